Context: an optimization exercise on an open-source flow, tuned for small area and a short achievable clock period. The choices shown serve that exercise and are no tape-out recipe.
At most, simulation tests tie the RTL to the original design; equivalence was not proved.
The runs stand in the order in which they began. Some may have run side by side, so a run need not build on the results above it, and the first need not be the original design.
Not every run is shown, and edits may drop behaviour that the tests do not exercise.
The RTL of runs 3, 4, 6, 7 and 9 was laid out without a check of its function.
Power is estimated from default activity; no workload was simulated.

[flow/config.mk]
export PLATFORM = sky130hd
export DESIGN_NAME = altfp_divider_33
export DESIGN_NICKNAME = altfp_divider_33
export VERILOG_FILES = /design/flow/design.v
export SDC_FILE = /design/flow/constraint.sdc
export NUM_CORES = 4
export LEC_CHECK = 0
export CAP_MARGIN = 20
export CORE_MARGIN = 2
export CORE_UTILIZATION = 45
export PLACE_DENSITY = 0.6
export SLEW_MARGIN = 20
[flow/constraint.sdc]
create_clock -name core_clock -period 5.0 [get_ports {clock}]
set_input_delay 1.0000 -clock core_clock [delete_from_list [all_inputs] [get_ports {clock}]]
set_output_delay 1.0000 -clock core_clock [all_outputs]
set_load 0.01 [all_outputs]
[flow/design.v]
module altfp_divider_33 (clk_en, clock, dataa, datab, result);
    input         clk_en;
    input         clock;
    input  [31:0] dataa;
    input  [31:0] datab;
    output [31:0] result;
    localparam NIT = 24;           
    localparam NDLY = 33 - 3 - NIT - 2;
    reg        s1_s;
    reg [7:0]  s1_ea, s1_eb;
    reg [22:0] s1_fa, s1_fb;
    always @(posedge clock) if (clk_en) begin
        s1_s  <= dataa[31] ^ datab[31];
        s1_ea <= dataa[30:23];
        s1_eb <= datab[30:23];
        s1_fa <= dataa[22:0];
        s1_fb <= datab[22:0];
    end
    wire a_zero = (s1_ea == 8'd0);
    wire b_zero = (s1_eb == 8'd0);
    wire a_max  = (s1_ea == 8'hff);
    wire b_max  = (s1_eb == 8'hff);
    wire a_nan  = a_max & (s1_fa != 23'd0);
    wire b_nan  = b_max & (s1_fb != 23'd0);
    wire a_inf  = a_max & ~a_nan;
    wire b_inf  = b_max & ~b_nan;
    wire r_nan  = a_nan | b_nan | (a_zero & b_zero) | (a_inf & b_inf);
    wire r_inf  = ~r_nan & (a_inf | b_zero);
    wire r_zero = ~r_nan & ~r_inf & (a_zero | b_inf);
    wire a_lt_b = (s1_fa < s1_fb);
    wire [9:0] e_hi = {2'b00, s1_ea} - {2'b00, s1_eb} + 10'd127;
    wire [9:0] e_lo = {2'b00, s1_ea} - {2'b00, s1_eb} + 10'd126;
    wire hi_ovf = ~e_hi[9] & (e_hi[8] | (e_hi[7:0] == 8'hff));
    wire hi_unf = e_hi[9] | (e_hi[8:0] == 9'd0);
    wire lo_ovf = ~e_lo[9] & (e_lo[8] | (e_lo[7:0] == 8'hff));
    wire lo_unf = e_lo[9] | (e_lo[8:0] == 9'd0);
    wire ovf = a_lt_b ? lo_ovf : hi_ovf;
    wire unf = a_lt_b ? lo_unf : hi_unf;
    wire [7:0] e_n = a_lt_b ? e_lo[7:0] : e_hi[7:0];
    wire spec = r_nan | r_inf | r_zero;
    wire big  = r_nan | r_inf | (~spec & ovf);
    wire kill = spec | ovf | unf;
    reg        s2_s, s2_lt, s2_kill, s2_nan;
    reg [7:0]  s2_e;
    reg [22:0] s2_fa, s2_fb;
    always @(posedge clock) if (clk_en) begin
        s2_s    <= s1_s;
        s2_lt   <= a_lt_b;
        s2_kill <= kill;
        s2_nan  <= r_nan;
        s2_e    <= big ? 8'hff : (kill ? 8'h00 : e_n);
        s2_fa   <= s1_fa;
        s2_fb   <= s1_fb;
    end
    wire [24:0] dvd = s2_lt ? {1'b1, s2_fa, 1'b0} : {1'b0, 1'b1, s2_fa};
    wire [24:0] r3  = dvd - {1'b0, 1'b1, s2_fb};
    reg        s3_s;
    reg [7:0]  s3_e;
    reg [22:0] s3_fb;
    reg [23:0] s3_r;
    always @(posedge clock) if (clk_en) begin
        s3_s  <= s2_s;
        s3_e  <= s2_e;
        s3_fb <= s2_kill ? 23'd0 : s2_fb;
        s3_r  <= s2_kill ? {1'b0, s2_nan, 22'd0} : r3[23:0];
    end
    wire        it_s  [0:NIT];
    wire [7:0]  it_e  [0:NIT];
    wire [22:0] it_fb [0:NIT];
    wire [23:0] it_r  [0:NIT];
    wire [NIT-1:0] it_q [0:NIT];
    assign it_s[0]  = s3_s;
    assign it_e[0]  = s3_e;
    assign it_fb[0] = s3_fb;
    assign it_r[0]  = s3_r;
    assign it_q[0]  = {NIT{1'b0}};
    genvar k;
    generate
        for (k = 0; k < NIT; k = k + 1) begin : g_it
            wire [25:0] t = {1'b0, it_r[k], 1'b0} - {2'b01, it_fb[k]};
            wire q = ~t[25];
            reg        s;
            reg [7:0]  e;
            reg [22:0] fb;
            reg [23:0] r;
            reg [NIT-1:0] qq;
            always @(posedge clock) if (clk_en) begin
                s  <= it_s[k];
                e  <= it_e[k];
                fb <= it_fb[k];
                r  <= q ? t[23:0] : {it_r[k][22:0], 1'b0};
                qq <= {it_q[k][NIT-2:0], q};
            end
            assign it_s[k+1]  = s;
            assign it_e[k+1]  = e;
            assign it_fb[k+1] = fb;
            assign it_r[k+1]  = r;
            assign it_q[k+1]  = qq;
        end
    endgenerate
    reg        st_s, st_st;
    reg [7:0]  st_e;
    reg [23:0] st_q;
    always @(posedge clock) if (clk_en) begin
        st_s  <= it_s[NIT];
        st_e  <= it_e[NIT];
        st_q  <= it_q[NIT];
        st_st <= |it_r[NIT];
    end
    wire inc = st_q[0] & (st_st | st_q[1]);
    wire [22:0] frac = st_q[23:1] + {22'd0, inc};
    wire [31:0] rd [0:NDLY];
    reg  [31:0] rd0;
    always @(posedge clock) if (clk_en) rd0 <= {st_s, st_e, frac};
    assign rd[0] = rd0;
    generate
        for (k = 0; k < NDLY; k = k + 1) begin : g_dly
            reg [31:0] d;
            always @(posedge clock) if (clk_en) d <= rd[k];
            assign rd[k+1] = d;
        end
    endgenerate
    assign result = rd[NDLY];
endmodule
[flow/run.sh]
#!/bin/bash
# synth_recipe.tcl (not shown) runs the flow's synth.tcl, then flattens the netlist and writes it again
# the make line also repeats each setting of config.mk as NAME=value (left out here)
make -C /OpenROAD-flow-scripts/flow DESIGN_CONFIG=/design/flow/config.mk WORK_HOME=/design/flow/orfs CLKGATE_MAP_FILE= SYNTH_SCRIPT=/design/flow/synth_recipe.tcl finish
==> results_tabular.tex, run 1 <==
\begin{tabular}{lr}
\hline
Metric & Value \\
\hline
\multicolumn{2}{l}{\textbf{Run status}} \\
\quad Status & complete, no violations \\
\multicolumn{2}{l}{\textbf{Placement}} \\
\quad Post-DP Area & 100900 sq um \\
\quad Port Buffer Count & 97 \\
\quad Detailed-placement wirelength estimate & 131900 um \\
\quad Post-placement setup slack & 0.9222 ns \\
\quad Placed cell count & 10240 \\
\quad GP Congestion & 0.8675 \\
\multicolumn{2}{l}{\textbf{Routing}} \\
\quad Highest metal layer with signal wires & met5 \\
\quad Wire length on met1 & 86330 um \\
\quad Wire length reported by the detailed router & 185200 um \\
\quad Number of antenna-violating nets in the routed design & 0 \\
\quad Met2 wire length & 85620 um \\
\quad 1st-iter DRT viols & 3925 \\
\quad Pre-antenna DRT Iters & 6 \\
\quad Via Count & 55950 \\
\quad Vias per std cell & 5.260 \\
\quad Wire length per cell after detailed routing & 17.41 um \\
\quad Total length of routed met3 wires & 7526 um \\
\quad Remaining DRCs & 0 \\
\multicolumn{2}{l}{\textbf{Clocking}} \\
\quad Resized cells post-CTS & 0 \\
\quad Hold buffer count at CTS & 0 \\
\quad Clock root buffer & clkbuf\_16 \\
\quad Clock tree from TritonCTS & done \\
\quad H-tree levels & 4 \\
\quad Max clock buf depth & 3 \\
\quad Clock latency on the worst-skew pair & 0.86 ns \\
\quad Clock-pin slew on the worst setup and hold paths & 0.06 ns \\
\quad Clock net sink count & 1992 \\
\quad Setup Fix Bufs, Post-CTS & 0 \\
\quad CTS Buf Count & 214 \\
\multicolumn{2}{l}{\textbf{Pwr}} \\
\quad P\_leak & 0.04212 uW \\
\quad Power per cell area & 617.8 nW/um\^{}2 \\
\quad Worst-case vdd ir drop & 370.1 uV \\
\multicolumn{2}{l}{\textbf{Floorplanning}} \\
\quad Standard-cell rows & 169 \\
\quad Die Y & 465.6 um \\
\quad Initial cell density of the core & 45.25\% \\
\quad Die footprint & 216700 sq um \\
\quad Core area & 211900 sq um \\
\quad Width of the chip & 465.6 um \\
\quad Count of pins on the block boundary & 98 \\
\multicolumn{2}{l}{\textbf{Layout}} \\
\quad Combined area of the multi-input logic cells & 32890 sq um \\
\quad Fin area & 107900 sq um \\
\quad Layout cells sized above 1 & 9.612\% \\
\quad Post-route non-filler standard cell count & 10640 \\
\quad Synthesis-to-layout area growth & 12.58\% \\
\quad Highest-count cells in the layout ignoring fill and taps & 1992 x edfxtp\_1, 762 x inv\_1, 588 x ha\_1 \\
\quad Most frequent standard cell in the layout excluding fill and tap cells & edfxtp\_1 \\
\quad Layout filler cell count & 18110 \\
\quad Number of nets in the finished design & 8317 \\
\quad Sequential cell area & 59820 sq um \\
\multicolumn{2}{l}{\textbf{Critical path}} \\
\quad Critical Path End Type & flop \\
\quad Kind of start point of the critical path & flop \\
\quad Crit path kind & flop to flop \\
\quad Required time of the critical path & 5.59 ns \\
\quad Maximum fanout along the worst path & 8 \\
\quad Worst EP arrival & 4.71 ns \\
\multicolumn{2}{l}{\textbf{Global route}} \\
\quad Wire length of the first global-routing pass & 297100 um \\
\quad Total gr overflow & 0 \\
\quad GR Util All Layers & 16.98\% \\
\quad Via count of the first global-routing pass & 55410 \\
\quad Maximum number of pins on one net before global-route repair & 156 \\
\quad Initial antenna violation count & 8 \\
\multicolumn{2}{l}{\textbf{Synth}} \\
\quad Cell area after technology mapping & 95870 sq um \\
\quad Cell types with the largest area share after synthesis & edfxtp\_1 62\%, ha\_1 7.7\%, mux2\_2 3.5\% \\
\quad Number of cells produced by synthesis & 7344 \\
\quad Cell type contributing the most total cell area after synthesis & edfxtp\_1 \\
\quad Total of warnings raised by yosys & 1 \\
\quad Flip-flop and latch count after synthesis & 1992 \\
\quad Number of distinct library cells after synthesis & 86 \\
\quad Sequential share of the synthesized area & 62.40\% \\
\quad Top FF cell, synth & edfxtp\_1 \\
\quad Fraction of synthesis flops using an asynchronous set or reset pin & 0\% \\
\quad Number of flops mapped to enable cells by yosys & 1992 \\
\quad Post-synth top area share & 62.40\% \\
\quad Syn Area/Cell & 13.05 sq um \\
\multicolumn{2}{l}{\textbf{Worst hold path}} \\
\quad Worst Hold Class & flop to flop \\
\multicolumn{2}{l}{\textbf{Timing}} \\
\quad Setup repair after global routing missed its margin & no \\
\quad Total setup violations reported at the end of the flow & 0 \\
\quad Worst Hold Slack & 0.3687 ns \\
\quad Worst slew margin & 31.34\% \\
\quad Max Freq & 242.9 MHz \\
\quad Post-route clock period utilization & 82.34\% \\
\quad Worst clock skew & 0.05754 ns \\
\quad Post-route setup slack & 0.8828 ns \\
\quad Transition time of the tightest slew-check pin & 1.017 ns \\
\quad Number of hold violations in the final report & 0 \\
\quad Total negative slack for setup checks & 0 ns \\
\quad Max-slew violation total from the final report & 0 \\
\quad Period minus WS final & 4.117 ns \\
\multicolumn{2}{l}{\textbf{Run}} \\
\quad Max-cap violations & 0 \\
\hline
\end{tabular}
cell usage after synthesis, types with 13 or more instances:
cell type and count:
edfxtp_1 1992, o21a_1 102, ha_1 588, fa_1 26
or3_1 27, nor2_1 438, a211oi_1 36, nor2b_1 129
nand4_1 35, nor3_1 90, or2_2 24, a21o_1 169
a21boi_0 25, clkbuf_1 80, o21ai_1 19, o211ai_1 21
a31oi_1 47, o21bai_1 50, a2111oi_0 13, nand3_1 102
and3_1 54, buf_2 15, o31ai_1 40, and2_1 35
a21oi_1 487, xnor2_1 312, inv_1 762, o21ai_0 399
nand2_1 366, a31o_2 13, nor4_1 29, xor2_1 162
mux2i_1 26, a41oi_1 15, a211o_1 24, nand2b_1 106
mux2_2 296
power breakdown:
| group | switching [uW] | total, uW | internal [uW] |
|---|---|---|---|
| clock network | 6580 | 15800 | 9220 |
| logic | 13700 | 25200 | 11500 |
| registers | 2070 | 25700 | 23600 |
| total | 22300 | 66700 | 44400 |
stage by stage:
step / total power (uW) / utilization, %
after global placement: 50450 / 47.61
final: 66670 / 50.94
after floorplan: 44590 / -
after global routing: 71290 / 50.94
after detailed placement: 51020 / 47.61
after CTS: 67260 / 50.93
critical path: stages, from the launching register on:
cell      delay, ns
edfxtp_1       0.37
inv_1          0.06
ha_1           0.22
fa_1           0.42
xor2_1         0.45
ha_1           0.36
inv_1          0.14
a21oi_1        0.44
nor2_1         0.10
a41o_1         0.24
and3_1         0.16
o32ai_1        0.44
o211a_1        0.35
o21ai_1        0.11
cell type report:
cell class / count / share of cell area, %
flip-flops and latches: 1992 / 55.43
multi-input cells: 4492 / 30.47
clock buffers: 257 / 5.112
well taps: 2821 / 3.270
inverters: 763 / 2.654
repair buffers: 174 / 1.649
clock inverters: 135 / 1.411
diodes: 2 / 0.004637
path summary, 6_finish.rpt:
kind	depth (start not counted)	slack, ns	to	from
setup / recovery	13	0.88	s2_e[7]	s1_ea[0]
hold / removal	0	0.37	g_it[9].qq[6]	g_it[8].qq[5]
setup reg to reg	13	0.88	s2_e[7]	s1_ea[0]
hold reg to reg	0	0.37	g_it[9].qq[6]	g_it[8].qq[5]
state kept, by name, indices dropped and copies added (netlist names), 23 cells and up:
name,count
g_dly.d,128
g_it.e,192
g_it.fb,529
g_it.qq,300
g_it.r,576
g_it.s,24
rd0,32
s1_fa,23
s1_fb,23
s2_fa,23
s2_fb,23
s3_fb,23
s3_r,24
st_q,24
kinds of logic after synthesis:
kind of cell	synth area share [%]
DFF	62.40
AOI/OAI and AO/OA	10.40
and+or+nand+nor	7.522
buffers and inverters	3.387
adders and majority gates	8.217
xor gates and xnor gates	4.330
muxes	3.748
metal layers:
metal  track usage, %  vias up
met1            23.55    26930
met4            5.721        2
met5                0        -
li1                 -    27720
met2            27.23      985
met3            2.683      313
==> inputs of run 2 (changes only) <==
--- a/flow/config.mk
+++ b/flow/config.mk
@@ -6,7 +6,9 @@
 export NUM_CORES = 4
 export LEC_CHECK = 0
+export ABC_CLOCK_PERIOD_IN_PS = 2500
 export CAP_MARGIN = 20
 export CORE_MARGIN = 2
 export CORE_UTILIZATION = 45
 export PLACE_DENSITY = 0.6
+export SETUP_SLACK_MARGIN = 2.5
 export SLEW_MARGIN = 20
==> results_tabular.tex, run 2 <==
\begin{tabular}{lr}
\hline
Metric & Value \\
\hline
\multicolumn{2}{l}{\textbf{Layout}} \\
\quad Synthesis-to-layout area growth & 28.63\% \\
\quad Layout cells sized above 1 & 29.98\% \\
\quad Top flop regs & g\_it.r (576), g\_it.fb (529), g\_it.qq (300) \\
\quad Max FFs per register & 576 \\
\quad Fin area & 123300 sq um \\
\quad Most frequent standard cell in the layout excluding fill and tap cells & edfxtp\_1 \\
\quad Highest-count cells in the layout ignoring fill and taps & 1992 x edfxtp\_1, 706 x inv\_1, 462 x ha\_1 \\
\quad Most flop-heavy register & g\_it.r \\
\quad Number of nets in the finished design & 9022 \\
\quad Layout filler cell count & 16350 \\
\multicolumn{2}{l}{\textbf{Timing}} \\
\quad Worst slew margin & 20.42\% \\
\quad Worst Hold Slack & 0.3902 ns \\
\quad Setup repair after global routing missed its margin & yes \\
\quad Worst clock skew & 0.06058 ns \\
\quad Max-slew violation total from the final report & 0 \\
\quad Total setup violations reported at the end of the flow & 0 \\
\quad Total negative slack for setup checks & 0 ns \\
\quad Transition time of the tightest slew-check pin & 1.185 ns \\
\quad Post-route clock period utilization & 70.39\% \\
\quad Max Freq & 284.1 MHz \\
\quad Period minus WS final & 3.520 ns \\
\quad Number of hold violations in the final report & 0 \\
\multicolumn{2}{l}{\textbf{Routing}} \\
\quad Wire length on met1 & 93930 um \\
\quad Met2 wire length & 109100 um \\
\quad Total length of routed met3 wires & 7311 um \\
\quad Pre-antenna DRT Iters & 5 \\
\quad Number of antenna-violating nets in the routed design & 0 \\
\quad Via Count & 60650 \\
\quad Wire length reported by the detailed router & 216000 um \\
\quad Wire length per cell after detailed routing & 19.05 um \\
\quad 1st-iter DRT viols & 3618 \\
\quad Vias per std cell & 5.348 \\
\quad Highest metal layer with signal wires & met4 \\
\quad Remaining DRCs & 0 \\
\multicolumn{2}{l}{\textbf{Pwr}} \\
\quad Sequential Power Share & 31.5\% \\
\quad P\_leak & 0.04821 uW \\
\quad Logic gate share of total power & 50.1\% \\
\quad Switch Pwr & 29530 uW \\
\quad Clock network fraction of design power & 18.4\% \\
\quad Cell internal power dissipation & 53480 uW \\
\quad Fraction of power spent switching nets & 35.58\% \\
\quad Worst-case vdd ir drop & 449.4 uV \\
\quad Power per cell area & 673.2 nW/um\^{}2 \\
\multicolumn{2}{l}{\textbf{Synth}} \\
\quad Fraction of synthesis flops using an asynchronous set or reset pin & 0\% \\
\quad Post-synth top area share & 62.40\% \\
\quad Sequential share of the synthesized area & 62.40\% \\
\quad Syn Area/Cell & 13.05 sq um \\
\quad Cell types with the largest area share after synthesis & edfxtp\_1 62\%, ha\_1 7.7\%, mux2\_2 3.5\% \\
\quad Number of distinct library cells after synthesis & 86 \\
\quad Number of flops mapped to enable cells by yosys & 1992 \\
\quad Cell area after technology mapping & 95870 sq um \\
\quad Cell type contributing the most total cell area after synthesis & edfxtp\_1 \\
\quad Most frequently used cell type in the post-synthesis netlist & edfxtp\_1 \\
\quad Most instantiated cells after synthesis & 1992 x edfxtp\_1, 762 x inv\_1, 588 x ha\_1 \\
\quad Number of cells produced by synthesis & 7344 \\
\quad Total of warnings raised by yosys & 1 \\
\quad Flip-flop and latch count after synthesis & 1992 \\
\quad Top FF cell, synth & edfxtp\_1 \\
\multicolumn{2}{l}{\textbf{Worst hold path}} \\
\quad Startpoint of the lowest-slack hold path & g\_it[7].e[1] \\
\quad Worst Hold Class & flop to flop \\
\multicolumn{2}{l}{\textbf{Critical path}} \\
\quad Most frequent cell on the critical path & buf\_6 \\
\quad Worst EP arrival & 4.10 ns \\
\quad Crit path kind & flop to flop \\
\quad Critical Path End Type & flop \\
\quad Source of the critical timing path & g\_it[0].fb[6] \\
\quad Largest stage delay on the critical path & 0.48 ns \\
\quad Library cell contributing the largest single delay on the critical path & nor4\_1 \\
\quad Required time of the critical path & 5.58 ns \\
\quad Kind of start point of the critical path & flop \\
\quad Maximum fanout along the worst path & 6 \\
\quad Crit path cell chain & inv\_1 > ha\_1 > nor4\_1 > a211oi\_2 > o21ai\_2 > buf\_6 > o31ai\_4 > a41o\_1 > o31a\_1 > o31a\_1 > buf\_6 > buf\_6 > clkbuf\_16 > mux2\_2 \\
\quad FF-to-FF Start & g\_it[0].fb[6] \\
\multicolumn{2}{l}{\textbf{Placement}} \\
\quad Post-DP Area & 102500 sq um \\
\quad Detailed-placement wirelength estimate & 129500 um \\
\quad Port Buffer Count & 97 \\
\quad GP Congestion & 0.8566 \\
\multicolumn{2}{l}{\textbf{Floorplanning}} \\
\quad Standard-cell rows & 169 \\
\quad Count of pins on the block boundary & 98 \\
\quad Die Y & 465.6 um \\
\quad Die footprint & 216700 sq um \\
\quad Width of the chip & 465.6 um \\
\quad Initial cell density of the core & 45.25\% \\
\quad Core area & 211900 sq um \\
\multicolumn{2}{l}{\textbf{Global route}} \\
\quad Wire length of the first global-routing pass & 333900 um \\
\quad Total gr overflow & 0 \\
\quad Via count of the first global-routing pass & 61100 \\
\quad GR Util All Layers & 19.20\% \\
\quad Initial antenna violation count & 2 \\
\quad Maximum number of pins on one net before global-route repair & 174 \\
\multicolumn{2}{l}{\textbf{Clocking}} \\
\quad Clock latency on the worst-skew pair & 0.87 ns \\
\quad Max clock buf depth & 3 \\
\quad Clock-pin slew on the worst setup and hold paths & 0.06 ns \\
\quad CTS Buf Count & 211 \\
\quad Clock tree from TritonCTS & done \\
\quad Clock root buffer & clkbuf\_16 \\
\quad Clock net sink count & 1992 \\
\quad H-tree levels & 4 \\
\multicolumn{2}{l}{\textbf{Run}} \\
\quad Max-cap violations & 0 \\
\multicolumn{2}{l}{\textbf{Run status}} \\
\quad Status & complete, no violations \\
\hline
\end{tabular}
==> run 2: area by class of cell <==
| type | instances | area [sq um] | share of cell area [%] |
|---|---|---|---|
| Sequential cell | 1992 | 59820 | 48.51 |
| Multi-Input combinational cell | 4518 | 40860 | 33.14 |
| Timing Repair Buffer | 851 | 9308 | 7.548 |
| Clock buffer | 256 | 5470 | 4.436 |
| Tap cell | 2821 | 3530 | 2.862 |
| Inverter | 763 | 2939 | 2.383 |
| Clock inverter | 130 | 1297 | 1.052 |
| Timing Repair inverter | 5 | 81.33 | 0.06595 |
| Antenna cell | 3 | 7.507 | 0.006088 |
==> run 2: path summary, 6_finish.rpt <==
kind	to	slack, ns	cells past startpoint
min reg2reg	g_it[8].e[1]	0.39	0
min	g_it[8].e[1]	0.39	0
max	g_it[1].r[22]	1.48	14
max reg2reg	g_it[1].r[22]	1.48	14
==> run 2: worst max-delay path: cells and delay by family (launching register included) <==
family	cells	cell delay (ns)
AOI/OAI and AO/OA	6	1.20
adders and majority gates	1	0.25
buffers and inverters	5	0.63
DFF	1	0.40
muxes	1	0.27
and+or+nand+nor	1	0.48
==> run 2: power groups by stage <==
| stage | logic [uW] | registers, uW | clock network [uW] |
|---|---|---|---|
| global route | 44800 | 26500 | 16300 |
| finish | 41600 | 26100 | 15200 |
| floorplan | 22200 | 25100 | 0 |
| detailed placement | 26700 | 26100 | 0 |
| global placement | 26200 | 26100 | 0 |
| CTS | 37300 | 26000 | 15700 |
==> run 2: metal layers <==
layer	global-route usage, %	vias up
li1	-	29170
met1	24.80	30010
met2	33.52	1087
met3	2.677	377
met4	5.692	0
met5	0	-
==> run 2: logic make-up (layout without fill, tap and decap cells) <==
family                   count (synthesis)  count (layout)  share of synthesized area [%]
AND/OR/NAND/NOR                       1492            1494                          7.522
other                                    0               3                              0
XOR/XNOR                               474             474                          4.330
AO/OA/AOI/OAI                         1590            1614                          10.40
buffers and inverters                  860            2005                          3.387
adder cells (fa/ha/maj)                614             614                          8.217
multiplexers                           322             322                          3.748
flip-flops                            1992            1992                          62.40
==> run 2: timing repair <==
| action | CTS | global route |
|---|---|---|
| hold buffers | 0 | 0 |
| endpoints found under the setup margin | 664 | 632 |
| pin swaps | 311 | 338 |
| setup buffers | 430 | 198 |
| cloned | 81 | 10 |
| resized for setup | 1168 | 585 |
==> run 2: stage by stage <==
step	util [%]	total power, uW	worst slack, ns	instances
3_5_place_dp	48.40	52880	1.020	10230
5_1_grt	58.20	87580	1.331	11340
3_3_place_gp	48.40	52340	0.9051	10230
6_report	58.20	83010	1.480	11340
2_1_floorplan	-	47310	1.794	7344
4_1_cts	56.13	79020	1.456	11130
==> inputs of run 3 (changes only) <==
--- a/flow/design.v
+++ b/flow/design.v
@@ -26,33 +26,27 @@
     wire b_inf  = b_max & ~b_nan;
     wire r_nan  = a_nan | b_nan | (a_zero & b_zero) | (a_inf & b_inf);
-    wire r_inf  = ~r_nan & (a_inf | b_zero);
-    wire r_zero = ~r_nan & ~r_inf & (a_zero | b_inf);
+    wire r_big  = r_nan | a_inf | b_zero;           
+    wire r_spec = r_big | a_zero | b_inf;           
     wire a_lt_b = (s1_fa < s1_fb);
-    wire [9:0] e_hi = {2'b00, s1_ea} - {2'b00, s1_eb} + 10'd127;
-    wire [9:0] e_lo = {2'b00, s1_ea} - {2'b00, s1_eb} + 10'd126;
-    wire hi_ovf = ~e_hi[9] & (e_hi[8] | (e_hi[7:0] == 8'hff));
-    wire hi_unf = e_hi[9] | (e_hi[8:0] == 9'd0);
-    wire lo_ovf = ~e_lo[9] & (e_lo[8] | (e_lo[7:0] == 8'hff));
-    wire lo_unf = e_lo[9] | (e_lo[8:0] == 9'd0);
-    wire ovf = a_lt_b ? lo_ovf : hi_ovf;
-    wire unf = a_lt_b ? lo_unf : hi_unf;
-    wire [7:0] e_n = a_lt_b ? e_lo[7:0] : e_hi[7:0];
-    wire spec = r_nan | r_inf | r_zero;
-    wire big  = r_nan | r_inf | (~spec & ovf);
-    wire kill = spec | ovf | unf;
-    reg        s2_s, s2_lt, s2_kill, s2_nan;
-    reg [7:0]  s2_e;
-    reg [22:0] s2_fa, s2_fb;
+    reg        s2_s, s2_lt, s2_nan, s2_big, s2_spec;
+    reg [9:0]  s2_e;
+    reg [24:0] s2_dvd;
+    reg [22:0] s2_fb;
     always @(posedge clock) if (clk_en) begin
         s2_s    <= s1_s;
         s2_lt   <= a_lt_b;
-        s2_kill <= kill;
         s2_nan  <= r_nan;
-        s2_e    <= big ? 8'hff : (kill ? 8'h00 : e_n);
-        s2_fa   <= s1_fa;
+        s2_big  <= r_big;
+        s2_spec <= r_spec;
+        s2_e    <= {2'b00, s1_ea} - {2'b00, s1_eb} + 10'd127;
+        s2_dvd  <= a_lt_b ? {1'b1, s1_fa, 1'b0} : {1'b0, 1'b1, s1_fa};
         s2_fb   <= s1_fb;
     end
-    wire [24:0] dvd = s2_lt ? {1'b1, s2_fa, 1'b0} : {1'b0, 1'b1, s2_fa};
-    wire [24:0] r3  = dvd - {1'b0, 1'b1, s2_fb};
+    wire [9:0]  e_n  = s2_e - {9'd0, s2_lt};
+    wire ovf  = ~e_n[9] & (e_n[8] | (e_n[7:0] == 8'hff));
+    wire unf  = e_n[9] | (e_n[8:0] == 9'd0);
+    wire big  = s2_big | (~s2_spec & ovf);
+    wire kill = s2_spec | ovf | unf;
+    wire [24:0] r3 = s2_dvd - {1'b0, 1'b1, s2_fb};
     reg        s3_s;
     reg [7:0]  s3_e;
@@ -61,7 +55,7 @@
     always @(posedge clock) if (clk_en) begin
         s3_s  <= s2_s;
-        s3_e  <= s2_e;
-        s3_fb <= s2_kill ? 23'd0 : s2_fb;
-        s3_r  <= s2_kill ? {1'b0, s2_nan, 22'd0} : r3[23:0];
+        s3_e  <= big ? 8'hff : (kill ? 8'h00 : e_n[7:0]);
+        s3_fb <= kill ? 23'd0 : s2_fb;
+        s3_r  <= kill ? {1'b0, s2_nan, 22'd0} : r3[23:0];
     end
     wire        it_s  [0:NIT];
==> results_tabular.tex, run 3 <==
\begin{tabular}{lr}
\hline
Metric & Value \\
\hline
\multicolumn{2}{l}{\textbf{Run}} \\
\quad Max-cap violations & 0 \\
\multicolumn{2}{l}{\textbf{Synth}} \\
\quad Fraction of synthesis flops using an asynchronous set or reset pin & 0\% \\
\quad Number of cells produced by synthesis & 7751 \\
\quad Combinational family with the most area after synthesis & compound AO/OA/AOI/OAI gates \\
\quad Cell types with the largest area share after synthesis & edfxtp\_1 61\%, ha\_1 7.5\%, a21oi\_1 3.4\% \\
\quad Sequential share of the synthesized area & 61.04\% \\
\quad Total of warnings raised by yosys & 1 \\
\quad Number of flops mapped to enable cells by yosys & 1996 \\
\quad Flip-flop and latch count after synthesis & 1996 \\
\quad Adder-cell area share of the yosys netlist & 7.985\% \\
\quad Cell type contributing the most total cell area after synthesis & edfxtp\_1 \\
\quad Simple logic cell fraction of the synthesized area & 7.928\% \\
\quad Cell area after technology mapping & 98190 sq um \\
\quad Most frequently used cell type in the post-synthesis netlist & edfxtp\_1 \\
\quad Top FF cell, synth & edfxtp\_1 \\
\quad Number of distinct library cells after synthesis & 98 \\
\quad Most instantiated cells after synthesis & 1996 x edfxtp\_1, 800 x inv\_1, 659 x a21oi\_1 \\
\quad Multiplexer share of the synthesized area & 3.057\% \\
\quad Compound-Gate Fraction of Synth Area & 12.07\% \\
\quad Fraction of synthesized cell area in xor and xnor cells & 4.148\% \\
\quad Syn Area/Cell & 12.67 sq um \\
\quad Post-synth top area share & 61.04\% \\
\multicolumn{2}{l}{\textbf{Floorplanning}} \\
\quad Standard-cell rows & 171 \\
\quad Count of pins on the block boundary & 98 \\
\quad Die footprint & 222000 sq um \\
\quad Width of the chip & 471.1 um \\
\quad Initial cell density of the core & 45.26\% \\
\quad Core area & 217000 sq um \\
\quad Die Y & 471.1 um \\
\multicolumn{2}{l}{\textbf{Global route}} \\
\quad Met1 Resource Use GR & 24.97\% \\
\quad Initial antenna violation count & 2 \\
\quad Total gr overflow & 0 \\
\quad Most used routing layer in global routing & met2 \\
\quad GR Util All Layers & 19.48\% \\
\quad GR met3 Demand/Resource & 2.807\% \\
\quad Wire length of the first global-routing pass & 347000 um \\
\quad Met2 track utilization from global routing & 33.92\% \\
\quad Maximum number of pins on one net before global-route repair & 130 \\
\quad Via count of the first global-routing pass & 63540 \\
\multicolumn{2}{l}{\textbf{Critical path}} \\
\quad Worst EP arrival & 3.90 ns \\
\quad Required time of the critical path & 5.58 ns \\
\quad Critical Path End Type & flop \\
\quad Crit path kind & flop to flop \\
\quad Kind of start point of the critical path & flop \\
\quad Maximum fanout along the worst path & 6 \\
\multicolumn{2}{l}{\textbf{Layout}} \\
\quad Utilization after layout & 58.19\% \\
\quad Most frequent standard cell in the layout excluding fill and tap cells & edfxtp\_1 \\
\quad Most flop-heavy register & g\_it.r \\
\quad Number of nets in the finished design & 9370 \\
\quad Synthesis-to-layout area growth & 28.57\% \\
\quad Layout cells sized above 1 & 29.04\% \\
\quad Top flop regs & g\_it.r (576), g\_it.fb (529), g\_it.qq (300) \\
\quad Highest-count cells in the layout ignoring fill and taps & 1996 x edfxtp\_1, 734 x inv\_1, 428 x ha\_1 \\
\quad Max FFs per register & 576 \\
\multicolumn{2}{l}{\textbf{Timing}} \\
\quad Max-slew violation total from the final report & 0 \\
\quad Total negative slack for setup checks & 0 ns \\
\quad Worst clock skew & 0.03234 ns \\
\quad Period minus WS final & 3.314 ns \\
\quad Total setup violations reported at the end of the flow & 0 \\
\quad Transition time of the tightest slew-check pin & 1.086 ns \\
\quad Setup repair after global routing missed its margin & yes \\
\quad Number of hold violations in the final report & 0 \\
\quad Post-route clock period utilization & 66.29\% \\
\quad Max Freq & 301.7 MHz \\
\quad Worst slew margin & 27.03\% \\
\multicolumn{2}{l}{\textbf{Routing}} \\
\quad Vias per std cell & 5.417 \\
\quad Pre-antenna DRT Iters & 5 \\
\quad Wire length reported by the detailed router & 224100 um \\
\quad Wire length per cell after detailed routing & 19.10 um \\
\quad Number of antenna-violating nets in the routed design & 0 \\
\quad Via Count & 63560 \\
\quad Remaining DRCs & 0 \\
\quad 1st-iter DRT viols & 4063 \\
\multicolumn{2}{l}{\textbf{Pwr}} \\
\quad Switch Pwr & 29500 uW \\
\quad Power per cell area & 660.7 nW/um\^{}2 \\
\quad P\_leak & 0.04916 uW \\
\quad Sequential Power Share & 31.6\% \\
\quad Logic gate share of total power & 49.1\% \\
\quad Fraction of power spent switching nets & 35.37\% \\
\quad Clock network fraction of design power & 19.3\% \\
\quad Worst-case vdd ir drop & 352.9 uV \\
\quad Cell internal power dissipation & 53910 uW \\
\multicolumn{2}{l}{\textbf{Clocking}} \\
\quad Clock latency on the worst-skew pair & 0.83 ns \\
\quad Clock root buffer & clkbuf\_16 \\
\quad CTS Buf Count & 212 \\
\quad Max clock buf depth & 3 \\
\quad Hold buffer count at CTS & 0 \\
\quad Clock-pin slew on the worst setup and hold paths & 0.07 ns \\
\quad H-tree levels & 4 \\
\quad Clock net sink count & 1996 \\
\quad Clock tree from TritonCTS & done \\
\multicolumn{2}{l}{\textbf{Run status}} \\
\quad Status & complete, no violations \\
\multicolumn{2}{l}{\textbf{Placement}} \\
\quad Port Buffer Count & 97 \\
\quad Detailed-placement wirelength estimate & 139300 um \\
\quad GP Congestion & 0.8631 \\
\multicolumn{2}{l}{\textbf{Worst hold path}} \\
\quad Worst Hold Class & flop to flop \\
\hline
\end{tabular}
## run 3: changes by cell type after synthesis, sizes merged, moves of 35 or more
cell | previous run | this run
o21ai | 418 | 383
inv | 763 | 803
nand2 | 366 | 318
nor2 | 438 | 569
a21oi | 487 | 662
mux2 | 296 | 233
xnor2 | 312 | 274
a21o | 169 | 262
buf | 17 | 56
## run 3: power groups by stage
stage / clock network (uW) / registers (uW) / logic, uW
floorplan: 0 / 25000 / 22500
global placement: 0 / 26200 / 26400
detailed placement: 0 / 26200 / 26900
CTS: 16600 / 26200 / 37100
global route: 17200 / 26700 / 44100
finish: 16100 / 26300 / 41000
## run 3: cell families after synthesis
| group | Yosys count |
|---|---|
| XOR/XNOR | 465 |
| AND/OR/NAND/NOR | 1607 |
| flip-flops | 1996 |
| multiplexers | 264 |
| adder cells (fa/ha/maj) | 611 |
| AO/OA/AOI/OAI | 1860 |
| buffers and inverters | 948 |
## run 3: final timing paths
check	cells past startpoint	startpoint	slack, ns	to
max reg2reg	14	g_it[12].r[0]	1.69	g_it[13].r[5]
max	14	g_it[12].r[0]	1.69	g_it[13].r[5]
min reg2reg	0	g_it[3].qq[3]	0.41	g_it[4].qq[4]
min	0	g_it[3].qq[3]	0.41	g_it[4].qq[4]
## run 3: repair_timing
action | in CTS | in global routing
resized for setup | 1284 | 611
pin swaps | 324 | 273
buffers inserted | 452 | 173
gates cloned | 79 | 4
setup endpoints to repair | 716 | 688
## run 3: final cells by class
cell class                 count  area, sq um
fill                       16960        90700
sequential                  1996        59940
multi-input combinational   4837        43040
timing repair buffer         837         9308
clock buffer                 254         5505
tap                         2854         3571
inverter                     803         3073
clock inverter               145         1689
timing repair inverter         6        118.9
antenna                        1        2.502
## run 3: metal layers
layer / routed length, um / vias to the layer above
met5: 13 / -
met3: 8636 / 400
li1: - / 30650
met1: 95510 / 31220
met2: 113600 / 1296
met4: 6336 / 2
## run 3: critical path, stage by stage, from the launching register on
cell	delay, ns
edfxtp_1	0.40
ha_1	0.29
nor2b_4	0.13
o31a_1	0.32
nor3_4	0.19
o211ai_1	0.10
buf_4	0.17
a221oi_4	0.25
o31a_1	0.24
nor3b_4	0.07
o31ai_4	0.18
buf_6	0.15
buf_12	0.12
buf_12	0.14
mux2_4	0.30
## run 3: through the flow
step	instances	hold WS [ns]	instance area (sq um)	total power (uW)	setup slack, ns
after floorplan	7751	0.4003	100900	47470	1.904
after global placement	10630	0.4002	104900	52620	1.199
after detailed placement	10630	0.4045	104900	53130	1.151
after CTS	11560	0.4049	122300	79900	1.705
after global routing	11730	0.4143	126200	88000	1.547
final	11730	0.4098	126200	83410	1.686
==> inputs of run 4 (changes only) <==
--- a/flow/design.v
+++ b/flow/design.v
@@ -6,5 +6,5 @@
     output [31:0] result;
     localparam NIT = 24;           
-    localparam NDLY = 33 - 3 - NIT - 2;
+    localparam NDLY = 33 - 3 - NIT - 3;
     reg        s1_s;
     reg [7:0]  s1_ea, s1_eb;
@@ -62,43 +62,80 @@
     wire [7:0]  it_e  [0:NIT];
     wire [22:0] it_fb [0:NIT];
-    wire [23:0] it_r  [0:NIT];
-    wire [NIT-1:0] it_q [0:NIT];
+    wire [25:0] it_ws [0:NIT];
+    wire [25:0] it_wc [0:NIT];
+    wire [NIT-1:0] it_qp [0:NIT];
+    wire [NIT-1:0] it_qn [0:NIT];
     assign it_s[0]  = s3_s;
     assign it_e[0]  = s3_e;
     assign it_fb[0] = s3_fb;
-    assign it_r[0]  = s3_r;
-    assign it_q[0]  = {NIT{1'b0}};
+    assign it_ws[0] = {2'b00, s3_r};
+    assign it_wc[0] = 26'd0;
+    assign it_qp[0] = {NIT{1'b0}};
+    assign it_qn[0] = {NIT{1'b0}};
     genvar k;
     generate
         for (k = 0; k < NIT; k = k + 1) begin : g_it
-            wire [25:0] t = {1'b0, it_r[k], 1'b0} - {2'b01, it_fb[k]};
-            wire q = ~t[25];
+            wire [25:0] ws = it_ws[k];
+            wire [25:0] wc = it_wc[k];
+            wire [4:0]  v  = ws[25:21] + wc[25:21];
+            wire qp = ~v[4];
+            wire qn = v[4] & ~(&v[3:0]);
+            wire [25:0] d  = {3'b001, it_fb[k]};
+            wire [25:0] x  = ({26{qp}} & ~d) | ({26{qn}} & d);
+            wire [25:0] a2 = {ws[24:0], 1'b0};
+            wire [25:0] c2 = {wc[24:0], 1'b0};
+            wire [25:0] sn = a2 ^ c2 ^ x;
+            wire [25:0] cn = (a2 & c2) | (a2 & x) | (c2 & x);
             reg        s;
             reg [7:0]  e;
             reg [22:0] fb;
-            reg [23:0] r;
-            reg [NIT-1:0] qq;
+            reg [25:0] rs, rc;
+            reg [NIT-1:0] rqp, rqn;
             always @(posedge clock) if (clk_en) begin
-                s  <= it_s[k];
-                e  <= it_e[k];
-                fb <= it_fb[k];
-                r  <= q ? t[23:0] : {it_r[k][22:0], 1'b0};
-                qq <= {it_q[k][NIT-2:0], q};
+                s   <= it_s[k];
+                e   <= it_e[k];
+                fb  <= it_fb[k];
+                rs  <= sn;
+                rc  <= {cn[24:0], qp};
+                rqp <= {it_qp[k][NIT-2:0], qp};
+                rqn <= {it_qn[k][NIT-2:0], qn};
             end
             assign it_s[k+1]  = s;
             assign it_e[k+1]  = e;
             assign it_fb[k+1] = fb;
-            assign it_r[k+1]  = r;
-            assign it_q[k+1]  = qq;
+            assign it_ws[k+1] = rs;
+            assign it_wc[k+1] = rc;
+            assign it_qp[k+1] = rqp;
+            assign it_qn[k+1] = rqn;
         end
     endgenerate
+    wire [25:0] fs = it_ws[NIT];
+    wire [25:0] fc = it_wc[NIT];
+    wire [25:0] fw = fs + fc;
+    wire [25:0] fd = {3'b001, it_fb[NIT]};
+    wire z0 = &((fs ^ fc) ~^ {fs[24:0] | fc[24:0], 1'b0});
+    wire [25:0] gs = fs ^ fc ^ fd;
+    wire [25:0] gc = {(fs[24:0] & fc[24:0]) | (fs[24:0] & fd[24:0]) | (fc[24:0] & fd[24:0]), 1'b0};
+    wire z1 = &((gs ^ gc) ~^ {gs[24:0] | gc[24:0], 1'b0});
+    reg        f1_s, f1_neg, f1_st;
+    reg [7:0]  f1_e;
+    reg [NIT-1:0] f1_qp, f1_qn;
+    always @(posedge clock) if (clk_en) begin
+        f1_s   <= it_s[NIT];
+        f1_e   <= it_e[NIT];
+        f1_neg <= fw[25];
+        f1_st  <= fw[25] ? ~z1 : ~z0;
+        f1_qp  <= it_qp[NIT];
+        f1_qn  <= it_qn[NIT];
+    end
+    wire [NIT-1:0] fq = f1_qp + ~f1_qn + {{(NIT-1){1'b0}}, ~f1_neg};
     reg        st_s, st_st;
     reg [7:0]  st_e;
     reg [23:0] st_q;
     always @(posedge clock) if (clk_en) begin
-        st_s  <= it_s[NIT];
-        st_e  <= it_e[NIT];
-        st_q  <= it_q[NIT];
-        st_st <= |it_r[NIT];
+        st_s  <= f1_s;
+        st_e  <= f1_e;
+        st_q  <= fq;
+        st_st <= f1_st;
     end
     wire inc = st_q[0] & (st_st | st_q[1]);
==> results_tabular.tex, run 4 <==
\begin{tabular}{lr}
\hline
Metric & Value \\
\hline
\multicolumn{2}{l}{\textbf{Run}} \\
\quad Max-cap violations & 0 \\
\multicolumn{2}{l}{\textbf{Timing}} \\
\quad Number of hold violations in the final report & 0 \\
\quad Worst Hold Slack & 0.3895 ns \\
\quad Post-route clock period utilization & 63.53\% \\
\quad Max-slew violation total from the final report & 0 \\
\quad Worst slew margin & 15.59\% \\
\quad Total negative slack for setup checks & 0 ns \\
\quad Max Freq & 314.8 MHz \\
\quad Worst clock skew & 0.04898 ns \\
\quad Period minus WS final & 3.176 ns \\
\quad Total setup violations reported at the end of the flow & 0 \\
\quad Transition time of the tightest slew-check pin & 1.266 ns \\
\quad Setup repair after global routing missed its margin & yes \\
\multicolumn{2}{l}{\textbf{Worst hold path}} \\
\quad Worst Hold Path Cells & 0 \\
\quad Worst Hold Class & flop to flop \\
\multicolumn{2}{l}{\textbf{Synth}} \\
\quad Sequential share of the synthesized area & 71.30\% \\
\quad Cell types with the largest area share after synthesis & edfxtp\_1 71\%, fa\_1 9.4\%, inv\_1 7.3\% \\
\quad Syn Area/Cell & 14.90 sq um \\
\quad Cell area after technology mapping & 122900 sq um \\
\quad Post-synth top area share & 71.30\% \\
\quad Most instantiated cells after synthesis & 2918 x edfxtp\_1, 2385 x inv\_1, 598 x nor2\_1 \\
\quad Top FF cell, synth & edfxtp\_1 \\
\quad Fraction of synthesis flops using an asynchronous set or reset pin & 0\% \\
\quad Flip-flop and latch count after synthesis & 2918 \\
\quad Number of flops mapped to enable cells by yosys & 2918 \\
\quad Most frequently used cell type in the post-synthesis netlist & edfxtp\_1 \\
\quad Number of cells produced by synthesis & 8247 \\
\quad Number of distinct library cells after synthesis & 66 \\
\quad Total of warnings raised by yosys & 1 \\
\quad Cell type contributing the most total cell area after synthesis & edfxtp\_1 \\
\multicolumn{2}{l}{\textbf{Run status}} \\
\quad Status & complete, no violations \\
\multicolumn{2}{l}{\textbf{Routing}} \\
\quad Via Count & 61030 \\
\quad Remaining DRCs & 0 \\
\quad Vias per std cell & 4.688 \\
\quad Wire length per cell after detailed routing & 17.67 um \\
\quad Pre-antenna DRT Iters & 8 \\
\quad Number of antenna-violating nets in the routed design & 0 \\
\quad 1st-iter DRT viols & 2832 \\
\quad Wire length reported by the detailed router & 230000 um \\
\multicolumn{2}{l}{\textbf{Critical path}} \\
\quad Worst reg-to-reg setup slack & 1.82 ns \\
\quad Crit path kind & flop to flop \\
\quad Critical Path End Type & flop \\
\quad Cell count of the worst reg-to-reg path & 16 \\
\quad End point of the critical path & g\_it[19].rs[7] \\
\quad Largest stage delay on the critical path & 0.52 ns \\
\quad Kind of start point of the critical path & flop \\
\quad Crit path cell chain & ha\_2 > inv\_2 > fa\_2 > nor2b\_4 > o21a\_1 > nor2\_2 > xnor2\_2 > buf\_12 > inv\_12 > buf\_12 > a31oi\_4 > buf\_6 > buf\_16 > a21oi\_4 > fa\_2 > inv\_1 \\
\quad Critical register-to-register path endpoint & g\_it[19].rs[7] \\
\quad Library cell contributing the largest single delay on the critical path & fa\_2 \\
\quad Maximum fanout along the worst path & 6 \\
\quad Required time of the critical path & 5.65 ns \\
\quad FF-to-FF Start & g\_it[18].rs[21] \\
\quad Worst EP arrival & 3.82 ns \\
\quad Source of the critical timing path & g\_it[18].rs[21] \\
\multicolumn{2}{l}{\textbf{Layout}} \\
\quad Utilization after layout & 57.37\% \\
\quad Number of nets in the finished design & 10130 \\
\quad Layout cells sized above 1 & 31.94\% \\
\quad Highest-count cells in the layout ignoring fill and taps & 2918 x edfxtp\_1, 1889 x inv\_1, 509 x nor2\_1 \\
\quad Most flop-heavy register & g\_it.rs \\
\quad Post-route non-filler standard cell count & 13020 \\
\quad Most frequent standard cell in the layout excluding fill and tap cells & edfxtp\_1 \\
\quad Top flop regs & g\_it.rs (623), g\_it.rc (576), g\_it.fb (552) \\
\quad Max FFs per register & 623 \\
\quad Synthesis-to-layout area growth & 26.61\% \\
\multicolumn{2}{l}{\textbf{Global route}} \\
\quad GR Util All Layers & 16.32\% \\
\quad Via count of the first global-routing pass & 65720 \\
\quad Initial antenna violation count & 2 \\
\quad Maximum number of pins on one net before global-route repair & 167 \\
\quad Total gr overflow & 0 \\
\quad Wire length of the first global-routing pass & 353900 um \\
\multicolumn{2}{l}{\textbf{Clocking}} \\
\quad Clock net sink count & 2918 \\
\quad Hold buffer count at CTS & 0 \\
\quad Clock-pin slew on the worst setup and hold paths & 0.06 ns \\
\quad Clock tree from TritonCTS & done \\
\quad Clock root buffer & clkbuf\_16 \\
\quad CTS Buf Count & 310 \\
\quad Max clock buf depth & 4 \\
\quad Clock latency on the worst-skew pair & 0.89 ns \\
\quad H-tree levels & 5 \\
\multicolumn{2}{l}{\textbf{Floorplanning}} \\
\quad Initial cell density of the core & 45.31\% \\
\quad Standard-cell rows & 191 \\
\quad Width of the chip & 526.6 um \\
\quad Die Y & 526.6 um \\
\quad Die footprint & 277300 sq um \\
\quad Count of pins on the block boundary & 98 \\
\quad Core area & 271200 sq um \\
\multicolumn{2}{l}{\textbf{Placement}} \\
\quad Port Buffer Count & 97 \\
\quad Detailed-placement wirelength estimate & 122400 um \\
\quad Placed cell count & 11890 \\
\quad GP Congestion & 0.7776 \\
\hline
\end{tabular}
## run 4: per-layer routing
| layer | wire length [um] | part of all wire, % | global-route usage, % | up-vias |
|---|---|---|---|---|
| met5 | 0 | 0 | 0 | - |
| met4 | 13400 | 5.8 | 7.590 | 0 |
| met3 | 6714 | 2.9 | 2.241 | 584 |
| met2 | 134300 | 58 | 33.39 | 887 |
| met1 | 75560 | 33 | 15.63 | 30510 |
| li1 | - | - | - | 29050 |
## run 4: how the worst min path moves through the flow
stage	start	endpoint
3_5_place_dp	g_it[23].e[6]	f1_e[6]
3_3_place_gp	g_it[15].e[0]	g_it[16].e[0]
6_report	g_it[5].e[2]	g_it[6].e[2]
5_1_grt	g_it[8].e[1]	g_it[9].e[1]
2_1_floorplan	g_it[23].e[0]	f1_e[0]
4_1_cts	g_it[5].e[2]	g_it[6].e[2]
## run 4: cells by family (layout without fill, tap and decap cells)
kind of cell | count (synthesis) | after routing | share of synthesized area [%]
simple gates | 921 | 928 | 3.306
other cells | 0 | 7 | 0
fa+ha+maj | 867 | 867 | 12.35
compound gates | 811 | 835 | 3.644
buf+inv | 2492 | 3655 | 7.630
flops | 2918 | 2918 | 71.30
mux | 29 | 29 | 0.2637
xor+xnor | 209 | 209 | 1.505
## run 4: layout make-up
class                           instances  area, sq um
Timing Repair Buffer                  713         8904
Tap cell                             3570         4467
Clock inverter                        179         1929
Antenna cell                            7        17.52
Sequential cell                      2918        87620
Inverter                             2385         9200
Fill cell                           20410       115600
Clock buffer                          378         8098
Multi-Input combinational cell       2868        35360
## run 4: timing repair
item	CTS	global route
pin swaps	177	215
setup endpoints to repair	1248	1224
setup buffers	324	142
gates resized for setup	1823	1044
gates cloned	81	13
## run 4: stage by stage
stage	worst slack [ns]	instance area [sq um]
3_3_place_gp	1.229	129700
4_1_cts	1.951	150800
3_5_place_dp	1.165	129700
2_1_floorplan	2.202	124200
5_1_grt	1.751	155600
6_report	1.824	155600
## run 4: critical path: cells and delay by family (launching register included)
kind	cells	cell delay, ns
fa+ha+maj	3	1.07
flops	1	0.36
buf+inv	7	0.66
xor+xnor	1	0.22
simple gates	2	0.20
compound gates	3	0.41
Power of run 4 is not shown: default switching activity piles up to over one toggle a cycle in this logic, so the estimate is an artifact.
==> inputs of run 5 (changes only) <==
==> flow/design.v (replaced) <==
module altfp_divider_33 (clk_en, clock, dataa, datab, result);
    input         clk_en;
    input         clock;
    input  [31:0] dataa;
    input  [31:0] datab;
    output [31:0] result;
    localparam NIT = 24;           
    localparam NDLY = 33 - 4 - NIT - 2;
    reg        s1_s;
    reg [7:0]  s1_ea, s1_eb;
    reg [22:0] s1_fa, s1_fb;
    always @(posedge clock) if (clk_en) begin
        s1_s  <= dataa[31] ^ datab[31];
        s1_ea <= dataa[30:23];
        s1_eb <= datab[30:23];
        s1_fa <= dataa[22:0];
        s1_fb <= datab[22:0];
    end
    wire a_zero = (s1_ea == 8'd0);
    wire b_zero = (s1_eb == 8'd0);
    wire a_max  = (s1_ea == 8'hff);
    wire b_max  = (s1_eb == 8'hff);
    wire a_nan  = a_max & (s1_fa != 23'd0);
    wire b_nan  = b_max & (s1_fb != 23'd0);
    wire a_inf  = a_max & ~a_nan;
    wire b_inf  = b_max & ~b_nan;
    wire r_nan  = a_nan | b_nan | (a_zero & b_zero) | (a_inf & b_inf);
    wire r_big  = r_nan | a_inf | b_zero;           
    wire r_spec = r_big | a_zero | b_inf;           
    wire a_lt_b = (s1_fa < s1_fb);
    reg        s2_s, s2_lt, s2_nan, s2_big, s2_spec;
    reg [9:0]  s2_e;
    reg [22:0] s2_fa;
    reg [22:0] s2_fb;
    always @(posedge clock) if (clk_en) begin
        s2_s    <= s1_s;
        s2_lt   <= a_lt_b;
        s2_nan  <= r_nan;
        s2_big  <= r_big;
        s2_spec <= r_spec;
        s2_e    <= {2'b00, s1_ea} - {2'b00, s1_eb} + 10'd127;
        s2_fa   <= s1_fa;
        s2_fb   <= s1_fb;
    end
    wire [9:0]  e_n  = s2_e - {9'd0, s2_lt};
    wire ovf  = ~e_n[9] & (e_n[8] | (e_n[7:0] == 8'hff));
    wire unf  = e_n[9] | (e_n[8:0] == 9'd0);
    wire big  = s2_big | (~s2_spec & ovf);
    wire kill = s2_spec | ovf | unf;
    reg        s2b_s, s2b_kill, s2b_nan;
    reg [7:0]  s2b_e;
    reg [24:0] s2b_dvd;
    reg [22:0] s2b_fb;
    always @(posedge clock) if (clk_en) begin
        s2b_s    <= s2_s;
        s2b_kill <= kill;
        s2b_nan  <= s2_nan;
        s2b_e    <= big ? 8'hff : (kill ? 8'h00 : e_n[7:0]);
        s2b_dvd  <= s2_lt ? {1'b1, s2_fa, 1'b0} : {1'b0, 1'b1, s2_fa};
        s2b_fb   <= s2_fb;
    end
    wire [24:0] r3 = s2b_dvd - {1'b0, 1'b1, s2b_fb};
    reg        s3_s;
    reg [7:0]  s3_e;
    reg [22:0] s3_fb;       
    reg [23:0] s3_r;
    always @(posedge clock) if (clk_en) begin
        s3_s  <= s2b_s;
        s3_e  <= s2b_e;
        s3_fb <= s2b_kill ? {23{1'b1}} : ~s2b_fb;
        s3_r  <= s2b_kill ? {1'b0, s2b_nan, 22'd0} : r3[23:0];
    end
    wire        it_s  [0:NIT];
    wire [7:0]  it_e  [0:NIT];
    wire [22:0] it_fb [0:NIT];      
    wire [23:0] it_r  [0:NIT];
    wire [NIT-1:0] it_q [0:NIT];
    assign it_s[0]  = s3_s;
    assign it_e[0]  = s3_e;
    assign it_fb[0] = s3_fb;
    assign it_r[0]  = s3_r;
    assign it_q[0]  = {NIT{1'b0}};
    genvar k;
    generate
        for (k = 0; k < NIT; k = k + 1) begin : g_it
            wire [25:0] t = {1'b0, it_r[k], 1'b0} + {3'b110, it_fb[k]} + 26'd1;
            wire q = ~t[25];
            reg        s;
            reg [7:0]  e;
            reg [22:0] fb;
            reg [23:0] r;
            reg [NIT-1:0] qq;
            always @(posedge clock) if (clk_en) begin
                s  <= it_s[k];
                e  <= it_e[k];
                fb <= it_fb[k];
                r  <= q ? t[23:0] : {it_r[k][22:0], 1'b0};
                qq <= {it_q[k][NIT-2:0], q};
            end
            assign it_s[k+1]  = s;
            assign it_e[k+1]  = e;
            assign it_fb[k+1] = fb;
            assign it_r[k+1]  = r;
            assign it_q[k+1]  = qq;
        end
    endgenerate
    reg        st_s, st_st;
    reg [7:0]  st_e;
    reg [23:0] st_q;
    always @(posedge clock) if (clk_en) begin
        st_s  <= it_s[NIT];
        st_e  <= it_e[NIT];
        st_q  <= it_q[NIT];
        st_st <= |it_r[NIT];
    end
    wire inc = st_q[0] & (st_st | st_q[1]);
    wire [22:0] frac = st_q[23:1] + {22'd0, inc};
    wire [31:0] rd [0:NDLY];
    reg  [31:0] rd0;
    always @(posedge clock) if (clk_en) rd0 <= {st_s, st_e, frac};
    assign rd[0] = rd0;
    generate
        for (k = 0; k < NDLY; k = k + 1) begin : g_dly
            reg [31:0] d;
            always @(posedge clock) if (clk_en) d <= rd[k];
            assign rd[k+1] = d;
        end
    endgenerate
    assign result = rd[NDLY];
endmodule
--- a/flow/config.mk
+++ b/flow/config.mk
@@ -6,9 +6,8 @@
 export NUM_CORES = 4
 export LEC_CHECK = 0
-export ABC_CLOCK_PERIOD_IN_PS = 2500
 export CAP_MARGIN = 20
 export CORE_MARGIN = 2
-export CORE_UTILIZATION = 45
-export PLACE_DENSITY = 0.6
-export SETUP_SLACK_MARGIN = 2.5
+export CORE_UTILIZATION = 60
+export PLACE_DENSITY = 0.7
+export SETUP_SLACK_MARGIN = 1.5
 export SLEW_MARGIN = 20
==> results_tabular.tex, run 5 <==
\begin{tabular}{lr}
\hline
Metric & Value \\
\hline
\multicolumn{2}{l}{\textbf{Run status}} \\
\quad Status & complete, no violations \\
\multicolumn{2}{l}{\textbf{Global route}} \\
\quad Maximum number of pins on one net before global-route repair & 126 \\
\quad Via count of the first global-routing pass & 55810 \\
\quad GR Util All Layers & 23.40\% \\
\quad Total gr overflow & 0 \\
\quad Wire length of the first global-routing pass & 302800 um \\
\quad Initial antenna violation count & 2 \\
\multicolumn{2}{l}{\textbf{Layout}} \\
\quad Post-route non-filler standard cell count & 9596 \\
\quad Most flop-heavy register & g\_it.r \\
\quad Layout cells sized above 1 & 11.08\% \\
\quad Sequential cell area & 60690 sq um \\
\quad Most frequent standard cell in the layout excluding fill and tap cells & edfxtp\_1 \\
\quad Ant. Diodes & 0 \\
\quad Number of nets in the finished design & 8041 \\
\quad Synthesis-to-layout area growth & 11.86\% \\
\quad Highest-count cells in the layout ignoring fill and taps & 2021 x edfxtp\_1, 584 x ha\_1, 515 x a21oi\_1 \\
\quad Top flop regs & g\_it.r (576), g\_it.fb (529), g\_it.qq (300) \\
\quad Layout filler cell count & 11200 \\
\quad Fin area & 107700 sq um \\
\quad Combined area of the multi-input logic cells & 34520 sq um \\
\quad Max FFs per register & 576 \\
\multicolumn{2}{l}{\textbf{Critical path}} \\
\quad Kind of start point of the critical path & flop \\
\quad Crit path cell chain & ha\_1 > a2111oi\_0 > o21ai\_0 > a41oi\_2 > o21a\_1 > o311ai\_1 > a21o\_1 > a21oi\_4 > buf\_12 > mux2\_2 \\
\quad Worst reg-to-reg setup slack & 1.58 ns \\
\quad Crit path kind & flop to flop \\
\quad Largest stage delay on the critical path & 0.44 ns \\
\quad Library cell contributing the largest single delay on the critical path & a2111oi\_0 \\
\quad Required time of the critical path & 5.56 ns \\
\quad Critical register-to-register path endpoint & g\_it[8].r[16] \\
\quad Maximum fanout along the worst path & 12 \\
\quad Cell count of the worst reg-to-reg path & 10 \\
\quad FF-to-FF Start & g\_it[7].r[5] \\
\quad Worst EP arrival & 3.98 ns \\
\quad Critical Path End Type & flop \\
\multicolumn{2}{l}{\textbf{Synth}} \\
\quad Post-synth top area share & 63.04\% \\
\quad Fraction of synthesis flops using an asynchronous set or reset pin & 0\% \\
\quad Number of cells produced by synthesis & 7051 \\
\quad Sequential share of the synthesized area & 63.04\% \\
\quad Most frequently used cell type in the post-synthesis netlist & edfxtp\_1 \\
\quad Cell type contributing the most total cell area after synthesis & edfxtp\_1 \\
\quad Cell area after technology mapping & 96270 sq um \\
\quad Total of warnings raised by yosys & 1 \\
\quad Cell types with the largest area share after synthesis & edfxtp\_1 63\%, ha\_1 7.6\%, mux2\_2 2.9\% \\
\quad Number of distinct library cells after synthesis & 104 \\
\quad Flip-flop and latch count after synthesis & 2021 \\
\quad Top FF cell, synth & edfxtp\_1 \\
\quad Number of flops mapped to enable cells by yosys & 2021 \\
\quad Most instantiated cells after synthesis & 2021 x edfxtp\_1, 585 x ha\_1, 523 x a21oi\_1 \\
\quad Syn Area/Cell & 13.65 sq um \\
\multicolumn{2}{l}{\textbf{Placement}} \\
\quad GP Congestion & 0.9223 \\
\quad Port Buffer Count & 97 \\
\quad Post-DP Area & 100000 sq um \\
\quad Detailed-placement wirelength estimate & 133900 um \\
\quad Post-placement setup slack & 1.192 ns \\
\quad Placed cell count & 9175 \\
\multicolumn{2}{l}{\textbf{Clocking}} \\
\quad H-tree levels & 4 \\
\quad Clock root buffer & clkbuf\_16 \\
\quad Clock-pin slew on the worst setup and hold paths & 0.06 ns \\
\quad Max clock buf depth & 3 \\
\quad Hold buffer count at CTS & 0 \\
\quad Clock net sink count & 2021 \\
\quad Clock tree from TritonCTS & done \\
\quad CTS Buf Count & 204 \\
\quad Clock latency on the worst-skew pair & 0.84 ns \\
\multicolumn{2}{l}{\textbf{Worst hold path}} \\
\quad Worst Hold Class & flop to flop \\
\quad Worst Hold Path Cells & 0 \\
\quad Startpoint of the lowest-slack hold path & g\_it[21].e[2] \\
\quad Destination of the worst hold path & g\_it[22].e[2] \\
\multicolumn{2}{l}{\textbf{Routing}} \\
\quad Remaining DRCs & 0 \\
\quad Number of antenna-violating nets in the routed design & 0 \\
\quad 1st-iter DRT viols & 4362 \\
\quad Wire length reported by the detailed router & 193700 um \\
\quad Vias per std cell & 5.954 \\
\quad Via Count & 57130 \\
\quad Wire length per cell after detailed routing & 20.19 um \\
\quad Pre-antenna DRT Iters & 6 \\
\multicolumn{2}{l}{\textbf{Floorplanning}} \\
\quad Die footprint & 163700 sq um \\
\quad Width of the chip & 404.6 um \\
\quad Initial cell density of the core & 60.57\% \\
\quad Count of pins on the block boundary & 98 \\
\quad Core area & 158900 sq um \\
\quad Standard-cell rows & 146 \\
\quad Die Y & 404.6 um \\
\multicolumn{2}{l}{\textbf{Pwr}} \\
\quad P\_leak & 0.04035 uW \\
\quad Power per cell area & 619.8 nW/um\^{}2 \\
\quad Worst-case vdd ir drop & 468.6 uV \\
\multicolumn{2}{l}{\textbf{Timing}} \\
\quad Total setup violations reported at the end of the flow & 0 \\
\quad Max Freq & 292.1 MHz \\
\quad Period minus WS final & 3.423 ns \\
\quad Transition time of the tightest slew-check pin & 0.9883 ns \\
\quad Total negative slack for setup checks & 0 ns \\
\quad Post-route setup slack & 1.577 ns \\
\quad Setup repair after global routing missed its margin & yes \\
\quad Number of hold violations in the final report & 0 \\
\quad Worst clock skew & 0.05028 ns \\
\quad Post-route clock period utilization & 68.47\% \\
\quad Worst slew margin & 34.11\% \\
\quad Max-slew violation total from the final report & 0 \\
\multicolumn{2}{l}{\textbf{Run}} \\
\quad Max-cap violations & 0 \\
\hline
\end{tabular}
[run 5: changes by cell type after synthesis, moves of 189 or more]
cell	previous run	this run
ha_1	290	585
nand2_1	91	379
fa_1	577	26
edfxtp_1	2918	2021
o21ai_0	87	376
inv_1	2385	273
a21o_1	44	233
mux2_2	23	244
[run 5: critical path, delay by kind of cell, from the launching register on]
kind	cells	cell delay, ns
compound gates	7	1.89
flops	1	0.41
fa+ha+maj	1	0.35
mux	1	0.34
buf+inv	1	0.16
[run 5: cell type report]
| type | instances | share of cell area (%) |
|---|---|---|
| flip-flops and latches | 2021 | 56.36 |
| repair buffers | 220 | 2.126 |
| multi-input cells | 4643 | 32.06 |
| inverters | 274 | 0.9551 |
| well taps | 2072 | 2.407 |
| clock buffers | 236 | 4.872 |
| clock inverters | 130 | 1.225 |
[run 5: per-layer routing]
metal,wire length [um],share of wire (%),up-vias,GRT usage (%)
li1,-,-,27600,-
met1,85520,44,27890,31.83
met2,94090,49,1310,39.10
met3,8327,4.3,329,3.055
met4,5775,3.0,0,7.862
met5,0,0,-,0
[run 5: repair_timing]
action	CTS	global route
setup endpoints to repair	292	346
pin swaps	10	24
resized for setup	29	69
gates cloned	7	7
buffers inserted	20	21
[run 5: kinds of logic after synthesis]
family / count (synthesis) / share of synthesized area [%]
flops: 2021 / 63.04
compound gates: 1718 / 11.51
simple gates: 1504 / 7.447
fa+ha+maj: 611 / 8.144
xor+xnor: 495 / 4.504
buf+inv: 399 / 1.782
mux: 303 / 3.570
[run 5: how the worst max path moves through the flow]
stage,cells past startpoint,slack (ns),to,start
2_1_floorplan,11,1.98,g_it[10].r[10],g_it[9].fb[1]
3_5_place_dp,10,1.19,g_it[17].r[19],g_it[16].fb[1]
3_3_place_gp,11,1.27,g_it[12].r[3],g_it[11].fb[1]
4_1_cts,9,1.50,g_it[5].r[21],g_it[4].r[12]
6_report,10,1.58,g_it[8].r[16],g_it[7].r[5]
5_1_grt,11,1.46,g_it[12].r[16],g_it[11].fb[3]
[run 5: power breakdown]
part / leakage [uW] / switching (uW) / total (uW) / internal (uW)
sequential: 0.0197 / 2310 / 26000 / 23700
combinational: 0.0175 / 14100 / 25800 / 11800
clock: 0.00317 / 6390 / 14900 / 8510
[run 5: per-stage QoR]
stage / hold slack (ns) / utilization (%) / power (uW)
final: 0.3770 / 67.76 / 66740
after global routing: 0.3866 / 67.76 / 70900
after CTS: 0.3692 / 67.36 / 66350
after detailed placement: 0.4045 / 62.92 / 50480
after global placement: 0.4004 / 62.92 / 49950
after floorplan: 0.4003 / - / 44620
==> inputs of run 6 (changes only) <==
--- a/flow/design.v
+++ b/flow/design.v
@@ -9,5 +9,5 @@
     reg        s1_s;
     reg [7:0]  s1_ea, s1_eb;
-    reg [22:0] s1_fa, s1_fb;
+    reg [22:0] s1_fa, s1_nfb;    
     always @(posedge clock) if (clk_en) begin
         s1_s  <= dataa[31] ^ datab[31];
@@ -15,5 +15,5 @@
         s1_eb <= datab[30:23];
         s1_fa <= dataa[22:0];
-        s1_fb <= datab[22:0];
+        s1_nfb <= ~datab[22:0];
     end
     wire a_zero = (s1_ea == 8'd0);
@@ -22,5 +22,5 @@
     wire b_max  = (s1_eb == 8'hff);
     wire a_nan  = a_max & (s1_fa != 23'd0);
-    wire b_nan  = b_max & (s1_fb != 23'd0);
+    wire b_nan  = b_max & (s1_nfb != {23{1'b1}});
     wire a_inf  = a_max & ~a_nan;
     wire b_inf  = b_max & ~b_nan;
@@ -28,9 +28,12 @@
     wire r_big  = r_nan | a_inf | b_zero;           
     wire r_spec = r_big | a_zero | b_inf;           
-    wire a_lt_b = (s1_fa < s1_fb);
+    wire [24:0] cmp_d;
+    wire cmp_c;
+    div_sub25 u_cmp (.x({2'b01, s1_fa}), .nfb(s1_nfb), .d(cmp_d), .c(cmp_c));
+    wire a_lt_b = ~cmp_c;
     reg        s2_s, s2_lt, s2_nan, s2_big, s2_spec;
     reg [9:0]  s2_e;
     reg [22:0] s2_fa;
-    reg [22:0] s2_fb;
+    reg [22:0] s2_nfb;
     always @(posedge clock) if (clk_en) begin
         s2_s    <= s1_s;
@@ -41,5 +44,5 @@
         s2_e    <= {2'b00, s1_ea} - {2'b00, s1_eb} + 10'd127;
         s2_fa   <= s1_fa;
-        s2_fb   <= s1_fb;
+        s2_nfb  <= s1_nfb;
     end
     wire [9:0]  e_n  = s2_e - {9'd0, s2_lt};
@@ -51,5 +54,5 @@
     reg [7:0]  s2b_e;
     reg [24:0] s2b_dvd;
-    reg [22:0] s2b_fb;
+    reg [22:0] s2b_nfb;
     always @(posedge clock) if (clk_en) begin
         s2b_s    <= s2_s;
@@ -58,7 +61,9 @@
         s2b_e    <= big ? 8'hff : (kill ? 8'h00 : e_n[7:0]);
         s2b_dvd  <= s2_lt ? {1'b1, s2_fa, 1'b0} : {1'b0, 1'b1, s2_fa};
-        s2b_fb   <= s2_fb;
+        s2b_nfb  <= s2_nfb;
     end
-    wire [24:0] r3 = s2b_dvd - {1'b0, 1'b1, s2b_fb};
+    wire [24:0] r3;
+    wire r3_c;
+    div_sub25 u_first (.x(s2b_dvd), .nfb(s2b_nfb), .d(r3), .c(r3_c));
     reg        s3_s;
     reg [7:0]  s3_e;
@@ -68,5 +73,5 @@
         s3_s  <= s2b_s;
         s3_e  <= s2b_e;
-        s3_fb <= s2b_kill ? {23{1'b1}} : ~s2b_fb;
+        s3_fb <= s2b_kill ? {23{1'b1}} : s2b_nfb;
         s3_r  <= s2b_kill ? {1'b0, s2b_nan, 22'd0} : r3[23:0];
     end
@@ -84,6 +89,7 @@
     generate
         for (k = 0; k < NIT; k = k + 1) begin : g_it
-            wire [25:0] t = {1'b0, it_r[k], 1'b0} + {3'b110, it_fb[k]} + 26'd1;
-            wire q = ~t[25];
+            wire [24:0] t;
+            wire q;
+            div_sub25 u_sub (.x({it_r[k], 1'b0}), .nfb(it_fb[k]), .d(t), .c(q));
             reg        s;
             reg [7:0]  e;
@@ -129,2 +135,50 @@
     assign result = rd[NDLY];
 endmodule
+module div_sub25 (x, nfb, d, c);
+    input  [24:0] x;
+    input  [22:0] nfb;
+    output [24:0] d;
+    output        c;
+    wire [24:0] nd = {2'b10, nfb};           
+    wire [24:0] g = x & nd;
+    wire [24:0] p = x ^ nd;
+    wire [24:0] gl [0:5];
+    wire [24:0] pl [0:5];
+    assign gl[0] = {g[24:1], g[0] | p[0]};
+    assign pl[0] = {p[24:1], 1'b0};
+    genvar l, i;
+    generate
+        for (l = 0; l < 5; l = l + 1) begin : g_l
+            for (i = 0; i < 25; i = i + 1) begin : g_b
+                if (((i >> l) & 1) == 1) begin : g_m
+                    localparam integer J = ((i >> l) << l) - 1;
+                    localparam integer LO = (i >> (l + 1)) << (l + 1);
+                    if (LO == 0) begin : g_g
+                        div_gcell u (.gh(gl[l][i]), .ph(pl[l][i]), .gl(gl[l][J]), .g(gl[l+1][i]));
+                        assign pl[l+1][i] = 1'b0;
+                    end else begin : g_gp
+                        div_gpcell u (.gh(gl[l][i]), .ph(pl[l][i]), .gl(gl[l][J]), .pl(pl[l][J]),
+                                      .g(gl[l+1][i]), .p(pl[l+1][i]));
+                    end
+                end else begin : g_p
+                    assign gl[l+1][i] = gl[l][i];
+                    assign pl[l+1][i] = pl[l][i];
+                end
+            end
+        end
+    endgenerate
+    wire [25:0] cy = {gl[5], 1'b1};
+    assign d = p ^ cy[24:0];
+    assign c = cy[25];
+endmodule
+module div_gcell (gh, ph, gl, g);
+    input gh, ph, gl;
+    output g;
+    assign g = gh | (ph & gl);
+endmodule
+module div_gpcell (gh, ph, gl, pl, g, p);
+    input gh, ph, gl, pl;
+    output g, p;
+    assign g = gh | (ph & gl);
+    assign p = ph & pl;
+endmodule
--- a/flow/config.mk
+++ b/flow/config.mk
@@ -12,2 +12,3 @@
 export SETUP_SLACK_MARGIN = 1.5
 export SLEW_MARGIN = 20
+export SYNTH_HIERARCHICAL = 1
==> results_tabular.tex, run 6 <==
\begin{tabular}{lr}
\hline
Metric & Value \\
\hline
\multicolumn{2}{l}{\textbf{Global route}} \\
\quad Wire length of the first global-routing pass & 262100 um \\
\quad Initial antenna violation count & 5 \\
\quad Maximum number of pins on one net before global-route repair & 148 \\
\quad Total gr overflow & 0 \\
\quad GR Util All Layers & 19.19\% \\
\quad Via count of the first global-routing pass & 54030 \\
\multicolumn{2}{l}{\textbf{Critical path}} \\
\quad Number of buffers and inverters on the critical path & 0 \\
\quad Kind of start point of the critical path & flop \\
\quad Largest stage delay on the critical path & 0.59 ns \\
\quad Worst EP arrival & 3.85 ns \\
\quad Maximum fanout along the worst path & 25 \\
\quad Required time of the critical path & 5.55 ns \\
\quad Cell count of the worst reg-to-reg path & 7 \\
\quad Crit path cell chain & ha\_1 > and2\_1 > a21o\_1 > a21o\_1 > a21o\_1 > a21o\_2 > mux2\_2 \\
\quad Crit path kind & flop to flop \\
\quad Worst reg-to-reg setup slack & 1.70 ns \\
\quad Gate family responsible for the most delay along the worst path & compound AO/OA/AOI/OAI gates \\
\quad Most frequent cell on the critical path & a21o\_1 \\
\quad Critical Path Stages & 7 \\
\quad Critical Path End Type & flop \\
\quad Library cell contributing the largest single delay on the critical path & a21o\_2 \\
\multicolumn{2}{l}{\textbf{Routing}} \\
\quad Wire length per cell after detailed routing & 17.45 um \\
\quad 1st-iter DRT viols & 2514 \\
\quad Wire length reported by the detailed router & 158700 um \\
\quad Number of antenna-violating nets in the routed design & 0 \\
\quad Via Count & 50510 \\
\quad Remaining DRCs & 0 \\
\quad Vias per std cell & 5.554 \\
\quad Pre-antenna DRT Iters & 5 \\
\multicolumn{2}{l}{\textbf{Floorplanning}} \\
\quad Width of the chip & 407.2 um \\
\quad Standard-cell rows & 147 \\
\quad Initial cell density of the core & 60.60\% \\
\quad Die footprint & 165800 sq um \\
\quad Core area & 160900 sq um \\
\quad Count of pins on the block boundary & 98 \\
\quad Die Y & 407.2 um \\
\multicolumn{2}{l}{\textbf{Clocking}} \\
\quad Clock tree from TritonCTS & done \\
\quad Hold buffer count at CTS & 0 \\
\quad Clock latency on the worst-skew pair & 0.84 ns \\
\quad Clock root buffer & clkbuf\_16 \\
\quad CTS Buf Count & 204 \\
\quad Max clock buf depth & 3 \\
\quad Clock-pin slew on the worst setup and hold paths & 0.07 ns \\
\quad H-tree levels & 4 \\
\quad Clock net sink count & 2021 \\
\multicolumn{2}{l}{\textbf{Synth}} \\
\quad Number of cells produced by synthesis & 6438 \\
\quad Syn Area/Cell & 15.15 sq um \\
\quad Total of warnings raised by yosys & 8 \\
\quad Cell area after technology mapping & 97520 sq um \\
\multicolumn{2}{l}{\textbf{Worst hold path}} \\
\quad Worst Hold Class & flop to flop \\
\quad Worst Hold Path Cells & 0 \\
\multicolumn{2}{l}{\textbf{Layout}} \\
\quad Synthesis-to-layout area growth & 11.30\% \\
\quad Layout filler cell count & 10990 \\
\quad Highest-count cells in the layout ignoring fill and taps & 2021 x edfxtp\_1, 1328 x a21o\_1, 792 x and2\_1 \\
\quad Most flop-heavy register & g\_it.r \\
\quad Post-route non-filler standard cell count & 9094 \\
\quad Layout cells sized above 1 & 14.21\% \\
\quad Most frequent standard cell in the layout excluding fill and tap cells & edfxtp\_1 \\
\quad Number of nets in the finished design & 7426 \\
\quad Max FFs per register & 576 \\
\quad Utilization after layout & 67.45\% \\
\quad Top flop regs & g\_it.r (576), g\_it.fb (529), g\_it.qq (300) \\
\multicolumn{2}{l}{\textbf{Run status}} \\
\quad Status & complete, no violations \\
\multicolumn{2}{l}{\textbf{Timing}} \\
\quad Max-slew violation total from the final report & 0 \\
\quad Worst slew margin & 37.86\% \\
\quad Total setup violations reported at the end of the flow & 0 \\
\quad Post-route clock period utilization & 65.98\% \\
\quad Setup repair after global routing missed its margin & no \\
\quad Worst Hold Slack & 0.4015 ns \\
\quad Transition time of the tightest slew-check pin & 0.9236 ns \\
\quad Max Freq & 303.1 MHz \\
\quad Total negative slack for setup checks & 0 ns \\
\quad Post-route setup slack & 1.701 ns \\
\quad Number of hold violations in the final report & 0 \\
\quad Period minus WS final & 3.299 ns \\
\quad Worst clock skew & 0.04371 ns \\
\multicolumn{2}{l}{\textbf{Run}} \\
\quad Max-cap violations & 0 \\
\multicolumn{2}{l}{\textbf{Placement}} \\
\quad Placed cell count & 8703 \\
\quad GP Congestion & 0.8143 \\
\quad Post-placement setup slack & 1.331 ns \\
\quad Port Buffer Count & 97 \\
\quad Detailed-placement wirelength estimate & 110300 um \\
\multicolumn{2}{l}{\textbf{Pwr}} \\
\quad Power per cell area & 593.9 nW/um\^{}2 \\
\quad P\_leak & 0.04723 uW \\
\quad Worst-case vdd ir drop & 386.7 uV \\
\hline
\end{tabular}
-- run 6: metal layers --
metal | GRT usage [%] | routed length [um] | vias up
met1 | 20.14 | 60150 | 24850
li1 | - | - | 24780
met4 | 8.685 | 6115 | 0
met5 | 0 | 0 | -
met2 | 37.32 | 88500 | 565
met3 | 2.891 | 3914 | 318
-- run 6: through the flow --
step | instance area (sq um) | power [uW]
after detailed placement | 101700 | 49460
after floorplan | 97620 | 44290
after CTS | 108500 | 65100
after global routing | 108500 | 68570
after global placement | 101700 | 48520
final | 108500 | 64470
-- run 6: repair_timing --
| action | 4_1_cts | 5_1_grt |
|---|---|---|
| endpoints found under the setup margin | 347 | 14 |
| setup buffers | 0 | 0 |
| resized for setup | 17 | 1 |
-- run 6: area by class of cell --
| class | instances | area [sq um] | area share [%] |
|---|---|---|---|
| repair buffers | 163 | 1697 | 1.563 |
| inverters | 170 | 638.1 | 0.5879 |
| clock inverters | 138 | 1553 | 1.431 |
| clock buffers | 239 | 5236 | 4.824 |
| well taps | 2160 | 2703 | 2.490 |
| diodes | 14 | 35.03 | 0.03228 |
| multi-input cells | 4189 | 36000 | 33.16 |
| flip-flops and latches | 2021 | 60690 | 55.91 |
-- run 6: worst reg2reg max path: stages (launching register included) --
cell	delay, ns
edfxtp_1	0.45
ha_1	0.37
and2_1	0.14
a21o_1	0.24
a21o_1	0.37
a21o_1	0.42
a21o_2	0.59
mux2_2	0.45
-- run 6: worst paths after layout --
kind,startpoint,to
worst max-delay path,g_it[4].r[1],g_it[5].r[1]
worst min-delay path,g_it[17].qq[6],g_it[18].qq[7]
worst max register to register,g_it[4].r[1],g_it[5].r[1]
worst min register to register,g_it[17].qq[6],g_it[18].qq[7]
-- run 6: power breakdown --
part	internal, uW	switching (uW)
registers	23700	1830
logic	12500	11200
clock network	8830	6440
total	45000	19400
==> inputs of run 7 (changes only) <==
--- a/flow/config.mk
+++ b/flow/config.mk
@@ -10,5 +10,5 @@
 export CORE_UTILIZATION = 60
 export PLACE_DENSITY = 0.7
-export SETUP_SLACK_MARGIN = 1.5
+export SETUP_SLACK_MARGIN = 2.7
 export SLEW_MARGIN = 20
 export SYNTH_HIERARCHICAL = 1
==> results_tabular.tex, run 7 <==
\begin{tabular}{lr}
\hline
Metric & Value \\
\hline
\multicolumn{2}{l}{\textbf{Critical path}} \\
\quad Required time of the critical path & 5.59 ns \\
\quad Library cell contributing the largest single delay on the critical path & or4\_4 \\
\quad Critical Path End Type & flop \\
\quad Worst EP arrival & 3.27 ns \\
\quad Kind of start point of the critical path & flop \\
\quad Crit path cell chain & inv\_1 > ha\_2 > inv\_2 > fa\_2 > a211oi\_2 > nor2\_2 > xor2\_2 > or2\_4 > or4\_4 > xor2\_1 \\
\quad Cell count of the worst reg-to-reg path & 10 \\
\quad Maximum fanout along the worst path & 3 \\
\quad FF-to-FF Start & s1\_ea[0] \\
\quad Largest stage delay on the critical path & 0.42 ns \\
\quad Crit path kind & flop to flop \\
\quad Source of the critical timing path & s1\_ea[0] \\
\quad Worst reg-to-reg setup slack & 2.31 ns \\
\quad Critical register-to-register path endpoint & s2\_e[7] \\
\multicolumn{2}{l}{\textbf{Routing}} \\
\quad Vias per std cell & 5.638 \\
\quad Number of antenna-violating nets in the routed design & 0 \\
\quad 1st-iter DRT viols & 2515 \\
\quad Remaining DRCs & 0 \\
\quad Pre-antenna DRT Iters & 5 \\
\quad Via Count & 53390 \\
\quad Wire length reported by the detailed router & 187500 um \\
\quad Wire length per cell after detailed routing & 19.81 um \\
\multicolumn{2}{l}{\textbf{Timing}} \\
\quad Max-slew violation total from the final report & 0 \\
\quad Worst clock skew & 0.03894 ns \\
\quad Number of hold violations in the final report & 0 \\
\quad Worst Hold Slack & 0.3989 ns \\
\quad Transition time of the tightest slew-check pin & 1.081 ns \\
\quad Total negative slack for setup checks & 0 ns \\
\quad Post-route setup slack & 2.314 ns \\
\quad Worst slew margin & 27.95\% \\
\quad Setup repair after global routing missed its margin & yes \\
\quad Period minus WS final & 2.686 ns \\
\quad Max Freq & 372.3 MHz \\
\quad Total setup violations reported at the end of the flow & 0 \\
\quad Post-route clock period utilization & 53.72\% \\
\multicolumn{2}{l}{\textbf{Global route}} \\
\quad Initial antenna violation count & 3 \\
\quad Wire length of the first global-routing pass & 292200 um \\
\quad Total gr overflow & 0 \\
\quad GR Util All Layers & 22.09\% \\
\quad Via count of the first global-routing pass & 57100 \\
\quad Most used routing layer in global routing & met2 \\
\quad Met2 track utilization from global routing & 44.14\% \\
\quad Maximum number of pins on one net before global-route repair & 162 \\
\quad Met1 Resource Use GR & 20.74\% \\
\quad GR met3 Demand/Resource & 3.230\% \\
\multicolumn{2}{l}{\textbf{Layout}} \\
\quad Max FFs per register & 576 \\
\quad Combined area of the multi-input logic cells & 41530 sq um \\
\quad Most flop-heavy register & g\_it.r \\
\quad Layout cells sized above 1 & 25.99\% \\
\quad Sequential cell area & 60690 sq um \\
\quad Layout filler cell count & 10040 \\
\quad Number of nets in the finished design & 7809 \\
\quad Synthesis-to-layout area growth & 19.71\% \\
\quad Top flop regs & g\_it.r (576), g\_it.fb (529), g\_it.qq (300) \\
\quad Highest-count cells in the layout ignoring fill and taps & 2021 x edfxtp\_1, 1238 x a21o\_1, 715 x and2\_1 \\
\quad Most frequent standard cell in the layout excluding fill and tap cells & edfxtp\_1 \\
\multicolumn{2}{l}{\textbf{Floorplanning}} \\
\quad Width of the chip & 407.2 um \\
\quad Count of pins on the block boundary & 98 \\
\quad Initial cell density of the core & 60.60\% \\
\quad Standard-cell rows & 147 \\
\quad Core area & 160900 sq um \\
\quad Die footprint & 165800 sq um \\
\quad Die Y & 407.2 um \\
\multicolumn{2}{l}{\textbf{Pwr}} \\
\quad Worst-case vdd ir drop & 472.4 uV \\
\quad P\_leak & 0.04959 uW \\
\quad Power per cell area & 609.7 nW/um\^{}2 \\
\multicolumn{2}{l}{\textbf{Placement}} \\
\quad GP Congestion & 0.8228 \\
\quad Port Buffer Count & 97 \\
\quad Post-placement setup slack & 1.286 ns \\
\quad Detailed-placement wirelength estimate & 108600 um \\
\multicolumn{2}{l}{\textbf{Synth}} \\
\quad Syn Area/Cell & 15.15 sq um \\
\quad Number of cells produced by synthesis & 6438 \\
\quad Total of warnings raised by yosys & 8 \\
\quad Cell area after technology mapping & 97520 sq um \\
\multicolumn{2}{l}{\textbf{Clocking}} \\
\quad Clock tree from TritonCTS & done \\
\quad Clock net sink count & 2021 \\
\quad Clock latency on the worst-skew pair & 0.85 ns \\
\quad H-tree levels & 4 \\
\quad Clock root buffer & clkbuf\_16 \\
\quad CTS Buf Count & 207 \\
\quad Clock-pin slew on the worst setup and hold paths & 0.06 ns \\
\quad Max clock buf depth & 3 \\
\multicolumn{2}{l}{\textbf{Worst hold path}} \\
\quad Destination of the worst hold path & g\_it[1].qq[1] \\
\quad Worst Hold Path Cells & 0 \\
\quad Worst Hold Class & flop to flop \\
\quad Startpoint of the lowest-slack hold path & g\_it[0].qq \\
\multicolumn{2}{l}{\textbf{Run}} \\
\quad Max-cap violations & 0 \\
\multicolumn{2}{l}{\textbf{Run status}} \\
\quad Status & complete, no violations \\
\hline
\end{tabular}
==> run 7: worst max-delay path: cells and delay by family (launching register included) <==
family	cells	cell delay (ns)
compound gates	1	0.27
xor+xnor	2	0.32
fa+ha+maj	2	0.53
buf+inv	2	0.13
flops	1	0.41
simple gates	3	0.76
==> run 7: per-layer routing <==
metal,up-vias,share of wire (%),routed length (um)
li1,25680,-,-
met3,531,2.7,5137
met4,0,6.2,11680
met5,-,0,0
met1,26320,34,63180
met2,855,57,107500
==> run 7: worst max-delay path by stage <==
stage	to	slack [ns]	depth (start not counted)
after floorplan	g_it[0].r[10]	2.36	9
after global placement	g_it[11].r[20]	1.38	7
after detailed placement	g_it[2].r[2]	1.29	7
after CTS	g_it[16].r[23]	2.35	9
after global routing	s2_e[7]	2.18	10
final	s2_e[7]	2.31	10
==> run 7: final cells by class <==
class,instances,area share (%)
clock inverter,148,1.341
sequential,2021,51.98
clock buffer,231,4.514
inverter,170,0.5466
tap,2160,2.315
timing repair buffer,476,3.711
multi-input combinational,4256,35.57
antenna,7,0.01500
==> run 7: through the flow <==
| stage | util, % | std cells | total power (uW) | area [sq um] |
|---|---|---|---|---|
| 6_report | 72.54 | 9469 | 71180 | 116700 |
| 2_1_floorplan | - | 6464 | 44930 | 98380 |
| 3_3_place_gp | 63.18 | 8704 | 48450 | 101700 |
| 3_5_place_dp | 63.18 | 8704 | 49370 | 101700 |
| 5_1_grt | 72.54 | 9468 | 75240 | 116700 |
| 4_1_cts | 70.67 | 9358 | 69600 | 113700 |
==> run 7: timing repair <==
| action | in CTS | in global routing |
|---|---|---|
| resized for setup | 619 | 242 |
| pin swaps | 216 | 83 |
| endpoints found under the setup margin | 657 | 644 |
| gates cloned | 69 | 9 |
| hold buffers | 0 | 0 |
| setup buffers | 206 | 95 |
==> run 7: where the power goes <==
group / internal [uW] / total (uW) / switching [uW]
Sequential: 23700 / 26100 / 2380
Clock: 8950 / 15400 / 6460
Combinational: 16200 / 29700 / 13400
Total: 48900 / 71200 / 22300
==> inputs of run 8 (changes only) <==
--- a/flow/design.v
+++ b/flow/design.v
@@ -33,5 +33,5 @@
     wire a_lt_b = ~cmp_c;
     reg        s2_s, s2_lt, s2_nan, s2_big, s2_spec;
-    reg [9:0]  s2_e;
+    reg [9:0]  s2_e;        
     reg [22:0] s2_fa;
     reg [22:0] s2_nfb;
@@ -42,9 +42,9 @@
         s2_big  <= r_big;
         s2_spec <= r_spec;
-        s2_e    <= {2'b00, s1_ea} - {2'b00, s1_eb} + 10'd127;
+        s2_e    <= {2'b00, s1_ea} - {2'b00, s1_eb};
         s2_fa   <= s1_fa;
         s2_nfb  <= s1_nfb;
     end
-    wire [9:0]  e_n  = s2_e - {9'd0, s2_lt};
+    wire [9:0]  e_n  = s2_e + (s2_lt ? 10'd126 : 10'd127);
     wire ovf  = ~e_n[9] & (e_n[8] | (e_n[7:0] == 8'hff));
     wire unf  = e_n[9] | (e_n[8:0] == 9'd0);
==> results_tabular.tex, run 8 <==
\begin{tabular}{lr}
\hline
Metric & Value \\
\hline
\multicolumn{2}{l}{\textbf{Layout}} \\
\quad Most flop-heavy register & g\_it.r \\
\quad Max FFs per register & 576 \\
\quad Top flop regs & g\_it.r (576), g\_it.fb (529), g\_it.qq (300) \\
\quad Utilization after layout & 73.33\% \\
\quad Combined area of the multi-input logic cells & 41890 sq um \\
\quad Layout cells sized above 1 & 27.45\% \\
\quad Synthesis-to-layout area growth & 21.24\% \\
\quad Number of nets in the finished design & 7901 \\
\quad Sequential cell area & 60660 sq um \\
\quad Highest-count cells in the layout ignoring fill and taps & 2020 x edfxtp\_1, 1246 x a21o\_1, 706 x and2\_1 \\
\quad Layout filler cell count & 10170 \\
\quad Ant. Diodes & 0 \\
\quad Most frequent standard cell in the layout excluding fill and tap cells & edfxtp\_1 \\
\multicolumn{2}{l}{\textbf{Clocking}} \\
\quad Clock root buffer & clkbuf\_16 \\
\quad Max clock buf depth & 3 \\
\quad Clock net sink count & 2020 \\
\quad CTS Buf Count & 205 \\
\quad Hold buffer count at CTS & 0 \\
\quad Clock latency on the worst-skew pair & 0.85 ns \\
\quad H-tree levels & 4 \\
\quad Clock tree from TritonCTS & done \\
\quad Clock-pin slew on the worst setup and hold paths & 0.06 ns \\
\multicolumn{2}{l}{\textbf{Floorplanning}} \\
\quad Standard-cell rows & 147 \\
\quad Width of the chip & 406.5 um \\
\quad Die Y & 406.5 um \\
\quad Count of pins on the block boundary & 98 \\
\quad Initial cell density of the core & 60.48\% \\
\quad Die footprint & 165300 sq um \\
\quad Core area & 160800 sq um \\
\multicolumn{2}{l}{\textbf{Timing}} \\
\quad Post-route setup slack & 2.374 ns \\
\quad Worst clock skew & 0.03047 ns \\
\quad Total setup violations reported at the end of the flow & 0 \\
\quad Post-route clock period utilization & 52.51\% \\
\quad Worst slew margin & 35.65\% \\
\quad Max Freq & 380.9 MHz \\
\quad Total negative slack for setup checks & 0 ns \\
\quad Period minus WS final & 2.626 ns \\
\quad Number of hold violations in the final report & 0 \\
\quad Max-slew violation total from the final report & 0 \\
\quad Worst Hold Slack & 0.3953 ns \\
\quad Setup repair after global routing missed its margin & yes \\
\quad Transition time of the tightest slew-check pin & 0.9653 ns \\
\multicolumn{2}{l}{\textbf{Global route}} \\
\quad Total gr overflow & 0 \\
\quad GR Util All Layers & 23.24\% \\
\quad Via count of the first global-routing pass & 55920 \\
\quad Initial antenna violation count & 2 \\
\quad Maximum number of pins on one net before global-route repair & 140 \\
\quad Wire length of the first global-routing pass & 301600 um \\
\multicolumn{2}{l}{\textbf{Routing}} \\
\quad Pre-antenna DRT Iters & 5 \\
\quad Wire length reported by the detailed router & 195200 um \\
\quad Via Count & 54200 \\
\quad Wire length per cell after detailed routing & 20.41 um \\
\quad 1st-iter DRT viols & 3060 \\
\quad Number of antenna-violating nets in the routed design & 0 \\
\quad Vias per std cell & 5.667 \\
\quad Remaining DRCs & 0 \\
\multicolumn{2}{l}{\textbf{Worst hold path}} \\
\quad Startpoint of the lowest-slack hold path & g\_it[11].e[0] \\
\quad Worst Hold Class & flop to flop \\
\quad Worst Hold Path Cells & 0 \\
\quad Destination of the worst hold path & g\_it[12].e[0] \\
\multicolumn{2}{l}{\textbf{Critical path}} \\
\quad Crit path kind & flop to flop \\
\quad Cell count of the worst reg-to-reg path & 8 \\
\quad Worst EP arrival & 3.21 ns \\
\quad Required time of the critical path & 5.58 ns \\
\quad FF-to-FF Start & g\_it[18].r[8] \\
\quad Maximum fanout along the worst path & 25 \\
\quad Critical register-to-register path endpoint & g\_it[19].r[5] \\
\quad Worst reg-to-reg setup slack & 2.37 ns \\
\quad Critical Path End Type & flop \\
\quad Kind of start point of the critical path & flop \\
\multicolumn{2}{l}{\textbf{Placement}} \\
\quad Detailed-placement wirelength estimate & 114700 um \\
\quad Port Buffer Count & 97 \\
\quad GP Congestion & 0.8180 \\
\quad Post-placement setup slack & 1.320 ns \\
\multicolumn{2}{l}{\textbf{Synth}} \\
\quad Cell area after technology mapping & 97220 sq um \\
\quad Number of cells produced by synthesis & 6408 \\
\quad Syn Area/Cell & 15.17 sq um \\
\quad Total of warnings raised by yosys & 8 \\
\multicolumn{2}{l}{\textbf{Pwr}} \\
\quad Power per cell area & 613.0 nW/um\^{}2 \\
\quad P\_leak & 0.05014 uW \\
\quad Worst-case vdd ir drop & 457.9 uV \\
\quad Total power consumption of the routed design & 72260 uW \\
\multicolumn{2}{l}{\textbf{Run status}} \\
\quad Status & complete, no violations \\
\multicolumn{2}{l}{\textbf{Run}} \\
\quad Max-cap violations & 0 \\
\hline
\end{tabular}
==> run 8: critical path: stages, from the launching register on <==
cell and delay [ns]:
edfxtp_1 0.39, ha_1 0.35, a21o_1 0.21, a21o_1 0.25, a21o_1 0.25, a21o_4 0.23, a21o_1 0.19, buf_12 0.16
mux2_2 0.29
==> run 8: power by group <==
group / leakage, uW / internal [uW] / switching (uW)
combinational: 0.0271 / 16600 / 13400
clock: 0.00338 / 9240 / 6500
sequential: 0.0197 / 23800 / 2710
==> run 8: final cells by class <==
class / instances / share of cell area [%]
Clock inverter: 138 / 1.415
Clock buffer: 247 / 4.522
Multi-Input combinational cell: 4249 / 35.54
Tap cell: 2160 / 2.293
Sequential cell: 2020 / 51.46
Timing Repair Buffer: 578 / 4.224
Inverter: 171 / 0.5488
==> run 8: what timing repair did <==
item,CTS,global route
gates cloned,87,3
hold endpoints to repair,0,0
pin swaps,223,125
resized for setup,663,237
buffers inserted,283,137
setup endpoints to repair,649,654
==> run 8: per-stage QoR <==
stage	area (sq um)	instances
3_5_place_dp	101400	8668
6_report	117900	9563
5_1_grt	117900	9563
3_3_place_gp	101400	8668
2_1_floorplan	98100	6434
4_1_cts	115000	9423
==> run 8: worst max path at each step <==
stage | cells past startpoint | to | startpoint
6_report | 8 | g_it[19].r[5] | g_it[18].r[8]
5_1_grt | 10 | g_it[19].r[23] | g_it[18].fb[0]
4_1_cts | 9 | g_it[0].r[12] | s3_fb[1]
3_5_place_dp | 7 | g_it[6].r[22] | g_it[5].fb[1]
3_3_place_gp | 7 | g_it[6].r[22] | g_it[5].fb[1]
2_1_floorplan | 9 | g_it[0].r[10] | s3_r[0]
==> run 8: routing by layer <==
layer  up-vias  global-route usage, %  share of wire (%)
met1     27070                  28.08                 41
met4         2                  8.070                3.0
met5         -                      0             0.0046
met2       881                  42.51                 53
met3       361                  3.101                3.2
li1      25880                      -                  -
==> inputs of run 9 (changes only) <==
--- a/flow/design.v
+++ b/flow/design.v
@@ -143,42 +143,182 @@
     wire [24:0] g = x & nd;
     wire [24:0] p = x ^ nd;
-    wire [24:0] gl [0:5];
-    wire [24:0] pl [0:5];
-    assign gl[0] = {g[24:1], g[0] | p[0]};
-    assign pl[0] = {p[24:1], 1'b0};
-    genvar l, i;
-    generate
-        for (l = 0; l < 5; l = l + 1) begin : g_l
-            for (i = 0; i < 25; i = i + 1) begin : g_b
-                if (((i >> l) & 1) == 1) begin : g_m
-                    localparam integer J = ((i >> l) << l) - 1;
-                    localparam integer LO = (i >> (l + 1)) << (l + 1);
-                    if (LO == 0) begin : g_g
-                        div_gcell u (.gh(gl[l][i]), .ph(pl[l][i]), .gl(gl[l][J]), .g(gl[l+1][i]));
-                        assign pl[l+1][i] = 1'b0;
-                    end else begin : g_gp
-                        div_gpcell u (.gh(gl[l][i]), .ph(pl[l][i]), .gl(gl[l][J]), .pl(pl[l][J]),
-                                      .g(gl[l+1][i]), .p(pl[l+1][i]));
-                    end
-                end else begin : g_p
-                    assign gl[l+1][i] = gl[l][i];
-                    assign pl[l+1][i] = pl[l][i];
-                end
-            end
-        end
-    endgenerate
-    wire [25:0] cy = {gl[5], 1'b1};
-    assign d = p ^ cy[24:0];
-    assign c = cy[25];
-endmodule
-module div_gcell (gh, ph, gl, g);
+    wire g0 = g[0] | p[0];                    
+    wire ga0_1;
+    div_g_pp u0 (.gh(g[1]), .ph(p[1]), .gl(g0), .g(ga0_1));
+    wire ga0_3, pa0_3;
+    div_gp_pp u1 (.gh(g[3]), .ph(p[3]), .gl(g[2]), .pl(p[2]), .g(ga0_3), .p(pa0_3));
+    wire ga0_5, pa0_5;
+    div_gp_pp u2 (.gh(g[5]), .ph(p[5]), .gl(g[4]), .pl(p[4]), .g(ga0_5), .p(pa0_5));
+    wire ga0_7, pa0_7;
+    div_gp_pp u3 (.gh(g[7]), .ph(p[7]), .gl(g[6]), .pl(p[6]), .g(ga0_7), .p(pa0_7));
+    wire ga0_9, pa0_9;
+    div_gp_pp u4 (.gh(g[9]), .ph(p[9]), .gl(g[8]), .pl(p[8]), .g(ga0_9), .p(pa0_9));
+    wire ga0_11, pa0_11;
+    div_gp_pp u5 (.gh(g[11]), .ph(p[11]), .gl(g[10]), .pl(p[10]), .g(ga0_11), .p(pa0_11));
+    wire ga0_13, pa0_13;
+    div_gp_pp u6 (.gh(g[13]), .ph(p[13]), .gl(g[12]), .pl(p[12]), .g(ga0_13), .p(pa0_13));
+    wire ga0_15, pa0_15;
+    div_gp_pp u7 (.gh(g[15]), .ph(p[15]), .gl(g[14]), .pl(p[14]), .g(ga0_15), .p(pa0_15));
+    wire ga0_17, pa0_17;
+    div_gp_pp u8 (.gh(g[17]), .ph(p[17]), .gl(g[16]), .pl(p[16]), .g(ga0_17), .p(pa0_17));
+    wire ga0_19, pa0_19;
+    div_gp_pp u9 (.gh(g[19]), .ph(p[19]), .gl(g[18]), .pl(p[18]), .g(ga0_19), .p(pa0_19));
+    wire ga0_21, pa0_21;
+    div_gp_pp u10 (.gh(g[21]), .ph(p[21]), .gl(g[20]), .pl(p[20]), .g(ga0_21), .p(pa0_21));
+    wire ga0_23, pa0_23;
+    div_gp_pp u11 (.gh(g[23]), .ph(p[23]), .gl(g[22]), .pl(p[22]), .g(ga0_23), .p(pa0_23));
+    wire ga1_2;
+    div_g_pn u12 (.gh(g[2]), .ph(p[2]), .gl(ga0_1), .g(ga1_2));
+    wire ga1_3;
+    div_g_nn u13 (.gh(ga0_3), .ph(pa0_3), .gl(ga0_1), .g(ga1_3));
+    wire ga1_6, pa1_6;
+    div_gp_pn u14 (.gh(g[6]), .ph(p[6]), .gl(ga0_5), .pl(pa0_5), .g(ga1_6), .p(pa1_6));
+    wire ga1_7, pa1_7;
+    div_gp_nn u15 (.gh(ga0_7), .ph(pa0_7), .gl(ga0_5), .pl(pa0_5), .g(ga1_7), .p(pa1_7));
+    wire ga1_10, pa1_10;
+    div_gp_pn u16 (.gh(g[10]), .ph(p[10]), .gl(ga0_9), .pl(pa0_9), .g(ga1_10), .p(pa1_10));
+    wire ga1_11, pa1_11;
+    div_gp_nn u17 (.gh(ga0_11), .ph(pa0_11), .gl(ga0_9), .pl(pa0_9), .g(ga1_11), .p(pa1_11));
+    wire ga1_14, pa1_14;
+    div_gp_pn u18 (.gh(g[14]), .ph(p[14]), .gl(ga0_13), .pl(pa0_13), .g(ga1_14), .p(pa1_14));
+    wire ga1_15, pa1_15;
+    div_gp_nn u19 (.gh(ga0_15), .ph(pa0_15), .gl(ga0_13), .pl(pa0_13), .g(ga1_15), .p(pa1_15));
+    wire ga1_18, pa1_18;
+    div_gp_pn u20 (.gh(g[18]), .ph(p[18]), .gl(ga0_17), .pl(pa0_17), .g(ga1_18), .p(pa1_18));
+    wire ga1_19, pa1_19;
+    div_gp_nn u21 (.gh(ga0_19), .ph(pa0_19), .gl(ga0_17), .pl(pa0_17), .g(ga1_19), .p(pa1_19));
+    wire ga1_22, pa1_22;
+    div_gp_pn u22 (.gh(g[22]), .ph(p[22]), .gl(ga0_21), .pl(pa0_21), .g(ga1_22), .p(pa1_22));
+    wire ga1_23, pa1_23;
+    div_gp_nn u23 (.gh(ga0_23), .ph(pa0_23), .gl(ga0_21), .pl(pa0_21), .g(ga1_23), .p(pa1_23));
+    wire ga2_4;
+    div_g_pp u24 (.gh(g[4]), .ph(p[4]), .gl(ga1_3), .g(ga2_4));
+    wire ga2_5;
+    div_g_np u25 (.gh(ga0_5), .ph(pa0_5), .gl(ga1_3), .g(ga2_5));
+    wire ga2_6;
+    div_g_np u26 (.gh(ga1_6), .ph(pa1_6), .gl(ga1_3), .g(ga2_6));
+    wire ga2_7;
+    div_g_pp u27 (.gh(ga1_7), .ph(pa1_7), .gl(ga1_3), .g(ga2_7));
+    wire ga2_12, pa2_12;
+    div_gp_pp u28 (.gh(g[12]), .ph(p[12]), .gl(ga1_11), .pl(pa1_11), .g(ga2_12), .p(pa2_12));
+    wire ga2_13, pa2_13;
+    div_gp_np u29 (.gh(ga0_13), .ph(pa0_13), .gl(ga1_11), .pl(pa1_11), .g(ga2_13), .p(pa2_13));
+    wire ga2_14, pa2_14;
+    div_gp_np u30 (.gh(ga1_14), .ph(pa1_14), .gl(ga1_11), .pl(pa1_11), .g(ga2_14), .p(pa2_14));
+    wire ga2_15, pa2_15;
+    div_gp_pp u31 (.gh(ga1_15), .ph(pa1_15), .gl(ga1_11), .pl(pa1_11), .g(ga2_15), .p(pa2_15));
+    wire ga2_20, pa2_20;
+    div_gp_pp u32 (.gh(g[20]), .ph(p[20]), .gl(ga1_19), .pl(pa1_19), .g(ga2_20), .p(pa2_20));
+    wire ga2_21, pa2_21;
+    div_gp_np u33 (.gh(ga0_21), .ph(pa0_21), .gl(ga1_19), .pl(pa1_19), .g(ga2_21), .p(pa2_21));
+    wire ga2_22, pa2_22;
+    div_gp_np u34 (.gh(ga1_22), .ph(pa1_22), .gl(ga1_19), .pl(pa1_19), .g(ga2_22), .p(pa2_22));
+    wire ga2_23, pa2_23;
+    div_gp_pp u35 (.gh(ga1_23), .ph(pa1_23), .gl(ga1_19), .pl(pa1_19), .g(ga2_23), .p(pa2_23));
+    wire ga3_8;
+    div_g_pn u36 (.gh(g[8]), .ph(p[8]), .gl(ga2_7), .g(ga3_8));
+    wire ga3_9;
+    div_g_nn u37 (.gh(ga0_9), .ph(pa0_9), .gl(ga2_7), .g(ga3_9));
+    wire ga3_10;
+    div_g_nn u38 (.gh(ga1_10), .ph(pa1_10), .gl(ga2_7), .g(ga3_10));
+    wire ga3_11;
+    div_g_pn u39 (.gh(ga1_11), .ph(pa1_11), .gl(ga2_7), .g(ga3_11));
+    wire ga3_12;
+    div_g_nn u40 (.gh(ga2_12), .ph(pa2_12), .gl(ga2_7), .g(ga3_12));
+    wire ga3_13;
+    div_g_pn u41 (.gh(ga2_13), .ph(pa2_13), .gl(ga2_7), .g(ga3_13));
+    wire ga3_14;
+    div_g_pn u42 (.gh(ga2_14), .ph(pa2_14), .gl(ga2_7), .g(ga3_14));
+    wire ga3_15;
+    div_g_nn u43 (.gh(ga2_15), .ph(pa2_15), .gl(ga2_7), .g(ga3_15));
+    wire ga3_24, pa3_24;
+    div_gp_pn u44 (.gh(g[24]), .ph(p[24]), .gl(ga2_23), .pl(pa2_23), .g(ga3_24), .p(pa3_24));
+    wire ga4_16;
+    div_g_pp u45 (.gh(g[16]), .ph(p[16]), .gl(ga3_15), .g(ga4_16));
+    wire ga4_17;
+    div_g_np u46 (.gh(ga0_17), .ph(pa0_17), .gl(ga3_15), .g(ga4_17));
+    wire ga4_18;
+    div_g_np u47 (.gh(ga1_18), .ph(pa1_18), .gl(ga3_15), .g(ga4_18));
+    wire ga4_19;
+    div_g_pp u48 (.gh(ga1_19), .ph(pa1_19), .gl(ga3_15), .g(ga4_19));
+    wire ga4_20;
+    div_g_np u49 (.gh(ga2_20), .ph(pa2_20), .gl(ga3_15), .g(ga4_20));
+    wire ga4_21;
+    div_g_pp u50 (.gh(ga2_21), .ph(pa2_21), .gl(ga3_15), .g(ga4_21));
+    wire ga4_22;
+    div_g_pp u51 (.gh(ga2_22), .ph(pa2_22), .gl(ga3_15), .g(ga4_22));
+    wire ga4_23;
+    div_g_np u52 (.gh(ga2_23), .ph(pa2_23), .gl(ga3_15), .g(ga4_23));
+    wire ga4_24;
+    div_g_np u53 (.gh(ga3_24), .ph(pa3_24), .gl(ga3_15), .g(ga4_24));
+    assign d[0] = ~p[0];
+    assign d[1] = p[1] ^ g0;
+    assign d[2] = p[2] ~^ ga0_1;
+    assign d[3] = p[3] ~^ ga1_2;
+    assign d[4] = p[4] ^ ga1_3;
+    assign d[5] = p[5] ~^ ga2_4;
+    assign d[6] = p[6] ^ ga2_5;
+    assign d[7] = p[7] ^ ga2_6;
+    assign d[8] = p[8] ~^ ga2_7;
+    assign d[9] = p[9] ~^ ga3_8;
+    assign d[10] = p[10] ^ ga3_9;
+    assign d[11] = p[11] ^ ga3_10;
+    assign d[12] = p[12] ~^ ga3_11;
+    assign d[13] = p[13] ^ ga3_12;
+    assign d[14] = p[14] ~^ ga3_13;
+    assign d[15] = p[15] ~^ ga3_14;
+    assign d[16] = p[16] ^ ga3_15;
+    assign d[17] = p[17] ~^ ga4_16;
+    assign d[18] = p[18] ^ ga4_17;
+    assign d[19] = p[19] ^ ga4_18;
+    assign d[20] = p[20] ~^ ga4_19;
+    assign d[21] = p[21] ^ ga4_20;
+    assign d[22] = p[22] ~^ ga4_21;
+    assign d[23] = p[23] ~^ ga4_22;
+    assign d[24] = p[24] ^ ga4_23;
+    assign c = ga4_24;
+endmodule
+module div_g_nn (gh, ph, gl, g);
     input gh, ph, gl;
     output g;
-    assign g = gh | (ph & gl);
-endmodule
-module div_gpcell (gh, ph, gl, pl, g, p);
+    assign g = (~gh | (~ph & ~gl));
+endmodule
+module div_g_np (gh, ph, gl, g);
+    input gh, ph, gl;
+    output g;
+    assign g = (~gh | (~ph & gl));
+endmodule
+module div_g_pn (gh, ph, gl, g);
+    input gh, ph, gl;
+    output g;
+    assign g = ~(gh | (ph & ~gl));
+endmodule
+module div_g_pp (gh, ph, gl, g);
+    input gh, ph, gl;
+    output g;
+    assign g = ~(gh | (ph & gl));
+endmodule
+module div_gp_nn (gh, ph, gl, pl, g, p);
     input gh, ph, gl, pl;
     output g, p;
-    assign g = gh | (ph & gl);
-    assign p = ph & pl;
-endmodule
+    assign g = (~gh | (~ph & ~gl));
+    assign p = (~ph & ~pl);
+endmodule
+module div_gp_np (gh, ph, gl, pl, g, p);
+    input gh, ph, gl, pl;
+    output g, p;
+    assign g = (~gh | (~ph & gl));
+    assign p = (~ph & pl);
+endmodule
+module div_gp_pn (gh, ph, gl, pl, g, p);
+    input gh, ph, gl, pl;
+    output g, p;
+    assign g = ~(gh | (ph & ~gl));
+    assign p = ~(ph & ~pl);
+endmodule
+module div_gp_pp (gh, ph, gl, pl, g, p);
+    input gh, ph, gl, pl;
+    output g, p;
+    assign g = ~(gh | (ph & gl));
+    assign p = ~(ph & pl);
+endmodule
==> results_tabular.tex, run 9 <==
\begin{tabular}{lr}
\hline
Metric & Value \\
\hline
\multicolumn{2}{l}{\textbf{Timing}} \\
\quad Max-slew violation total from the final report & 0 \\
\quad Total setup violations reported at the end of the flow & 0 \\
\quad Post-route setup slack & 2.371 ns \\
\quad Worst clock skew & 0.02894 ns \\
\quad Transition time of the tightest slew-check pin & 1.079 ns \\
\quad Total negative slack for setup checks & 0 ns \\
\quad Number of hold violations in the final report & 0 \\
\quad Max Freq & 380.3 MHz \\
\quad Post-route clock period utilization & 52.59\% \\
\quad Period minus WS final & 2.629 ns \\
\quad Worst slew margin & 27.37\% \\
\quad Setup repair after global routing missed its margin & yes \\
\multicolumn{2}{l}{\textbf{Critical path}} \\
\quad Source of the critical timing path & g\_it[21].fb[5] \\
\quad Maximum fanout along the worst path & 6 \\
\quad Critical Path End Type & flop \\
\quad Cell count of the worst reg-to-reg path & 10 \\
\quad Crit path kind & flop to flop \\
\quad Kind of start point of the critical path & flop \\
\quad Required time of the critical path & 5.60 ns \\
\quad FF-to-FF Start & g\_it[21].fb[5] \\
\quad Worst EP arrival & 3.23 ns \\
\multicolumn{2}{l}{\textbf{Clocking}} \\
\quad Clock root buffer & clkbuf\_16 \\
\quad H-tree levels & 4 \\
\quad Clock-pin slew on the worst setup and hold paths & 0.06 ns \\
\quad CTS Buf Count & 207 \\
\quad Max clock buf depth & 3 \\
\quad Clock tree from TritonCTS & done \\
\quad Clock latency on the worst-skew pair & 0.86 ns \\
\quad Clock net sink count & 2020 \\
\multicolumn{2}{l}{\textbf{Placement}} \\
\quad Post-placement setup slack & 1.477 ns \\
\quad Post-DP Area & 106800 sq um \\
\quad Detailed-placement wirelength estimate & 117200 um \\
\quad Port Buffer Count & 97 \\
\quad GP Congestion & 0.7956 \\
\multicolumn{2}{l}{\textbf{Layout}} \\
\quad Highest-count cells in the layout ignoring fill and taps & 2020 x edfxtp\_1, 772 x buf\_4, 685 x a21oi\_2 \\
\quad Number of nets in the finished design & 8864 \\
\quad Synthesis-to-layout area growth & 32.74\% \\
\quad Layout cells sized above 1 & 47.02\% \\
\quad Most flop-heavy register & g\_it.r \\
\quad Max FFs per register & 576 \\
\quad Fin area & 130400 sq um \\
\quad Top flop regs & g\_it.r (576), g\_it.fb (529), g\_it.qq (300) \\
\quad Most frequent standard cell in the layout excluding fill and tap cells & edfxtp\_1 \\
\multicolumn{2}{l}{\textbf{Routing}} \\
\quad Vias per std cell & 5.406 \\
\quad Pre-antenna DRT Iters & 5 \\
\quad Number of antenna-violating nets in the routed design & 0 \\
\quad Wire length reported by the detailed router & 204300 um \\
\quad 1st-iter DRT viols & 2610 \\
\quad Total length of routed met3 wires & 5206 um \\
\quad Wire length per cell after detailed routing & 19.38 um \\
\quad Met2 wire length & 114200 um \\
\quad Remaining DRCs & 0 \\
\quad Highest metal layer with signal wires & met4 \\
\quad Wire length on met1 & 75020 um \\
\quad Via Count & 57000 \\
\multicolumn{2}{l}{\textbf{Global route}} \\
\quad Initial antenna violation count & 1 \\
\quad Total gr overflow & 0 \\
\quad Wire length of the first global-routing pass & 307600 um \\
\quad Via count of the first global-routing pass & 58830 \\
\quad GR Util All Layers & 23.26\% \\
\quad Maximum number of pins on one net before global-route repair & 129 \\
\multicolumn{2}{l}{\textbf{Synth}} \\
\quad Cell area after technology mapping & 98260 sq um \\
\quad Total of warnings raised by yosys & 7 \\
\quad Number of cells produced by synthesis & 6933 \\
\quad Syn Area/Cell & 14.17 sq um \\
\multicolumn{2}{l}{\textbf{Pwr}} \\
\quad Clock network fraction of design power & 18.2\% \\
\quad Sequential Power Share & 30.9\% \\
\quad Switch Pwr & 28730 uW \\
\quad Fraction of power spent switching nets & 33.31\% \\
\quad Logic gate share of total power & 50.9\% \\
\quad P\_leak & 0.04910 uW \\
\quad Cell internal power dissipation & 57510 uW \\
\quad Power per cell area & 661.2 nW/um\^{}2 \\
\quad Total power consumption of the routed design & 86240 uW \\
\quad Worst-case vdd ir drop & 510.0 uV \\
\multicolumn{2}{l}{\textbf{Floorplanning}} \\
\quad Die footprint & 167000 sq um \\
\quad Die Y & 408.7 um \\
\quad Width of the chip & 408.7 um \\
\quad Initial cell density of the core & 60.37\% \\
\quad Count of pins on the block boundary & 98 \\
\quad Standard-cell rows & 148 \\
\quad Core area & 162800 sq um \\
\multicolumn{2}{l}{\textbf{Worst hold path}} \\
\quad Worst Hold Path Cells & 0 \\
\quad Startpoint of the lowest-slack hold path & g\_it[9].qq[9] \\
\quad Worst Hold Class & flop to flop \\
\multicolumn{2}{l}{\textbf{Run status}} \\
\quad Status & complete, no violations \\
\multicolumn{2}{l}{\textbf{Run}} \\
\quad Max-cap violations & 0 \\
\hline
\end{tabular}
## run 9: metal layers
layer / GRT usage [%] / vias up
met2: 45.42 / 769
met4: 10.80 / 0
met3: 2.967 / 457
met1: 24.48 / 28170
met5: 0 / -
li1: - / 27600
## run 9: worst paths after layout
| kind | slack [ns] | end |
|---|---|---|
| worst max register to register | 2.37 | g_it[22].r[23] |
| worst min register to register | 0.41 | g_it[10].qq[10] |
| worst max-delay path | 2.37 | g_it[22].r[23] |
| worst min-delay path | 0.41 | g_it[10].qq[10] |
## run 9: layout make-up
cell class / count / area (sq um)
diodes: 1 / 2.502
multi-input cells: 4165 / 46720
fillers: 8453 / 32340
flip-flops and latches: 2020 / 60660
repair buffers: 1096 / 10670
clock inverters: 150 / 1684
clock buffers: 238 / 5296
inverters: 698 / 2679
well taps: 2175 / 2721
## run 9: per-stage QoR
stage / std cells / util (%) / hold WS, ns
final: 10540 / 80.13 / 0.4075
after global routing: 10540 / 80.13 / 0.4168
after CTS: 10160 / 76.76 / 0.4094
after detailed placement: 9226 / 65.61 / 0.4045
after global placement: 9219 / 65.49 / 0.4004
after floorplan: 6959 / - / 0.4003
## run 9: power by group through the flow
stage | Combinational [uW] | Clock, uW | Sequential [uW]
finish | 43900 | 15700 | 26700
global route | 46900 | 16600 | 27000
CTS | 39700 | 16000 | 26400
detailed placement | 31200 | 0 | 26100
global placement | 30000 | 0 | 26000
floorplan | 27300 | 0 | 25300
## run 9: what timing repair did
item / 4_1_cts / 5_1_grt
setup endpoints to repair: 653 / 636
gates resized for setup: 1069 / 441
hold buffers: 0 / 0
pin swaps: 321 / 335
gates cloned: 38 / 2
setup buffers: 509 / 379
## run 9: worst max-delay path: stages, from the launching register on
cell	delay, ns
edfxtp_1	0.43
ha_4	0.32
nand2_2	0.08
nor2_2	0.17
a21oi_4	0.10
o21ai_4	0.23
clkinvlp_4	0.17
buf_6	0.16
o21ai_4	0.19
clkbuf_16	0.21
mux2_4	0.30
==> inputs of run 10 (changes only) <==
==> flow/design.v: back to that of run 8 <==
--- a/flow/config.mk
+++ b/flow/config.mk
@@ -8,7 +8,7 @@
 export CAP_MARGIN = 20
 export CORE_MARGIN = 2
-export CORE_UTILIZATION = 60
-export PLACE_DENSITY = 0.7
-export SETUP_SLACK_MARGIN = 2.7
+export CORE_UTILIZATION = 70
+export PLACE_DENSITY = 0.8
+export SETUP_SLACK_MARGIN = 3.0
 export SLEW_MARGIN = 20
 export SYNTH_HIERARCHICAL = 1
==> results_tabular.tex, run 10 <==
\begin{tabular}{lr}
\hline
Metric & Value \\
\hline
\multicolumn{2}{l}{\textbf{Run status}} \\
\quad Status & complete, no violations \\
\multicolumn{2}{l}{\textbf{Global route}} \\
\quad Via count of the first global-routing pass & 58630 \\
\quad Wire length of the first global-routing pass & 324200 um \\
\quad Initial antenna violation count & 2 \\
\quad Total gr overflow & 0 \\
\quad Maximum number of pins on one net before global-route repair & 134 \\
\quad GR Util All Layers & 29.51\% \\
\multicolumn{2}{l}{\textbf{Layout}} \\
\quad Sequential cell area & 60660 sq um \\
\quad Utilization after layout & 85.01\% \\
\quad Fin area & 117000 sq um \\
\quad Post-route non-filler standard cell count & 9152 \\
\quad Layout filler cell count & 6185 \\
\quad Highest-count cells in the layout ignoring fill and taps & 2020 x edfxtp\_1, 1235 x a21o\_1, 689 x and2\_1 \\
\quad Max FFs per register & 576 \\
\quad Synthesis-to-layout area growth & 20.36\% \\
\quad Number of nets in the finished design & 7872 \\
\quad Combined area of the multi-input logic cells & 42080 sq um \\
\quad Top flop regs & g\_it.r (576), g\_it.fb (529), g\_it.qq (300) \\
\quad Most flop-heavy register & g\_it.r \\
\quad Most frequent standard cell in the layout excluding fill and tap cells & edfxtp\_1 \\
\quad Layout cells sized above 1 & 27.39\% \\
\multicolumn{2}{l}{\textbf{Clocking}} \\
\quad Clock tree from TritonCTS & done \\
\quad Clock net sink count & 2020 \\
\quad Clock root buffer & clkbuf\_16 \\
\quad CTS Buf Count & 196 \\
\quad Max clock buf depth & 3 \\
\quad Clock latency on the worst-skew pair & 0.87 ns \\
\quad Hold buffer count at CTS & 0 \\
\quad H-tree levels & 4 \\
\quad Clock-pin slew on the worst setup and hold paths & 0.10 ns \\
\multicolumn{2}{l}{\textbf{Pwr}} \\
\quad Logic gate share of total power & 42.9\% \\
\quad Switch Pwr & 24270 uW \\
\quad Sequential Power Share & 36.1\% \\
\quad Cell internal power dissipation & 49150 uW \\
\quad Worst-case vdd ir drop & 453.3 uV \\
\quad Power per cell area & 627.4 nW/um\^{}2 \\
\quad Fraction of power spent switching nets & 33.05\% \\
\quad Clock network fraction of design power & 21.1\% \\
\quad P\_leak & 0.04996 uW \\
\multicolumn{2}{l}{\textbf{Critical path}} \\
\quad Maximum fanout along the worst path & 7 \\
\quad Kind of start point of the critical path & flop \\
\quad Worst EP arrival & 3.29 ns \\
\quad Crit path cell chain & inv\_2 > ha\_4 > inv\_1 > a21o\_1 > a21o\_1 > a21o\_4 > a21o\_4 > a21o\_1 > xor2\_1 > mux2\_4 \\
\quad Critical Path End Type & flop \\
\quad Largest stage delay on the critical path & 0.46 ns \\
\quad Library cell contributing the largest single delay on the critical path & edfxtp\_1 \\
\quad Required time of the critical path & 5.55 ns \\
\quad Crit path kind & flop to flop \\
\quad Most frequent cell on the critical path & a21o\_1 \\
\multicolumn{2}{l}{\textbf{Floorplanning}} \\
\quad Standard-cell rows & 136 \\
\quad Core area & 137700 sq um \\
\quad Initial cell density of the core & 70.63\% \\
\quad Width of the chip & 376.7 um \\
\quad Die footprint & 141900 sq um \\
\quad Die Y & 376.7 um \\
\quad Count of pins on the block boundary & 98 \\
\multicolumn{2}{l}{\textbf{Routing}} \\
\quad Remaining DRCs & 0 \\
\quad 1st-iter DRT viols & 4369 \\
\quad Wire length per cell after detailed routing & 25.05 um \\
\quad Via Count & 57000 \\
\quad Pre-antenna DRT Iters & 6 \\
\quad Number of antenna-violating nets in the routed design & 0 \\
\quad Vias per std cell & 6.228 \\
\quad Wire length reported by the detailed router & 229200 um \\
\multicolumn{2}{l}{\textbf{Placement}} \\
\quad Port Buffer Count & 97 \\
\quad Detailed-placement wirelength estimate & 114300 um \\
\quad GP Congestion & 0.8363 \\
\quad Post-DP Area & 101000 sq um \\
\quad Placed cell count & 8297 \\
\multicolumn{2}{l}{\textbf{Timing}} \\
\quad Transition time of the tightest slew-check pin & 0.9957 ns \\
\quad Total setup violations reported at the end of the flow & 0 \\
\quad Max Freq & 364.6 MHz \\
\quad Post-route clock period utilization & 54.85\% \\
\quad Worst clock skew & 0.07346 ns \\
\quad Setup repair after global routing missed its margin & yes \\
\quad Total negative slack for setup checks & 0 ns \\
\quad Max-slew violation total from the final report & 0 \\
\quad Number of hold violations in the final report & 0 \\
\quad Period minus WS final & 2.743 ns \\
\quad Worst slew margin & 33.62\% \\
\multicolumn{2}{l}{\textbf{Synth}} \\
\quad Total of warnings raised by yosys & 8 \\
\quad Syn Area/Cell & 15.17 sq um \\
\quad Number of cells produced by synthesis & 6408 \\
\quad Cell area after technology mapping & 97220 sq um \\
\multicolumn{2}{l}{\textbf{Worst hold path}} \\
\quad Worst Hold Class & flop to flop \\
\multicolumn{2}{l}{\textbf{Run}} \\
\quad Max-cap violations & 0 \\
\hline
\end{tabular}
[run 10: layer usage]
metal | up-vias | global-route usage [%] | wire [um]
li1 | 25830 | - | -
met1 | 28620 | 32.75 | 82210
met5 | - | 0 | 10
met3 | 689 | 4.212 | 10340
met2 | 1858 | 55.21 | 123200
met4 | 2 | 14.34 | 13510
[run 10: power by group through the flow]
| stage | clock network, uW | logic, uW | registers (uW) |
|---|---|---|---|
| 2_1_floorplan | 0 | 19900 | 25100 |
| 4_1_cts | 15500 | 28400 | 26100 |
| 5_1_grt | 16300 | 33600 | 26800 |
| 3_5_place_dp | 0 | 23500 | 26100 |
| 6_report | 15500 | 31500 | 26500 |
| 3_3_place_gp | 0 | 22400 | 26000 |
[run 10: cell type report]
class                      instances  area share [%]
clock inverter                   124           1.412
inverter                         171          0.5592
timing repair buffer             548           3.996
sequential                      2020           51.83
antenna                            1        0.002138
clock buffer                     235           4.316
tap                             1794           1.918
multi-input combinational       4259           35.96
[run 10: what timing repair did]
item,CTS,global route
gates resized for setup,701,284
setup buffers,232,166
endpoints found under the setup margin,669,672
cloned,95,2
pin swaps,248,155
[run 10: critical path: cells and delay by family (launching register included)]
family / cells / cell delay, ns
AOI/OAI and AO/OA: 5 / 1.15
DFF: 1 / 0.46
muxes: 1 / 0.28
buffers and inverters: 2 / 0.21
adders and majority gates: 1 / 0.17
xor gates and xnor gates: 1 / 0.17
[run 10: metrics by stage]
step | power [uW] | setup WS [ns] | hold slack, ns
after global routing | 76690 | 2.242 | 0.4061
after CTS | 69910 | 2.419 | 0.4024
final | 73420 | 2.257 | 0.3922
after floorplan | 45020 | 2.362 | 0.4003
after detailed placement | 49580 | 1.310 | 0.4045
after global placement | 48460 | 1.389 | 0.4000
[run 10: worst paths after layout]
| kind | from | cells past startpoint | slack [ns] | to |
|---|---|---|---|---|
| setup reg to reg | g_it[14].fb[0] | 10 | 2.26 | g_it[15].r[23] |
| hold / removal | rd0[1] | 0 | 0.39 | g_dly[0].d[1] |
| setup / recovery | g_it[14].fb[0] | 10 | 2.26 | g_it[15].r[23] |
| hold reg to reg | rd0[1] | 0 | 0.39 | g_dly[0].d[1] |
==> inputs of run 11 (changes only) <==
--- a/flow/config.mk
+++ b/flow/config.mk
@@ -8,6 +8,7 @@
 export CAP_MARGIN = 20
 export CORE_MARGIN = 2
-export CORE_UTILIZATION = 70
-export PLACE_DENSITY = 0.8
+export CORE_UTILIZATION = 60
+export CTS_BUF_LIST = sky130_fd_sc_hd__clkbuf_8
+export PLACE_DENSITY = 0.7
 export SETUP_SLACK_MARGIN = 3.0
 export SLEW_MARGIN = 20
==> results_tabular.tex, run 11 <==
\begin{tabular}{lr}
\hline
Metric & Value \\
\hline
\multicolumn{2}{l}{\textbf{Timing}} \\
\quad Max Freq & 381.1 MHz \\
\quad Max-slew violation total from the final report & 0 \\
\quad Total setup violations reported at the end of the flow & 0 \\
\quad Post-route setup slack & 2.376 ns \\
\quad Transition time of the tightest slew-check pin & 0.9643 ns \\
\quad Worst clock skew & 0.07581 ns \\
\quad Post-route clock period utilization & 52.48\% \\
\quad Worst slew margin & 35.72\% \\
\quad Number of hold violations in the final report & 0 \\
\quad Total negative slack for setup checks & 0 ns \\
\quad Period minus WS final & 2.624 ns \\
\quad Setup repair after global routing missed its margin & yes \\
\multicolumn{2}{l}{\textbf{Global route}} \\
\quad Via count of the first global-routing pass & 56960 \\
\quad GR Util All Layers & 23.79\% \\
\quad Initial antenna violation count & 3 \\
\quad Total gr overflow & 0 \\
\quad Maximum number of pins on one net before global-route repair & 146 \\
\quad Wire length of the first global-routing pass & 307700 um \\
\multicolumn{2}{l}{\textbf{Floorplanning}} \\
\quad Width of the chip & 406.5 um \\
\quad Core area & 160800 sq um \\
\quad Die footprint & 165300 sq um \\
\quad Count of pins on the block boundary & 98 \\
\quad Die Y & 406.5 um \\
\quad Initial cell density of the core & 60.48\% \\
\quad Standard-cell rows & 147 \\
\multicolumn{2}{l}{\textbf{Critical path}} \\
\quad Critical Path Stages & 8 \\
\quad Crit path cell chain & ha\_4 > a21o\_1 > a21o\_4 > a21o\_4 > a21o\_4 > a21o\_1 > xor2\_1 > mux2\_4 \\
\quad Library cell contributing the largest single delay on the critical path & edfxtp\_1 \\
\quad Required time of the critical path & 5.74 ns \\
\quad Largest stage delay on the critical path & 0.44 ns \\
\quad Critical register-to-register path endpoint & g\_it[20].r[23] \\
\quad Worst reg-to-reg setup slack & 2.38 ns \\
\quad End point of the critical path & g\_it[20].r[23] \\
\quad Crit path kind & flop to flop \\
\quad Worst EP arrival & 3.37 ns \\
\quad Most frequent cell on the critical path & a21o\_4 \\
\quad Kind of start point of the critical path & flop \\
\quad Gate family responsible for the most delay along the worst path & compound AO/OA/AOI/OAI gates \\
\quad FF-to-FF Start & g\_it[19].r[0] \\
\quad Cell count of the worst reg-to-reg path & 8 \\
\quad Number of buffers and inverters on the critical path & 0 \\
\quad Critical Path End Type & flop \\
\quad Maximum fanout along the worst path & 6 \\
\quad Source of the critical timing path & g\_it[19].r[0] \\
\multicolumn{2}{l}{\textbf{Routing}} \\
\quad Vias per std cell & 5.638 \\
\quad Number of antenna-violating nets in the routed design & 0 \\
\quad Pre-antenna DRT Iters & 8 \\
\quad Via Count & 54990 \\
\quad 1st-iter DRT viols & 3336 \\
\quad Remaining DRCs & 0 \\
\quad Wire length per cell after detailed routing & 20.39 um \\
\quad Wire length reported by the detailed router & 198900 um \\
\multicolumn{2}{l}{\textbf{Run}} \\
\quad Max-cap violations & 0 \\
\multicolumn{2}{l}{\textbf{Clocking}} \\
\quad CTS Buf Count & 350 \\
\quad Clock net sink count & 2020 \\
\quad Clock latency on the worst-skew pair & 1.07 ns \\
\quad Clock-pin slew on the worst setup and hold paths & 0.06 ns \\
\quad H-tree levels & 5 \\
\quad Clock root buffer & clkbuf\_8 \\
\quad Clock tree from TritonCTS & done \\
\quad Max clock buf depth & 4 \\
\multicolumn{2}{l}{\textbf{Placement}} \\
\quad Port Buffer Count & 97 \\
\quad Post-DP Area & 101200 sq um \\
\quad GP Congestion & 0.8276 \\
\quad Post-placement setup slack & 1.366 ns \\
\quad Detailed-placement wirelength estimate & 112900 um \\
\multicolumn{2}{l}{\textbf{Run status}} \\
\quad Status & complete, no violations \\
\multicolumn{2}{l}{\textbf{Synth}} \\
\quad Number of cells produced by synthesis & 6408 \\
\quad Cell area after technology mapping & 97220 sq um \\
\quad Syn Area/Cell & 15.17 sq um \\
\quad Total of warnings raised by yosys & 8 \\
\multicolumn{2}{l}{\textbf{Layout}} \\
\quad Number of nets in the finished design & 8022 \\
\quad Utilization after layout & 72.48\% \\
\quad Layout filler cell count & 10380 \\
\quad Most frequent standard cell in the layout excluding fill and tap cells & edfxtp\_1 \\
\quad Most flop-heavy register & g\_it.r \\
\quad Fin area & 116500 sq um \\
\quad Layout cells sized above 1 & 27.80\% \\
\quad Max FFs per register & 576 \\
\quad Synthesis-to-layout area growth & 19.84\% \\
\quad Sequential cell area & 60660 sq um \\
\quad Combined area of the multi-input logic cells & 41700 sq um \\
\quad Top flop regs & g\_it.r (576), g\_it.fb (529), g\_it.qq (300) \\
\quad Highest-count cells in the layout ignoring fill and taps & 2020 x edfxtp\_1, 1235 x a21o\_1, 699 x and2\_1 \\
\multicolumn{2}{l}{\textbf{Pwr}} \\
\quad Worst-case vdd ir drop & 387.7 uV \\
\quad Total power consumption of the routed design & 69890 uW \\
\quad P\_leak & 0.05021 uW \\
\quad Power per cell area & 599.9 nW/um\^{}2 \\
\multicolumn{2}{l}{\textbf{Worst hold path}} \\
\quad Worst Hold Class & flop to flop \\
\hline
\end{tabular}
-- run 11: power by group --
part	total [uW]	internal [uW]	switching, uW
Clock	13600	7110	6440
Sequential	26400	23800	2620
Combinational	29900	16400	13500
Total	69900	47300	22600
-- run 11: what timing repair did --
item,4_1_cts,5_1_grt
setup buffers,271,131
endpoints found under the hold margin,0,0
pin swaps,259,101
endpoints found under the setup margin,667,663
cloned,97,0
hold buffers,0,0
resized for setup,717,202
-- run 11: final cells by class --
type                       count  area share (%)
multi-input combinational   4257           35.79
inverter                     171          0.5616
antenna                        6         0.01289
clock inverter               237           1.053
sequential                  2020           52.06
tap                         2160           2.320
timing repair buffer         546           3.976
clock buffer                 358           4.229
-- run 11: worst reg2reg max path: cells and delay by family (launching register included) --
family,cells,cell delay (ns)
compound gates,5,1.17
xor+xnor,1,0.16
fa+ha+maj,1,0.27
flops,1,0.44
mux,1,0.26
-- run 11: worst min-delay path by stage --
stage                        start             end  depth (start not counted)
finish               g_it[17].e[1]   g_it[18].e[1]                          0
global route         g_it[17].e[1]   g_it[18].e[1]                          0
CTS                  g_it[17].e[1]   g_it[18].e[1]                          0
detailed placement         rd0[19]  g_dly[0].d[19]                          0
global placement    g_dly[0].d[21]  g_dly[1].d[21]                          0
floorplan                   rd0[0]   g_dly[0].d[0]                          0
-- run 11: routing by layer --
layer	vias up	track usage, %	wire length [um]
met5	-	0	0
met4	0	8.564	6000
met2	978	43.10	104400
met1	27420	28.69	81470
met3	421	3.635	6978
li1	26180	-	-
-- run 11: metrics by stage --
stage / std cells / hold WS [ns]
detailed placement: 8655 / 0.4045
CTS: 9618 / 0.3673
global route: 9752 / 0.3687
global placement: 8655 / 0.4009
finish: 9755 / 0.3691
floorplan: 6434 / 0.4003
==> inputs of run 12 (changes only) <==
--- a/flow/config.mk
+++ b/flow/config.mk
@@ -9,5 +9,4 @@
 export CORE_MARGIN = 2
 export CORE_UTILIZATION = 60
-export CTS_BUF_LIST = sky130_fd_sc_hd__clkbuf_8
 export PLACE_DENSITY = 0.7
 export SETUP_SLACK_MARGIN = 3.0
==> results_tabular.tex, run 12 <==
\begin{tabular}{lr}
\hline
Metric & Value \\
\hline
\multicolumn{2}{l}{\textbf{Timing}} \\
\quad Period minus WS final & 2.603 ns \\
\quad Transition time of the tightest slew-check pin & 0.9660 ns \\
\quad Setup repair after global routing missed its margin & yes \\
\quad Max-slew violation total from the final report & 0 \\
\quad Total negative slack for setup checks & 0 ns \\
\quad Post-route clock period utilization & 52.05\% \\
\quad Worst slew margin & 35.60\% \\
\quad Total setup violations reported at the end of the flow & 0 \\
\quad Max Freq & 384.2 MHz \\
\quad Number of hold violations in the final report & 0 \\
\quad Worst clock skew & 0.06825 ns \\
\multicolumn{2}{l}{\textbf{Clocking}} \\
\quad Clock root buffer & clkbuf\_16 \\
\quad Clock-pin slew on the worst setup and hold paths & 0.06 ns \\
\quad Clock latency on the worst-skew pair & 0.85 ns \\
\quad Max clock buf depth & 3 \\
\quad Clock net sink count & 2020 \\
\quad Clock tree from TritonCTS & done \\
\quad Hold buffer count at CTS & 0 \\
\quad H-tree levels & 4 \\
\quad CTS Buf Count & 204 \\
\multicolumn{2}{l}{\textbf{Synth}} \\
\quad Cell area after technology mapping & 97220 sq um \\
\quad Total of warnings raised by yosys & 8 \\
\quad Number of cells produced by synthesis & 6408 \\
\quad Syn Area/Cell & 15.17 sq um \\
\multicolumn{2}{l}{\textbf{Critical path}} \\
\quad Critical Path End Type & flop \\
\quad Crit path cell chain & ha\_1 > a21o\_1 > a21o\_4 > a21o\_4 > a21o\_4 > a21o\_4 > buf\_12 > mux2\_2 \\
\quad Maximum fanout along the worst path & 13 \\
\quad Required time of the critical path & 5.55 ns \\
\quad Worst EP arrival & 3.15 ns \\
\quad Library cell contributing the largest single delay on the critical path & edfxtp\_1 \\
\quad Number of buffers and inverters on the critical path & 1 \\
\quad Most frequent cell on the critical path & a21o\_4 \\
\quad Largest stage delay on the critical path & 0.39 ns \\
\quad Crit path kind & flop to flop \\
\quad Gate family responsible for the most delay along the worst path & compound AO/OA/AOI/OAI gates \\
\quad Kind of start point of the critical path & flop \\
\multicolumn{2}{l}{\textbf{Layout}} \\
\quad Ant. Diodes & 0 \\
\quad Number of nets in the finished design & 7833 \\
\quad Layout cells sized above 1 & 26.56\% \\
\quad Most frequent standard cell in the layout excluding fill and tap cells & edfxtp\_1 \\
\quad Post-route non-filler standard cell count & 9491 \\
\quad Top flop regs & g\_it.r (576), g\_it.fb (529), g\_it.qq (300) \\
\quad Highest-count cells in the layout ignoring fill and taps & 2020 x edfxtp\_1, 1235 x a21o\_1, 705 x and2\_1 \\
\quad Most flop-heavy register & g\_it.r \\
\quad Synthesis-to-layout area growth & 20.10\% \\
\quad Max FFs per register & 576 \\
\multicolumn{2}{l}{\textbf{Placement}} \\
\quad Placed cell count & 8655 \\
\quad GP Congestion & 0.8276 \\
\quad Port Buffer Count & 97 \\
\quad Detailed-placement wirelength estimate & 112900 um \\
\multicolumn{2}{l}{\textbf{Routing}} \\
\quad Highest metal layer with signal wires & met4 \\
\quad Met2 wire length & 103400 um \\
\quad Via Count & 53860 \\
\quad Number of antenna-violating nets in the routed design & 0 \\
\quad Wire length per cell after detailed routing & 20.55 um \\
\quad Vias per std cell & 5.675 \\
\quad Pre-antenna DRT Iters & 5 \\
\quad Remaining DRCs & 0 \\
\quad Wire length on met1 & 81090 um \\
\quad Total length of routed met3 wires & 5908 um \\
\quad Wire length reported by the detailed router & 195100 um \\
\quad 1st-iter DRT viols & 3113 \\
\multicolumn{2}{l}{\textbf{Pwr}} \\
\quad Total power consumption of the routed design & 71260 uW \\
\quad Power per cell area & 610.3 nW/um\^{}2 \\
\quad Worst-case vdd ir drop & 410.3 uV \\
\quad P\_leak & 0.04967 uW \\
\multicolumn{2}{l}{\textbf{Floorplanning}} \\
\quad Core area & 160800 sq um \\
\quad Initial cell density of the core & 60.48\% \\
\quad Width of the chip & 406.5 um \\
\quad Die footprint & 165300 sq um \\
\quad Count of pins on the block boundary & 98 \\
\quad Standard-cell rows & 147 \\
\quad Die Y & 406.5 um \\
\multicolumn{2}{l}{\textbf{Global route}} \\
\quad Initial antenna violation count & 0 \\
\quad Wire length of the first global-routing pass & 303100 um \\
\quad GR Util All Layers & 23.35\% \\
\quad Maximum number of pins on one net before global-route repair & 146 \\
\quad Via count of the first global-routing pass & 55570 \\
\quad Total gr overflow & 0 \\
\multicolumn{2}{l}{\textbf{Worst hold path}} \\
\quad Worst Hold Class & flop to flop \\
\multicolumn{2}{l}{\textbf{Run}} \\
\quad Max-cap violations & 0 \\
\multicolumn{2}{l}{\textbf{Run status}} \\
\quad Status & complete, no violations \\
\hline
\end{tabular}
## run 12: power by group
group | switching [uW] | internal [uW] | total [uW]
combinational | 13300 | 16100 | 29500
clock | 6540 | 8830 | 15400
sequential | 2630 | 23800 | 26400
## run 12: through the flow
step | area (sq um) | hold slack [ns] | worst slack [ns] | utilization, %
3_5_place_dp | 101200 | 0.4045 | 1.366 | 62.98
5_1_grt | 116800 | 0.3927 | 2.321 | 72.64
6_report | 116800 | 0.3822 | 2.397 | 72.64
3_3_place_gp | 101200 | 0.4009 | 1.383 | 62.98
4_1_cts | 114400 | 0.3761 | 2.418 | 71.15
2_1_floorplan | 98100 | 0.4003 | 2.362 | -
## run 12: worst reg2reg max path, stage by stage (launching register included)
cell and delay [ns]:
edfxtp_1 0.39, ha_1 0.33, a21o_1 0.21, a21o_4 0.23, a21o_4 0.23, a21o_4 0.26, a21o_4 0.25, buf_12 0.15
mux2_2 0.30
## run 12: worst paths after layout
path / start / endpoint / slack, ns / cells past startpoint
hold / removal: g_it[16].qq[15] / g_it[17].qq[16] / 0.38 / 0
hold reg to reg: g_it[16].qq[15] / g_it[17].qq[16] / 0.38 / 0
setup reg to reg: g_it[18].fb[1] / g_it[19].r[2] / 2.40 / 8
setup / recovery: g_it[18].fb[1] / g_it[19].r[2] / 2.40 / 8
## run 12: final cells by class
cell class / instances / area [sq um]
timing repair buffer: 504 / 4245
clock inverter: 137 / 1551
clock buffer: 243 / 5273
inverter: 171 / 654.4
sequential: 2020 / 60660
fill: 10200 / 43980
multi-input combinational: 4256 / 41680
tap: 2160 / 2703
## run 12: per-layer routing
layer,global-route usage (%),vias up
met1,28.87,27020
met2,42.67,802
li1,-,25730
met5,0,-
met4,6.667,0
met3,3.105,308
## run 12: repair_timing
item,in CTS,in global routing
cloned,94,1
pin swaps,238,111
endpoints found under the setup margin,667,665
gates resized for setup,693,198
setup buffers,254,107
==> inputs of run 13 (changes only) <==
--- a/flow/design.v
+++ b/flow/design.v
@@ -6,15 +6,10 @@
     output [31:0] result;
     localparam NIT = 24;           
-    localparam NDLY = 33 - 4 - NIT - 2;
-    reg        s1_s;
-    reg [7:0]  s1_ea, s1_eb;
-    reg [22:0] s1_fa, s1_nfb;    
-    always @(posedge clock) if (clk_en) begin
-        s1_s  <= dataa[31] ^ datab[31];
-        s1_ea <= dataa[30:23];
-        s1_eb <= datab[30:23];
-        s1_fa <= dataa[22:0];
-        s1_nfb <= ~datab[22:0];
-    end
+    localparam NDLY = 33 - 3 - NIT - 2;
+    wire        s1_s   = dataa[31] ^ datab[31];
+    wire [7:0]  s1_ea  = dataa[30:23];
+    wire [7:0]  s1_eb  = datab[30:23];
+    wire [22:0] s1_fa  = dataa[22:0];
+    wire [22:0] s1_nfb = ~datab[22:0];    
     wire a_zero = (s1_ea == 8'd0);
     wire b_zero = (s1_eb == 8'd0);
==> results_tabular.tex, run 13 <==
\begin{tabular}{lr}
\hline
Metric & Value \\
\hline
\multicolumn{2}{l}{\textbf{Clocking}} \\
\quad Clock net sink count & 1989 \\
\quad Clock latency on the worst-skew pair & 0.87 ns \\
\quad H-tree levels & 4 \\
\quad Hold buffer count at CTS & 0 \\
\quad Clock-pin slew on the worst setup and hold paths & 0.06 ns \\
\quad CTS Buf Count & 203 \\
\quad Max clock buf depth & 3 \\
\quad Clock root buffer & clkbuf\_16 \\
\quad Clock tree from TritonCTS & done \\
\multicolumn{2}{l}{\textbf{Placement}} \\
\quad Port Buffer Count & 97 \\
\quad Post-DP Area & 100700 sq um \\
\quad GP Congestion & 0.8376 \\
\quad Detailed-placement wirelength estimate & 112800 um \\
\multicolumn{2}{l}{\textbf{Timing}} \\
\quad Max Freq & 389.7 MHz \\
\quad Worst clock skew & 0.04143 ns \\
\quad Number of hold violations in the final report & 0 \\
\quad Worst slew margin & 39.91\% \\
\quad Post-route clock period utilization & 51.33\% \\
\quad Total negative slack for setup checks & 0 ns \\
\quad Period minus WS final & 2.566 ns \\
\quad Setup repair after global routing missed its margin & yes \\
\quad Transition time of the tightest slew-check pin & 0.9014 ns \\
\quad Total setup violations reported at the end of the flow & 0 \\
\quad Max-slew violation total from the final report & 0 \\
\multicolumn{2}{l}{\textbf{Pwr}} \\
\quad Logic gate share of total power & 41.9\% \\
\quad Clock network fraction of design power & 21.7\% \\
\quad P\_leak & 0.05002 uW \\
\quad Power per cell area & 610.6 nW/um\^{}2 \\
\quad Cell internal power dissipation & 49060 uW \\
\quad Worst-case vdd ir drop & 492.8 uV \\
\quad Sequential Power Share & 36.4\% \\
\quad Fraction of power spent switching nets & 31.58\% \\
\quad Switch Pwr & 22640 uW \\
\multicolumn{2}{l}{\textbf{Layout}} \\
\quad Sequential cell area & 59730 sq um \\
\quad Synthesis-to-layout area growth & 21.78\% \\
\quad Layout filler cell count & 9878 \\
\quad Max FFs per register & 576 \\
\quad Fin area & 117400 sq um \\
\quad Most flop-heavy register & g\_it.r \\
\quad Top flop regs & g\_it.r (576), g\_it.fb (529), g\_it.qq (300) \\
\quad Ant. Diodes & 0 \\
\quad Most frequent standard cell in the layout excluding fill and tap cells & edfxtp\_1 \\
\quad Highest-count cells in the layout ignoring fill and taps & 1989 x edfxtp\_1, 1244 x a21o\_1, 706 x and2\_1 \\
\quad Layout cells sized above 1 & 28.45\% \\
\quad Combined area of the multi-input logic cells & 42500 sq um \\
\quad Number of nets in the finished design & 7866 \\
\multicolumn{2}{l}{\textbf{Routing}} \\
\quad Wire length per cell after detailed routing & 20.72 um \\
\quad Pre-antenna DRT Iters & 7 \\
\quad Vias per std cell & 5.713 \\
\quad Number of antenna-violating nets in the routed design & 0 \\
\quad Via Count & 53970 \\
\quad 1st-iter DRT viols & 3105 \\
\quad Remaining DRCs & 0 \\
\quad Wire length reported by the detailed router & 195700 um \\
\multicolumn{2}{l}{\textbf{Synth}} \\
\quad Number of cells produced by synthesis & 6393 \\
\quad Cell area after technology mapping & 96430 sq um \\
\quad Total of warnings raised by yosys & 8 \\
\quad Syn Area/Cell & 15.08 sq um \\
\multicolumn{2}{l}{\textbf{Global route}} \\
\quad GR Util All Layers & 23.55\% \\
\quad Via count of the first global-routing pass & 55890 \\
\quad Wire length of the first global-routing pass & 302400 um \\
\quad Total gr overflow & 0 \\
\quad Initial antenna violation count & 0 \\
\quad Maximum number of pins on one net before global-route repair & 159 \\
\multicolumn{2}{l}{\textbf{Floorplanning}} \\
\quad Die footprint & 163900 sq um \\
\quad Standard-cell rows & 147 \\
\quad Die Y & 404.9 um \\
\quad Initial cell density of the core & 60.26\% \\
\quad Count of pins on the block boundary & 98 \\
\quad Width of the chip & 404.9 um \\
\quad Core area & 160000 sq um \\
\multicolumn{2}{l}{\textbf{Critical path}} \\
\quad Gate family responsible for the most delay along the worst path & compound AO/OA/AOI/OAI gates \\
\quad Most frequent cell on the critical path & a21o\_4 \\
\quad Number of buffers and inverters on the critical path & 1 \\
\quad Crit path cell chain & ha\_4 > a21o\_1 > a21o\_4 > a21o\_4 > a21o\_4 > a21o\_4 > buf\_6 > mux2\_4 \\
\quad Crit path kind & flop to flop \\
\quad Largest stage delay on the critical path & 0.44 ns \\
\quad Library cell contributing the largest single delay on the critical path & edfxtp\_1 \\
\quad Source of the critical timing path & g\_it[13].r[0] \\
\quad Worst EP arrival & 3.16 ns \\
\quad Maximum fanout along the worst path & 7 \\
\quad Kind of start point of the critical path & flop \\
\quad FF-to-FF Start & g\_it[13].r[0] \\
\quad Required time of the critical path & 5.59 ns \\
\quad Critical Path End Type & flop \\
\multicolumn{2}{l}{\textbf{Run}} \\
\quad Max-cap violations & 0 \\
\multicolumn{2}{l}{\textbf{Worst hold path}} \\
\quad Worst Hold Class & flop to flop \\
\quad Startpoint of the lowest-slack hold path & s2b\_e[2] \\
\multicolumn{2}{l}{\textbf{Run status}} \\
\quad Status & complete, no violations \\
\hline
\end{tabular}
## run 13: per-stage QoR
step | utilization [%] | setup slack, ns | hold slack, ns | cells | total power (uW)
after floorplan | - | 2.362 | 0.4003 | 6419 | 44630
after global placement | 62.92 | 1.461 | 0.4003 | 8557 | 48360
after detailed placement | 62.92 | 1.404 | 0.4045 | 8557 | 49140
after CTS | 71.61 | 2.439 | 0.3919 | 9312 | 70160
after global routing | 73.39 | 2.378 | 0.4098 | 9447 | 75780
final | 73.39 | 2.434 | 0.3993 | 9447 | 71700
## run 13: final cells by class
class                   count  share of cell area [%]
repair buffers            565                   4.195
clock inverters           139                   1.450
inverters                 173                  0.6041
clock buffers             237                   4.471
well taps                2086                   2.223
flip-flops and latches   1989                   50.86
multi-input cells        4258                   36.19
## run 13: power groups by stage
stage / Clock (uW) / Combinational [uW] / Sequential (uW)
after global placement: 0 / 22600 / 25800
after CTS: 15900 / 28300 / 25900
after detailed placement: 0 / 23300 / 25800
final: 15600 / 30000 / 26100
after global routing: 16600 / 32800 / 26400
after floorplan: 0 / 19900 / 24700
## run 13: final timing paths
path | to | slack (ns) | cells after the start
setup reg to reg | g_it[14].r[20] | 2.43 | 8
hold / removal | s3_e[2] | 0.40 | 0
setup / recovery | g_it[14].r[20] | 2.43 | 8
hold reg to reg | s3_e[2] | 0.40 | 0
## run 13: what timing repair did
action                     CTS  global route
buffers inserted           291           134
gates resized for setup    711           239
pin swaps                  240           116
gates cloned                88             1
setup endpoints to repair  671           665
## run 13: metal layers
metal	routed length [um]	share of wire (%)	vias to the layer above	track usage [%]
met5	0	0	-	0
li1	-	-	25790	-
met3	6044	3.1	337	3.095
met2	105700	54	839	44.16
met1	76860	39	27000	27.18
met4	7044	3.6	0	9.014
==> inputs of run 14 (changes only) <==
--- a/flow/config.mk
+++ b/flow/config.mk
@@ -10,5 +10,5 @@
 export CORE_UTILIZATION = 60
 export PLACE_DENSITY = 0.7
-export SETUP_SLACK_MARGIN = 3.0
+export SETUP_SLACK_MARGIN = 3.5
 export SLEW_MARGIN = 20
 export SYNTH_HIERARCHICAL = 1
==> results_tabular.tex, run 14 <==
\begin{tabular}{lr}
\hline
Metric & Value \\
\hline
\multicolumn{2}{l}{\textbf{Run status}} \\
\quad Status & complete, no violations \\
\multicolumn{2}{l}{\textbf{Critical path}} \\
\quad Largest stage delay on the critical path & 0.48 ns \\
\quad Number of buffers and inverters on the critical path & 3 \\
\quad Crit path cell chain & inv\_1 > ha\_2 > inv\_2 > a21o\_1 > a21o\_1 > a21o\_4 > a21o\_4 > a21o\_4 > clkbuf\_16 > mux2\_2 \\
\quad Maximum fanout along the worst path & 6 \\
\quad Required time of the critical path & 5.56 ns \\
\quad Library cell contributing the largest single delay on the critical path & edfxtp\_1 \\
\quad Worst EP arrival & 3.18 ns \\
\quad Critical Path End Type & flop \\
\quad Crit path kind & flop to flop \\
\quad Gate family responsible for the most delay along the worst path & compound AO/OA/AOI/OAI gates \\
\quad Most frequent cell on the critical path & a21o\_4 \\
\quad Cell count of the worst reg-to-reg path & 10 \\
\quad Kind of start point of the critical path & flop \\
\quad Critical Path Stages & 10 \\
\multicolumn{2}{l}{\textbf{Layout}} \\
\quad Max FFs per register & 576 \\
\quad Highest-count cells in the layout ignoring fill and taps & 1989 x edfxtp\_1, 1247 x a21o\_1, 688 x and2\_1 \\
\quad Utilization after layout & 74.26\% \\
\quad Top flop regs & g\_it.r (576), g\_it.fb (529), g\_it.qq (300) \\
\quad Most frequent standard cell in the layout excluding fill and tap cells & edfxtp\_1 \\
\quad Most flop-heavy register & g\_it.r \\
\quad Synthesis-to-layout area growth & 23.22\% \\
\quad Post-route non-filler standard cell count & 9544 \\
\quad Layout cells sized above 1 & 31.08\% \\
\quad Number of nets in the finished design & 7963 \\
\multicolumn{2}{l}{\textbf{Global route}} \\
\quad Met2 track utilization from global routing & 45.14\% \\
\quad Via count of the first global-routing pass & 56940 \\
\quad Most used routing layer in global routing & met2 \\
\quad Initial antenna violation count & 1 \\
\quad Wire length of the first global-routing pass & 309900 um \\
\quad Met1 Resource Use GR & 27.93\% \\
\quad Maximum number of pins on one net before global-route repair & 160 \\
\quad GR met3 Demand/Resource & 3.170\% \\
\quad Total gr overflow & 0 \\
\quad GR Util All Layers & 24.11\% \\
\multicolumn{2}{l}{\textbf{Worst hold path}} \\
\quad Worst Hold Path Cells & 0 \\
\quad Worst Hold Class & flop to flop \\
\multicolumn{2}{l}{\textbf{Timing}} \\
\quad Number of hold violations in the final report & 0 \\
\quad Worst Hold Slack & 0.3699 ns \\
\quad Period minus WS final & 2.627 ns \\
\quad Max Freq & 380.6 MHz \\
\quad Post-route setup slack & 2.373 ns \\
\quad Worst clock skew & 0.05818 ns \\
\quad Worst slew margin & 63.13\% \\
\quad Total negative slack for setup checks & 0 ns \\
\quad Transition time of the tightest slew-check pin & 0.5480 ns \\
\quad Total setup violations reported at the end of the flow & 0 \\
\quad Max-slew violation total from the final report & 0 \\
\quad Setup repair after global routing missed its margin & yes \\
\quad Post-route clock period utilization & 52.54\% \\
\multicolumn{2}{l}{\textbf{Pwr}} \\
\quad Sequential Power Share & 36.5\% \\
\quad Worst-case vdd ir drop & 442.3 uV \\
\quad Logic gate share of total power & 42.8\% \\
\quad Switch Pwr & 22710 uW \\
\quad Clock network fraction of design power & 20.7\% \\
\quad Fraction of power spent switching nets & 31.69\% \\
\quad Power per cell area & 603.0 nW/um\^{}2 \\
\quad Cell internal power dissipation & 48940 uW \\
\quad P\_leak & 0.05059 uW \\
\multicolumn{2}{l}{\textbf{Routing}} \\
\quad Number of antenna-violating nets in the routed design & 0 \\
\quad Remaining DRCs & 0 \\
\quad Via Count & 54410 \\
\quad Pre-antenna DRT Iters & 5 \\
\quad 1st-iter DRT viols & 3004 \\
\quad Vias per std cell & 5.701 \\
\quad Wire length reported by the detailed router & 201100 um \\
\quad Wire length per cell after detailed routing & 21.07 um \\
\multicolumn{2}{l}{\textbf{Placement}} \\
\quad Post-placement setup slack & 1.431 ns \\
\quad Placed cell count & 8567 \\
\quad GP Congestion & 0.8017 \\
\quad Port Buffer Count & 97 \\
\quad Detailed-placement wirelength estimate & 111200 um \\
\multicolumn{2}{l}{\textbf{Clocking}} \\
\quad Hold buffer count at CTS & 0 \\
\quad Clock net sink count & 1989 \\
\quad Max clock buf depth & 3 \\
\quad H-tree levels & 4 \\
\quad CTS Buf Count & 202 \\
\quad Clock root buffer & clkbuf\_16 \\
\quad Clock-pin slew on the worst setup and hold paths & 0.06 ns \\
\quad Clock latency on the worst-skew pair & 0.85 ns \\
\quad Clock tree from TritonCTS & done \\
\multicolumn{2}{l}{\textbf{Floorplanning}} \\
\quad Width of the chip & 404.9 um \\
\quad Count of pins on the block boundary & 98 \\
\quad Die Y & 404.9 um \\
\quad Standard-cell rows & 147 \\
\quad Initial cell density of the core & 60.26\% \\
\quad Core area & 160000 sq um \\
\quad Die footprint & 163900 sq um \\
\multicolumn{2}{l}{\textbf{Synth}} \\
\quad Syn Area/Cell & 15.08 sq um \\
\quad Number of cells produced by synthesis & 6393 \\
\quad Cell area after technology mapping & 96430 sq um \\
\quad Total of warnings raised by yosys & 8 \\
\multicolumn{2}{l}{\textbf{Run}} \\
\quad Max-cap violations & 0 \\
\hline
\end{tabular}
## run 14: path summary, 6_finish.rpt
check / start / to / slack (ns)
worst min-delay path: g_it[2].qq[0] / g_it[3].qq[1] / 0.37
worst max-delay path: g_it[8].fb[0] / g_it[9].r[21] / 2.37
worst max register to register: g_it[8].fb[0] / g_it[9].r[21] / 2.37
worst min register to register: g_it[2].qq[0] / g_it[3].qq[1] / 0.37
## run 14: what timing repair did
action | in CTS | in global routing
pin swaps | 320 | 118
gates resized for setup | 1048 | 278
buffers inserted | 365 | 127
endpoints found under the setup margin | 2203 | 924
cloned | 103 | 7
## run 14: metrics by stage
stage	total power (uW)	instance area, sq um
floorplan	44640	97760
global placement	48330	100900
detailed placement	49120	100900
CTS	69960	115800
global route	75630	118800
finish	71650	118800
## run 14: power by group through the flow
stage               registers [uW]  clock network (uW)  logic (uW)
finish                       26100               14800       30700
floorplan                    24700                   0       19900
CTS                          25900               15200       28900
global placement             25800                   0       22500
detailed placement           25800                   0       23300
global route                 26500               15800       33400
## run 14: final cells by class
cell class | count | area, sq um
clock buffers | 245 | 5216
multi-input cells | 4261 | 43200
flip-flops and latches | 1989 | 59730
fillers | 9651 | 41190
repair buffers | 660 | 6022
inverters | 173 | 711.9
clock inverters | 129 | 1336
diodes | 1 | 2.502
well taps | 2086 | 2610
## run 14: routing by layer
metal  wire [um]  share of wire [%]  vias up
met2      108000                 54      831
li1            -                  -    25990
met4        8073                4.0        0
met5           0                  0        -
met1       79030                 39    27220
met3        5998                3.0      371
==> inputs of run 15 (changes only) <==
--- a/flow/design.v
+++ b/flow/design.v
@@ -136,13 +136,24 @@
     output        c;
     wire [24:0] nd = {2'b10, nfb};           
-    wire [24:0] g = x & nd;
-    wire [24:0] p = x ^ nd;
-    wire [24:0] gl [0:5];
-    wire [24:0] pl [0:5];
-    assign gl[0] = {g[24:1], g[0] | p[0]};
-    assign pl[0] = {p[24:1], 1'b0};
+    wire [24:0] p = x ^ nd;                  
+    wire [24:0] gl [1:5];
+    wire [24:0] pl [1:5];
     genvar l, i;
     generate
-        for (l = 0; l < 5; l = l + 1) begin : g_l
+        for (i = 0; i < 25; i = i + 1) begin : g_b0
+            if (i == 0) begin : g_c
+                div_l0c u (.x0(x[0]), .n0(nd[0]), .g(gl[1][0]));
+                assign pl[1][0] = 1'b0;
+            end else if (i == 1) begin : g_g
+                div_l0g u (.x1(x[1]), .n1(nd[1]), .x0(x[0]), .n0(nd[0]), .g(gl[1][1]));
+                assign pl[1][1] = 1'b0;
+            end else if ((i & 1) == 1) begin : g_gp
+                div_l0gp u (.x1(x[i]), .n1(nd[i]), .x0(x[i-1]), .n0(nd[i-1]),
+                            .g(gl[1][i]), .p(pl[1][i]));
+            end else begin : g_e
+                div_l0e u (.x(x[i]), .n(nd[i]), .g(gl[1][i]), .p(pl[1][i]));
+            end
+        end
+        for (l = 1; l < 5; l = l + 1) begin : g_l
             for (i = 0; i < 25; i = i + 1) begin : g_b
                 if (((i >> l) & 1) == 1) begin : g_m
@@ -167,4 +178,26 @@
     assign c = cy[25];
 endmodule
+module div_l0c (x0, n0, g);
+    input x0, n0;
+    output g;
+    assign g = x0 | n0;
+endmodule
+module div_l0g (x1, n1, x0, n0, g);
+    input x1, n1, x0, n0;
+    output g;
+    assign g = (x1 & n1) | ((x1 | n1) & (x0 | n0));
+endmodule
+module div_l0gp (x1, n1, x0, n0, g, p);
+    input x1, n1, x0, n0;
+    output g, p;
+    assign g = (x1 & n1) | ((x1 | n1) & x0 & n0);
+    assign p = (x1 | n1) & (x0 | n0);
+endmodule
+module div_l0e (x, n, g, p);
+    input x, n;
+    output g, p;
+    assign g = x & n;
+    assign p = x | n;
+endmodule
 module div_gcell (gh, ph, gl, g);
     input gh, ph, gl;
--- a/flow/config.mk
+++ b/flow/config.mk
@@ -10,5 +10,5 @@
 export CORE_UTILIZATION = 60
 export PLACE_DENSITY = 0.7
-export SETUP_SLACK_MARGIN = 3.5
+export SETUP_SLACK_MARGIN = 3.0
 export SLEW_MARGIN = 20
 export SYNTH_HIERARCHICAL = 1
==> results_tabular.tex, run 15 <==
\begin{tabular}{lr}
\hline
Metric & Value \\
\hline
\multicolumn{2}{l}{\textbf{Run status}} \\
\quad Status & complete, no violations \\
\multicolumn{2}{l}{\textbf{Routing}} \\
\quad Wire length reported by the detailed router & 203500 um \\
\quad Via Count & 60080 \\
\quad Number of antenna-violating nets in the routed design & 0 \\
\quad 1st-iter DRT viols & 3594 \\
\quad Pre-antenna DRT Iters & 5 \\
\quad Remaining DRCs & 0 \\
\quad Vias per std cell & 5.770 \\
\quad Wire length per cell after detailed routing & 19.54 um \\
\multicolumn{2}{l}{\textbf{Floorplanning}} \\
\quad Width of the chip & 422.0 um \\
\quad Initial cell density of the core & 60.31\% \\
\quad Standard-cell rows & 153 \\
\quad Die Y & 422.0 um \\
\quad Core area & 173800 sq um \\
\quad Die footprint & 178100 sq um \\
\quad Count of pins on the block boundary & 98 \\
\multicolumn{2}{l}{\textbf{Layout}} \\
\quad Most flop-heavy register & g\_it.r \\
\quad Number of nets in the finished design & 7987 \\
\quad Synthesis-to-layout area growth & 17.18\% \\
\quad Layout filler cell count & 11470 \\
\quad Ant. Diodes & 0 \\
\quad Utilization after layout & 70.67\% \\
\quad Layout cells sized above 1 & 28.64\% \\
\quad Top flop regs & g\_it.r (576), g\_it.fb (529), g\_it.qq (300) \\
\quad Highest-count cells in the layout ignoring fill and taps & 1989 x edfxtp\_1, 946 x a21o\_1, 550 x xor3\_1 \\
\quad Max FFs per register & 576 \\
\quad Most frequent standard cell in the layout excluding fill and tap cells & edfxtp\_1 \\
\multicolumn{2}{l}{\textbf{Pwr}} \\
\quad Switch Pwr & 23770 uW \\
\quad Total power consumption of the routed design & 76650 uW \\
\quad Cell internal power dissipation & 52880 uW \\
\quad Worst-case vdd ir drop & 434.1 uV \\
\quad Power per cell area & 624.0 nW/um\^{}2 \\
\quad Fraction of power spent switching nets & 31.01\% \\
\quad P\_leak & 0.05103 uW \\
\quad Sequential Power Share & 36.2\% \\
\quad Logic gate share of total power & 44.2\% \\
\quad Clock network fraction of design power & 19.7\% \\
\multicolumn{2}{l}{\textbf{Critical path}} \\
\quad Required time of the critical path & 5.60 ns \\
\quad Critical Path End Type & flop \\
\quad Crit path kind & flop to flop \\
\quad Maximum fanout along the worst path & 13 \\
\quad Worst reg-to-reg setup slack & 2.35 ns \\
\quad Cell count of the worst reg-to-reg path & 8 \\
\quad Worst EP arrival & 3.25 ns \\
\quad Kind of start point of the critical path & flop \\
\multicolumn{2}{l}{\textbf{Timing}} \\
\quad Number of hold violations in the final report & 0 \\
\quad Setup repair after global routing missed its margin & yes \\
\quad Total negative slack for setup checks & 0 ns \\
\quad Worst clock skew & 0.04638 ns \\
\quad Worst slew margin & 38.09\% \\
\quad Transition time of the tightest slew-check pin & 0.9287 ns \\
\quad Post-route clock period utilization & 53.05\% \\
\quad Period minus WS final & 2.653 ns \\
\quad Post-route setup slack & 2.347 ns \\
\quad Max Freq & 377.0 MHz \\
\quad Total setup violations reported at the end of the flow & 0 \\
\quad Worst Hold Slack & 0.3766 ns \\
\quad Max-slew violation total from the final report & 0 \\
\multicolumn{2}{l}{\textbf{Worst hold path}} \\
\quad Worst Hold Class & flop to flop \\
\quad Worst Hold Path Cells & 0 \\
\multicolumn{2}{l}{\textbf{Clocking}} \\
\quad CTS Buf Count & 204 \\
\quad H-tree levels & 4 \\
\quad Clock net sink count & 1989 \\
\quad Max clock buf depth & 3 \\
\quad Clock tree from TritonCTS & done \\
\quad Clock root buffer & clkbuf\_16 \\
\quad Clock-pin slew on the worst setup and hold paths & 0.06 ns \\
\quad Clock latency on the worst-skew pair & 0.85 ns \\
\multicolumn{2}{l}{\textbf{Synth}} \\
\quad Total of warnings raised by yosys & 8 \\
\quad Cell area after technology mapping & 104800 sq um \\
\quad Number of cells produced by synthesis & 6972 \\
\quad Syn Area/Cell & 15.04 sq um \\
\multicolumn{2}{l}{\textbf{Global route}} \\
\quad Wire length of the first global-routing pass & 320500 um \\
\quad Total gr overflow & 0 \\
\quad Maximum number of pins on one net before global-route repair & 175 \\
\quad GR Util All Layers & 22.41\% \\
\quad Via count of the first global-routing pass & 60420 \\
\quad Initial antenna violation count & 0 \\
\multicolumn{2}{l}{\textbf{Placement}} \\
\quad Post-placement setup slack & 1.599 ns \\
\quad Detailed-placement wirelength estimate & 112900 um \\
\quad GP Congestion & 0.7882 \\
\quad Port Buffer Count & 97 \\
\multicolumn{2}{l}{\textbf{Run}} \\
\quad Max-cap violations & 0 \\
\hline
\end{tabular}
==> run 15: worst max-delay path, stage by stage (launching register included) <==
cell	delay [ns]
edfxtp_1	0.44
o21ai_0	0.27
nand2_1	0.14
a21o_4	0.24
a21o_4	0.25
a21o_4	0.26
a21o_4	0.27
buf_12	0.17
mux2_4	0.33
==> run 15: repair_timing <==
| action | CTS | global route |
|---|---|---|
| pin swaps | 224 | 181 |
| gates cloned | 82 | 2 |
| buffers inserted | 267 | 173 |
| setup endpoints to repair | 677 | 667 |
| hold buffers | 0 | 0 |
| resized for setup | 513 | 162 |
==> run 15: power by group through the flow <==
stage / Clock [uW] / Combinational [uW] / Sequential (uW)
2_1_floorplan: 0 / 23200 / 26900
3_3_place_gp: 0 / 26100 / 27900
3_5_place_dp: 0 / 26700 / 28100
4_1_cts: 15500 / 32400 / 27700
5_1_grt: 16100 / 36200 / 28300
6_report: 15100 / 33800 / 27700
==> run 15: layout make-up <==
cell class / count / area (sq um) / share of cell area (%)
Tap cell: 2325 / 2909 / 2.368
Clock inverter: 146 / 1451 / 1.181
Multi-Input combinational cell: 5078 / 47730 / 38.85
Sequential cell: 1989 / 59730 / 48.62
Clock buffer: 238 / 5233 / 4.259
Inverter: 44 / 190.2 / 0.1548
Timing Repair Buffer: 592 / 5607 / 4.564
==> run 15: metal layers <==
layer | track usage, % | part of all wire [%]
met4 | 10.74 | 5.4
met5 | 0 | 0
met2 | 42.37 | 54
met3 | 2.930 | 3.1
met1 | 24.70 | 38
==> run 15: worst paths after layout <==
check | endpoint | startpoint
worst max-delay path | g_it[17].r[7] | g_it[16].fb[0]
worst min-delay path | g_it[7].e[1] | g_it[6].e[1]
worst max register to register | g_it[17].r[7] | g_it[16].fb[0]
worst min register to register | g_it[7].e[1] | g_it[6].e[1]
==> run 15: stage by stage <==
step           instances  area, sq um
2_1_floorplan       7121       106300
3_3_place_gp        9504       109600
3_5_place_dp        9504       109600
4_1_cts            10240       120800
5_1_grt            10410       122800
6_report           10410       122800

-- what the ideal ports hide --
The results above use ideal ports. As a check the final layouts listed here were re-extracted and re-timed, cells and wires unchanged. Step 1: set_driving_cell puts a clkbuf_16 on clock and a buf_2 on each other input, an assumption about the parent block. Step 2 moves the port delays by t, midway between the first and last clock arrival at a register: inputs arrive t later, outputs are due t later. That takes back most of the time a late clock gives input paths. Three values: no drivers, after step 1, after step 2; two values: the first two.
| run | t, ns | setup slack, ns | worst data-port slew with drivers (ns) |
|---|---|---|---|
| run 1 | 0.912 | 0.883 / 0.883 / 0.883 | 0.08 |
| run 2 | 0.935 | 1.480 / 1.480 / 1.480 | 0.08 |
| run 3 | 0.907 | 1.686 / 1.686 / 1.686 | 0.08 |
| run 4 | 0.960 | 1.824 / 1.824 / 1.824 | 0.08 |
| run 5 | 0.897 | 1.577 / 1.577 / 1.577 | 0.08 |
| run 6 | 0.899 | 1.701 / 1.701 / 1.701 | 0.08 |
| run 7 | 0.915 | 2.314 / 2.314 / 2.063 | 0.08 |
| run 8 | 0.922 | 2.374 / 2.374 / 2.097 | 0.08 |
| run 9 | 0.934 | 2.371 / 2.371 / 2.085 | 0.08 |
| run 10 | 0.917 | 2.257 / 2.257 / 2.102 | 0.08 |
| run 11 | 1.115 | 2.376 / 2.347 / 2.082 | 0.08 |
| run 12 | 0.900 | 2.397 / 2.397 / 2.128 | 0.08 |
| run 13 | 0.924 | 2.434 / 2.434 / 2.134 | 0.08 |
| run 14 | 0.894 | 2.373 / 2.373 / 2.312 | 0.34 |
| run 15 | 0.916 | 2.347 / 2.347 / 2.091 | 0.09 |
After both steps setup and hold are still met in every run listed. The setup slack of run 13, which loses most, moves by 0.000 ns with the drivers and by -0.300 ns with both steps.
